Context: an optimization exercise on an open-source flow, tuned for small area. The choices shown serve that exercise and are no tape-out recipe.
RTL that was checked went through simulation tests only; none was proved equivalent to the original.
The runs stand in the order in which they began. Some may have run side by side, so a run need not build on the results above it, and the first need not be the original design.
Some runs may be left out. An edit can pass the tests and still lose a function that they never use.
No functional check of the RTL was part of runs 1 to 3.
Power and IR drop assume default switching activity.

<file path="flow/design.v">
module isb(input clk,
    input rst,
    input pause,
    input outEnable,  
    output outReady,
    output [15:0]dataOut,  
    input inEnable,  
    output inReady,
    input [15:0]dataIn);  
reg [15:0]buffer[0:31];
reg [4:0]head;
reg [4:0]tail;
reg [4:0]count;
assign inReady = (count < 32);
assign dataOut = (outReady && outEnable && (count > 0)) ? buffer[head] :
                 (outReady && outEnable) ? dataIn :
                 16'h0000;
wire empty = (count == 0);
assign outReady = !empty || inEnable;
always @(posedge clk) begin
if(rst) begin
    head <= 0;
    tail <= 0;
    count <= 0;
end
else begin
    if(!empty) begin
        if(outEnable && !pause) begin
            count <= count - 1;
            if(head == 31) begin
                head <= 0;
            end
            else begin
                head <= head + 1;
            end
        end
    end
    else begin
        if(outEnable && pause) begin
            count <= count + 1;
            buffer[tail] <= dataIn;
            if(tail == 31) begin
                tail <= 0;
            end
            else begin
                tail <= tail + 1;
            end
        end
    end
    if(inEnable) begin
        if(!(count == 0 && outEnable)) begin 
            if(!empty && outEnable && !pause) begin
                count <= count;
            end
            else begin
                count <= count + 1;
            end
            buffer[tail] <= dataIn;
            if(tail == 31) begin
                tail <= 0;
            end
            else begin
                tail <= tail + 1;
            end
        end
    end
end
end
endmodule
module adder(input clk,
    input rst,
    input writeEnabled,
    input [50:0]line,
    input loadOutReady,
    input [15:0]loadOut,
    input [3:0]loadOutSrc,
    output [3:0]nextRA,
    output [1:0]RAFilled,
    output floatOutReady,
    output [15:0]floatOut,
    output [3:0]floatOutSrc,
    output [3:0]floatOutReg,
    output isJeq,
    output jeqTaken);
    reg [50:0]rs0;
    reg [50:0]rs1;
    assign nextRA = (rs0 == 0) ? 4'd0 :
                  (rs1 == 0) ? 4'd1 :
                  4'hF;
    assign RAFilled = rs0[46:46] + rs1[46:46];  
    wire float0Ready = rs0[46:46] && rs0[25:25] && rs0[4:4];  
    wire [3:0]rs0Opcode = rs0[45:42];
    wire [3:0]rs0src0 = rs0[24:21];
    wire [3:0]rs0src1 = rs0[3:0];
    wire [3:0]rs0Reg = rs0[50:47];
    wire [15:0]rs0v0 = rs0[41:26];
    wire [15:0]rs0v1 = rs0[20:5];
    wire [15:0]rs0Add = rs0v0 + rs0v1;
    wire rs0Jeq = (rs0v0 == rs0v1);
    wire float1Ready = !float0Ready && rs1[46:46] && rs1[25:25] && rs1[4:4];  
    wire [3:0]rs1Opcode = rs1[45:42];
    wire [3:0]rs1src0 = rs1[24:21];
    wire [3:0]rs1src1 = rs1[3:0];
    wire [3:0]rs1Reg = rs1[50:47];
    wire [15:0]rs1v0 = rs1[41:26];
    wire [15:0]rs1v1 = rs1[20:5];
    wire [15:0]rs1Add = rs1v0 + rs1v1;
    wire rs1Jeq = (rs1v0 == rs1v1);
    assign floatOut = (float0Ready && (rs0Opcode == 1 || rs0Opcode == 5)) ? rs0Add :
                        (float1Ready && (rs1Opcode == 1 || rs1Opcode == 5)) ? rs1Add :
                        (float0Ready && (rs0Opcode == 6)) ? {12'b0, rs0Reg} :
                        (float1Ready && (rs1Opcode == 6)) ? {12'b0, rs1Reg} :
                        16'hF;
    assign floatOutSrc = (float0Ready) ? 4'd0 :
                        (float1Ready) ? 4'd1 :
                        4'hF;
    assign floatOutReg = (float0Ready && (rs0Opcode == 1 || rs0Opcode == 5)) ? rs0Reg :
                        (float1Ready && (rs1Opcode == 1)) ? rs1Reg :
                        4'hF;
    assign floatOutReady = float0Ready || float1Ready;
    assign isJeq = (float0Ready && (rs0Opcode == 6)) || (float1Ready && (rs1Opcode == 6));
    assign jeqTaken = isJeq && ((float0Ready && rs0Jeq) || (float1Ready && rs1Jeq));
    always @(posedge clk) begin
        if(rst) begin
            rs0 <= 0;
            rs1 <= 0;
        end
        else begin
        if(writeEnabled) begin
            if(nextRA == 0) begin
                rs0 <= line;
            end
            if(nextRA == 1) begin
                rs1 <= line;
            end
        end
        if(float0Ready) begin
            rs0 <= 0;
            if((rs1src0 == floatOutSrc) && (rs1 != 0)) begin
                rs1[41:26] <= floatOut;
                rs1[25:25] <= 1;
                rs1[24:21] <= 4'hF;
            end
            if((rs1src1 == floatOutSrc) && (rs1 != 0)) begin
                rs1[20:5] <= floatOut;
                rs1[4:4] <= 1;
                rs1[3:0] <= 4'hF;
            end
        end
        else if(float1Ready) begin
            rs1 <= 0;
            if((rs0src0 == floatOutSrc) && (rs0 != 0)) begin
                rs0[41:26] <= floatOut;
                rs0[25:25] <= 1;
            end
            if((rs0src1 == floatOutSrc) && (rs0 != 0)) begin
                rs0[20:5] <= floatOut;
                rs0[4:4] <= 1;
            end
        end
        if(loadOutReady) begin
            if((rs0src0 == loadOutSrc) && !rs0[25:25]) begin
                rs0[41:26] <= loadOut;
                rs0[25:25] <= 1;
            end
            if((rs0src1 == loadOutSrc) && !rs0[4:4]) begin
                rs0[20:5] <= loadOut;
                rs0[4:4] <= 1;
            end
            if((rs1src0 == loadOutSrc) && !rs1[25:25]) begin
                rs1[41:26] <= loadOut;
                rs1[25:25] <= 1;
                rs1[24:21] <= 4'hF;
            end
            if((rs1src1 == loadOutSrc) && !rs1[4:4]) begin
                rs1[20:5] <= loadOut;
                rs1[4:4] <= 1;
                rs1[3:0] <= 4'hF;
            end
        end
        end
    end
endmodule
module loader(input clk,
    input rst,
    input writeEnabled,
    input [50:0]line,
    input floatOutReady,
    input [15:0]floatOut,
    input [3:0]floatOutSrc,
    input memReady,
    output loadMem,
    output [15:0]memAddr,
    input [15:0]memOut,
    output [3:0]nextRA,
    output [1:0]RAFilled,
    output loadOutReady,
    output [15:0]loadOut,
    output [3:0]loadOutSrc,
    output [3:0]loadOutReg);
    reg [50:0]rs0;
    reg [50:0]rs1;
    reg fetching;
    assign nextRA = (rs0 == 0) ? 4'd2 :
                  (rs1 == 0) ? 4'd3 :
                  4'hF;
    assign RAFilled = rs0[46:46] + rs1[46:46];  
    wire load0Ready = rs0[46:46] && rs0[25:25] && rs0[4:4];  
    wire [3:0]rs0Opcode = rs0[45:42];
    wire [3:0]rs0src0 = rs0[24:21];
    wire [3:0]rs0Reg = rs0[50:47];
    wire [15:0]rs0Addr = rs0[41:26];
    wire load1Ready = !load0Ready && rs1[46:46] && rs1[25:25] && rs1[4:4];  
    wire [3:0]rs1Opcode = rs1[45:42];
    wire [3:0]rs1src0 = rs1[24:21];
    wire [3:0]rs1Reg = rs1[50:47];
    wire [15:0]rs1Addr = rs1[41:26];
    assign loadMem = (load0Ready || load1Ready) && !fetching;
    assign memAddr = (load0Ready) ? rs0Addr :
                   (load1Ready) ? rs1Addr :
                    16'hF;
    assign loadOut = memOut;
    assign loadOutSrc = (load0Ready) ? 4'd2 :
                        (load1Ready) ? 4'd3 :
                        4'hF;
    assign loadOutReg = (load0Ready) ? rs0Reg :
                        (load1Ready) ? rs1Reg :
                        4'hF;
    assign loadOutReady = memReady;
    always @(posedge clk) begin
        if(rst) begin
            rs0 <= 0;
            rs1 <= 0;
            fetching <= 0;
        end
        else begin
        if(writeEnabled) begin
            if(nextRA == 2) begin
                rs0 <= line;
            end
            else begin
                rs1 <= line;
            end
        end
        if(memReady) begin
            fetching <= 0;
        end
        else if(loadMem) begin
            fetching <= 1;
        end
        if(memReady) begin
            if(load0Ready) begin
                rs0 <= 0;
                if((rs1src0 == loadOutSrc) && (rs1 != 0)) begin
                    rs1[41:26] <= loadOut;
                    rs1[25:25] <= 1;
                end
            end
            else if(load1Ready) begin
                rs1 <= 0;
                if((rs0src0 == loadOutSrc) && (rs0 != 0)) begin
                    rs0[41:26] <= loadOut;
                    rs0[25:25] <= 1;
                end
            end
        end
        if(floatOutReady) begin
            if((rs0src0 == floatOutSrc) && (rs0 != 0)) begin
                rs0[41:26] <= floatOut;
                rs0[25:25] <= 1;
            end
            if((rs1src0 == floatOutSrc) && (rs1 != 0)) begin
                rs1[41:26] <= floatOut;
                rs1[25:25] <= 1;
            end
        end
        end
    end
endmodule
module bPredictor(input clk,
    input rst,
    input [15:0]laPC,
    output [15:0]address,
    input branch,
    input [15:0]branchPC,
    input [15:0]branchAddr,
    output firstHit
    );
    reg [28:0]pTable[31:0];
    wire [4:0]index = laPC[4:0];
    wire [10:0]tag = laPC[15:5];
    wire [1:0]state = pTable[index][1:0];
    assign address = (state > 0) ? pTable[index][17:2] : 16'hFFFF;
    wire [4:0]wIndex = branchPC[4:0];
    assign firstHit = (pTable[wIndex] == 0) && branch;
    wire [28:0]writeValue;
    assign writeValue[28:18] = branchPC[15:5];
    assign writeValue[17:2] = branchAddr;
    assign writeValue[1:0] = 1;
    integer i;
    always @(posedge clk) begin
        if(rst) begin
            for(i = 0; i < 32; i = i+1) begin
                pTable[i] <= 0;
            end
        end
        else if(branch) begin
            pTable[wIndex] <= writeValue;
        end
    end
endmodule
module prefetcher(input clk,
    input rst,
    input [15:0]pc,
    input memAccess,
    input [15:0]memAddress,
    output submitMemRequest,
    output [15:0]requestAddress,
    output [15:0]orlOutput,
    output [15:0]laPC,
    input [15:0]bpAddress,
    input firstHit,
    input [15:0]branchAddr
    );
    reg [48:0]rpt[31:0];
    reg memRequest;
    reg [15:0]requestAddressR;
    reg [15:0]laPCR;
    reg orlCheck;
    reg[15:0]orl[99:0];
    assign submitMemRequest = memRequest && !orlCheck;
    assign requestAddress = requestAddressR;
    assign laPC = laPCR;
    assign orlOutput = orl[99];
    wire [10:0]pcTag = pc[15:5];
    wire [4:0]pcIndex = pc[4:0];
    wire [48:0]pcEntry = (pc < 32) ? rpt[pc[4:0]] : 49'h0;
    wire pcEntryV = pcEntry[43:43];
    wire [10:0]pcEntryTag = pcEntry[42:32];
    wire [15:0]pcEntryAddr = pcEntry[31:16];
    wire [13:0]pcEntryStride = pcEntry[15:2];
    wire [1:0]pcEntryState = pcEntry[1:0];
    wire [4:0]pcEntryTimes = pcEntry[48:44];
    wire pcEntryHit = memAccess && pcEntryV && pcTag == pcEntryTag;
    wire [15:0]pcNextAddress = memAddress + (memAddress - pcEntryAddr);
    wire [48:0]init;
    assign init[48:44] = 0;
    assign init[43:43] = 1;
    assign init[42:32] = pcEntryTag;
    assign init[31:16] = memAddress;
    assign init[15:2] = 0;
    assign init[1:0] = 0;
    wire [15:0]pcDelta = memAddress - pcEntryAddr;
    wire [48:0]transient;
    assign transient[48:44] = (pcEntryTimes != 0) ? (pcEntryTimes - 5'd1) : 5'd0;
    assign transient[43:43] = 1;
    assign transient[42:32] = pcEntryTag;
    assign transient[31:16] = memAddress;
    assign transient[15:2] = pcDelta[13:0];
    assign transient[1:0] = 1;
    wire [48:0]stable;
    assign stable[48:44] = (pcEntryTimes != 0) ? (pcEntryTimes - 5'd1) : 5'd0;
    assign stable[43:43] = 1;
    assign stable[42:32] = pcEntryTag;
    assign stable[31:16] = memAddress;
    assign stable[15:2] = pcDelta[13:0];
    assign stable[1:0] = 2;
    wire [48:0]none;
    assign none[48:44] = (pcEntryTimes != 0) ? (pcEntryTimes - 5'd1) : 5'd0;
    assign none[43:43] = 1;
    assign none[42:32] = pcEntryTag;
    assign none[31:16] = memAddress;
    assign none[15:2] = pcDelta[13:0];
    assign none[1:0] = 3;
    wire [10:0]laPCTag = laPCR[15:5];
    wire [4:0]laPCIndex = laPCR[4:0];
    wire [48:0]laPCEntry = (laPCR < 32) ? rpt[laPCR[4:0]] : 49'h0;
    wire laPCEntryV = laPCEntry[43:43];
    wire [15:0]laPCEntryAddr = laPCEntry[31:16];
    wire [13:0]laPCEntryStride = laPCEntry[15:2];
    wire [1:0]laPCEntryState = laPCEntry[1:0];
    wire [4:0]laPCEntryTimes = laPCEntry[48:44];
    wire [15:0]laPCNextAddress = laPCEntryAddr + {2'b0, laPCEntryStride}*({11'b0, laPCEntryTimes}+16'd1);
    wire [48:0]laPCRPT;
    assign laPCRPT[48:44] = laPCEntryTimes + 5'd1;
    assign laPCRPT[43:0] = laPCEntry[43:0];
    always @(posedge clk) begin
        if(rst) begin
            laPCR <= 0;
        end
        else if(firstHit) begin
            laPCR <= branchAddr;
        end
        else if(bpAddress != 16'hFFFF) begin
            laPCR <= bpAddress;
        end
        else begin
            laPCR <= laPCR + 1;
        end
    end
    integer i;
    always @(posedge clk) begin
        if(rst) begin
            for(i = 0; i < 32; i = i + 1) begin
                rpt[i] <= 0;
            end
            memRequest <= 0;
            requestAddressR <= 0;
        end
        else if(memAccess) begin
            if(pcEntryHit) begin
                if(pcEntryState == 0) begin
                    rpt[pcIndex] <= transient;
                end
                else if({2'b0, pcEntryStride} == pcDelta && (pcEntryState != 3)) begin
                    rpt[pcIndex] <= stable;
                end
                else if({2'b0, pcEntryStride} == pcDelta && (pcEntryState == 3)) begin
                    rpt[pcIndex] <= transient;
                end
                else if({2'b0, pcEntryStride} != pcDelta && (pcEntryState == 2)) begin
                    rpt[pcIndex] <= init;
                end
                else if({2'b0, pcEntryStride} != pcDelta && (pcEntryState == 1) || (pcEntryState == 3)) begin
                    rpt[pcIndex] <= none;
                end
                if(pcEntryState != 3) begin
                    memRequest <= 1;
                    requestAddressR <= pcNextAddress;
                end
            end
            else begin
                rpt[pcIndex] <= init;
            end
        end
        else if(laPCEntryV) begin
            memRequest <= 1;
            requestAddressR <= laPCNextAddress;
            rpt[laPCIndex] <= laPCRPT;
        end
        else begin
            memRequest <= 0;
            requestAddressR <= 0;
        end
    end
    always @(posedge clk) begin
        if(rst) begin
            for(i = 0; i < 100; i = i + 1) begin
                orl[i] <= 16'hFFFF;
            end
            orlCheck <= 0;
        end
        else begin
        for(i = 1; i < 100; i = i + 1) begin
            orl[i] <= orl[i-1];
            if(memAccess) begin
                if(orl[i] == pcNextAddress) begin
                    orlCheck <= 1;
                end
            end
            else if(laPCEntryV) begin
                if(orl[i] == laPCNextAddress) begin
                    orlCheck <= 1;
                end
            end
            else if(memRequest) begin
                orlCheck <= 0;
            end
        end
        if(memAccess) begin
            orl[0] <= memAddress;
        end
        else if(memRequest) begin
            orl[0] <= requestAddressR;
        end
        else begin
           orl[0] <= 16'hFFFF;
        end
        end
    end
endmodule
module cache(input clk,
    input rst,
    input iReadEnable,
    input [15:0]iAddress,
    output iMemReady,
    output [15:0]iDataOut,
    input dReadEnable,
    input [15:0]dAddress,
    output dMemReady,
    output [15:0]dDataOut,
    input [15:0]pc,
    input jmp,
    input [11:0]jmpAddr,
    output fetchEnable,
    output [15:0]fetchAddr,
    input iReady,
    input [63:0]iData,
    output dMemEnable,
    output [15:0]dMemAddress,
    input dReady,
    input [63:0]dData);
    integer i;
    reg [79:0]iCache[31:0];
    reg iCacheV[31:0];
    reg iLRU[31:0];
    reg [15:0]raddr;
    wire [15:0]iAddressReal = iReadEnable ? iAddress : raddr;
    wire [3:0]index = iAddressReal[5:2];
    wire [15:0]iTag = {6'b0, iAddressReal[15:6]};
    wire [1:0]blockIndex = iAddressReal[1:0];
    wire [79:0]iCacheAssign;
    assign iCacheAssign[79:64] = iTag;  
    assign iCacheAssign[63:0] = iData;  
    wire [79:0]value1 = iCache[{1'b0, index}];
    wire value1V = iCacheV[{1'b0, index}];
    wire [15:0]value1Tag = value1[79:64];
    wire [63:0]value1Val = value1[63:0];
    wire [79:0]value2 = iCache[{1'b1, index}];
    wire value2V = iCacheV[{1'b1, index}];
    wire [15:0]value2Tag = value2[79:64];
    wire [63:0]value2Val = value2[63:0];
    wire icachev1Hit = (value1V && (value1Tag == iTag));
    wire icachev2Hit = (value2V && (value2Tag == iTag));
    wire icacheHit = icachev1Hit || icachev2Hit;
    wire [63:0]icacheVal = icachev1Hit ? value1Val :
                        icachev2Hit ? value2Val :
                        64'h0;
    assign fetchEnable = (!icacheHit && iReadEnable);
    assign fetchAddr = iAddress;
    assign iMemReady = (icacheHit) ? 1'b1 :
                    iReady;
    wire [63:0]iBlockOut = (icacheHit) ? icacheVal :
                         iData;
    assign iDataOut = (blockIndex == 3) ? iBlockOut[15:0] :
                          (blockIndex == 2) ? iBlockOut[31:16] :
                          (blockIndex == 1) ? iBlockOut[47:32] :
                          iBlockOut[63:48];
    always @(posedge clk) begin
        if(rst) begin
            raddr <= 16'h0000;
        end
        else if(iReadEnable) begin
            raddr <= iAddress;
        end
    end
    always @(posedge clk) begin
        if(rst) begin
            for(i = 0;i<16;i = i+1) begin
                iLRU[i] <= 0;
                iLRU[i+16] <= 1;
                iCacheV[i] <= 0;
                iCacheV[i+16] <= 0;
            end
        end
        else if(iReady) begin
            if(!value1V) begin
                iCacheV[{1'b0, index}] <= 1;
                iLRU[{1'b0, index}] <= 0;
                iLRU[{1'b1, index}] <= 1;
            end
            else if(!value2V) begin
                iCacheV[{1'b1, index}] <= 1;
                iLRU[{1'b0, index}] <= 1;
                iLRU[{1'b1, index}] <= 0;
            end
            else if(iLRU[{1'b0, index}]) begin
                iCacheV[{1'b0, index}] <= 1;
                iLRU[{1'b0, index}] <= 0;
                iLRU[{1'b1, index}] <= 1;
            end
            else begin
                iCacheV[{1'b1, index}] <= 1;
                iLRU[{1'b0, index}] <= 1;
                iLRU[{1'b1, index}] <= 0;
            end
        end
    end
    always @(posedge clk) begin
        if(!rst && iReady) begin
            if(!value1V) begin
                iCache[{1'b0, index}] <= iCacheAssign;
            end
            else if(!value2V) begin
                iCache[{1'b1, index}] <= iCacheAssign;
            end
            else if(iLRU[{1'b0, index}]) begin
                iCache[{1'b0, index}] <= iCacheAssign;
            end
            else begin
                iCache[{1'b1, index}] <= iCacheAssign;
            end
        end
    end
    reg [79:0]dCache[31:0];
    reg dCacheV[31:0];
    reg dLRU[31:0];
    wire memRequest;
    wire [15:0]requestAddress;
    wire [15:0]orlOutput;
    reg [15:0]daddr;
    wire [15:0]dAddressRead = dReadEnable ? dAddress :  
                              orlOutput;  
    wire [3:0]dIndex = dAddressRead[5:2];
    wire [15:0]dTag = {6'b0, dAddressRead[15:6]};
    wire [1:0]dBlockIndex = dAddressRead[1:0];
    wire [79:0]dvalue1 = dCache[{1'b0, dIndex}];
    wire dvalue1V = dCacheV[{1'b0, dIndex}];
    wire [15:0]dvalue1Tag = dvalue1[79:64];
    wire [63:0]dvalue1Val = dvalue1[63:0];
    wire [79:0]dvalue2 = dCache[{1'b1, dIndex}];
    wire dvalue2V = dCacheV[{1'b1, dIndex}];
    wire [15:0]dvalue2Tag = dvalue2[79:64];
    wire [63:0]dvalue2Val = dvalue2[63:0];
    wire dcachev1Hit = (dvalue1V && (dvalue1Tag == dTag));
    wire dcachev2Hit = (dvalue2V && (dvalue2Tag == dTag));
    wire dcacheHit = dcachev1Hit || dcachev2Hit;
    wire [63:0]dcacheVal = dcachev1Hit ? dvalue1Val :
                        dcachev2Hit ? dvalue2Val :
                        64'h0;
    wire dataComplete = (dReady && orlOutput == daddr);
    assign dMemReady = (dcacheHit && dReadEnable) ? 1'b1 :
                     dataComplete;  
    wire [63:0]dBlockOut = (dcacheHit) ? dcacheVal :
                         dData;
    assign dDataOut = (dBlockIndex == 3) ? dBlockOut[15:0] :
                          (dBlockIndex == 2) ? dBlockOut[31:16] :
                          (dBlockIndex == 1) ? dBlockOut[47:32] :
                          dBlockOut[63:48];
    assign dMemEnable = (!dcacheHit && dReadEnable) || memRequest;
    assign dMemAddress = (dReadEnable) ? dAddress :
                       requestAddress;
    wire [15:0]dAddressWrite = orlOutput;  
    wire [3:0]dIndexW = dAddressWrite[5:2];
    wire [79:0]dCacheAssign;
    assign dCacheAssign[79:64] = dTag;  
    assign dCacheAssign[63:0] = dData;  
    always @(posedge clk) begin
        if(rst) begin
            daddr <= 16'hFFFF;
        end
        else if(dReadEnable && !dMemReady) begin
            daddr <= dAddress;
        end
        else if(dMemReady) begin
            daddr <= 16'hFFFF;
        end
    end
    always @(posedge clk) begin
        if(rst) begin
            for(i = 0;i<16;i = i+1) begin
                dLRU[i] <= 0;
                dLRU[i+16] <= 1;
                dCacheV[i] <= 0;
                dCacheV[i+16] <= 0;
            end
        end
        else if(dReady) begin
            if(!dvalue1V) begin
                dCacheV[{1'b0, dIndexW}] <= 1;
                dLRU[{1'b0, dIndexW}] <= 0;
                dLRU[{1'b1, dIndexW}] <= 1;
            end
            else if(!dvalue2V) begin
                dCacheV[{1'b1, dIndexW}] <= 1;
                dLRU[{1'b0, dIndexW}] <= 1;
                dLRU[{1'b1, dIndexW}] <= 0;
            end
            else if(dLRU[{1'b0, dIndexW}]) begin
                dCacheV[{1'b0, dIndexW}] <= 1;
                dLRU[{1'b0, dIndexW}] <= 0;
                dLRU[{1'b1, dIndexW}] <= 1;
            end
            else begin
                dCacheV[{1'b1, dIndexW}] <= 1;
                dLRU[{1'b0, dIndexW}] <= 1;
                dLRU[{1'b1, dIndexW}] <= 0;
            end
        end
    end
    always @(posedge clk) begin
        if(!rst && dReady) begin
            if(!dvalue1V) begin
                dCache[{1'b0, dIndexW}] <= dCacheAssign;
            end
            else if(!dvalue2V) begin
                dCache[{1'b1, dIndexW}] <= dCacheAssign;
            end
            else if(dLRU[{1'b0, dIndexW}]) begin
                dCache[{1'b0, dIndexW}] <= dCacheAssign;
            end
            else begin
                dCache[{1'b1, dIndexW}] <= dCacheAssign;
            end
        end
    end
    wire branch = jmp;
    wire [15:0]branchPC = pc;
    wire [15:0]branchAddr = {4'b0, jmpAddr};
    wire [15:0]bpAddress;
    wire firstHit;
    wire [15:0]laPC;
    bPredictor bp(clk, rst,
        laPC,
        bpAddress,
        branch,
        branchPC,
        branchAddr,
        firstHit);
    wire resetPC = firstHit;
    prefetcher pre(clk, rst,
        pc,
        dReadEnable,
        dAddress,
        memRequest,
        requestAddress,
        orlOutput,
        laPC,
        bpAddress,
        resetPC,
        branchAddr
        );
endmodule
module cpu_top(input clk,
    input rst,
    output imem_req,
    output [15:0]imem_addr,
    input imem_ready,
    input [63:0]imem_data,
    output dmem_req,
    output [15:0]dmem_addr,
    input dmem_ready,
    input [63:0]dmem_data,
    output halted,
    output [255:0]regs_out);
    reg fetching;
    reg stallFetch;  
    reg [15:0]pc;
    wire inReady;
    wire outReady;
    wire [15:0]isbOut;
    wire iRead = !fetching && inReady && !stallFetch;
    wire [15:0]imemIn = pc;
    wire imemReady;
    wire [15:0]imemOut;
    wire fastFetch = (imemReady && iRead);
    wire earlyJump = imemReady && (imemOut[15:12] == 2) && (fetching || fastFetch);
    wire [11:0]jmpDest = imemOut[11:0];
    wire jeq = imemReady && (imemOut[15:12] == 6) && (fetching || fastFetch);
    wire dData;
    wire [15:0]dmemIn;
    wire dmemReady;
    wire [15:0]dmemOut;
    wire [3:0]nextFloatRA;
    wire [1:0]floatFilled;
    wire floatOutReady;
    wire [15:0]floatOut;
    wire [3:0]floatOutSrc;
    wire [3:0]floatOutReg;
    wire isJeq;
    wire jeqTaken;
    wire [3:0]nextLoadRA;
    wire [1:0]loadFilled;
    wire loadOutReady;
    wire [15:0]loadOut;
    wire [3:0]loadOutSrc;
    wire [3:0]loadOutReg;
    cache i0(clk, rst,
       iRead,
       imemIn,
       imemReady,
       imemOut,
       dData,
       dmemIn,
       dmemReady,
       dmemOut,
       pc,
       earlyJump,
       jmpDest,
       imem_req, imem_addr, imem_ready, imem_data,
       dmem_req, dmem_addr, dmem_ready, dmem_data
    );
    always @(posedge clk) begin
        if(rst) begin
            fetching <= 0;
            stallFetch <= 0;
            pc <= 16'h0000;
        end
        else begin
        if(iRead && !fastFetch) begin
            fetching <= 1;
        end
        else if(imemReady) begin
            if(stallFetch && !isJeq) begin
                pc <= pc;
            end
            else if(jeqTaken) begin
                pc <= pc + floatOut;
            end
            else if(earlyJump) begin
                pc <= {4'b0, jmpDest};
            end
            else if(jeq) begin
                pc <= pc;
            end
            else begin
                pc <= pc + 1;
            end
            fetching <= 0;
        end
        if(jeq) begin
            stallFetch <= 1;
        end
        if(isJeq) begin
            stallFetch <= 0;
        end
        end
    end
    reg stallDispatch;
    wire willStall;
    wire pause = stallDispatch || willStall;
    wire outEnable = outReady;
    wire inEnable = imemReady && inReady && !earlyJump && !stallFetch;
    wire [15:0]isbIn = imemOut;
    isb ib(clk, rst,
        pause,
        outEnable,  
        outReady,  
        isbOut,  
        inEnable,  
        inReady,  
        isbIn);  
    reg [15:0]regs[0:15];
    reg [3:0]regsSource[0:15];
    reg regsValid[0:15];
    wire [15:0]inst = isbOut;
    wire [3:0]opcode = inst[15:12];
    wire [3:0]ra = inst[11:8];
    wire [3:0]rb = inst[7:4];
    wire [3:0]rt = inst[3:0];
    wire [15:0]ii = {8'b0, inst[11:4]};  
    wire [50:0]addRS;  
    wire [50:0]loadRS;
    wire floatWE;
    wire loadWE;
    wire overwriteAdd = (floatWE && floatOutReady && floatOutReg == addRS[50:47] && addRS[45:42] == 1) ||  
                        (loadWE && floatOutReady && floatOutReg == loadRS[50:47]);  
    wire overwriteLoad = (floatWE && loadOutReady && loadOutReg == addRS[50:47] && addRS[45:42] == 1) ||  
                         (loadWE && loadOutReady && loadOutReg == loadRS[50:47]);  
    wire needsFloat = (opcode == 1) || (opcode == 5) || (opcode == 6);
    wire needsLoad = (opcode == 4) || (opcode == 5);
    assign willStall = (outEnable) &&
        ((needsFloat && (floatFilled == 2)) ||
        (needsLoad && (loadFilled == 2)) ||
        ((opcode == 3) && (floatFilled > 0 || loadFilled > 0)));
    reg finish;
    assign halted = finish;
    genvar g;
    generate
        for (g = 0; g < 16; g = g + 1) begin : regs_o
            assign regs_out[16*g+15:16*g] = regs[g];
        end
    endgenerate
    integer i;
    always @(posedge clk) begin
        if(rst) begin
            for (i = 0; i < 16; i = i + 1) begin
                regs[i] <= 16'h0000;
                regsSource[i] <= 4'hF;
                regsValid[i] <= 1;
            end
            stallDispatch <= 0;
            finish <= 0;
        end
        else begin
        if(floatOutReady && !isJeq) begin
            if((regsSource[floatOutReg] == floatOutSrc) && (regsValid[floatOutReg] == 0) && !overwriteAdd) begin
                regs[floatOutReg] <= floatOut;
                regsValid[floatOutReg] <= 1;
            end
        end
        if(loadOutReady) begin
            if((regsSource[loadOutReg] == loadOutSrc) && (regsValid[loadOutReg] == 0) && !overwriteLoad) begin
                regs[loadOutReg] <= loadOut;
                regsValid[loadOutReg] <= 1;
            end
        end
        stallDispatch <= (outEnable) &&  
                         ((needsFloat && (floatFilled == 2)) ||  
                         (needsLoad && (loadFilled == 2)) ||  
                         ((opcode == 3) && (floatFilled > 0 || loadFilled > 0)));  
        if(outEnable && !finish && !pause) begin
            if(opcode == 0) begin
                regs[rt] <= ii;
                regsSource[rt] <= 4'hF;  
                regsValid[rt] <= 1;  
            end
            else if(opcode == 1) begin
                regsValid[rt] <= 0;
                if(nextFloatRA == 0) begin
                    regsSource[rt] <= 0;
                end
                else begin
                    regsSource[rt] <= 1;
                end
            end
            else if(opcode == 3) begin
                if(floatFilled == 0 && loadFilled == 0) begin
                    finish <= 1;
                end
            end
            else if(opcode == 4) begin
                regsValid[rt] <= 0;
                if(nextLoadRA == 2) begin
                    regsSource[rt] <= 2;
                end
                else begin
                    regsSource[rt] <= 3;
                end
            end
            else if(opcode == 5) begin
                regsValid[rt] <= 0;
                if(nextLoadRA == 2) begin
                    regsSource[rt] <= 2;
                end
                else begin
                    regsSource[rt] <= 3;
                end
            end
        end
        end
    end
    assign addRS[50:47] = rt;
    assign addRS[46:46] = 1;
    assign addRS[45:42] = opcode;
    assign addRS[41:26] = (regsValid[ra]) ? regs[ra] :  
                          (floatOutReady && floatOutSrc == regsSource[ra]) ? floatOut :  
                          (loadOutReady && loadOutSrc == regsSource[ra]) ? loadOut :  
                           {12'b0, regsSource[ra]};  
    assign addRS[25:25] = (regsValid[ra]) ? 1'b1 :
                          (floatOutReady && floatOutSrc == regsSource[ra]) ? 1'b1 :
                          (loadOutReady && loadOutSrc == regsSource[ra]) ? 1'b1 :
                           1'b0;
    assign addRS[24:21] = (regsSource[ra]);  
    assign addRS[20:5] = (regsValid[rb]) ? regs[rb] :  
                         (floatOutReady && floatOutSrc == regsSource[rb]) ? floatOut :  
                         (loadOutReady && loadOutSrc == regsSource[rb]) ? loadOut :  
                          {12'b0, regsSource[rb]};  
    assign addRS[4:4] = (regsValid[rb]) ? 1'b1 :
                        (floatOutReady && floatOutSrc == regsSource[rb]) ? 1'b1 :
                        (loadOutReady && loadOutSrc == regsSource[rb]) ? 1'b1 :
                         1'b0;
    assign addRS[3:0] = (regsSource[rb]);  
    assign floatWE = !pause && outEnable && needsFloat;
    adder add(clk, rst,
        floatWE, addRS,
        loadOutReady,loadOut,loadOutSrc,
        nextFloatRA,floatFilled,floatOutReady,
        floatOut,floatOutSrc,floatOutReg,
        isJeq,jeqTaken);
    assign loadRS[50:47] = rt;
    assign loadRS[46:46] = 1;
    assign loadRS[45:42] = opcode;
    assign loadRS[41:26] = (opcode == 4) ? ii : 16'h0000;  
    assign loadRS[25:25] = (opcode == 4) ? 1'b1 : 1'b0;  
    assign loadRS[24:21] = (opcode == 5) ? nextFloatRA : 4'hF;
    assign loadRS[20:5] = 16'hFFFF;  
    assign loadRS[4:4] = 1;
    assign loadRS[3:0] = 4'hF;
    assign loadWE = !pause && outEnable && needsLoad;
    loader load(clk, rst,
        loadWE, loadRS,  
        !isJeq ? floatOutReady : 1'b0,floatOut,floatOutSrc,  
        dmemReady,dData,dmemIn,dmemOut,  
        nextLoadRA,loadFilled,loadOutReady,  
        loadOut,loadOutSrc,loadOutReg);  
endmodule
</file>
<file path="flow/run.sh">
#!/bin/bash
# synth_recipe.tcl (not shown) runs the flow's synth.tcl, then flattens the netlist and writes it again
# the make line also repeats each setting of config.mk as NAME=value (left out here)
make -C /OpenROAD-flow-scripts/flow DESIGN_CONFIG=/design/flow/config.mk WORK_HOME=/design/flow/orfs CLKGATE_MAP_FILE= SYNTH_SCRIPT=/design/flow/synth_recipe.tcl finish
</file>
<file path="flow/config.mk">
export PLATFORM = sky130hd
export DESIGN_NAME = cpu_top
export DESIGN_NICKNAME = cpu_top
export VERILOG_FILES = /design/flow/design.v
export SDC_FILE = /design/flow/constraint.sdc
export NUM_CORES = 8
export LEC_CHECK = 0
export CAP_MARGIN = 20
export CORE_MARGIN = 2
export CORE_UTILIZATION = 25
export PLACE_DENSITY = 0.35
export SLEW_MARGIN = 20
</file>
<file path="flow/constraint.sdc">
create_clock -name core_clock -period 20.0 [get_ports {clk}]
set_input_delay 4.0000 -clock core_clock [delete_from_list [all_inputs] [get_ports {clk}]]
set_output_delay 4.0000 -clock core_clock [all_outputs]
set_load 0.01 [all_outputs]
</file>
==> out/results.txt, run 1 <==
Die Y: 1.34 mm
Die area: 1.79 mm^2
Top Ports: 423
Setup repair after global routing missed its margin: no
Maximum clock path buffer count: 6
Top cells by area, synth: edfxtp_1, dfxtp_1, mux4_2, xnor2_1, nand2_1
Area Overhead vs Synth: 17.1%
Crit start category: flop
PD cells: 140 mW/mm^2
Clock Sink Count: 9914
Commonest cells in the netlist: edfxtp_1, nand2_1, nor2_1, dfxtp_1, clkbuf_1
Share of the synthesized area in the top cell type: 52.0%
Cts repair resizes: 0
CTS clk-pin slew, worst paths: 60 ps
Skew final: 134 ps
Layout cells sized above 1: 19.5%
First-pass GRT wire length: 2630 mm
GP Congestion: 0.873
# setup viols final: 0
Max_slew headroom: 23.1%
Critical Path Max Stage Delay: 830 ps
Final Critical Period: 13530 ps
Final period util: 67.6%
Final Hold Violating Endpoints: 0
Worst-margin pin slew: 1120 ps
Area leader, netlist: edfxtp_1
Post-synthesis async set-or-reset flop share: 0%
Post-DP HPWL: 1180 mm
Cell Area, Synth: 0.446 mm^2
Tightest Hold Check Type: flop to flop
Yosys cell types: 121
FF-to-FF path depth: 39
Status: complete, no violations
Number of fill cells: 179000
Peak Freq: 0.0739 GHz
Grt ovf: 0
H-tree depth: 7
Clk Latency, worst-skew pair: 1360 ps
Slowest CP cell: nor4_2
Final std cells w/o fill: 58700
Sequential fraction of the synthesis area: 61.8%
Post-route DRC violation count: 0
1st-iter DRT viols: 30500
Synthesis-stage register bit count: 9914
Routed len/inst: 32.9 um
Kind of critical path: flop to flop
Core Box Area: 1.78 mm^2
Initial Util: 25.1%
TritonCTS clock tree: built
Worst Hold Depth: 1
Antenna violations before repair: 159
ANT nets after route: 0
Critical path data arrival time: 14750 ps
Slew Limit Fails: 0
Final WL: 1930 mm
Placed Instances: 56400
GRT Total Usage: 20.8%
DR pass1 iterations: 7
Number of flops mapped to enable cells by yosys: 7728
DP Worst Slack: 6340 ps
Max_cap viols: 0
CTS Root Cell: clkbuf_16
Ys Warns: 8
Post-DR vias/cell: 5.02
Syn Nets: 34100
Vias in the first global route: 298000
Largest net degree at the start of global routing: 248
Post-Syn Instances: 33800
IO buf count: 422
Most numerous cell in the Yosys netlist: edfxtp_1
Worst Setup End Kind: flop
Num rows: 490
Nets@finish: 34400
Vias after detailed routing: 295000
Die W: 1.34 mm
Leak: 0.173 uW
Setup TNS Final: 0 ps
Top_reg_cell synth: edfxtp_1
Worst vdd ir: 0.797 mV
CTS Buf Count: 1303
Final worst slack: 6470 ps
Post-CTS Setup Repair Bufs: 0
Hold buffer count at cts: 0
Avg Cell Area, Syn: 13.2 um^2
CP required: 21220 ps
Worst-path fanout max: 77
==> worst paths after layout <==
kind	from	endpoint	slack (ps)
hold / removal	i0.pre.orl[0][13]	i0.pre.orl[1][13]	400
setup reg to reg	i0.pre.laPCR[0]	i0.pre.orlCheck	6470
hold reg to reg	i0.pre.orl[0][13]	i0.pre.orl[1][13]	400
setup / recovery	i0.pre.laPCR[0]	i0.pre.orlCheck	6470
==> sequential cells by signal (all words and copies together), names as in the netlist, 32 cells and up, named ones only <==
name,count
load.rs1,51
i0.pre.rpt,1568
regs,256
i0.iCache,2368
i0.dCache,2368
add.rs0,49
regsSource,48
i0.iCacheV,32
ib.buffer,512
i0.pre.orl,1600
load.rs0,51
add.rs1,51
i0.bp.pTable,768
i0.dCacheV,32
==> worst max-delay path: cells and delay by family (launching register included) <==
family                     cells  cell delay, ps
AOI/OAI and AO/OA             12            3030
xor gates and xnor gates       3             970
adders and majority gates      6            2670
buffers and inverters          8            2380
DFF                            1             720
muxes                          4            1800
and+or+nand+nor                6            1650
==> layout by cell type (no fill, tap or decap), drive strengths merged, types with 730 or more instances in the layout <==
cell type / synthesis / layout
edfxtp: 7728 / 7728
nand2: 3679 / 3679
nor2: 2507 / 2507
dfxtp: 2186 / 2186
mux4: 1822 / 1822
clkbuf: 1870 / 1784
xnor2: 1683 / 1683
xor2: 1521 / 1521
or2: 1520 / 1520
buf: 743 / 1222
nand3: 1050 / 1050
and3: 947 / 947
mux2i: 730 / 730
==> power by group <==
group	switching, uW	internal [uW]
Clock	9230	13000
Sequential	414	22600
Combinational	18400	9530
==> cells by family (layout without fill, tap and decap cells) <==
kind of cell / Yosys count / after routing / synth area share (%)
AO/OA/AOI/OAI: 3396 / 3396 / 5.23
buffers and inverters: 3008 / 4278 / 2.70
flip-flops: 9914 / 9914 / 61.8
AND/OR/NAND/NOR: 11500 / 11500 / 12.4
other: 0 / 33 / 0
multiplexers: 2582 / 2582 / 10.9
XOR/XNOR: 3204 / 3204 / 6.29
adder cells (fa/ha/maj): 177 / 177 / 0.599
==> routing by layer <==
metal  vias up  wire, um  track usage (%)
li1     126000         -                -
met1    157000    861000             28.7
met5         -        64                0
met3      2465    102000             2.74
met4        10     61000             5.92
met2      9722    905000             34.1
==> metrics by stage <==
step                hold WS (ps)  total power, uW  utilization [%]  instance area (um^2)
floorplan                    389            41500                -                446000
global placement             394            51900             27.1                482000
detailed placement           395            51700             27.1                483000
CTS                          406            74300             29.3                522000
global route                 426            76700             29.3                522000
finish                       402            73300             29.3                522000
==> cell type report <==
| cell class | count | area [um^2] | area share, % |
|---|---|---|---|
| Clock buffer | 1782 | 35900 | 6.88 |
| Tap cell | 23600 | 29500 | 5.66 |
| Antenna cell | 33 | 82.6 | 0.0158 |
| Multi-Input combinational cell | 20900 | 162000 | 30.9 |
| Inverter | 395 | 1500 | 0.288 |
| Sequential cell | 9914 | 276000 | 52.8 |
| Timing Repair Buffer | 1635 | 14200 | 2.72 |
| Clock inverter | 466 | 3440 | 0.658 |
==> run 2, diff against run 1 <==
==> flow/design.v (replaced) <==
module isb(input clk,
    input rst,
    input pause,
    input outEnable,  
    output outReady,
    output [14:0]dataOut,  
    input inEnable,  
    input [14:0]dataIn);
reg [14:0]buffer[0:31];
reg [4:0]head;
reg [4:0]tail;
reg [4:0]count;
wire empty = (count == 0);
assign outReady = !empty || inEnable;
wire [31:0]headOH = 32'b1 << head;
reg [14:0]headData;
integer k;
always @(*) begin
    headData = 15'b0;
    for(k = 0; k < 32; k = k + 1) headData = headData | ({15{headOH[k]}} & buffer[k]);
end
assign dataOut = empty ? dataIn : headData;
wire pop = !empty && outEnable && !pause;
wire pushA = empty && outEnable && pause;
wire pushB = inEnable && !(empty && outEnable);
wire push = pushA || pushB;
always @(posedge clk) begin
    if(rst) begin
        head <= 0;
        tail <= 0;
        count <= 0;
    end
    else begin
        if(pop) head <= head + 5'd1;
        if(push) tail <= tail + 5'd1;
        if(push && !pop) count <= count + 5'd1;
        else if(pop && !push) count <= count - 5'd1;
    end
end
always @(posedge clk) begin
    if(!rst && push) buffer[tail] <= dataIn;
end
endmodule
module adder(input clk,
    input rst,
    input writeEnabled,
    input [3:0]lineReg,
    input [1:0]lineOp,
    input [15:0]lineV0,
    input lineR0,
    input [2:0]lineS0,
    input [15:0]lineV1,
    input lineR1,
    input [2:0]lineS1,
    input loadOutReady,
    input [15:0]loadOut,
    input [2:0]loadOutSrc,
    output [2:0]nextRA,
    output [1:0]RAFilled,
    output floatOutReady,
    output [15:0]floatOut,
    output [2:0]floatOutSrc,
    output [3:0]floatOutReg,
    output isJeq,
    output jeqTaken,
    output [3:0]jeqOffset);
    reg busy0, busy1;
    reg [3:0]reg0, reg1;
    reg [1:0]op0, op1;
    reg [15:0]v00, v01, v10, v11;
    reg r00, r01, r10, r11;
    reg [2:0]s00, s01, s10, s11;
    assign nextRA = !busy0 ? 3'd0 :
                    !busy1 ? 3'd1 :
                    3'd4;
    assign RAFilled = {1'b0, busy0} + {1'b0, busy1};
    wire float0Ready = busy0 && r00 && r01;
    wire float1Ready = !float0Ready && busy1 && r10 && r11;
    wire [15:0]a = float0Ready ? v00 : v10;
    wire [15:0]b = float0Ready ? v01 : v11;
    wire [1:0]op = float0Ready ? op0 : op1;
    wire [3:0]rg = float0Ready ? reg0 : reg1;
    assign floatOutReady = float0Ready || float1Ready;
    assign floatOut = op[1] ? {12'b0, rg} : (a + b);
    assign floatOutSrc = float0Ready ? 3'd0 :
                         float1Ready ? 3'd1 :
                         3'd4;
    assign floatOutReg = (float0Ready && !op0[1]) ? reg0 :
                         (float1Ready && op1 == 2'b00) ? reg1 :
                         4'hF;
    assign isJeq = floatOutReady && op[1];
    assign jeqTaken = isJeq && (a == b);
    assign jeqOffset = rg;
    always @(posedge clk) begin
        if(rst) begin
            busy0 <= 0;
            busy1 <= 0;
        end
        else begin
            if(writeEnabled && !busy0) busy0 <= 1;
            else if(writeEnabled && !busy1) busy1 <= 1;
            if(float0Ready) busy0 <= 0;
            else if(float1Ready) busy1 <= 0;
        end
    end
    always @(posedge clk) begin
        if(!rst) begin
        if(writeEnabled) begin
            if(!busy0) begin
                reg0 <= lineReg; op0 <= lineOp;
                v00 <= lineV0; r00 <= lineR0; s00 <= lineS0;
                v01 <= lineV1; r01 <= lineR1; s01 <= lineS1;
            end
            else if(!busy1) begin
                reg1 <= lineReg; op1 <= lineOp;
                v10 <= lineV0; r10 <= lineR0; s10 <= lineS0;
                v11 <= lineV1; r11 <= lineR1; s11 <= lineS1;
            end
        end
        if(float0Ready) begin
            if((s10 == 3'd0) && busy1) begin
                v10 <= floatOut; r10 <= 1; s10 <= 3'd4;
            end
            if((s11 == 3'd0) && busy1) begin
                v11 <= floatOut; r11 <= 1; s11 <= 3'd4;
            end
        end
        else if(float1Ready) begin
            if((s00 == 3'd1) && busy0) begin
                v00 <= floatOut; r00 <= 1;
            end
            if((s01 == 3'd1) && busy0) begin
                v01 <= floatOut; r01 <= 1;
            end
        end
        if(loadOutReady) begin
            if(busy0 && (s00 == loadOutSrc) && !r00) begin
                v00 <= loadOut; r00 <= 1;
            end
            if(busy0 && (s01 == loadOutSrc) && !r01) begin
                v01 <= loadOut; r01 <= 1;
            end
            if(busy1 && (s10 == loadOutSrc) && !r10) begin
                v10 <= loadOut; r10 <= 1; s10 <= 3'd4;
            end
            if(busy1 && (s11 == loadOutSrc) && !r11) begin
                v11 <= loadOut; r11 <= 1; s11 <= 3'd4;
            end
        end
        end
    end
endmodule
module loader(input clk,
    input rst,
    input writeEnabled,
    input [3:0]lineReg,
    input [15:0]lineV,
    input lineR,
    input [2:0]lineS,
    input floatOutReady,
    input [15:0]floatOut,
    input [2:0]floatOutSrc,
    input memReady,
    output loadMem,
    output [15:0]memAddr,
    output [2:0]nextRA,
    output [1:0]RAFilled,
    output loadOutReady,
    output [2:0]loadOutSrc,
    output [3:0]loadOutReg);
    reg busy0, busy1;
    reg r0, r1;
    reg [3:0]reg0, reg1;
    reg [15:0]v0, v1;
    reg [2:0]s0, s1;
    reg fetching;
    wire nz0 = busy0 || r0;
    wire nz1 = busy1 || r1;
    assign nextRA = !nz0 ? 3'd2 :
                    !nz1 ? 3'd3 :
                    3'd7;
    assign RAFilled = {1'b0, busy0} + {1'b0, busy1};
    wire load0Ready = busy0 && r0;
    wire load1Ready = !load0Ready && busy1 && r1;
    assign loadMem = (load0Ready || load1Ready) && !fetching;
    assign memAddr = load0Ready ? v0 : v1;  
    assign loadOutSrc = load0Ready ? 3'd2 :
                        load1Ready ? 3'd3 :
                        3'd4;
    assign loadOutReg = load0Ready ? reg0 :
                        load1Ready ? reg1 :
                        4'hF;
    assign loadOutReady = memReady;
    wire w0 = writeEnabled && !nz0;
    wire w1 = writeEnabled && nz0;
    wire c0 = memReady && load0Ready;
    wire c1 = memReady && load1Ready;
    wire f0 = floatOutReady && (s0 == floatOutSrc) && nz0;
    wire f1 = floatOutReady && (s1 == floatOutSrc) && nz1;
    always @(posedge clk) begin
        if(rst) begin
            busy0 <= 0;
            busy1 <= 0;
            r0 <= 0;
            r1 <= 0;
            fetching <= 0;
        end
        else begin
            if(memReady) fetching <= 0;
            else if(loadMem) fetching <= 1;
            if(f0) r0 <= 1;
            else if(c0) r0 <= 0;
            else if(w0) r0 <= lineR;
            if(c0) busy0 <= 0;
            else if(w0) busy0 <= 1;
            if(f1) r1 <= 1;
            else if(c1) r1 <= 0;
            else if(w1) r1 <= lineR;
            if(c1) busy1 <= 0;
            else if(w1) busy1 <= 1;
        end
    end
    always @(posedge clk) begin
        if(!rst) begin
            if(w0) reg0 <= lineReg;
            if(w1) reg1 <= lineReg;
            if(c0) s0 <= 3'd0;
            else if(w0) s0 <= lineS;
            if(c1) s1 <= 3'd0;
            else if(w1) s1 <= lineS;
            if(f0) v0 <= floatOut;
            else if(w0) v0 <= lineV;
            if(f1) v1 <= floatOut;
            else if(w1) v1 <= lineV;
        end
    end
endmodule
module bPredictor(input clk,
    input rst,
    input [15:0]laPC,
    output bpValid,
    output [11:0]bpAddr,
    input branch,
    input [4:0]branchIdx,
    input [11:0]branchAddr,
    output firstHit
    );
    reg [31:0]valid;
    reg [11:0]target[31:0];
    wire [4:0]index = laPC[4:0];
    wire [31:0]indexOH = 32'b1 << index;
    reg [11:0]rdTarget;
    integer k;
    always @(*) begin
        rdTarget = 12'b0;
        for(k = 0; k < 32; k = k + 1) rdTarget = rdTarget | ({12{indexOH[k]}} & target[k]);
    end
    assign bpValid = |(indexOH & valid);
    assign bpAddr = rdTarget;
    assign firstHit = !valid[branchIdx] && branch;
    always @(posedge clk) begin
        if(rst) begin
            valid <= 32'b0;
        end
        else if(branch) begin
            valid[branchIdx] <= 1'b1;
        end
    end
    always @(posedge clk) begin
        if(branch) begin
            target[branchIdx] <= branchAddr;
        end
    end
endmodule
module prefetcher(input clk,
    input rst,
    input [15:0]pc,
    input memAccess,
    input [15:0]memAddress,
    output submitMemRequest,
    output [15:0]requestAddress,
    output [15:0]orlOutput,
    output [15:0]laPC,
    input bpValid,
    input [11:0]bpAddr,
    input firstHit,
    input [11:0]branchAddr
    );
    reg [31:0]rptV;
    reg [4:0]rptTimes[31:0];
    reg [15:0]rptAddr[31:0];
    reg [13:0]rptStride[31:0];
    reg [1:0]rptState[31:0];
    reg memRequest;
    reg [15:0]requestAddressR;
    reg [15:0]laPCR;
    reg orlCheck;
    assign submitMemRequest = memRequest && !orlCheck;
    assign requestAddress = requestAddressR;
    assign laPC = laPCR;
    wire [15:0]rdPC = memAccess ? pc : laPCR;
    wire [4:0]idx = rdPC[4:0];
    wire inRange = (rdPC[15:5] == 11'd0);
    wire [31:0]idxOH = 32'b1 << idx;
    wire [31:0]rsel = idxOH & rptV & {32{inRange}};
    wire eV = |rsel;
    reg [4:0]eTimes;
    reg [15:0]eAddr;
    reg [13:0]eStride;
    reg [1:0]eState;
    integer k;
    always @(*) begin
        eTimes = 0; eAddr = 0; eStride = 0; eState = 0;
        for(k = 0; k < 32; k = k + 1) begin
            eTimes = eTimes | ({5{rsel[k]}} & rptTimes[k]);
            eAddr = eAddr | ({16{rsel[k]}} & rptAddr[k]);
            eStride = eStride | ({14{rsel[k]}} & rptStride[k]);
            eState = eState | ({2{rsel[k]}} & rptState[k]);
        end
    end
    wire laPCEntryV = !memAccess && eV;
    wire [15:0]pcDelta = memAddress - eAddr;
    wire strideEq = (pcDelta[15:14] == 2'b00) && (pcDelta[13:0] == eStride);
    wire [4:0]timesDec = (eTimes != 0) ? (eTimes - 5'd1) : 5'd0;
    wire toInit = !eV || (!strideEq && eState == 2'd2);
    wire [1:0]newState = toInit ? 2'd0 :
                         (eState == 2'd0) ? 2'd1 :
                         strideEq ? ((eState == 2'd3) ? 2'd1 : 2'd2) :
                         2'd3;
    wire [15:0]laMul = {2'b0, eStride} * ({11'b0, eTimes} + 16'd1);
    wire [15:0]nextA = memAccess ? memAddress : eAddr;
    wire [15:0]nextB = memAccess ? pcDelta : laMul;
    wire [15:0]nextAddress = nextA + nextB;
    integer i;
    always @(posedge clk) begin
        if(rst) begin
            rptV <= 32'b0;
        end
        else if(memAccess) begin
            rptV[idx] <= 1'b1;
        end
    end
    always @(posedge clk) begin
        if(!rst) begin
            if(memAccess) begin
                rptAddr[idx] <= memAddress;
                rptStride[idx] <= toInit ? 14'd0 : pcDelta[13:0];
                rptState[idx] <= newState;
                rptTimes[idx] <= toInit ? 5'd0 : timesDec;
            end
            else if(laPCEntryV) begin
                rptTimes[idx] <= eTimes + 5'd1;
            end
        end
    end
    always @(posedge clk) begin
        if(rst) begin
            memRequest <= 0;
            requestAddressR <= 0;
        end
        else if(memAccess) begin
            if(eV && eState != 2'd3) begin
                memRequest <= 1;
                requestAddressR <= nextAddress;
            end
        end
        else if(laPCEntryV) begin
            memRequest <= 1;
            requestAddressR <= nextAddress;
        end
        else begin
            memRequest <= 0;
            requestAddressR <= 0;
        end
    end
    always @(posedge clk) begin
        if(rst) begin
            laPCR <= 0;
        end
        else if(firstHit) begin
            laPCR <= {4'b0, branchAddr};
        end
        else if(bpValid) begin
            laPCR <= {4'b0, bpAddr};
        end
        else begin
            laPCR <= laPCR + 16'd1;
        end
    end
    reg [15:0]orl[99:0];
    reg [6:0]orlFill;
    assign orlOutput = orl[99];  
    always @(posedge clk) begin
        if(rst) begin
            orlFill <= 0;
        end
        else if(orlFill != 7'd100) begin
            orlFill <= orlFill + 7'd1;
        end
    end
    always @(posedge clk) begin
        for(i = 1; i < 100; i = i + 1) begin
            orl[i] <= orl[i-1];
        end
        if(memAccess) begin
            orl[0] <= memAddress;
        end
        else if(memRequest) begin
            orl[0] <= requestAddressR;
        end
        else begin
            orl[0] <= 16'hFFFF;
        end
    end
    reg orlHit;
    always @(*) begin
        orlHit = 1'b0;
        for(i = 1; i < 100; i = i + 1) begin
            if(i < orlFill) begin
                if(orl[i] == nextAddress) orlHit = 1'b1;
            end
        end
        if(orlFill < 7'd100 && nextAddress == 16'hFFFF) orlHit = 1'b1;
    end
    always @(posedge clk) begin
        if(rst) begin
            orlCheck <= 0;
        end
        else if(memAccess || laPCEntryV) begin
            if(orlHit) orlCheck <= 1;
        end
        else if(memRequest) begin
            orlCheck <= 0;
        end
    end
endmodule
module cache(input clk,
    input rst,
    input iReadEnable,
    input [15:0]iAddress,
    output iMemReady,
    output [14:0]iDataOut,
    input dReadEnable,
    input [15:0]dAddress,
    output dMemReady,
    output [15:0]dDataOut,
    input [15:0]pc,
    input jmp,
    input [11:0]jmpAddr,
    output fetchEnable,
    output [15:0]fetchAddr,
    input iReady,
    input [63:0]iData,
    output dMemEnable,
    output [15:0]dMemAddress,
    input dReady,
    input [63:0]dData);
    function [14:0] cw(input [15:0] w);
        cw = {w[14:12] | {3{w[15]}}, w[11:0]};
    endfunction
    reg [9:0]iTag0[15:0];
    reg [9:0]iTag1[15:0];
    reg [59:0]iDat0[15:0];
    reg [59:0]iDat1[15:0];
    reg [15:0]iV0;
    reg [15:0]iV1;
    reg [15:0]iLRU;
    reg [15:0]raddr;
    wire [15:0]iAddressReal = iReadEnable ? iAddress : raddr;
    wire [3:0]index = iAddressReal[5:2];
    wire [9:0]iTag = iAddressReal[15:6];
    wire [1:0]blockIndex = iAddressReal[1:0];
    wire value1V = iV0[index];
    wire value2V = iV1[index];
    wire icachev1Hit = value1V && (iTag0[index] == iTag);
    wire icachev2Hit = value2V && (iTag1[index] == iTag);
    wire icacheHit = icachev1Hit || icachev2Hit;
    wire [59:0]iDataC = {cw(iData[63:48]), cw(iData[47:32]), cw(iData[31:16]), cw(iData[15:0])};
    wire [15:0]iSetOH = 16'b1 << index;
    wire [3:0]iWordOH = 4'b1 << blockIndex;
    reg [14:0]iHitWord;
    integer k, w;
    always @(*) begin
        iHitWord = 15'b0;
        for(k = 0; k < 16; k = k + 1) begin
            for(w = 0; w < 4; w = w + 1) begin
                iHitWord = iHitWord
                    | ({15{iSetOH[k] && iWordOH[w] && icachev1Hit}} & iDat0[k][59-15*w -: 15])
                    | ({15{iSetOH[k] && iWordOH[w] && icachev2Hit && !icachev1Hit}} & iDat1[k][59-15*w -: 15]);
            end
        end
    end
    assign iDataOut = icacheHit ? iHitWord :
                      (blockIndex == 3) ? iDataC[14:0] :
                      (blockIndex == 2) ? iDataC[29:15] :
                      (blockIndex == 1) ? iDataC[44:30] :
                      iDataC[59:45];
    assign fetchEnable = (!icacheHit && iReadEnable);
    assign fetchAddr = iAddress;
    assign iMemReady = icacheHit || iReady;
    always @(posedge clk) begin
        if(rst) begin
            raddr <= 16'h0000;
        end
        else if(iReadEnable) begin
            raddr <= iAddress;
        end
    end
    wire iFillW0 = !value1V || (value2V && iLRU[index]);
    always @(posedge clk) begin
        if(rst) begin
            iV0 <= 16'b0;
            iV1 <= 16'b0;
            iLRU <= 16'b0;
        end
        else if(iReady) begin
            if(iFillW0) iV0[index] <= 1'b1;
            else iV1[index] <= 1'b1;
            iLRU[index] <= !iFillW0;
        end
    end
    always @(posedge clk) begin
        if(!rst && iReady) begin
            if(iFillW0) begin
                iTag0[index] <= iTag;
                iDat0[index] <= iDataC;
            end
            else begin
                iTag1[index] <= iTag;
                iDat1[index] <= iDataC;
            end
        end
    end
    reg [9:0]dTag0[15:0];
    reg [9:0]dTag1[15:0];
    reg [63:0]dDat0[15:0];
    reg [63:0]dDat1[15:0];
    reg [15:0]dV0;
    reg [15:0]dV1;
    reg [15:0]dLRU;
    wire memRequest;
    wire [15:0]requestAddress;
    wire [15:0]orlOutput;
    reg [15:0]daddr;
    wire [15:0]dAddressRead = dReadEnable ? dAddress : orlOutput;
    wire [3:0]dIndex = dAddressRead[5:2];
    wire [9:0]dTag = dAddressRead[15:6];
    wire [1:0]dBlockIndex = dAddressRead[1:0];
    wire dvalue1V = dV0[dIndex];
    wire dvalue2V = dV1[dIndex];
    wire dcachev1Hit = dvalue1V && (dTag0[dIndex] == dTag);
    wire dcachev2Hit = dvalue2V && (dTag1[dIndex] == dTag);
    wire dcacheHit = dcachev1Hit || dcachev2Hit;
    wire [15:0]dSetOH = 16'b1 << dIndex;
    wire [3:0]dWordOH = 4'b1 << dBlockIndex;
    reg [15:0]dHitWord;
    always @(*) begin
        dHitWord = 16'b0;
        for(k = 0; k < 16; k = k + 1) begin
            for(w = 0; w < 4; w = w + 1) begin
                dHitWord = dHitWord
                    | ({16{dSetOH[k] && dWordOH[w] && dcachev1Hit}} & dDat0[k][63-16*w -: 16])
                    | ({16{dSetOH[k] && dWordOH[w] && dcachev2Hit && !dcachev1Hit}} & dDat1[k][63-16*w -: 16]);
            end
        end
    end
    wire dataComplete = (dReady && orlOutput == daddr);
    assign dMemReady = (dcacheHit && dReadEnable) || dataComplete;
    assign dDataOut = dcacheHit ? dHitWord :
                      (dBlockIndex == 3) ? dData[15:0] :
                      (dBlockIndex == 2) ? dData[31:16] :
                      (dBlockIndex == 1) ? dData[47:32] :
                      dData[63:48];
    assign dMemEnable = (!dcacheHit && dReadEnable) || memRequest;
    assign dMemAddress = dReadEnable ? dAddress : requestAddress;
    wire [3:0]dIndexW = orlOutput[5:2];
    wire dFillW0 = !dvalue1V || (dvalue2V && dLRU[dIndexW]);
    always @(posedge clk) begin
        if(rst) begin
            daddr <= 16'hFFFF;
        end
        else if(dReadEnable && !dMemReady) begin
            daddr <= dAddress;
        end
        else if(dMemReady) begin
            daddr <= 16'hFFFF;
        end
    end
    always @(posedge clk) begin
        if(rst) begin
            dV0 <= 16'b0;
            dV1 <= 16'b0;
            dLRU <= 16'b0;
        end
        else if(dReady) begin
            if(dFillW0) dV0[dIndexW] <= 1'b1;
            else dV1[dIndexW] <= 1'b1;
            dLRU[dIndexW] <= !dFillW0;
        end
    end
    always @(posedge clk) begin
        if(!rst && dReady) begin
            if(dFillW0) begin
                dTag0[dIndexW] <= dTag;
                dDat0[dIndexW] <= dData;
            end
            else begin
                dTag1[dIndexW] <= dTag;
                dDat1[dIndexW] <= dData;
            end
        end
    end
    wire bpValid;
    wire [11:0]bpAddr;
    wire firstHit;
    wire [15:0]laPC;
    bPredictor bp(clk, rst,
        laPC,
        bpValid,
        bpAddr,
        jmp,
        pc[4:0],
        jmpAddr,
        firstHit);
    prefetcher pre(clk, rst,
        pc,
        dReadEnable,
        dAddress,
        memRequest,
        requestAddress,
        orlOutput,
        laPC,
        bpValid,
        bpAddr,
        firstHit,
        jmpAddr
        );
endmodule
module cpu_top(input clk,
    input rst,
    output imem_req,
    output [15:0]imem_addr,
    input imem_ready,
    input [63:0]imem_data,
    output dmem_req,
    output [15:0]dmem_addr,
    input dmem_ready,
    input [63:0]dmem_data,
    output halted,
    output [255:0]regs_out);
    localparam [2:0] SF = 3'd4;
    reg fetching;
    reg stallFetch;  
    reg [15:0]pc;
    wire iRead = !fetching && !stallFetch;
    wire imemReady;
    wire [14:0]imemOut;  
    wire fastFetch = (imemReady && iRead);
    wire earlyJump = imemReady && (imemOut[14:12] == 3'd2) && (fetching || fastFetch);
    wire [11:0]jmpDest = imemOut[11:0];
    wire jeq = imemReady && (imemOut[14:12] == 3'd6) && (fetching || fastFetch);
    wire dData;
    wire [15:0]dmemIn;
    wire dmemReady;
    wire [15:0]dmemOut;
    wire [2:0]nextFloatRA;
    wire [1:0]floatFilled;
    wire floatOutReady;
    wire [15:0]floatOut;
    wire [2:0]floatOutSrc;
    wire [3:0]floatOutReg;
    wire isJeq;
    wire jeqTaken;
    wire [3:0]jeqOffset;
    wire [2:0]nextLoadRA;
    wire [1:0]loadFilled;
    wire loadOutReady;
    wire [15:0]loadOut = dmemOut;
    wire [2:0]loadOutSrc;
    wire [3:0]loadOutReg;
    cache i0(clk, rst,
       iRead,
       pc,
       imemReady,
       imemOut,
       dData,
       dmemIn,
       dmemReady,
       dmemOut,
       pc,
       earlyJump,
       jmpDest,
       imem_req, imem_addr, imem_ready, imem_data,
       dmem_req, dmem_addr, dmem_ready, dmem_data
    );
    always @(posedge clk) begin
        if(rst) begin
            fetching <= 0;
            stallFetch <= 0;
            pc <= 16'h0000;
        end
        else begin
        if(iRead && !fastFetch) begin
            fetching <= 1;
        end
        else if(imemReady) begin
            if(stallFetch && !isJeq) begin
                pc <= pc;
            end
            else if(jeqTaken) begin
                pc <= pc + {12'b0, jeqOffset};
            end
            else if(earlyJump) begin
                pc <= {4'b0, jmpDest};
            end
            else if(jeq) begin
                pc <= pc;
            end
            else begin
                pc <= pc + 16'd1;
            end
            fetching <= 0;
        end
        if(jeq) begin
            stallFetch <= 1;
        end
        if(isJeq) begin
            stallFetch <= 0;
        end
        end
    end
    reg stallDispatch;
    wire willStall;
    wire pause = stallDispatch || willStall;
    wire outReady;
    wire outEnable = outReady;
    wire inEnable = imemReady && !earlyJump && !stallFetch;
    wire [14:0]isbOut;
    isb ib(clk, rst,
        pause,
        outEnable,
        outReady,
        isbOut,
        inEnable,
        imemOut);
    reg [15:0]regs[0:15];
    reg [2:0]regsSource[0:15];
    reg [15:0]regsValid;
    wire [14:0]inst = isbOut;
    wire [2:0]opcode = inst[14:12];
    wire [3:0]ra = inst[11:8];
    wire [3:0]rb = inst[7:4];
    wire [3:0]rt = inst[3:0];
    wire [15:0]ii = {8'b0, inst[11:4]};
    wire opMov = (opcode == 3'd0);
    wire opAdd = (opcode == 3'd1);
    wire opHalt = (opcode == 3'd3);
    wire opLd = (opcode == 3'd4);
    wire opLdr = (opcode == 3'd5);
    wire opJeq = (opcode == 3'd6);
    wire needsFloat = opAdd || opLdr || opJeq;
    wire needsLoad = opLd || opLdr;
    wire floatWE;
    wire loadWE;
    wire overwriteAdd = (floatWE && floatOutReady && floatOutReg == rt && opAdd) ||
                        (loadWE && floatOutReady && floatOutReg == rt);
    wire overwriteLoad = (floatWE && loadOutReady && loadOutReg == rt && opAdd) ||
                         (loadWE && loadOutReady && loadOutReg == rt);
    wire stallCond = (needsFloat && (floatFilled == 2)) ||
                     (needsLoad && (loadFilled == 2)) ||
                     (opHalt && (floatFilled != 0 || loadFilled != 0));
    assign willStall = outEnable && stallCond;
    reg finish;
    assign halted = finish;
    genvar g;
    generate
        for (g = 0; g < 16; g = g + 1) begin : regs_o
            assign regs_out[16*g+15:16*g] = regs[g];
        end
    endgenerate
    wire floatWrite = floatOutReady && !isJeq &&
        (regsSource[floatOutReg] == floatOutSrc) && !regsValid[floatOutReg] && !overwriteAdd;
    wire loadWrite = loadOutReady &&
        (regsSource[loadOutReg] == loadOutSrc) && !regsValid[loadOutReg] && !overwriteLoad;
    wire dispatch = outEnable && !finish && !pause;
    integer i;
    always @(posedge clk) begin
        if(rst) begin
            for (i = 0; i < 16; i = i + 1) begin
                regs[i] <= 16'h0000;
                regsSource[i] <= SF;
            end
            regsValid <= 16'hFFFF;
            stallDispatch <= 0;
            finish <= 0;
        end
        else begin
        if(floatWrite) begin
            regs[floatOutReg] <= floatOut;
            regsValid[floatOutReg] <= 1;
        end
        if(loadWrite) begin
            regs[loadOutReg] <= loadOut;
            regsValid[loadOutReg] <= 1;
        end
        stallDispatch <= willStall;
        if(dispatch) begin
            if(opMov) begin
                regs[rt] <= ii;
                regsSource[rt] <= SF;
                regsValid[rt] <= 1;
            end
            else if(opAdd) begin
                regsValid[rt] <= 0;
                regsSource[rt] <= (nextFloatRA == 3'd0) ? 3'd0 : 3'd1;
            end
            else if(opHalt) begin
                if(floatFilled == 0 && loadFilled == 0) begin
                    finish <= 1;
                end
            end
            else if(opLd || opLdr) begin
                regsValid[rt] <= 0;
                regsSource[rt] <= (nextLoadRA == 3'd2) ? 3'd2 : 3'd3;
            end
        end
        end
    end
    wire [15:0]raOH = 16'b1 << ra;
    wire [15:0]rbOH = 16'b1 << rb;
    reg [15:0]regA, regB;
    reg [2:0]srcA, srcB;
    integer k;
    always @(*) begin
        regA = 0; regB = 0; srcA = 0; srcB = 0;
        for(k = 0; k < 16; k = k + 1) begin
            regA = regA | ({16{raOH[k]}} & regs[k]);
            regB = regB | ({16{rbOH[k]}} & regs[k]);
            srcA = srcA | ({3{raOH[k]}} & regsSource[k]);
            srcB = srcB | ({3{rbOH[k]}} & regsSource[k]);
        end
    end
    wire validA = |(raOH & regsValid);
    wire validB = |(rbOH & regsValid);
    wire fA = floatOutReady && floatOutSrc == srcA;
    wire lA = loadOutReady && loadOutSrc == srcA;
    wire fB = floatOutReady && floatOutSrc == srcB;
    wire lB = loadOutReady && loadOutSrc == srcB;
    wire [15:0]valA = validA ? regA : fA ? floatOut : loadOut;
    wire rdyA = validA || fA || lA;
    wire [15:0]valB = validB ? regB : fB ? floatOut : loadOut;
    wire rdyB = validB || fB || lB;
    assign floatWE = !pause && outEnable && needsFloat;
    adder add(clk, rst,
        floatWE,
        rt, {opJeq, opLdr},
        valA, rdyA, srcA,
        valB, rdyB, srcB,
        loadOutReady, loadOut, loadOutSrc,
        nextFloatRA, floatFilled, floatOutReady,
        floatOut, floatOutSrc, floatOutReg,
        isJeq, jeqTaken, jeqOffset);
    assign loadWE = !pause && outEnable && needsLoad;
    loader load(clk, rst,
        loadWE,
        rt, ii, opLd, opLdr ? nextFloatRA : SF,
        !isJeq && floatOutReady, floatOut, floatOutSrc,
        dmemReady, dData, dmemIn,
        nextLoadRA, loadFilled, loadOutReady,
        loadOutSrc, loadOutReg);
endmodule
--- a/flow/config.mk
+++ b/flow/config.mk
@@ -7,6 +7,8 @@
 export LEC_CHECK = 0
 export CAP_MARGIN = 20
 export CORE_MARGIN = 2
-export CORE_UTILIZATION = 25
-export PLACE_DENSITY = 0.35
+export CORE_UTILIZATION = 50
+export CTS_BUF_LIST = sky130_fd_sc_hd__clkbuf_8
+export CTS_CLUSTER_SIZE = 20
+export PLACE_DENSITY = 0.6
 export SLEW_MARGIN = 20
==> out/results.txt, run 2 <==
Leak: 0.135 uW
Top Ports: 423
Final worst slack: 4750 ps
Slowest CP cell: a2111oi_0
Grt ovf: 0
Sequential fraction of the synthesis area: 71.7%
Max FFs per register: 1600
Setup repair after global routing missed its margin: no
Area leader, netlist: edfxtp_1
Status: complete, no violations
Antenna violations before repair: 113
Post-DP HPWL: 922 mm
Placed Instances: 33200
Routed len/inst: 41.8 um
Cts repair resizes: 0
CTS Root Cell: clkbuf_8
Worst Setup End Kind: flop
Setup TNS Final: 0 ps
Final WL: 1500 mm
Final period util: 76.3%
Final std cells w/o fill: 35800
Worst vdd ir: 0.171 mV
Final Critical Period: 15250 ps
GP Congestion: 1.00
Post-route DRC violation count: 0
Vias after detailed routing: 250000
TritonCTS clock tree: built
Register with the most flip-flops: i0.pre.orl
Skew final: 129 ps
Sw frac: 31.1%
Post-CTS Setup Repair Bufs: 0
Commonest non-fill, non-tap cell in the layout: edfxtp_1
Most numerous cell in the Yosys netlist: edfxtp_1
1st-iter DRT viols: 43100
H-tree depth: 7
Die Y: 838 um
CTS Buf Count: 1505
Commonest cells in the netlist: edfxtp_1, dfxtp_1, a22oi_1, nand2_1, nor2_1
Die W: 838 um
IO buf count: 422
Slew Limit Fails: 0
Most used cell, CP: buf_4
Largest net degree at the start of global routing: 133
CTS clk-pin slew, worst paths: 60 ps
Ys Warns: 8
Yosys cell types: 138
DP Worst Slack: 5150 ps
Peak Freq: 0.0656 GHz
NetSw: 13700 uW
Tightest Hold Check Type: flop to flop
Top flop regs: i0.pre.orl x1600, i0.dDat0 x1024, i0.dDat1 x1024
Post-DR vias/cell: 6.97
Top cells by area, synth: edfxtp_1, dfxtp_1, a22oi_1, xnor2_1, xor2_1
Critical Path Max Stage Delay: 820 ps
Total power: 44100 uW
DR pass1 iterations: 14
Final core utilization: 57.4%
Kind of critical path: flop to flop
Num rows: 306
Vias in the first global route: 235000
Crit start category: flop
Share of the synthesized area in the top cell type: 60.1%
Initial Util: 50.2%
Clock Sink Count: 8986
Worst-path fanout max: 69
# setup viols final: 0
Cell Area, Synth: 0.348 mm^2
Final Hold Violating Endpoints: 0
Max_cap viols: 0
Max_slew headroom: 8.76%
ANT nets after route: 0
Comb power frac: 17.9%
Synthesis-stage register bit count: 8986
Avg Cell Area, Syn: 14.6 um^2
Clock Power Share: 34.7%
Worst-margin pin slew: 1360 ps
Syn Nets: 24100
Post-synthesis async set-or-reset flop share: 0%
Core Box Area: 0.694 mm^2
CP required: 21300 ps
Clk Latency, worst-skew pair: 1540 ps
Area Overhead vs Synth: 14.5%
GRT Total Usage: 41.5%
First-pass GRT wire length: 2010 mm
Die area: 0.703 mm^2
PD cells: 111 mW/mm^2
Nets@finish: 25700
Number of flops mapped to enable cells by yosys: 6967
Maximum clock path buffer count: 5
Top_reg_cell synth: edfxtp_1
Post-Syn Instances: 23800
Hold buffer count at cts: 0
Sequential power share: 47.4%
Internal power: 30400 uW
Layout cells sized above 1: 14.9%
Commonest cells after routing, fill and taps aside: edfxtp_1, dfxtp_1, a22oi_1
Critical path data arrival time: 16550 ps
Number of fill cells: 55000
[run 2: per-layer routing]
layer	up-vias	track usage (%)	wire (um)
met4	82	26.8	118000
met5	-	0.217	863
met1	125000	52.8	521000
met2	21800	60.8	641000
li1	97500	-	-
met3	5349	14.3	217000
[run 2: kinds of logic (layout without fill, tap and decap cells)]
group | count (synthesis) | in the layout | share of synthesized area (%)
AO/OA/AOI/OAI | 5548 | 5548 | 12.0
adder cells (fa/ha/maj) | 178 | 178 | 0.745
multiplexers | 452 | 452 | 1.51
AND/OR/NAND/NOR | 5261 | 5261 | 7.64
flip-flops | 8986 | 8986 | 71.7
buffers and inverters | 1738 | 4472 | 2.02
other | 0 | 63 | 0
XOR/XNOR | 1602 | 1602 | 4.33
[run 2: cell type report]
cell class,count,area (um^2),area share [%]
Timing Repair Buffer,1635,13700,3.44
Antenna cell,63,158,0.0396
Sequential cell,8986,250000,62.6
Clock inverter,942,4640,1.16
Multi-Input combinational cell,13000,95300,23.9
Tap cell,9240,11600,2.90
Clock buffer,1637,22500,5.65
Inverter,258,981,0.246
[run 2: through the flow]
| step | instance area (um^2) | hold WS [ps] |
|---|---|---|
| 2_1_floorplan | 348000 | 310 |
| 4_1_cts | 398000 | 312 |
| 3_5_place_dp | 371000 | 312 |
| 5_1_grt | 398000 | 314 |
| 3_3_place_gp | 371000 | 311 |
| 6_report | 399000 | 323 |
[run 2: path summary, 6_finish.rpt]
check,startpoint,to,slack (ps),depth (start not counted)
setup / recovery,load.busy0,i0.pre.orlCheck,4750,46
hold / removal,i0.pre.orl[58][9],i0.pre.orl[59][9],320,0
setup reg to reg,load.busy0,i0.pre.orlCheck,4750,46
hold reg to reg,i0.pre.orl[58][9],i0.pre.orl[59][9],320,0
[run 2: worst max-delay path: cells and delay by family, from the launching register on]
kind            cells  cell delay (ps)
flops               1              660
xor+xnor            2              920
fa+ha+maj           7             2960
simple gates       13             4210
buf+inv             8             2650
compound gates     16             3450
[run 2: power groups by stage]
stage	Clock, uW	Combinational, uW	Sequential, uW
detailed placement	0	7370	21300
global route	16100	7940	20900
finish	15300	7920	20900
global placement	0	7340	21300
CTS	15300	7390	20900
floorplan	0	3790	21200
==> run 3, diff against run 2 <==
==> flow/config.mk (replaced) <==
export PLATFORM = sky130hd
export DESIGN_NAME = cpu_top
export DESIGN_NICKNAME = cpu_top
export VERILOG_FILES = /design/flow/design.v
export SDC_FILE = /design/flow/constraint.sdc
export NUM_CORES = 8
export LEC_CHECK = 0
export ABC_AREA = 1
export CAP_MARGIN = 20
export CORE_MARGIN = 2
export CORE_UTILIZATION = 40
export PLACE_DENSITY = 0.5
export SLEW_MARGIN = 20
==> out/results.txt, run 3 <==
Slowest CP cell: xnor2_1
Synthesis-stage register bit count: 8986
Commonest non-fill, non-tap cell in the layout: nand2_1
Final worst slack: 4240 ps
Max_slew headroom: 10.9%
Post-synthesis async set-or-reset flop share: 0%
Sequential power share: 44.4%
1st-iter DRT viols: 38300
Slew Limit Fails: 0
Top Ports: 423
Tightest Hold Check Type: flop to flop
Hold buffer count at cts: 0
Layout cells sized above 1: 10.4%
Number of fill cells: 82100
WP buf/inv: 11
Initial Util: 40.2%
Final Critical Period: 15760 ps
Final period util: 78.8%
Num rows: 348
Top flop regs: i0.pre.orl x1600, i0.dDat0 x1024, i0.dDat1 x1024
Clk Latency, worst-skew pair: 1240 ps
Clock Sink Count: 8986
Post-DR vias/cell: 5.87
NetSw: 15600 uW
Top cells by area, synth: edfxtp_1, dfxtp_1, nand2_1, nor2_1, nand3_1
CTS clk-pin slew, worst paths: 70 ps
Post-route DRC violation count: 0
Core Box Area: 0.898 mm^2
Antenna violations before repair: 102
Skew final: 128 ps
Cts repair resizes: 0
Avg Cell Area, Syn: 11.4 um^2
Largest net degree at the start of global routing: 196
CP required: 21090 ps
Sequential fraction of the synthesis area: 69.2%
Final core utilization: 46.0%
CTS Root Cell: clkbuf_16
Commonest cells in the netlist: nand2_1, edfxtp_1, nor2_1, dfxtp_1, inv_1
Commonest cells after routing, fill and taps aside: nand2_1, edfxtp_1, nor2_1
Leak: 0.152 uW
Comb power frac: 19.4%
PD cells: 118 mW/mm^2
Max FFs per register: 1600
Worst Setup End Kind: flop
CTS Buf Count: 963
Area Overhead vs Synth: 14.7%
Number of flops mapped to enable cells by yosys: 6967
Peak Freq: 0.0635 GHz
Setup TNS Final: 0 ps
Status: complete, no violations
# setup viols final: 0
Maximum clock path buffer count: 5
Post-DP HPWL: 960 mm
Critical Path Max Stage Delay: 730 ps
Grt ovf: 0
Most numerous cell in the Yosys netlist: nand2_1
ANT nets after route: 0
Worst vdd ir: 0.137 mV
Worst-path fanout max: 60
Register with the most flip-flops: i0.pre.orl
Kind of critical path: flop to flop
Ys Warns: 8
GRT Total Usage: 32.7%
TritonCTS clock tree: built
Worst-margin pin slew: 1300 ps
Internal power: 33200 uW
GP Congestion: 0.974
Total power: 48700 uW
Most used cell, CP: nand2_1
Post-CTS Setup Repair Bufs: 0
Sw frac: 32.0%
Setup repair after global routing missed its margin: no
Top_reg_cell synth: edfxtp_1
Clock Power Share: 36.2%
Area leader, netlist: edfxtp_1
Die W: 954 um
Vias in the first global route: 245000
Die Y: 954 um
Routed len/inst: 33.9 um
Top cell family by delay on the critical path: simple AND/OR/NAND/NOR gates
Crit start category: flop
DP Worst Slack: 4390 ps
DR pass1 iterations: 10
Final WL: 1540 mm
IO buf count: 422
Max_cap viols: 0
Critical path data arrival time: 16840 ps
First-pass GRT wire length: 2080 mm
H-tree depth: 6
Nets@finish: 33000
Cell Area, Synth: 0.361 mm^2
Hold WS: 311 ps
Vias after detailed routing: 266000
Syn Nets: 32000
Post-Syn Instances: 31700
Share of the synthesized area in the top cell type: 58.0%
Yosys cell types: 79
Final Hold Violating Endpoints: 0
Die area: 0.909 mm^2
==> run 3: cell count changes after synthesis, sizes merged, moves of 304 or more <==
cell | previous run | this run
xor2 | 740 | 339
a221oi | 615 | 295
nand2 | 1300 | 8141
nor2 | 1081 | 2914
nand3 | 699 | 1612
a22oi | 1650 | 97
xnor2 | 786 | 378
inv | 252 | 1677
nand4 | 517 | 1185
a21oi | 594 | 1025
o21ai | 421 | 725
==> run 3: cell families (layout without fill, tap and decap cells) <==
| group | Yosys count | in the layout | synth area share, % |
|---|---|---|---|
| simple gates | 14700 | 14700 | 17.4 |
| flops | 8986 | 8986 | 69.2 |
| compound gates | 3916 | 3916 | 7.30 |
| buf+inv | 3174 | 4926 | 3.62 |
| xor+xnor | 717 | 717 | 1.74 |
| fa+ha+maj | 178 | 178 | 0.719 |
| mux | 4 | 4 | 0.0111 |
| other cells | 0 | 21 | 0 |
==> run 3: worst reg2reg max path, delay by kind of cell (launching register included) <==
| family | cells | cell delay (ps) |
|---|---|---|
| compound gates | 9 | 1350 |
| xor+xnor | 1 | 730 |
| fa+ha+maj | 6 | 2660 |
| buf+inv | 11 | 3200 |
| flops | 1 | 350 |
| simple gates | 35 | 7360 |
==> run 3: path summary, 6_finish.rpt <==
| kind | end | startpoint | depth (start not counted) | slack, ps |
|---|---|---|---|---|
| setup / recovery | i0.pre.orlCheck | load.busy0 | 62 | 4240 |
| hold / removal | i0.pre.orl[1][5] | i0.pre.orl[0][5] | 0 | 310 |
| setup reg to reg | i0.pre.orlCheck | load.busy0 | 62 | 4240 |
| hold reg to reg | i0.pre.orl[1][5] | i0.pre.orl[0][5] | 0 | 310 |
==> run 3: metal layers <==
metal / up-vias / GRT usage, % / part of all wire, %
met2: 15400 / 49.4 / 44
met3: 2793 / 7.49 / 11
met4: 34 / 12.7 / 4.6
li1: 114000 / - / -
met1: 134000 / 45.9 / 41
met5: - / 0 / 0.017
==> run 3: cell type report <==
cell class,count,area [um^2],share of cell area (%)
sequential,8986,250000,60.4
multi-input combinational,19500,100000,24.3
clock buffer,1258,26200,6.33
tap,11900,14900,3.60
timing repair buffer,1459,11700,2.83
inverter,1721,6480,1.57
clock inverter,488,4350,1.05
antenna,21,52.6,0.0127
==> run 3: power by group through the flow <==
stage                     sequential (uW)  combinational [uW]  clock (uW)
after floorplan                     21900                4420           0
final                               21600                9440       17700
after global routing                21700                9710       18500
after global placement              22000                9020           0
after CTS                           21600                9080       17800
after detailed placement            22000                9060           0
==> run 3: through the flow <==
step	cell area [um^2]	instances
finish	414000	45400
global route	414000	45300
CTS	413000	45300
detailed placement	383000	43600
global placement	383000	43600
floorplan	361000	31700
==> run 4, diff against run 3 <==
--- a/flow/design.v
+++ b/flow/design.v
@@ -9,8 +9,7 @@
 reg [14:0]buffer[0:31];
 reg [4:0]head;
 reg [4:0]tail;
-reg [4:0]count;
-wire empty = (count == 0);
+wire empty = (head == tail);
 assign outReady = !empty || inEnable;
 wire [31:0]headOH = 32'b1 << head;
 reg [14:0]headData;
@@ -28,13 +27,10 @@
     if(rst) begin
         head <= 0;
         tail <= 0;
-        count <= 0;
     end
     else begin
         if(pop) head <= head + 5'd1;
         if(push) tail <= tail + 5'd1;
-        if(push && !pop) count <= count + 5'd1;
-        else if(pop && !push) count <= count - 5'd1;
     end
 end
 always @(posedge clk) begin
@@ -465,8 +461,7 @@
     reg [15:0]iV0;
     reg [15:0]iV1;
     reg [15:0]iLRU;
-    reg [15:0]raddr;
-    wire [15:0]iAddressReal = iReadEnable ? iAddress : raddr;
+    wire [15:0]iAddressReal = iAddress;
     wire [3:0]index = iAddressReal[5:2];
     wire [9:0]iTag = iAddressReal[15:6];
     wire [1:0]blockIndex = iAddressReal[1:0];
@@ -498,14 +493,6 @@
     assign fetchEnable = (!icacheHit && iReadEnable);
     assign fetchAddr = iAddress;
     assign iMemReady = icacheHit || iReady;
-    always @(posedge clk) begin
-        if(rst) begin
-            raddr <= 16'h0000;
-        end
-        else if(iReadEnable) begin
-            raddr <= iAddress;
-        end
-    end
     wire iFillW0 = !value1V || (value2V && iLRU[index]);
     always @(posedge clk) begin
         if(rst) begin
==> flow/config.mk (replaced) <==
export PLATFORM = sky130hd
export DESIGN_NAME = cpu_top
export DESIGN_NICKNAME = cpu_top
export VERILOG_FILES = /design/flow/design.v
export SDC_FILE = /design/flow/constraint.sdc
export NUM_CORES = 8
export LEC_CHECK = 0
export CAP_MARGIN = 20
export CORE_MARGIN = 2
export CORE_UTILIZATION = 45
export CTS_CLUSTER_DIAMETER = 100
export CTS_CLUSTER_SIZE = 24
export PLACE_DENSITY = 0.55
export SLEW_MARGIN = 20
==> out/results.txt, run 4 <==
Top flop regs: i0.pre.orl x1600, i0.dDat0 x1024, i0.dDat1 x1024
Placed cell areas: 0.370 mm^2
CP required: 20960 ps
Die Y: 882 um
DR pass1 iterations: 13
Final period util: 71.1%
Post-route DRC violation count: 0
Routed len/inst: 43.6 um
Die area: 0.778 mm^2
Top_reg_cell synth: edfxtp_1
FF-to-FF path depth: 45
Worst r2r dst: i0.pre.orlCheck
Max FFs per register: 1600
Yosys cell types: 116
WL met1: 541 mm
Hold path start: i0.pre.orl[0][12]
Vias in the first global route: 225000
Nets@finish: 24500
# setup viols final: 0
Skew final: 99.9 ps
Avg Cell Area, Syn: 14.6 um^2
H-tree depth: 5
Hold buffer count at cts: 0
Final WL: 1510 mm
Most numerous cell in the Yosys netlist: edfxtp_1
Post-DR vias/cell: 6.98
Commonest cells after routing, fill and taps aside: edfxtp_1, dfxtp_1, a22oi_1
WL met2: 656 mm
Worst Setup End Kind: flop
Setup repair after global routing missed its margin: no
Syn Nets: 24000
Worst-path fanout max: 40
Worst-margin pin slew: 1340 ps
Final worst slack: 5780 ps
DR WL met3: 195 mm
Area leader, netlist: edfxtp_1
Register with the most flip-flops: i0.pre.orl
Critical Path Max Stage Delay: 930 ps
Setup TNS Final: 0 ps
Top Metal Used: met5
Leak: 0.123 uW
Status: complete, no violations
First-pass GRT wire length: 2010 mm
CTS Root Cell: clkbuf_16
Critical path data arrival time: 15180 ps
Hold WS: 329 ps
Final std cells w/o fill: 34600
Post-DP HPWL: 949 mm
Area Overhead vs Synth: 10.2%
Worst hold endpoint: i0.pre.orl[1][12]
Vias after detailed routing: 242000
DP Worst Slack: 5600 ps
Synthesis-stage register bit count: 8969
Commonest non-fill, non-tap cell in the layout: edfxtp_1
Core Box Area: 0.768 mm^2
Largest net degree at the start of global routing: 102
Sequential fraction of the synthesis area: 71.9%
CTS clk-pin slew, worst paths: 100 ps
Post-Syn Instances: 23700
CTS Buf Count: 423
ANT nets after route: 0
CP Launch Point: load.fetching
Initial Util: 45.1%
Post-synthesis async set-or-reset flop share: 0%
Top cells by area, synth: edfxtp_1, dfxtp_1, a22oi_1, xnor2_1, xor2_1
GP Congestion: 1.01
Kind of critical path: flop to flop
Share of the synthesized area in the top cell type: 60.3%
GRT Total Usage: 37.6%
Commonest cells in the netlist: edfxtp_1, dfxtp_1, a22oi_1, nand2_1, clkbuf_1
Max_cap viols: 0
Number of flops mapped to enable cells by yosys: 6967
Post-CTS Setup Repair Bufs: 0
Clk Latency, worst-skew pair: 1180 ps
Worst vdd ir: 0.229 mV
Num rows: 322
Max_slew headroom: 10.3%
Critical R2R Launch: load.fetching
PD cells: 104 mW/mm^2
Placed Instances: 34000
Slew Limit Fails: 0
Cts repair resizes: 0
Tightest Hold Check Type: flop to flop
Final Hold Violating Endpoints: 0
Slowest CP cell: or4_1
Most used cell, CP: ha_1
IO buf count: 422
Top Ports: 423
Clock Sink Count: 8969
Antenna violations before repair: 108
Maximum clock path buffer count: 4
Die W: 882 um
Peak Freq: 0.0703 GHz
Grt ovf: 0
Reg-to-reg setup timing slack: 5780 ps
Ys Warns: 8
Cell Area, Synth: 0.347 mm^2
TritonCTS clock tree: built
Final Critical Period: 14220 ps
1st-iter DRT viols: 42700
Layout cells sized above 1: 10.4%
Crit start category: flop
Worst Hold Depth: 0
Fin area: 0.382 mm^2
-- run 4: cell type report --
type                            instances  area (um^2)
Fill cell                           65200       386000
Sequential cell                      8969       249000
Multi-Input combinational cell      13000        93900
Timing Repair Buffer                 1605        13100
Tap cell                            10200        12800
Clock buffer                          515        11200
Inverter                              235          891
Clock inverter                         50          828
Antenna cell                           57          143
-- run 4: worst max path at each step --
stage                           end  slack (ps)  cells past startpoint
finish              i0.pre.orlCheck        5780                     45
global route        i0.pre.orlCheck        5010                     44
CTS                 i0.pre.orlCheck        5540                     44
detailed placement  i0.pre.orlCheck        5600                     44
global placement    i0.pre.orlCheck        5690                     44
floorplan           i0.pre.orlCheck        7770                     50
-- run 4: logic make-up (layout without fill, tap and decap cells) --
logic type	after synthesis	count (layout)	synth area share (%)
flip-flops	8969	8969	71.9
AND/OR/NAND/NOR	5434	5434	7.98
AO/OA/AOI/OAI	5407	5407	12.0
buffers and inverters	1773	2405	2.02
XOR/XNOR	1615	1615	4.08
multiplexers	353	353	1.34
adder cells (fa/ha/maj)	174	174	0.732
other	0	57	0
-- run 4: worst max-delay path: cells and delay by family, from the launching register on --
family	cells	cell delay, ps
flops	1	880
xor+xnor	3	530
simple gates	16	4540
compound gates	12	2390
fa+ha+maj	7	3290
buf+inv	7	2260
-- run 4: routing by layer --
metal	track usage [%]	up-vias
li1	-	94400
met1	48.6	124000
met2	56.5	18900
met3	10.6	4335
met4	23.1	78
met5	0	-
-- run 4: through the flow --
step	utilization (%)	total power, uW
floorplan	-	25300
global route	49.7	40300
global placement	48.1	29400
CTS	49.7	39200
detailed placement	48.1	29400
finish	49.7	39700
-- run 4: where the power goes --
group / internal [uW] / switching, uW
combinational: 2060 / 6500
clock: 4070 / 6060
sequential: 20600 / 334
total: 26800 / 12900
==> run 5, diff against run 4 <==
==> flow/design.v (replaced) <==
module orlmatch #(parameter N = 99) (
    input [N*16-1:0]entries,
    input [N-1:0]valid,
    input allValid,
    input [15:0]addr,
    output hit);
    reg h;
    integer k;
    always @(*) begin
        h = 1'b0;
        for(k = 0; k < N; k = k + 1) begin
            if(valid[k] && entries[k*16 +: 16] == addr) h = 1'b1;
        end
        if(!allValid && addr == 16'hFFFF) h = 1'b1;
    end
    assign hit = h;
endmodule
module aoread #(parameter N = 2, parameter W = 1) (
    input [N-1:0]sel,
    input [N*W-1:0]data,
    output reg [W-1:0]out);
    integer k;
    always @(*) begin
        out = {W{1'b0}};
        for(k = 0; k < N; k = k + 1) begin
            out = out | ({W{sel[k]}} & data[k*W +: W]);
        end
    end
endmodule
module cpu_top(input clk,
    input rst,
    output imem_req,
    output [15:0]imem_addr,
    input imem_ready,
    input [63:0]imem_data,
    output dmem_req,
    output [15:0]dmem_addr,
    input dmem_ready,
    input [63:0]dmem_data,
    output halted,
    output [255:0]regs_out);
    localparam [2:0] SF = 3'd4;
    integer i, k, w;
    function [15:0] add16(input [15:0] a, input [15:0] b, input cin);
        integer j;
        reg c;
        begin
            c = cin;
            for(j = 0; j < 16; j = j + 1) begin
                add16[j] = a[j] ^ b[j] ^ c;
                c = (a[j] & b[j]) | (c & (a[j] ^ b[j]));
            end
        end
    endfunction
    function [15:0] inc16(input [15:0] a);
        integer j;
        reg c;
        begin
            c = 1'b1;
            for(j = 0; j < 16; j = j + 1) begin
                inc16[j] = a[j] ^ c;
                c = c & a[j];
            end
        end
    endfunction
    function [6:0] inc7(input [6:0] a);
        integer j;
        reg c;
        begin
            c = 1'b1;
            for(j = 0; j < 7; j = j + 1) begin
                inc7[j] = a[j] ^ c;
                c = c & a[j];
            end
        end
    endfunction
    function [4:0] inc5(input [4:0] a);
        integer j;
        reg c;
        begin
            c = 1'b1;
            for(j = 0; j < 5; j = j + 1) begin
                inc5[j] = a[j] ^ c;
                c = c & a[j];
            end
        end
    endfunction
    function [4:0] dec5(input [4:0] a);
        integer j;
        reg b;
        begin
            b = 1'b1;
            for(j = 0; j < 5; j = j + 1) begin
                dec5[j] = a[j] ^ b;
                b = b & !a[j];
            end
        end
    endfunction
    function [14:0] cw(input [15:0] x);
        cw = {x[14:12] | {3{x[15]}}, x[11:0]};
    endfunction
    reg fetching;
    reg stallFetch;  
    reg [15:0]pc;
    wire iRead = !fetching && !stallFetch;
    wire imemReady;
    wire [14:0]imemOut;
    wire fastFetch = (imemReady && iRead);
    wire earlyJump = imemReady && (imemOut[14:12] == 3'd2) && (fetching || fastFetch);
    wire [11:0]jmpDest = imemOut[11:0];
    wire jeq = imemReady && (imemOut[14:12] == 3'd6) && (fetching || fastFetch);
    wire floatOutReady;
    wire [15:0]floatOut;
    wire [2:0]floatOutSrc;
    wire [3:0]floatOutReg;
    wire isJeq;
    wire jeqTaken;
    wire [3:0]jeqOffset;
    always @(posedge clk) begin
        if(rst) begin
            fetching <= 0;
            stallFetch <= 0;
            pc <= 16'h0000;
        end
        else begin
        if(iRead && !fastFetch) begin
            fetching <= 1;
        end
        else if(imemReady) begin
            if(stallFetch && !isJeq) begin
                pc <= pc;
            end
            else if(jeqTaken) begin
                pc <= add16(pc, {12'b0, jeqOffset}, 1'b0);
            end
            else if(earlyJump) begin
                pc <= {4'b0, jmpDest};
            end
            else if(jeq) begin
                pc <= pc;
            end
            else begin
                pc <= inc16(pc);
            end
            fetching <= 0;
        end
        if(jeq) begin
            stallFetch <= 1;
        end
        if(isJeq) begin
            stallFetch <= 0;
        end
        end
    end
    reg [9:0]iTag0[15:0];
    reg [9:0]iTag1[15:0];
    reg [59:0]iDat0[15:0];
    reg [59:0]iDat1[15:0];
    reg [15:0]iV0;
    reg [15:0]iV1;
    reg [15:0]iLRU;
    wire [3:0]index = pc[5:2];
    wire [9:0]iTag = pc[15:6];
    wire [1:0]blockIndex = pc[1:0];
    wire [15:0]iSetOH = 16'b1 << index;
    wire [3:0]iWordOH = 4'b1 << blockIndex;
    reg [159:0]iTagData;
    always @(*) begin
        for(k = 0; k < 16; k = k + 1) begin
            iTagData[k*10 +: 10] = iTag0[k];
        end
    end
    reg [159:0]iTagData1;
    always @(*) begin
        for(k = 0; k < 16; k = k + 1) begin
            iTagData1[k*10 +: 10] = iTag1[k];
        end
    end
    wire [9:0]rdTag0, rdTag1;
    aoread #(.N(16), .W(10)) iTagRd0(.sel(iSetOH), .data(iTagData), .out(rdTag0));
    aoread #(.N(16), .W(10)) iTagRd1(.sel(iSetOH), .data(iTagData1), .out(rdTag1));
    wire value1V = |(iSetOH & iV0);
    wire value2V = |(iSetOH & iV1);
    wire icachev1Hit = value1V && (rdTag0 == iTag);
    wire icachev2Hit = value2V && (rdTag1 == iTag);
    wire icacheHit = icachev1Hit || icachev2Hit;
    reg [127:0]iWordSel;
    reg [1919:0]iWordData;
    always @(*) begin
        for(k = 0; k < 16; k = k + 1) begin
            for(w = 0; w < 4; w = w + 1) begin
                iWordSel[k*4+w] = iSetOH[k] && iWordOH[w] && icachev1Hit;
                iWordSel[64+k*4+w] = iSetOH[k] && iWordOH[w] && icachev2Hit && !icachev1Hit;
                iWordData[(k*4+w)*15 +: 15] = iDat0[k][59-15*w -: 15];
                iWordData[(64+k*4+w)*15 +: 15] = iDat1[k][59-15*w -: 15];
            end
        end
    end
    wire [14:0]iHitWord;
    aoread #(.N(128), .W(15)) iWordRd(.sel(iWordSel), .data(iWordData), .out(iHitWord));
    wire [59:0]iDataC = {cw(imem_data[63:48]), cw(imem_data[47:32]), cw(imem_data[31:16]), cw(imem_data[15:0])};
    assign imemOut = icacheHit ? iHitWord :
                     (blockIndex == 3) ? iDataC[14:0] :
                     (blockIndex == 2) ? iDataC[29:15] :
                     (blockIndex == 1) ? iDataC[44:30] :
                     iDataC[59:45];
    assign imem_req = !icacheHit && iRead;
    assign imem_addr = pc;
    assign imemReady = icacheHit || imem_ready;
    wire iFillW0 = !value1V || (value2V && |(iSetOH & iLRU));
    always @(posedge clk) begin
        if(rst) begin
            iV0 <= 16'b0;
            iV1 <= 16'b0;
            iLRU <= 16'b0;
        end
        else if(imem_ready) begin
            if(iFillW0) iV0[index] <= 1'b1;
            else iV1[index] <= 1'b1;
            iLRU[index] <= !iFillW0;
        end
    end
    always @(posedge clk) begin
        if(!rst && imem_ready) begin
            if(iFillW0) begin
                iTag0[index] <= iTag;
                iDat0[index] <= iDataC;
            end
            else begin
                iTag1[index] <= iTag;
                iDat1[index] <= iDataC;
            end
        end
    end
    reg [31:0]bpV;
    reg [11:0]bpTarget[31:0];
    reg [15:0]laPCR;
    wire [31:0]laOH = 32'b1 << laPCR[4:0];
    reg [383:0]bpData;
    always @(*) begin
        for(k = 0; k < 32; k = k + 1) begin
            bpData[k*12 +: 12] = bpTarget[k];
        end
    end
    wire [11:0]bpAddr;
    aoread #(.N(32), .W(12)) bpRd(.sel(laOH), .data(bpData), .out(bpAddr));
    wire bpValid = |(laOH & bpV);
    wire [31:0]pcOH = 32'b1 << pc[4:0];
    wire firstHit = !(|(pcOH & bpV)) && earlyJump;
    always @(posedge clk) begin
        if(rst) begin
            bpV <= 32'b0;
        end
        else if(earlyJump) begin
            bpV[pc[4:0]] <= 1'b1;
        end
    end
    always @(posedge clk) begin
        if(earlyJump) begin
            bpTarget[pc[4:0]] <= jmpDest;
        end
    end
    wire memAccess;           
    wire [15:0]memAddress;    
    wire dmemReady;
    wire [15:0]dmemOut;
    reg memRequest;
    reg orlCheck;
    reg [15:0]requestAddressR;
    wire [15:0]orlOutput;
    reg [9:0]dTag0[15:0];
    reg [9:0]dTag1[15:0];
    reg [63:0]dDat0[15:0];
    reg [63:0]dDat1[15:0];
    reg [15:0]dV0;
    reg [15:0]dV1;
    reg [15:0]dLRU;
    reg [15:0]daddr;
    wire [15:0]dAddressRead = memAccess ? memAddress : orlOutput;
    wire [3:0]dIndex = dAddressRead[5:2];
    wire [9:0]dTag = dAddressRead[15:6];
    wire [1:0]dBlockIndex = dAddressRead[1:0];
    wire [15:0]dSetOH = 16'b1 << dIndex;
    wire [3:0]dWordOH = 4'b1 << dBlockIndex;
    reg [159:0]dTagData0, dTagData1;
    always @(*) begin
        for(k = 0; k < 16; k = k + 1) begin
            dTagData0[k*10 +: 10] = dTag0[k];
            dTagData1[k*10 +: 10] = dTag1[k];
        end
    end
    wire [9:0]rdDTag0, rdDTag1;
    aoread #(.N(16), .W(10)) dTagRd0(.sel(dSetOH), .data(dTagData0), .out(rdDTag0));
    aoread #(.N(16), .W(10)) dTagRd1(.sel(dSetOH), .data(dTagData1), .out(rdDTag1));
    wire dvalue1V = |(dSetOH & dV0);
    wire dvalue2V = |(dSetOH & dV1);
    wire dcachev1Hit = dvalue1V && (rdDTag0 == dTag);
    wire dcachev2Hit = dvalue2V && (rdDTag1 == dTag);
    wire dcacheHit = dcachev1Hit || dcachev2Hit;
    reg [127:0]dWordSel;
    reg [2047:0]dWordData;
    always @(*) begin
        for(k = 0; k < 16; k = k + 1) begin
            for(w = 0; w < 4; w = w + 1) begin
                dWordSel[k*4+w] = dSetOH[k] && dWordOH[w] && dcachev1Hit;
                dWordSel[64+k*4+w] = dSetOH[k] && dWordOH[w] && dcachev2Hit && !dcachev1Hit;
                dWordData[(k*4+w)*16 +: 16] = dDat0[k][63-16*w -: 16];
                dWordData[(64+k*4+w)*16 +: 16] = dDat1[k][63-16*w -: 16];
            end
        end
    end
    wire [15:0]dHitWord;
    aoread #(.N(128), .W(16)) dWordRd(.sel(dWordSel), .data(dWordData), .out(dHitWord));
    wire dataComplete = (dmem_ready && orlOutput == daddr);
    assign dmemReady = (dcacheHit && memAccess) || dataComplete;
    assign dmemOut = dcacheHit ? dHitWord :
                     (dBlockIndex == 3) ? dmem_data[15:0] :
                     (dBlockIndex == 2) ? dmem_data[31:16] :
                     (dBlockIndex == 1) ? dmem_data[47:32] :
                     dmem_data[63:48];
    wire submitMemRequest = memRequest && !orlCheck;
    assign dmem_req = (!dcacheHit && memAccess) || submitMemRequest;
    assign dmem_addr = memAccess ? memAddress : requestAddressR;
    wire [3:0]dIndexW = orlOutput[5:2];
    wire [15:0]dSetWOH = 16'b1 << dIndexW;
    wire dFillW0 = !dvalue1V || (dvalue2V && |(dSetWOH & dLRU));
    always @(posedge clk) begin
        if(rst) begin
            daddr <= 16'hFFFF;
        end
        else if(memAccess && !dmemReady) begin
            daddr <= memAddress;
        end
        else if(dmemReady) begin
            daddr <= 16'hFFFF;
        end
    end
    always @(posedge clk) begin
        if(rst) begin
            dV0 <= 16'b0;
            dV1 <= 16'b0;
            dLRU <= 16'b0;
        end
        else if(dmem_ready) begin
            if(dFillW0) dV0[dIndexW] <= 1'b1;
            else dV1[dIndexW] <= 1'b1;
            dLRU[dIndexW] <= !dFillW0;
        end
    end
    always @(posedge clk) begin
        if(!rst && dmem_ready) begin
            if(dFillW0) begin
                dTag0[dIndexW] <= dTag;
                dDat0[dIndexW] <= dmem_data;
            end
            else begin
                dTag1[dIndexW] <= dTag;
                dDat1[dIndexW] <= dmem_data;
            end
        end
    end
    reg [31:0]rptV;
    reg [4:0]rptTimes[31:0];
    reg [15:0]rptAddr[31:0];
    reg [13:0]rptStride[31:0];
    reg [1:0]rptState[31:0];
    wire [15:0]rdPC = memAccess ? pc : laPCR;
    wire [4:0]idx = rdPC[4:0];
    wire inRange = (rdPC[15:5] == 11'd0);
    wire [31:0]idxOH = 32'b1 << idx;
    wire [31:0]rsel = idxOH & rptV & {32{inRange}};
    wire eV = |rsel;
    reg [1183:0]rptData;
    always @(*) begin
        for(k = 0; k < 32; k = k + 1) begin
            rptData[k*37 +: 37] = {rptTimes[k], rptAddr[k], rptStride[k], rptState[k]};
        end
    end
    wire [4:0]eTimes;
    wire [15:0]eAddr;
    wire [13:0]eStride;
    wire [1:0]eState;
    aoread #(.N(32), .W(37)) rptRd(.sel(rsel), .data(rptData), .out({eTimes, eAddr, eStride, eState}));
    wire laPCEntryV = !memAccess && eV;
    wire [15:0]pcDelta = add16(memAddress, ~eAddr, 1'b1);
    wire strideEq = (pcDelta[15:14] == 2'b00) && (pcDelta[13:0] == eStride);
    wire [4:0]timesDec = (eTimes != 0) ? dec5(eTimes) : 5'd0;
    wire toInit = !eV || (!strideEq && eState == 2'd2);
    wire [1:0]newState = toInit ? 2'd0 :
                         (eState == 2'd0) ? 2'd1 :
                         strideEq ? ((eState == 2'd3) ? 2'd1 : 2'd2) :
                         2'd3;
    reg [15:0]laMul;
    integer m;
    always @(*) begin
        laMul = {2'b0, eStride};
        for(m = 0; m < 5; m = m + 1) begin
            laMul = add16(laMul, eTimes[m] ? ({2'b0, eStride} << m) : 16'd0, 1'b0);
        end
    end
    wire [15:0]nextA = memAccess ? memAddress : eAddr;
    wire [15:0]nextB = memAccess ? pcDelta : laMul;
    wire [15:0]nextAddress = add16(nextA, nextB, 1'b0);
    always @(posedge clk) begin
        if(rst) begin
            rptV <= 32'b0;
        end
        else if(memAccess) begin
            rptV[idx] <= 1'b1;
        end
    end
    always @(posedge clk) begin
        if(!rst) begin
            if(memAccess) begin
                rptAddr[idx] <= memAddress;
                rptStride[idx] <= toInit ? 14'd0 : pcDelta[13:0];
                rptState[idx] <= newState;
                rptTimes[idx] <= toInit ? 5'd0 : timesDec;
            end
            else if(laPCEntryV) begin
                rptTimes[idx] <= inc5(eTimes);
            end
        end
    end
    always @(posedge clk) begin
        if(rst) begin
            memRequest <= 0;
            requestAddressR <= 0;
        end
        else if(memAccess) begin
            if(eV && eState != 2'd3) begin
                memRequest <= 1;
                requestAddressR <= nextAddress;
            end
        end
        else if(laPCEntryV) begin
            memRequest <= 1;
            requestAddressR <= nextAddress;
        end
        else begin
            memRequest <= 0;
            requestAddressR <= 0;
        end
    end
    always @(posedge clk) begin
        if(rst) begin
            laPCR <= 0;
        end
        else if(firstHit) begin
            laPCR <= {4'b0, jmpDest};
        end
        else if(bpValid) begin
            laPCR <= {4'b0, bpAddr};
        end
        else begin
            laPCR <= inc16(laPCR);
        end
    end
    reg [15:0]orl[99:0];
    reg [6:0]orlFill;
    assign orlOutput = orl[99];  
    always @(posedge clk) begin
        if(rst) begin
            orlFill <= 0;
        end
        else if(orlFill != 7'd100) begin
            orlFill <= inc7(orlFill);
        end
    end
    always @(posedge clk) begin
        for(i = 1; i < 100; i = i + 1) begin
            orl[i] <= orl[i-1];
        end
        if(memAccess) begin
            orl[0] <= memAddress;
        end
        else if(memRequest) begin
            orl[0] <= requestAddressR;
        end
        else begin
            orl[0] <= 16'hFFFF;
        end
    end
    wire [2:0]fh = orlFill[6:4];
    wire [3:0]fl = orlFill[3:0];
    reg [6:0]gtH, eqH;
    reg [15:0]gtL;
    reg [98:0]orlValid;
    reg [1583:0]orlEntries;
    integer h;
    always @(*) begin
        for(h = 0; h < 7; h = h + 1) begin
            gtH[h] = (fh > h);
            eqH[h] = (fh == h);
        end
        for(h = 0; h < 16; h = h + 1) begin
            gtL[h] = (fl > h);
        end
        for(i = 1; i < 100; i = i + 1) begin
            orlValid[i-1] = gtH[i / 16] | (eqH[i / 16] & gtL[i % 16]);
            orlEntries[(i-1)*16 +: 16] = orl[i];
        end
    end
    wire orlHit;
    orlmatch #(.N(99)) orlm(.entries(orlEntries), .valid(orlValid), .allValid(orlValid[98]),
        .addr(nextAddress), .hit(orlHit));
    always @(posedge clk) begin
        if(rst) begin
            orlCheck <= 0;
        end
        else if(memAccess || laPCEntryV) begin
            if(orlHit) orlCheck <= 1;
        end
        else if(memRequest) begin
            orlCheck <= 0;
        end
    end
    reg [14:0]buffer[0:31];
    reg [4:0]head;
    reg [4:0]tail;
    reg stallDispatch;
    wire willStall;
    wire pause = stallDispatch || willStall;
    wire isbEmpty = (head == tail);
    wire inEnable = imemReady && !earlyJump && !stallFetch;
    wire outEnable = !isbEmpty || inEnable;
    wire [31:0]headOH = 32'b1 << head;
    reg [479:0]bufData;
    always @(*) begin
        for(k = 0; k < 32; k = k + 1) begin
            bufData[k*15 +: 15] = buffer[k];
        end
    end
    wire [14:0]headData;
    aoread #(.N(32), .W(15)) bufRd(.sel(headOH), .data(bufData), .out(headData));
    wire pop = !isbEmpty && outEnable && !pause;
    wire pushA = isbEmpty && outEnable && pause;
    wire pushB = inEnable && !(isbEmpty && outEnable);
    wire push = pushA || pushB;
    always @(posedge clk) begin
        if(rst) begin
            head <= 0;
            tail <= 0;
        end
        else begin
            if(pop) head <= inc5(head);
            if(push) tail <= inc5(tail);
        end
    end
    always @(posedge clk) begin
        if(!rst && push) buffer[tail] <= imemOut;
    end
    reg [15:0]regs[0:15];
    reg [2:0]regsSource[0:15];
    reg [15:0]regsValid;
    wire [14:0]inst = isbEmpty ? imemOut : headData;
    wire [2:0]opcode = inst[14:12];
    wire [3:0]ra = inst[11:8];
    wire [3:0]rb = inst[7:4];
    wire [3:0]rt = inst[3:0];
    wire [15:0]ii = {8'b0, inst[11:4]};
    wire opMov = (opcode == 3'd0);
    wire opAdd = (opcode == 3'd1);
    wire opHalt = (opcode == 3'd3);
    wire opLd = (opcode == 3'd4);
    wire opLdr = (opcode == 3'd5);
    wire opJeq = (opcode == 3'd6);
    wire needsFloat = opAdd || opLdr || opJeq;
    wire needsLoad = opLd || opLdr;
    reg aBusy0, aBusy1;
    reg lBusy0, lBusy1;
    wire floatFull = aBusy0 && aBusy1;
    wire floatAny = aBusy0 || aBusy1;
    wire loadFull = lBusy0 && lBusy1;
    wire loadAny = lBusy0 || lBusy1;
    wire floatWE = !pause && outEnable && needsFloat;
    wire loadWE = !pause && outEnable && needsLoad;
    wire loadOutReady = dmemReady;
    wire [15:0]loadOut = dmemOut;
    wire [2:0]loadOutSrc;
    wire [3:0]loadOutReg;
    wire overwriteAdd = (floatWE && floatOutReady && floatOutReg == rt && opAdd) ||
                        (loadWE && floatOutReady && floatOutReg == rt);
    wire overwriteLoad = (floatWE && loadOutReady && loadOutReg == rt && opAdd) ||
                         (loadWE && loadOutReady && loadOutReg == rt);
    wire stallCond = (needsFloat && floatFull) ||
                     (needsLoad && loadFull) ||
                     (opHalt && (floatAny || loadAny));
    assign willStall = outEnable && stallCond;
    reg finish;
    assign halted = finish;
    genvar g;
    generate
        for (g = 0; g < 16; g = g + 1) begin : regs_o
            assign regs_out[16*g+15:16*g] = regs[g];
        end
    endgenerate
    wire [15:0]fRegOH = 16'b1 << floatOutReg;
    wire [15:0]lRegOH = 16'b1 << loadOutReg;
    reg [2:0]fRegSrc, lRegSrc;
    always @(*) begin
        fRegSrc = 0; lRegSrc = 0;
        for(k = 0; k < 16; k = k + 1) begin
            fRegSrc = fRegSrc | ({3{fRegOH[k]}} & regsSource[k]);
            lRegSrc = lRegSrc | ({3{lRegOH[k]}} & regsSource[k]);
        end
    end
    wire floatWrite = floatOutReady && !isJeq &&
        (fRegSrc == floatOutSrc) && !(|(fRegOH & regsValid)) && !overwriteAdd;
    wire loadWrite = loadOutReady &&
        (lRegSrc == loadOutSrc) && !(|(lRegOH & regsValid)) && !overwriteLoad;
    wire dispatch = outEnable && !finish && !pause;
    wire aNext0 = !aBusy0;
    wire lNext0;
    always @(posedge clk) begin
        if(rst) begin
            for (i = 0; i < 16; i = i + 1) begin
                regs[i] <= 16'h0000;
                regsSource[i] <= SF;
            end
            regsValid <= 16'hFFFF;
            stallDispatch <= 0;
            finish <= 0;
        end
        else begin
        if(floatWrite) begin
            regs[floatOutReg] <= floatOut;
            regsValid[floatOutReg] <= 1;
        end
        if(loadWrite) begin
            regs[loadOutReg] <= loadOut;
            regsValid[loadOutReg] <= 1;
        end
        stallDispatch <= willStall;
        if(dispatch) begin
            if(opMov) begin
                regs[rt] <= ii;
                regsSource[rt] <= SF;
                regsValid[rt] <= 1;
            end
            else if(opAdd) begin
                regsValid[rt] <= 0;
                regsSource[rt] <= aNext0 ? 3'd0 : 3'd1;
            end
            else if(opHalt) begin
                if(!floatAny && !loadAny) begin
                    finish <= 1;
                end
            end
            else if(opLd || opLdr) begin
                regsValid[rt] <= 0;
                regsSource[rt] <= lNext0 ? 3'd2 : 3'd3;
            end
        end
        end
    end
    wire [15:0]raOH = 16'b1 << ra;
    wire [15:0]rbOH = 16'b1 << rb;
    reg [319:0]regData;
    always @(*) begin
        for(k = 0; k < 16; k = k + 1) begin
            regData[k*20 +: 20] = {regsValid[k], regsSource[k], regs[k]};
        end
    end
    wire [15:0]regA, regB;
    wire [2:0]srcA, srcB;
    wire validA, validB;
    aoread #(.N(16), .W(20)) regRdA(.sel(raOH), .data(regData), .out({validA, srcA, regA}));
    aoread #(.N(16), .W(20)) regRdB(.sel(rbOH), .data(regData), .out({validB, srcB, regB}));
    wire fA = floatOutReady && floatOutSrc == srcA;
    wire lA = loadOutReady && loadOutSrc == srcA;
    wire fB = floatOutReady && floatOutSrc == srcB;
    wire lB = loadOutReady && loadOutSrc == srcB;
    wire [15:0]valA = validA ? regA : fA ? floatOut : loadOut;
    wire rdyA = validA || fA || lA;
    wire [15:0]valB = validB ? regB : fB ? floatOut : loadOut;
    wire rdyB = validB || fB || lB;
    reg [3:0]aReg0, aReg1;
    reg [1:0]aOp0, aOp1;
    reg [15:0]v00, v01, v10, v11;
    reg r00, r01, r10, r11;
    reg [2:0]s00, s01, s10, s11;
    wire float0Ready = aBusy0 && r00 && r01;
    wire float1Ready = !float0Ready && aBusy1 && r10 && r11;
    wire [15:0]fa = float0Ready ? v00 : v10;
    wire [15:0]fb = float0Ready ? v01 : v11;
    wire [1:0]fop = float0Ready ? aOp0 : aOp1;
    wire [3:0]frg = float0Ready ? aReg0 : aReg1;
    assign floatOutReady = float0Ready || float1Ready;
    assign floatOut = fop[1] ? {12'b0, frg} : add16(fa, fb, 1'b0);
    assign floatOutSrc = float0Ready ? 3'd0 :
                         float1Ready ? 3'd1 :
                         SF;
    assign floatOutReg = (float0Ready && !aOp0[1]) ? aReg0 :
                         (float1Ready && aOp1 == 2'b00) ? aReg1 :
                         4'hF;
    assign isJeq = floatOutReady && fop[1];
    assign jeqTaken = isJeq && (fa == fb);
    assign jeqOffset = frg;
    wire aw0 = floatWE && !aBusy0;
    wire aw1 = floatWE && aBusy0 && !aBusy1;
    always @(posedge clk) begin
        if(rst) begin
            aBusy0 <= 0;
            aBusy1 <= 0;
        end
        else begin
            if(aw0) aBusy0 <= 1;
            else if(aw1) aBusy1 <= 1;
            if(float0Ready) aBusy0 <= 0;
            else if(float1Ready) aBusy1 <= 0;
        end
    end
    always @(posedge clk) begin
        if(!rst) begin
        if(aw0) begin
            aReg0 <= rt; aOp0 <= {opJeq, opLdr};
            v00 <= valA; r00 <= rdyA; s00 <= srcA;
            v01 <= valB; r01 <= rdyB; s01 <= srcB;
        end
        if(aw1) begin
            aReg1 <= rt; aOp1 <= {opJeq, opLdr};
            v10 <= valA; r10 <= rdyA; s10 <= srcA;
            v11 <= valB; r11 <= rdyB; s11 <= srcB;
        end
        if(float0Ready) begin
            if((s10 == 3'd0) && aBusy1) begin
                v10 <= floatOut; r10 <= 1; s10 <= SF;
            end
            if((s11 == 3'd0) && aBusy1) begin
                v11 <= floatOut; r11 <= 1; s11 <= SF;
            end
        end
        else if(float1Ready) begin
            if((s00 == 3'd1) && aBusy0) begin
                v00 <= floatOut; r00 <= 1;
            end
            if((s01 == 3'd1) && aBusy0) begin
                v01 <= floatOut; r01 <= 1;
            end
        end
        if(loadOutReady) begin
            if(aBusy0 && (s00 == loadOutSrc) && !r00) begin
                v00 <= loadOut; r00 <= 1;
            end
            if(aBusy0 && (s01 == loadOutSrc) && !r01) begin
                v01 <= loadOut; r01 <= 1;
            end
            if(aBusy1 && (s10 == loadOutSrc) && !r10) begin
                v10 <= loadOut; r10 <= 1; s10 <= SF;
            end
            if(aBusy1 && (s11 == loadOutSrc) && !r11) begin
                v11 <= loadOut; r11 <= 1; s11 <= SF;
            end
        end
        end
    end
    reg lr0, lr1;
    reg [3:0]lReg0, lReg1;
    reg [15:0]lv0, lv1;
    reg [2:0]ls0, ls1;
    reg lFetching;
    wire lnz0 = lBusy0 || lr0;
    wire lnz1 = lBusy1 || lr1;
    assign lNext0 = !lnz0;
    wire load0Ready = lBusy0 && lr0;
    wire load1Ready = !load0Ready && lBusy1 && lr1;
    assign memAccess = (load0Ready || load1Ready) && !lFetching;
    assign memAddress = load0Ready ? lv0 : lv1;  
    assign loadOutSrc = load0Ready ? 3'd2 :
                        load1Ready ? 3'd3 :
                        SF;
    assign loadOutReg = load0Ready ? lReg0 :
                        load1Ready ? lReg1 :
                        4'hF;
    wire lfReady = !isJeq && floatOutReady;
    wire lw0 = loadWE && !lnz0;
    wire lw1 = loadWE && lnz0;
    wire lc0 = loadOutReady && load0Ready;
    wire lc1 = loadOutReady && load1Ready;
    wire lf0 = lfReady && (ls0 == floatOutSrc) && lnz0;
    wire lf1 = lfReady && (ls1 == floatOutSrc) && lnz1;
    wire [2:0]lineS = opLdr ? (aNext0 ? 3'd0 : (aBusy1 ? SF : 3'd1)) : SF;
    always @(posedge clk) begin
        if(rst) begin
            lBusy0 <= 0;
            lBusy1 <= 0;
            lr0 <= 0;
            lr1 <= 0;
            lFetching <= 0;
        end
        else begin
            if(loadOutReady) lFetching <= 0;
            else if(memAccess) lFetching <= 1;
            if(lf0) lr0 <= 1;
            else if(lc0) lr0 <= 0;
            else if(lw0) lr0 <= opLd;
            if(lc0) lBusy0 <= 0;
            else if(lw0) lBusy0 <= 1;
            if(lf1) lr1 <= 1;
            else if(lc1) lr1 <= 0;
            else if(lw1) lr1 <= opLd;
            if(lc1) lBusy1 <= 0;
            else if(lw1) lBusy1 <= 1;
        end
    end
    always @(posedge clk) begin
        if(!rst) begin
            if(lw0) lReg0 <= rt;
            if(lw1) lReg1 <= rt;
            if(lc0) ls0 <= 3'd0;
            else if(lw0) ls0 <= lineS;
            if(lc1) ls1 <= 3'd0;
            else if(lw1) ls1 <= lineS;
            if(lf0) lv0 <= floatOut;
            else if(lw0) lv0 <= ii;
            if(lf1) lv1 <= floatOut;
            else if(lw1) lv1 <= ii;
        end
    end
endmodule
--- a/flow/config.mk
+++ b/flow/config.mk
@@ -5,10 +5,11 @@
 export SDC_FILE = /design/flow/constraint.sdc
 export NUM_CORES = 8
 export LEC_CHECK = 0
-export CAP_MARGIN = 20
+export CAP_MARGIN = 10
 export CORE_MARGIN = 2
 export CORE_UTILIZATION = 45
 export CTS_CLUSTER_DIAMETER = 100
 export CTS_CLUSTER_SIZE = 24
 export PLACE_DENSITY = 0.55
-export SLEW_MARGIN = 20
+export SLEW_MARGIN = 10
+export SYNTH_HIERARCHICAL = 1
==> out/results.txt, run 5 <==
Vias in the first global route: 205000
Maximum clock path buffer count: 4
Setup TNS Final: 0 ps
CTS Root Cell: clkbuf_16
GRT Total Usage: 31.1%
Kind of critical path: flop to flop
Worst-margin pin slew: 1400 ps
GP Congestion: 0.952
Critical Path Max Stage Delay: 890 ps
Commonest cells in the netlist: edfxtp_1, dfxtp_1, a22oi_1, xor2_1, nor2_1
Die area: 0.772 mm^2
Most used cell, CP: fa_1
Slowest CP cell: and3_2
Post-Syn Instances: 22400
Grt ovf: 0
Max_slew headroom: 6.60%
# setup viols final: 0
Top cells by area, synth: edfxtp_1, dfxtp_1, a22oi_1, xor2_1, a22o_1
Synth Area in Simple Gates: 6.14%
Post-DR vias/cell: 6.49
Synth Area in Adders: 1.10%
Cell Area, Synth: 0.344 mm^2
Share of the synthesized area in the top cell type: 60.8%
Yosys cell types: 110
Crit start category: flop
Setup repair after global routing missed its margin: no
Worst r2r dst: orlCheck
Layout cells sized above 1: 10.1%
Initial Util: 45.1%
Commonest cells after routing, fill and taps aside: edfxtp_1, dfxtp_1, a22oi_1
Top_reg_cell synth: edfxtp_1
Die W: 878 um
Xor-xnor portion of the synthesized cell area: 4.37%
Largest net degree at the start of global routing: 121
Hold buffer count at cts: 0
Max FFs per register: 1600
Final Critical Period: 17470 ps
Reg-to-reg setup timing slack: 2530 ps
Commonest non-fill, non-tap cell in the layout: edfxtp_1
Skew final: 105 ps
Sequential fraction of the synthesis area: 72.4%
Final core utilization: 48.8%
Die Y: 878 um
Worst Hold Depth: 0
Antenna violations before repair: 103
Nets@finish: 23000
Critical R2R Launch: lBusy1
CTS Buf Count: 424
Area Overhead vs Synth: 8.19%
Worst Setup End Kind: flop
Final WL: 1240 mm
Critical path data arrival time: 18420 ps
Syn Nets: 22700
CP required: 20950 ps
Max_cap viols: 0
Top cell family by delay on the critical path: adder cells
Post-route DRC violation count: 0
Final period util: 87.3%
Worst path depth: 44
Cts repair resizes: 0
Hold path start: orl[0][9]
Most numerous cell in the Yosys netlist: edfxtp_1
Area leader, netlist: edfxtp_1
Post-CTS Setup Repair Bufs: 0
Clk Latency, worst-skew pair: 1130 ps
Multi-input gate area: 0.0856 mm^2
Avg Cell Area, Syn: 15.4 um^2
Worst hold endpoint: orl[1][9]
Top Ports: 423
Number of flops mapped to enable cells by yosys: 6967
CTS clk-pin slew, worst paths: 100 ps
Num rows: 321
Leak: 0.123 uW
Worst vdd ir: 0.122 mV
Slew Limit Fails: 0
TritonCTS clock tree: built
Vias after detailed routing: 214000
IO buf count: 422
Ys Warns: 16
Sequential cell area: 0.249 mm^2
Post-DP HPWL: 802 mm
Post-synthesis mux area share: 0.820%
WP buf/inv: 6
Status: complete, no violations
Post-synthesis async set-or-reset flop share: 0%
H-tree depth: 5
Core Box Area: 0.763 mm^2
FF-to-FF path depth: 44
1st-iter DRT viols: 32300
Tightest Hold Check Type: flop to flop
Number of fill cells: 64800
Peak Freq: 0.0573 GHz
Synth Area in Compound Gates: 11.9%
Synthesis-stage register bit count: 8965
ANT nets after route: 0
Routed len/inst: 37.6 um
Top flop regs: orl x1600, dDat0 x1024, dDat1 x1024
Register with the most flip-flops: orl
PD cells: 95.3 mW/mm^2
First-pass GRT wire length: 1700 mm
Main combinational cell family by area after synthesis: compound AO/OA/AOI/OAI gates
Final Hold Violating Endpoints: 0
DR pass1 iterations: 10
Worst-path fanout max: 51
Clock Sink Count: 8965
-- run 5: changes by cell type in the layout (fill, tap and decap cells not counted), sizes merged, moves of 124 or more --
| cell | before | now |
|---|---|---|
| xor2 | 778 | 1233 |
| nand4 | 547 | 820 |
| xnor2 | 836 | 485 |
| nand3 | 769 | 308 |
| a22o | 702 | 1033 |
| nor3 | 381 | 188 |
| a21oi | 518 | 380 |
| a221oi | 684 | 1027 |
| nand2 | 1255 | 762 |
| o21ai | 416 | 249 |
| a222oi | 199 | 14 |
| a22oi | 1474 | 1808 |
| o221ai | 191 | 67 |
-- run 5: cell type report --
class | count | share of cell area, %
flip-flops and latches | 8965 | 67.0
multi-input cells | 11600 | 23.0
well taps | 10200 | 3.42
clock buffers | 540 | 3.02
diodes | 57 | 0.0383
clock inverters | 52 | 0.202
repair buffers | 1468 | 3.12
inverters | 229 | 0.250
-- run 5: worst max-delay path by stage --
stage                      start  slack (ps)  endpoint
after CTS                 lBusy1        2850  orlCheck
after detailed placement  lBusy1        2930  orlCheck
after global placement    lBusy1        2940  orlCheck
final                     lBusy1        2530  orlCheck
after global routing      lBusy1        2000  orlCheck
after floorplan              lr0        5470  orlCheck
-- run 5: kinds of logic (layout without fill, tap and decap cells) --
kind of cell,Yosys count,count (layout)
DFF,8965,8965
AOI/OAI and AO/OA,5193,5193
and+or+nand+nor,4149,4149
buffers and inverters,1835,2289
xor gates and xnor gates,1718,1718
muxes,254,254
adders and majority gates,247,247
other,0,57
-- run 5: routing by layer --
metal	share of wire [%]	vias to the layer above	global-route usage (%)
met1	40	111000	43.2
met5	0.010	-	0.00615
met4	5.5	18	13.7
met3	9.7	2160	5.96
li1	-	88300	-
met2	45	12500	47.9
-- run 5: power breakdown --
group	internal (uW)	total, uW	leakage (uW)	switching, uW
Combinational	1240	4870	0.0387	3620
Sequential	20400	20600	0.0787	223
Clock	4040	9970	0.00582	5930
Total	25700	35500	0.123	9780
-- run 5: through the flow --
step	hold WS (ps)	std cells	total power (uW)	area, um^2	worst slack [ps]
finish	334	33000	35500	372000	2530
global route	339	33000	36200	372000	2000
CTS	332	33000	35400	372000	2850
detailed placement	312	32400	25700	360000	2930
global placement	310	32400	25700	360000	2940
floorplan	310	22400	23400	344000	5470
==> run 6, diff against run 5 <==
--- a/flow/design.v
+++ b/flow/design.v
@@ -156,9 +156,11 @@
     reg [9:0]iTag1[15:0];
     reg [59:0]iDat0[15:0];
     reg [59:0]iDat1[15:0];
-    reg [15:0]iV0;
-    reg [15:0]iV1;
-    reg [15:0]iLRU;
+    reg [15:0]iA;
+    reg [15:0]iB;
+    wire [15:0]iV0 = iA | iB;
+    wire [15:0]iV1 = iA;
+    wire [15:0]iLRU = iA & iB;
     wire [3:0]index = pc[5:2];
     wire [9:0]iTag = pc[15:6];
     wire [1:0]blockIndex = pc[1:0];
@@ -210,14 +212,12 @@
     wire iFillW0 = !value1V || (value2V && |(iSetOH & iLRU));
     always @(posedge clk) begin
         if(rst) begin
-            iV0 <= 16'b0;
-            iV1 <= 16'b0;
-            iLRU <= 16'b0;
+            iA <= 16'b0;
+            iB <= 16'b0;
         end
         else if(imem_ready) begin
-            if(iFillW0) iV0[index] <= 1'b1;
-            else iV1[index] <= 1'b1;
-            iLRU[index] <= !iFillW0;
+            iA[index] <= value1V;
+            iB[index] <= !iFillW0 || !value1V;
         end
     end
     always @(posedge clk) begin
==> flow/flow/run.sh (new file) <==
#!/bin/bash
set -euo pipefail
export BUFFER_PORTS_ARGS="-buffer_cell sky130_fd_sc_hd__buf_1"
export CTS_ARGS="-sink_clustering_enable -repair_clock_nets -sink_clustering_size 22 -sink_clustering_max_diameter 100 -dont_use_dummy_load"
bash standard.sh > standard.log 2>&1
==> flow/standard.sh (new file) <==
#!/bin/bash
# synth_recipe.tcl (not shown) runs the flow's synth.tcl, then flattens the netlist and writes it again
# the make line also repeats each setting of config.mk as NAME=value (left out here)
make -C /OpenROAD-flow-scripts/flow DESIGN_CONFIG=/design/flow/config.mk WORK_HOME=/design/flow/orfs CLKGATE_MAP_FILE= SYNTH_SCRIPT=/design/flow/synth_recipe.tcl "${@:-finish}"
--- a/flow/config.mk
+++ b/flow/config.mk
@@ -9,7 +9,7 @@
 export CORE_MARGIN = 2
 export CORE_UTILIZATION = 45
 export CTS_CLUSTER_DIAMETER = 100
-export CTS_CLUSTER_SIZE = 24
+export CTS_CLUSTER_SIZE = 22
 export PLACE_DENSITY = 0.55
 export SLEW_MARGIN = 10
 export SYNTH_HIERARCHICAL = 1
removed: flow/run.sh
==> out/results.txt, run 6 <==
Clock Sink Count: 8949
Post-route DRC violation count: 0
Vias after detailed routing: 215000
Num rows: 321
Ys Warns: 16
Critical R2R Launch: lBusy1
Register with the most flip-flops: orl
Post-DR vias/cell: 6.55
Setup repair after global routing missed its margin: no
Worst r2r dst: orlCheck
Commonest cells after routing, fill and taps aside: edfxtp_1, dfxtp_1, a22oi_1
# setup viols final: 0
1st-iter DRT viols: 33100
Critical path data arrival time: 18410 ps
Core Box Area: 0.763 mm^2
Post-CTS Setup Repair Bufs: 0
Die W: 879 um
Syn Nets: 22800
Tightest Hold Check Type: flop to flop
Worst vdd ir: 0.211 mV
Leak: 0.123 uW
IO buf count: 422
Hold buffer count at cts: 0
Cell Area, Synth: 0.344 mm^2
Multi-input gate area: 0.0859 mm^2
Grt ovf: 0
Clk Latency, worst-skew pair: 1120 ps
Kind of critical path: flop to flop
H-tree depth: 5
Vias in the first global route: 205000
Post-synthesis async set-or-reset flop share: 0%
Top Ports: 423
Post-DP HPWL: 789 mm
Sequential cell area: 0.249 mm^2
Area leader, netlist: edfxtp_1
Routed len/inst: 37.3 um
GP Congestion: 0.968
Share of the synthesized area in the top cell type: 60.8%
Nets@finish: 23100
Area Overhead vs Synth: 7.31%
Setup TNS Final: 0 ps
Peak Freq: 0.0573 GHz
Most numerous cell in the Yosys netlist: edfxtp_1
Slew Limit Fails: 0
CTS Buf Count: 450
Die area: 0.772 mm^2
Commonest non-fill, non-tap cell in the layout: edfxtp_1
Post-Syn Instances: 22400
Top flop regs: orl x1600, dDat0 x1024, dDat1 x1024
Skew final: 100 ps
Yosys cell types: 135
Die Y: 879 um
Top cells by area, synth: edfxtp_1, dfxtp_1, a22oi_1, xor2_1, a221oi_1
Worst Setup End Kind: flop
PD cells: 105 mW/mm^2
Commonest cells in the netlist: edfxtp_1, dfxtp_1, a22oi_1, xor2_1, nor2_1
Worst-path fanout max: 38
Largest net degree at the start of global routing: 80
Initial Util: 45.1%
Most used cell, CP: fa_1
Slowest CP cell: buf_4
Top_reg_cell synth: edfxtp_1
Number of flops mapped to enable cells by yosys: 6967
Max_slew headroom: 6.73%
ANT nets after route: 0
Status: complete, no violations
CP required: 20950 ps
Synthesis-stage register bit count: 8949
Max_cap viols: 0
Setup crit end: orlCheck
Final WL: 1230 mm
Hold WS: 261 ps
Cts repair resizes: 0
Reg-to-reg setup timing slack: 2540 ps
CP Launch Point: lBusy1
Number of fill cells: 65100
CTS clk-pin slew, worst paths: 90 ps
Worst-margin pin slew: 1390 ps
Worst Hold Depth: 0
Final period util: 87.3%
Final Critical Period: 17460 ps
Critical Path Max Stage Delay: 700 ps
CTS Root Cell: clkbuf_16
Sequential fraction of the synthesis area: 72.3%
Layout cells sized above 1: 10.1%
Final Hold Violating Endpoints: 0
Crit start category: flop
FF-to-FF path depth: 47
First-pass GRT wire length: 1680 mm
Avg Cell Area, Syn: 15.4 um^2
Antenna violations before repair: 95
TritonCTS clock tree: built
Maximum clock path buffer count: 4
Max FFs per register: 1600
DR pass1 iterations: 8
GRT Total Usage: 30.6%
## run 6: layer usage
layer,track usage (%),vias up,routed length [um],part of all wire (%)
li1,-,88300,-,-
met1,43.3,112000,496000,40
met2,47.4,13100,550000,45
met3,6.00,2041,127000,10
met4,10.7,16,52700,4.3
met5,0,-,134,0.011
## run 6: worst min-delay path by stage
| stage | start | end |
|---|---|---|
| after global placement | orl[0][12] | orl[1][12] |
| after detailed placement | orl[0][0] | orl[1][0] |
| after CTS | orl[28][7] | orl[29][7] |
| after global routing | orl[29][0] | orl[30][0] |
| after floorplan | orl[0][0] | orl[1][0] |
| final | orl[28][7] | orl[29][7] |
## run 6: cell type report
class	count	area share (%)
Timing Repair Buffer	1470	2.61
Clock buffer	450	3.05
Sequential cell	8949	67.4
Inverter	245	0.269
Multi-Input combinational cell	11600	23.3
Antenna cell	22	0.0149
Tap cell	10200	3.45
## run 6: logic make-up after synthesis
family / count (synthesis) / share of synthesized area [%]
xor gates and xnor gates: 1700 / 4.32
DFF: 8949 / 72.3
AOI/OAI and AO/OA: 5190 / 12.0
muxes: 258 / 0.841
adders and majority gates: 247 / 1.10
and+or+nand+nor: 4166 / 6.23
buffers and inverters: 1876 / 3.27
## run 6: critical path: cells and delay by family, from the launching register on
family	cells	cell delay (ps)
buffers and inverters	7	2550
muxes	2	570
and+or+nand+nor	11	3150
DFF	1	430
xor gates and xnor gates	3	980
adders and majority gates	19	8140
AOI/OAI and AO/OA	5	1280
## run 6: where the power goes
group	switching, uW	internal [uW]	total, uW
Clock	5730	3990	9730
Combinational	5850	1950	7800
Sequential	439	20700	21200
## run 6: metrics by stage
step	util (%)	std cells	total power, uW	worst slack [ps]	cell area (um^2)
5_1_grt	48.4	32900	39600	2060	369000
3_3_place_gp	46.9	32400	29000	2540	358000
2_1_floorplan	-	22400	25700	5740	344000
4_1_cts	48.4	32800	38500	2740	369000
3_5_place_dp	46.9	32400	29000	2780	358000
6_report	48.4	32900	38700	2540	369000
==> run 7, diff against run 6 <==
--- a/flow/design.v
+++ b/flow/design.v
@@ -1,3 +1,9 @@
+module aoi222(input a1, input b1, input a2, input b2, input a3, input b3, output y);
+    assign y = !((a1 && b1) || (a2 && b2) || (a3 && b3));
+endmodule
+module aoi22(input a1, input b1, input a2, input b2, output y);
+    assign y = !((a1 && b1) || (a2 && b2));
+endmodule
 module orlmatch #(parameter N = 99) (
     input [N*16-1:0]entries,
     input [N-1:0]valid,
@@ -18,14 +24,31 @@
 module aoread #(parameter N = 2, parameter W = 1) (
     input [N-1:0]sel,
     input [N*W-1:0]data,
-    output reg [W-1:0]out);
-    integer k;
-    always @(*) begin
-        out = {W{1'b0}};
-        for(k = 0; k < N; k = k + 1) begin
-            out = out | ({W{sel[k]}} & data[k*W +: W]);
+    output [W-1:0]out);
+    localparam G3 = N / 3;           
+    localparam R = N - 3 * G3;       
+    localparam G = G3 + (R > 0 ? 1 : 0);
+    wire [G*W-1:0]n;   
+    genvar g, b;
+    generate
+        for(b = 0; b < W; b = b + 1) begin : bits
+            for(g = 0; g < G3; g = g + 1) begin : grp
+                aoi222 u(.a1(sel[3*g]), .b1(data[(3*g)*W+b]),
+                         .a2(sel[3*g+1]), .b2(data[(3*g+1)*W+b]),
+                         .a3(sel[3*g+2]), .b3(data[(3*g+2)*W+b]),
+                         .y(n[b*G+g]));
+            end
+            if(R == 2) begin : rest2
+                aoi22 u(.a1(sel[3*G3]), .b1(data[(3*G3)*W+b]),
+                        .a2(sel[3*G3+1]), .b2(data[(3*G3+1)*W+b]),
+                        .y(n[b*G+G3]));
+            end
+            if(R == 1) begin : rest1
+                assign n[b*G+G3] = !(sel[3*G3] && data[(3*G3)*W+b]);
+            end
+            assign out[b] = !(&n[b*G +: G]);
         end
-    end
+    endgenerate
 endmodule
 module cpu_top(input clk,
     input rst,
==> flow/flow/run.sh (replaced) <==
#!/bin/bash
set -euo pipefail
export BUFFER_PORTS_ARGS="-buffer_cell sky130_fd_sc_hd__buf_1"
export CTS_ARGS="-sink_clustering_enable -repair_clock_nets -sink_clustering_size 24 -sink_clustering_max_diameter 100 -dont_use_dummy_load"
bash standard.sh > standard.log 2>&1
--- a/flow/config.mk
+++ b/flow/config.mk
@@ -9,7 +9,7 @@
 export CORE_MARGIN = 2
 export CORE_UTILIZATION = 45
 export CTS_CLUSTER_DIAMETER = 100
-export CTS_CLUSTER_SIZE = 22
+export CTS_CLUSTER_SIZE = 24
 export PLACE_DENSITY = 0.55
 export SLEW_MARGIN = 10
 export SYNTH_HIERARCHICAL = 1
==> out/results.txt, run 7 <==
Status: complete, no violations
Worst-path fanout max: 43
Largest net degree at the start of global routing: 137
Yosys cell types: 118
IO buf count: 422
Post-CTS Setup Repair Bufs: 0
CTS Root Cell: clkbuf_16
Avg Cell Area, Syn: 16.2 um^2
Skew final: 115 ps
Final core utilization: 48.9%
Core Box Area: 0.744 mm^2
Most numerous cell in the Yosys netlist: edfxtp_1
Post-DP HPWL: 768 mm
Num rows: 317
Layout cells sized above 1: 9.90%
DP Worst Slack: 2330 ps
Routed len/inst: 37.9 um
Nets@finish: 22100
Worst-margin pin slew: 1350 ps
Reg-to-reg setup timing slack: 2230 ps
Die Y: 867 um
DR pass1 iterations: 14
Top Metal Used: met5
Slowest CP cell: dfxtp_1
Top Ports: 423
Setup repair after global routing missed its margin: no
Setup TNS Final: 0 ps
Total power: 37100 uW
Sequential fraction of the synthesis area: 74.2%
Crit start category: flop
Number of flops mapped to enable cells by yosys: 6967
Post-DR vias/cell: 6.66
Commonest cells in the netlist: edfxtp_1, a222oi_1, dfxtp_1, nor2_1, xor2_1
Post-Syn Instances: 20800
Leak: 0.123 uW
TritonCTS clock tree: built
Worst Setup End Kind: flop
Final Critical Period: 17770 ps
1st-iter DRT viols: 41100
Syn Nets: 21100
Area leader, netlist: edfxtp_1
Max FFs per register: 1600
Ys Warns: 9
Post-route DRC violation count: 0
Post-synthesis async set-or-reset flop share: 0%
Vias in the first global route: 198000
Top cells by area, synth: edfxtp_1, dfxtp_1, a222oi_1, xor2_1, nand4_1
Critical path data arrival time: 18670 ps
Cts repair resizes: 0
GRT Total Usage: 30.6%
Area Overhead vs Synth: 8.41%
Final period util: 88.8%
Share of the synthesized area in the top cell type: 62.4%
Peak Freq: 0.0563 GHz
Most used cell, CP: fa_1
CTS Buf Count: 421
ANT nets after route: 0
Commonest cells after routing, fill and taps aside: edfxtp_1, a222oi_1, dfxtp_1
PD cells: 102 mW/mm^2
Final Hold Violating Endpoints: 0
Max_cap viols: 0
Final WL: 1200 mm
Clock Sink Count: 8949
Hold buffer count at cts: 0
Clk Latency, worst-skew pair: 1130 ps
Top flop regs: orl x1600, dDat0 x1024, dDat1 x1024
First-pass GRT wire length: 1630 mm
CTS clk-pin slew, worst paths: 90 ps
Vias after detailed routing: 210000
Cell Area, Synth: 0.335 mm^2
WL met1: 460 mm
Antenna violations before repair: 92
Worst vdd ir: 0.169 mV
Grt ovf: 0
Commonest non-fill, non-tap cell in the layout: edfxtp_1
Maximum clock path buffer count: 4
Hold WS: 318 ps
Slew Limit Fails: 0
H-tree depth: 5
Register with the most flip-flops: orl
Max_slew headroom: 9.60%
WL met2: 542 mm
Synthesis-stage register bit count: 8949
Tightest Hold Check Type: flop to flop
# setup viols final: 0
CP required: 20900 ps
Die W: 867 um
Critical Path Max Stage Delay: 970 ps
Kind of critical path: flop to flop
Initial Util: 45.1%
Final worst slack: 2230 ps
Die area: 0.752 mm^2
GP Congestion: 0.957
DR WL met3: 133 mm
Top_reg_cell synth: edfxtp_1
run 7: per-module statistics from Yosys (local to each module, per instance), a selection:
module   cell area [um^2]  times used  flops+latches  cells inside
aoi222               10.0        2342              0             1
cpu_top            285000           1           8949         14900
aoi22                12.5          95              0             1
run 7: report_power, final:
part / internal [uW] / switching (uW)
clock network: 3750 / 5620
registers: 20600 / 326
logic: 1700 / 5100
total: 26000 / 11000
run 7: routing by layer:
layer	vias up	track usage, %
li1	86200	-
met1	109000	41.8
met2	13100	47.9
met3	2216	6.64
met4	28	12.7
met5	-	0
run 7: per-stage QoR:
| step | instance area (um^2) | std cells |
|---|---|---|
| floorplan | 335000 | 20800 |
| global placement | 353000 | 31100 |
| detailed placement | 353000 | 31100 |
| CTS | 363000 | 31600 |
| global route | 363000 | 31600 |
| finish | 364000 | 31600 |
run 7: logic make-up after synthesis:
logic type | Yosys count | share of synthesized area (%)
simple gates | 4414 | 6.57
xor+xnor | 1706 | 4.46
flops | 8949 | 74.2
fa+ha+maj | 247 | 1.13
compound gates | 3857 | 10.3
buf+inv | 1188 | 2.10
mux | 391 | 1.25
run 7: worst paths after layout:
check / startpoint / to / cells after the start
max: lFetching / orlCheck / 45
min: orl[71][0] / orl[72][0] / 0
max reg2reg: lFetching / orlCheck / 45
min reg2reg: orl[71][0] / orl[72][0] / 0
run 7: critical path, delay by kind of cell (launching register included):
family	cells	cell delay, ps
buffers and inverters	5	1500
adder cells (fa/ha/maj)	18	7970
AO/OA/AOI/OAI	5	1540
flip-flops	1	970
AND/OR/NAND/NOR	11	3670
multiplexers	1	420
XOR/XNOR	5	1320
run 7: cell type report:
cell class | count | area, um^2
multi-input cells | 10600 | 81100
inverters | 252 | 1020
flip-flops and latches | 8949 | 249000
repair buffers | 1433 | 9490
well taps | 9889 | 12400
clock buffers | 421 | 10500
fillers | 62800 | 380000
diodes | 36 | 90.1
==> run 8, diff against run 7 <==
==> flow/flow/run.sh (replaced) <==
#!/bin/bash
set -euo pipefail
export BUFFER_PORTS_ARGS="-buffer_cell sky130_fd_sc_hd__buf_1"
export CTS_ARGS="-sink_clustering_enable -repair_clock_nets -sink_clustering_size 25 -sink_clustering_max_diameter 100 -dont_use_dummy_load"
bash standard.sh > standard.log 2>&1
--- a/flow/config.mk
+++ b/flow/config.mk
@@ -9,7 +9,7 @@
 export CORE_MARGIN = 2
 export CORE_UTILIZATION = 45
 export CTS_CLUSTER_DIAMETER = 100
-export CTS_CLUSTER_SIZE = 24
+export CTS_CLUSTER_SIZE = 25
 export PLACE_DENSITY = 0.55
 export SLEW_MARGIN = 10
 export SYNTH_HIERARCHICAL = 1
==> out/results.txt, run 8 <==
Status: complete, no violations
Yosys cell types: 118
Layout cells sized above 1: 9.84%
Worst-margin pin slew: 1350 ps
Synth Area in Adders: 1.13%
Syn Nets: 21100
Final core utilization: 48.8%
Number of flops mapped to enable cells by yosys: 6967
Die Y: 867 um
Sw frac: 29.9%
Top Ports: 423
Crit start category: flop
Commonest cells in the netlist: edfxtp_1, a222oi_1, dfxtp_1, nor2_1, xor2_1
Area leader, netlist: edfxtp_1
Top_reg_cell synth: edfxtp_1
Clock Sink Count: 8949
Clk Latency, worst-skew pair: 1130 ps
Setup TNS Final: 0 ps
Final WL: 1200 mm
Ys Warns: 9
Post-synthesis async set-or-reset flop share: 0%
Vias in the first global route: 198000
Maximum clock path buffer count: 4
Sequential power share: 56.6%
Register with the most flip-flops: orl
Max_cap viols: 0
Max FFs per register: 1600
Kind of critical path: flop to flop
PD cells: 102 mW/mm^2
Synth Area in Simple Gates: 6.57%
Tightest Hold Check Type: flop to flop
Num rows: 317
Initial Util: 45.1%
Share of the synthesized area in the top cell type: 62.4%
Synth Area in Compound Gates: 10.3%
GRT Total Usage: 30.7%
1st-iter DRT viols: 41300
Skew final: 158 ps
Cts repair resizes: 0
Xor-xnor portion of the synthesized cell area: 4.46%
Hold buffer count at cts: 0
Worst Setup End Kind: flop
Post-Syn Instances: 20800
Post-route DRC violation count: 0
Post-CTS Setup Repair Bufs: 0
Slew Limit Fails: 0
# setup viols final: 0
DR pass1 iterations: 12
ANT nets after route: 0
Final worst slack: 2250 ps
Hold WS: 284 ps
Final Critical Period: 17750 ps
Internal power: 25900 uW
Avg Cell Area, Syn: 16.2 um^2
CTS Root Cell: clkbuf_16
Worst-path fanout max: 43
Die W: 867 um
Most numerous cell in the Yosys netlist: edfxtp_1
Final Hold Violating Endpoints: 0
Clock Power Share: 25.0%
Area Overhead vs Synth: 8.30%
IO buf count: 422
Routed len/inst: 37.9 um
Post-DR vias/cell: 6.65
Worst vdd ir: 0.172 mV
First-pass GRT wire length: 1630 mm
Commonest non-fill, non-tap cell in the layout: edfxtp_1
Core Box Area: 0.744 mm^2
Setup repair after global routing missed its margin: no
Leak: 0.123 uW
Nets@finish: 22000
Sequential fraction of the synthesis area: 74.2%
Vias after detailed routing: 210000
Top flop regs: orl x1600, dDat0 x1024, dDat1 x1024
Cell Area, Synth: 0.335 mm^2
Post-DP HPWL: 768 mm
Grt ovf: 0
TritonCTS clock tree: built
Top cells by area, synth: edfxtp_1, dfxtp_1, a222oi_1, xor2_1, nand4_1
DP Worst Slack: 2330 ps
Post-synthesis mux area share: 1.25%
CTS clk-pin slew, worst paths: 100 ps
Peak Freq: 0.0563 GHz
Placed Instances: 31100
Main combinational cell family by area after synthesis: compound AO/OA/AOI/OAI gates
Final period util: 88.8%
H-tree depth: 5
Comb power frac: 18.4%
Commonest cells after routing, fill and taps aside: edfxtp_1, a222oi_1, dfxtp_1
Final std cells w/o fill: 31600
Critical path data arrival time: 18720 ps
Synthesis-stage register bit count: 8949
Slowest CP cell: dfxtp_1
Critical Path Max Stage Delay: 960 ps
Most used cell, CP: fa_1
Die area: 0.752 mm^2
Antenna violations before repair: 96
Largest net degree at the start of global routing: 137
Max_slew headroom: 9.48%
Number of fill cells: 62800
NetSw: 11000 uW
CTS Buf Count: 407
CP required: 20970 ps
GP Congestion: 0.957
## run 8: cells by family (layout without fill, tap and decap cells)
group	after synthesis	in the layout
DFF	8949	8949
and+or+nand+nor	4414	4414
AOI/OAI and AO/OA	3857	3857
xor gates and xnor gates	1706	1706
buffers and inverters	1188	2092
muxes	391	391
adders and majority gates	247	247
other	0	35
## run 8: power groups by stage
stage               clock, uW  sequential [uW]  combinational (uW)
finish                   9250            20900                6810
floorplan                   0            21200                3460
CTS                      9340            20900                6550
global route             9940            21000                6920
global placement            0            21300                6530
detailed placement          0            21300                6530
## run 8: worst paths after layout
check              start  slack, ps  depth (start not counted)           to
max reg2reg    lFetching       2250                         45     orlCheck
min reg2reg  orl[54][15]        280                          0  orl[55][15]
min          orl[54][15]        280                          0  orl[55][15]
max            lFetching       2250                         45     orlCheck
## run 8: metal layers
layer,global-route usage (%),wire length (um)
met1,42.0,462000
met2,47.8,542000
met3,6.58,133000
met4,12.5,59900
met5,0,262
## run 8: per-stage QoR
step / instance area, um^2 / total power [uW]
6_report: 363000 / 37000
3_3_place_gp: 353000 / 27900
4_1_cts: 363000 / 36800
3_5_place_dp: 353000 / 27900
5_1_grt: 363000 / 37800
2_1_floorplan: 335000 / 24700
## run 8: per-module statistics from Yosys (local to each module, per instance), excerpt
| module | flops+latches | cells inside |
|---|---|---|
| aoi222 | 0 | 1 |
| cpu_top | 8949 | 14900 |
| aoi22 | 0 | 1 |
## run 8: cell type report
| type | instances | area, um^2 | share of cell area, % |
|---|---|---|---|
| flip-flops and latches | 8949 | 249000 | 68.5 |
| multi-input cells | 10600 | 81100 | 22.3 |
| well taps | 9889 | 12400 | 3.41 |
| clock buffers | 407 | 10200 | 2.80 |
| repair buffers | 1433 | 9480 | 2.61 |
| inverters | 252 | 1020 | 0.280 |
| diodes | 35 | 87.6 | 0.0241 |
## run 8: worst max-delay path: cells and delay by family (launching register included)
family / cells / cell delay [ps]
compound gates: 5 / 1500
simple gates: 11 / 3700
mux: 1 / 420
buf+inv: 5 / 1500
fa+ha+maj: 18 / 7990
xor+xnor: 5 / 1340
flops: 1 / 960
==> run 9, diff against run 8 <==
--- a/flow/design.v
+++ b/flow/design.v
@@ -209,20 +209,21 @@
     wire icachev1Hit = value1V && (rdTag0 == iTag);
     wire icachev2Hit = value2V && (rdTag1 == iTag);
     wire icacheHit = icachev1Hit || icachev2Hit;
-    reg [127:0]iWordSel;
-    reg [1919:0]iWordData;
+    reg [63:0]iWordSel;
+    reg [959:0]iWordData0, iWordData1;
     always @(*) begin
         for(k = 0; k < 16; k = k + 1) begin
             for(w = 0; w < 4; w = w + 1) begin
-                iWordSel[k*4+w] = iSetOH[k] && iWordOH[w] && icachev1Hit;
-                iWordSel[64+k*4+w] = iSetOH[k] && iWordOH[w] && icachev2Hit && !icachev1Hit;
-                iWordData[(k*4+w)*15 +: 15] = iDat0[k][59-15*w -: 15];
-                iWordData[(64+k*4+w)*15 +: 15] = iDat1[k][59-15*w -: 15];
+                iWordSel[k*4+w] = iSetOH[k] && iWordOH[w];
+                iWordData0[(k*4+w)*15 +: 15] = iDat0[k][59-15*w -: 15];
+                iWordData1[(k*4+w)*15 +: 15] = iDat1[k][59-15*w -: 15];
             end
         end
     end
-    wire [14:0]iHitWord;
-    aoread #(.N(128), .W(15)) iWordRd(.sel(iWordSel), .data(iWordData), .out(iHitWord));
+    wire [14:0]iWord0, iWord1;
+    aoread #(.N(64), .W(15)) iWordRd0(.sel(iWordSel), .data(iWordData0), .out(iWord0));
+    aoread #(.N(64), .W(15)) iWordRd1(.sel(iWordSel), .data(iWordData1), .out(iWord1));
+    wire [14:0]iHitWord = icachev1Hit ? iWord0 : iWord1;
     wire [59:0]iDataC = {cw(imem_data[63:48]), cw(imem_data[47:32]), cw(imem_data[31:16]), cw(imem_data[15:0])};
     assign imemOut = icacheHit ? iHitWord :
                      (blockIndex == 3) ? iDataC[14:0] :
@@ -320,20 +321,21 @@
     wire dcachev1Hit = dvalue1V && (rdDTag0 == dTag);
     wire dcachev2Hit = dvalue2V && (rdDTag1 == dTag);
     wire dcacheHit = dcachev1Hit || dcachev2Hit;
-    reg [127:0]dWordSel;
-    reg [2047:0]dWordData;
+    reg [63:0]dWordSel;
+    reg [1023:0]dWordData0, dWordData1;
     always @(*) begin
         for(k = 0; k < 16; k = k + 1) begin
             for(w = 0; w < 4; w = w + 1) begin
-                dWordSel[k*4+w] = dSetOH[k] && dWordOH[w] && dcachev1Hit;
-                dWordSel[64+k*4+w] = dSetOH[k] && dWordOH[w] && dcachev2Hit && !dcachev1Hit;
-                dWordData[(k*4+w)*16 +: 16] = dDat0[k][63-16*w -: 16];
-                dWordData[(64+k*4+w)*16 +: 16] = dDat1[k][63-16*w -: 16];
+                dWordSel[k*4+w] = dSetOH[k] && dWordOH[w];
+                dWordData0[(k*4+w)*16 +: 16] = dDat0[k][63-16*w -: 16];
+                dWordData1[(k*4+w)*16 +: 16] = dDat1[k][63-16*w -: 16];
             end
         end
     end
-    wire [15:0]dHitWord;
-    aoread #(.N(128), .W(16)) dWordRd(.sel(dWordSel), .data(dWordData), .out(dHitWord));
+    wire [15:0]dWord0, dWord1;
+    aoread #(.N(64), .W(16)) dWordRd0(.sel(dWordSel), .data(dWordData0), .out(dWord0));
+    aoread #(.N(64), .W(16)) dWordRd1(.sel(dWordSel), .data(dWordData1), .out(dWord1));
+    wire [15:0]dHitWord = dcachev1Hit ? dWord0 : dWord1;
     wire dataComplete = (dmem_ready && orlOutput == daddr);
     assign dmemReady = (dcacheHit && memAccess) || dataComplete;
     assign dmemOut = dcacheHit ? dHitWord :
==> flow/flow/run.sh (replaced) <==
#!/bin/bash
set -euo pipefail
export BUFFER_PORTS_ARGS="-buffer_cell sky130_fd_sc_hd__buf_1"
export CTS_ARGS="-sink_clustering_enable -repair_clock_nets -sink_clustering_size 24 -sink_clustering_max_diameter 100 -dont_use_dummy_load"
bash standard.sh > standard.log 2>&1
--- a/flow/config.mk
+++ b/flow/config.mk
@@ -9,7 +9,7 @@
 export CORE_MARGIN = 2
 export CORE_UTILIZATION = 45
 export CTS_CLUSTER_DIAMETER = 100
-export CTS_CLUSTER_SIZE = 25
+export CTS_CLUSTER_SIZE = 24
 export PLACE_DENSITY = 0.55
 export SLEW_MARGIN = 10
 export SYNTH_HIERARCHICAL = 1
==> out/results.txt, run 9 <==
Setup repair after global routing missed its margin: no
Most used cell, CP: fa_1
Top cells by area, synth: edfxtp_1, dfxtp_1, a222oi_1, xor2_1, nand4_1
Synth Area in Adders: 1.13%
Leak: 0.120 uW
Final Hold Violating Endpoints: 0
Cell Area, Synth: 0.334 mm^2
Top flop regs: orl x1600, dDat0 x1024, dDat1 x1024
GRT Total Usage: 29.5%
Top_reg_cell synth: edfxtp_1
Final WL: 1150 mm
Maximum clock path buffer count: 4
Commonest non-fill, non-tap cell in the layout: edfxtp_1
Register with the most flip-flops: orl
CTS Root Cell: clkbuf_16
Sequential fraction of the synthesis area: 74.5%
Max FFs per register: 1600
First-pass GRT wire length: 1590 mm
Post-synthesis mux area share: 0.931%
Reg-to-reg setup timing slack: 1850 ps
Status: complete, no violations
Die area: 0.749 mm^2
Area Overhead vs Synth: 8.33%
Kind of critical path: flop to flop
H-tree depth: 5
Syn Nets: 20800
Initial Util: 45.1%
Ys Warns: 9
Synth Area in Simple Gates: 6.41%
Number of flops mapped to enable cells by yosys: 6967
Share of the synthesized area in the top cell type: 62.7%
1st-iter DRT viols: 36300
# setup viols final: 0
Worst-margin pin slew: 1370 ps
Final core utilization: 48.9%
Setup TNS Final: 0 ps
Cts repair resizes: 0
Sequential cell area: 0.249 mm^2
Post-Syn Instances: 20400
Post-CTS Setup Repair Bufs: 0
WP buf/inv: 6
Vias after detailed routing: 206000
Worst-path fanout max: 42
Top cell family by delay on the critical path: adder cells
Worst vdd ir: 0.165 mV
Core Box Area: 0.740 mm^2
Avg Cell Area, Syn: 16.3 um^2
Commonest cells after routing, fill and taps aside: edfxtp_1, a222oi_1, dfxtp_1
CTS clk-pin slew, worst paths: 100 ps
Skew final: 150 ps
Final Critical Period: 18150 ps
Peak Freq: 0.0551 GHz
Worst Hold Depth: 0
Clk Latency, worst-skew pair: 1150 ps
Worst Setup End Kind: flop
Main combinational cell family by area after synthesis: compound AO/OA/AOI/OAI gates
DR pass1 iterations: 10
CTS Buf Count: 421
Hold buffer count at cts: 0
Slew Limit Fails: 0
TritonCTS clock tree: built
Yosys cell types: 114
FF-to-FF path depth: 46
Synth Area in Compound Gates: 10.4%
Commonest cells in the netlist: edfxtp_1, a222oi_1, dfxtp_1, xor2_1, nor2_1
DP Worst Slack: 2050 ps
Die Y: 865 um
Nets@finish: 21700
Vias in the first global route: 199000
Max_cap viols: 0
Number of fill cells: 62600
Multi-input gate area: 0.0805 mm^2
GP Congestion: 0.935
Max_slew headroom: 8.16%
Most numerous cell in the Yosys netlist: edfxtp_1
Post-synthesis async set-or-reset flop share: 0%
Antenna violations before repair: 61
Post-route DRC violation count: 0
ANT nets after route: 0
Tightest Hold Check Type: flop to flop
Worst path depth: 46
Clock Sink Count: 8949
Die W: 865 um
PD cells: 109 mW/mm^2
Post-DR vias/cell: 6.62
Crit start category: flop
IO buf count: 422
Synthesis-stage register bit count: 8949
Critical path data arrival time: 19110 ps
Final worst slack: 1850 ps
Grt ovf: 0
CP required: 20960 ps
Top Ports: 423
Slowest CP cell: or3_1
Area leader, netlist: edfxtp_1
Largest net degree at the start of global routing: 68
Final period util: 90.7%
Critical Path Max Stage Delay: 940 ps
Routed len/inst: 36.8 um
Num rows: 316
Layout cells sized above 1: 9.78%
Xor-xnor portion of the synthesized cell area: 4.51%
Post-DP HPWL: 721 mm
run 9: power by group:
part           total (uW)  internal (uW)  switching, uW
sequential          21200          20800            409
clock                9360           3750           5610
combinational        8740           2230           6510
total               39300          26800          12500
run 9: worst register-to-register path: cells and delay by family, from the launching register on:
kind	cells	cell delay, ps
adders and majority gates	19	8390
and+or+nand+nor	11	4280
buffers and inverters	6	1760
AOI/OAI and AO/OA	5	1230
DFF	1	910
xor gates and xnor gates	3	790
muxes	2	670
run 9: logic make-up after synthesis:
family | count (synthesis)
adders and majority gates | 248
xor gates and xnor gates | 1721
muxes | 282
buffers and inverters | 1147
DFF | 8949
and+or+nand+nor | 4183
AOI/OAI and AO/OA | 3910
run 9: per-layer routing:
metal  wire length, um  GRT usage, %
met5               215             0
met1            453000          40.8
met3            114000          5.38
met4             50200          10.8
met2            530000          47.0
run 9: final cells by class:
type / instances / share of cell area (%)
repair buffers: 1344 / 2.38
flip-flops and latches: 8949 / 68.8
inverters: 219 / 0.247
clock buffers: 421 / 2.91
multi-input cells: 10300 / 22.2
well taps: 9858 / 3.41
diodes: 16 / 0.0111
run 9: path summary, 6_finish.rpt:
path,from,end
max,lBusy0,orlCheck
max reg2reg,lBusy0,orlCheck
min reg2reg,orl[0][8],orl[1][8]
min,orl[0][8],orl[1][8]
run 9: Yosys stat by module (local to each module, per instance), a selection:
module	area [um^2]	flip-flops and latches	copies in the design	cells inside
cpu_top	284000	8949	1	14500
aoi222	10.0	0	2342	1
aoi22	12.5	0	64	1
run 9: through the flow:
step | cell area (um^2) | std cells | total power [uW] | hold WS (ps)
finish | 362000 | 31200 | 39300 | 297
detailed placement | 351000 | 30700 | 30000 | 312
global placement | 351000 | 30700 | 30000 | 314
CTS | 362000 | 31100 | 39100 | 293
global route | 362000 | 31100 | 40300 | 302
floorplan | 334000 | 20400 | 26000 | 310
==> run 10, diff against run 9 <==
==> flow/flow/run.sh (replaced) <==
#!/bin/bash
set -euo pipefail
export BUFFER_PORTS_ARGS="-buffer_cell sky130_fd_sc_hd__buf_1"
export CTS_ARGS="-sink_clustering_enable -repair_clock_nets -sink_clustering_size 25 -sink_clustering_max_diameter 100 -dont_use_dummy_load"
bash standard.sh > standard.log 2>&1
--- a/flow/config.mk
+++ b/flow/config.mk
@@ -9,7 +9,7 @@
 export CORE_MARGIN = 2
 export CORE_UTILIZATION = 45
 export CTS_CLUSTER_DIAMETER = 100
-export CTS_CLUSTER_SIZE = 24
+export CTS_CLUSTER_SIZE = 25
 export PLACE_DENSITY = 0.55
 export SLEW_MARGIN = 10
 export SYNTH_HIERARCHICAL = 1
==> out/results.txt, run 10 <==
IO buf count: 422
Main combinational cell family by area after synthesis: compound AO/OA/AOI/OAI gates
Top flop regs: orl x1600, dDat0 x1024, dDat1 x1024
Leak: 0.120 uW
Total power: 39200 uW
Sequential fraction of the synthesis area: 74.5%
Final worst slack: 1900 ps
Clock Sink Count: 8949
Cts repair resizes: 0
Setup TNS Final: 0 ps
Worst Hold Depth: 0
CP required: 20930 ps
Final WL: 1150 mm
DP Worst Slack: 2050 ps
DR pass1 iterations: 14
Initial Util: 45.1%
Layout cells sized above 1: 9.72%
Worst-margin pin slew: 1350 ps
H-tree depth: 5
Most used cell, CP: fa_1
Post-DP HPWL: 721 mm
Max_slew headroom: 9.69%
Max FFs per register: 1600
Number of fill cells: 62600
Max_cap viols: 0
Vias in the first global route: 199000
Share of the synthesized area in the top cell type: 62.7%
Final period util: 90.5%
Kind of critical path: flop to flop
Top Ports: 423
Nets@finish: 21600
Post-synthesis async set-or-reset flop share: 0%
Slew Limit Fails: 0
Final Critical Period: 18100 ps
Critical Path Max Stage Delay: 950 ps
Crit start category: flop
Avg Cell Area, Syn: 16.3 um^2
Critical path data arrival time: 19020 ps
Die area: 0.749 mm^2
Tightest Hold Check Type: flop to flop
Worst Setup End Kind: flop
Clk Latency, worst-skew pair: 1150 ps
Synth Area in Adders: 1.13%
Slowest CP cell: or3_1
Die Y: 865 um
Status: complete, no violations
Largest net degree at the start of global routing: 68
GP Congestion: 0.935
Commonest non-fill, non-tap cell in the layout: edfxtp_1
Xor-xnor portion of the synthesized cell area: 4.51%
ANT nets after route: 0
Yosys cell types: 114
PD cells: 108 mW/mm^2
Hold WS: 293 ps
Setup repair after global routing missed its margin: no
1st-iter DRT viols: 37200
Maximum clock path buffer count: 4
Final core utilization: 48.8%
Routed len/inst: 36.8 um
Post-Syn Instances: 20400
Synthesis-stage register bit count: 8949
Number of flops mapped to enable cells by yosys: 6967
Register with the most flip-flops: orl
GRT Total Usage: 29.5%
Area leader, netlist: edfxtp_1
TritonCTS clock tree: built
Top cells by area, synth: edfxtp_1, dfxtp_1, a222oi_1, xor2_1, nand4_1
Ys Warns: 9
Synth Area in Simple Gates: 6.41%
Worst vdd ir: 0.168 mV
First-pass GRT wire length: 1590 mm
Hold buffer count at cts: 0
CTS Root Cell: clkbuf_16
Grt ovf: 0
Most numerous cell in the Yosys netlist: edfxtp_1
Worst-path fanout max: 42
CTS clk-pin slew, worst paths: 100 ps
FF-to-FF path depth: 46
Post-DR vias/cell: 6.63
CTS Buf Count: 408
Vias after detailed routing: 206000
Synth Area in Compound Gates: 10.4%
# setup viols final: 0
Area Overhead vs Synth: 8.24%
Peak Freq: 0.0553 GHz
Antenna violations before repair: 59
Post-CTS Setup Repair Bufs: 0
Top_reg_cell synth: edfxtp_1
Commonest cells in the netlist: edfxtp_1, a222oi_1, dfxtp_1, xor2_1, nor2_1
Commonest cells after routing, fill and taps aside: edfxtp_1, a222oi_1, dfxtp_1
Cell Area, Synth: 0.334 mm^2
Post-route DRC violation count: 0
Core Box Area: 0.740 mm^2
Num rows: 316
Skew final: 146 ps
Syn Nets: 20800
Die W: 865 um
Post-synthesis mux area share: 0.931%
Final Hold Violating Endpoints: 0
run 10: cell count changes in the layout (fill, tap and decap cells not counted), sizes merged:
cell and delta:
clkbuf -13, diode +5
run 10: worst paths after layout:
check / endpoint / slack, ps / from
setup / recovery: orlCheck / 1900 / lBusy0
hold / removal: orl[90][0] / 290 / orl[89][0]
setup reg to reg: orlCheck / 1900 / lBusy0
hold reg to reg: orl[90][0] / 290 / orl[89][0]
run 10: logic make-up (layout without fill, tap and decap cells):
| group | count (synthesis) | in the layout |
|---|---|---|
| flip-flops | 8949 | 8949 |
| adder cells (fa/ha/maj) | 248 | 248 |
| multiplexers | 282 | 282 |
| AND/OR/NAND/NOR | 4183 | 4183 |
| AO/OA/AOI/OAI | 3910 | 3910 |
| buffers and inverters | 1147 | 1971 |
| XOR/XNOR | 1721 | 1721 |
| other | 0 | 21 |
run 10: Yosys stat by module, one instance, submodules excluded, a selection:
| module | area, um^2 | times used | cells inside | flip-flops and latches |
|---|---|---|---|---|
| aoi22 | 12.5 | 64 | 1 | 0 |
| aoi222 | 10.0 | 2342 | 1 | 0 |
| cpu_top | 284000 | 1 | 14500 | 8949 |
run 10: power breakdown:
group | internal (uW) | total [uW] | leakage (uW) | switching, uW
Sequential | 20800 | 21200 | 0.0802 | 410
Combinational | 2230 | 8750 | 0.0345 | 6520
Clock | 3640 | 9230 | 0.00503 | 5590
run 10: cell type report:
cell class | instances | area [um^2] | area share, %
tap | 9858 | 12300 | 3.41
inverter | 219 | 892 | 0.247
timing repair buffer | 1344 | 8610 | 2.38
multi-input combinational | 10300 | 80400 | 22.3
sequential | 8949 | 249000 | 68.9
clock buffer | 408 | 10200 | 2.82
antenna | 21 | 52.6 | 0.0145
run 10: through the flow:
step,cell area (um^2),cells
floorplan,334000,20400
global placement,351000,30700
detailed placement,351000,30700
CTS,361000,31100
global route,361000,31100
finish,361000,31100
run 10: critical path: cells and delay by family, from the launching register on:
| family | cells | cell delay (ps) |
|---|---|---|
| simple gates | 11 | 4180 |
| buf+inv | 6 | 1740 |
| fa+ha+maj | 19 | 8370 |
| flops | 1 | 910 |
| mux | 2 | 640 |
| xor+xnor | 3 | 740 |
| compound gates | 5 | 1200 |
run 10: per-layer routing:
layer | wire (um) | vias up | global-route usage [%]
met5 | 147 | - | 0
met4 | 51700 | 24 | 11.1
met3 | 112000 | 1963 | 5.28
met2 | 528000 | 12100 | 46.8
met1 | 454000 | 107000 | 40.8
li1 | - | 85200 | -

## what the ideal ports hide
Ports are ideal in the flow. The routed layouts listed here were re-timed in OpenROAD.
Step 1, drivers: a clkbuf_16 drives clk and a buf_2 each remaining input, both assumed.
Step 2 also shifts input and output timing later by t, the mid clock arrival at the registers, as if the neighbouring blocks saw the same clock.
Slacks: ideal / step 1 / step 2; pairs: ideal / step 1.
run	t, ns	slack for setup (ns)	clock arrival spread, ns	worst register clock-pin slew, ns
run 1	1.482	6.475 / 6.475 / 6.475	0.144 / 0.144	0.07 / 0.07
run 2	1.615	4.748 / 4.748 / 4.748	0.141 / 0.141	0.07 / 0.07
run 3	1.289	4.243 / 4.243 / 4.243	0.135 / 0.135	0.08 / 0.08
run 4	1.292	5.778 / 5.778 / 5.778	0.101 / 0.100	0.12 / 0.12
run 5	1.235	2.533 / 2.533 / 2.533	0.116 / 0.116	0.11 / 0.11
run 6	1.224	2.536 / 2.536 / 2.536	0.135 / 0.135	0.11 / 0.11
run 7	1.203	2.234 / 2.234 / 2.234	0.147 / 0.147	0.11 / 0.11
run 8	1.217	2.250 / 2.250 / 2.250	0.201 / 0.202	0.11 / 0.11
run 9	1.207	1.852 / 1.852 / 1.852	0.151 / 0.151	0.11 / 0.11
run 10	1.201	1.904 / 1.904 / 1.904	0.171 / 0.172	0.12 / 0.12
After both steps setup and hold are still met in every run listed.
